Source: an optimization exercise on an open RTL-to-GDS flow (aim: small area, a short achievable clock period and few clock cycles). Production flows keep margins and buffers that such runs may drop.
At most, simulation tests tie the RTL to the original design; equivalence was not proved.
The runs stand in the order in which they began. Some may have run side by side, so a run need not build on the results above it, and the first need not be the original design.
The series may have gaps, and a smaller design here may also do less where the tests do not look.
No functional check of the RTL was part of runs 3, 6 to 8 and 12 to 14.

--- design/flow/run.sh ---
#!/bin/bash
# synth_recipe.tcl (not shown) runs the flow's synth.tcl, then flattens the netlist and writes it again
# the make line also repeats each setting of config.mk as NAME=value (left out here)
make -C /OpenROAD-flow-scripts/flow DESIGN_CONFIG=/design/flow/config.mk WORK_HOME=/design/flow/orfs CLKGATE_MAP_FILE= SYNTH_SCRIPT=/design/flow/synth_recipe.tcl finish
--- design/flow/config.mk ---
export PLATFORM = sky130hd
export DESIGN_NAME = tpu_top
export DESIGN_NICKNAME = tpu_top
export VERILOG_FILES = /design/flow/design.v
export SDC_FILE = /design/flow/constraint.sdc
export NUM_CORES = 8
export LEC_CHECK = 0
export CAP_MARGIN = 20
export CORE_MARGIN = 2
export CORE_UTILIZATION = 40
export SLEW_MARGIN = 20
--- design/flow/constraint.sdc ---
create_clock -name core_clock -period 9.0 [get_ports {clk}]
set_input_delay 1.8000 -clock core_clock [delete_from_list [all_inputs] [get_ports {clk}]]
set_output_delay 1.8000 -clock core_clock [all_outputs]
set_load 0.01 [all_outputs]
--- design/flow/design.v ---
module addr_sel
(
	input clk,
	input [6:0] addr_serial_num,							 
	output reg [9:0] sram_raddr_w0,			 
	output reg [9:0] sram_raddr_w1,			 
	output reg [9:0] sram_raddr_d0,
	output reg [9:0] sram_raddr_d1
);
wire [9:0] sram_raddr_w0_nx;			 
wire [9:0] sram_raddr_w1_nx;			 
wire [9:0] sram_raddr_d0_nx;
wire [9:0] sram_raddr_d1_nx;
always@(posedge clk) begin				 
	sram_raddr_w0 <= sram_raddr_w0_nx;
	sram_raddr_w1 <= sram_raddr_w1_nx;
	sram_raddr_d0 <= sram_raddr_d0_nx;
	sram_raddr_d1 <= sram_raddr_d1_nx;
end
assign sram_raddr_w0_nx = (addr_serial_num<=98)? { {3{1'd0}} , addr_serial_num} : 127;
assign sram_raddr_w1_nx = (addr_serial_num>=4 && addr_serial_num<=102)? { {3{1'd0}} , addr_serial_num-7'd4} : 127;
assign sram_raddr_d0_nx = (addr_serial_num<=98)? { {3{1'd0}} , addr_serial_num} : 127;
assign sram_raddr_d1_nx = (addr_serial_num>=4 && addr_serial_num<=102)? { {3{1'd0}} , addr_serial_num-7'd4} : 127;
endmodule
module quantize#(
	parameter ARRAY_SIZE = 8,
	parameter SRAM_DATA_WIDTH = 32,
	parameter DATA_WIDTH = 8,
	parameter OUTPUT_DATA_WIDTH = 16
)
(
	input signed [ARRAY_SIZE*(DATA_WIDTH+DATA_WIDTH+5)-1:0] ori_data,
	output reg signed [ARRAY_SIZE*OUTPUT_DATA_WIDTH-1:0] quantized_data
);
localparam max_val = 32767,min_val = -32768;
localparam ORI_WIDTH = DATA_WIDTH+DATA_WIDTH+5;
reg signed [ORI_WIDTH-1:0] ori_shifted_data;
integer i;
always@* begin
	for(i=0; i<ARRAY_SIZE; i=i+1) begin	
		ori_shifted_data = ori_data[i*ORI_WIDTH +: ORI_WIDTH];
		if(ori_shifted_data >= max_val) quantized_data[i*OUTPUT_DATA_WIDTH +: OUTPUT_DATA_WIDTH] = max_val;
		else if(ori_shifted_data <= min_val) quantized_data[i*OUTPUT_DATA_WIDTH +: OUTPUT_DATA_WIDTH] = min_val;
		else quantized_data[i*OUTPUT_DATA_WIDTH +: OUTPUT_DATA_WIDTH] = ori_shifted_data[OUTPUT_DATA_WIDTH-1:0];
	end
end
endmodule
module systolic#(
	parameter ARRAY_SIZE = 8,
	parameter SRAM_DATA_WIDTH = 32,
	parameter DATA_WIDTH = 8
)
(
	input clk,
	input srstn,
	input alu_start,												 
	input [8:0] cycle_num,
	input [SRAM_DATA_WIDTH-1:0] sram_rdata_w0,		 
	input [SRAM_DATA_WIDTH-1:0] sram_rdata_w1,
	input [SRAM_DATA_WIDTH-1:0] sram_rdata_d0,		 
	input [SRAM_DATA_WIDTH-1:0] sram_rdata_d1,
	input [5:0] matrix_index,
	output reg signed [(ARRAY_SIZE*(DATA_WIDTH+DATA_WIDTH+5))-1:0] mul_outcome
);
localparam FIRST_OUT = ARRAY_SIZE+1;
localparam PARALLEL_START = ARRAY_SIZE+ARRAY_SIZE+1;
localparam OUTCOME_WIDTH = DATA_WIDTH+DATA_WIDTH+5;
reg signed [OUTCOME_WIDTH-1:0] matrix_mul_2D [0:ARRAY_SIZE-1] [0:ARRAY_SIZE-1]; 		
reg signed [OUTCOME_WIDTH-1:0] matrix_mul_2D_nx [0:ARRAY_SIZE-1] [0:ARRAY_SIZE-1]; 		
reg signed [DATA_WIDTH-1:0] data_queue [0:ARRAY_SIZE-1] [0:ARRAY_SIZE-1];
reg signed [DATA_WIDTH-1:0] weight_queue [0:ARRAY_SIZE-1] [0:ARRAY_SIZE-1];
reg signed [DATA_WIDTH+DATA_WIDTH-1:0] mul_result;
reg [5:0] upper_bound;
reg [5:0] lower_bound;
integer i,j;
always@(posedge clk) begin
	if(~srstn) begin
		for(i=0; i<ARRAY_SIZE; i=i+1) begin
			for(j=0; j<ARRAY_SIZE; j=j+1) begin
				weight_queue[i][j] <= 0;
				data_queue[i][j]   <= 0;
			end
		end
	end
	else begin
		if(alu_start) begin
			for(i=0; i<4; i=i+1) begin
				weight_queue[0][i] <= sram_rdata_w0[31-8*i-:8];
				weight_queue[0][i+4] <= sram_rdata_w1[31-8*i-:8];
			end
			for(i=1; i<ARRAY_SIZE; i=i+1) 
				for(j=0; j<ARRAY_SIZE; j=j+1) 
					weight_queue[i][j] <= weight_queue[i-1][j];
			for(i=0; i<4; i=i+1) begin
				data_queue[i][0] <= sram_rdata_d0[31-8*i-:8];
				data_queue[i+4][0] <= sram_rdata_d1[31-8*i-:8];
			end
			for(i=0; i<ARRAY_SIZE; i=i+1) 
				for(j=1; j<ARRAY_SIZE; j=j+1) 
					data_queue[i][j] <= data_queue[i][j-1];
		end
	end
end
always@(posedge clk) begin
	if(~srstn) begin
		for(i=0; i<ARRAY_SIZE; i=i+1) 
			for(j=0; j<ARRAY_SIZE; j=j+1)  
				matrix_mul_2D[i][j] <= 0;
	end
	else begin
		for(i=0; i<ARRAY_SIZE; i=i+1) 
			for(j=0; j<ARRAY_SIZE; j=j+1) 
				matrix_mul_2D[i][j] <= matrix_mul_2D_nx[i][j];
	end
end
always@(*) begin
	if(alu_start) begin			 
		for(i=0; i<ARRAY_SIZE; i=i+1) begin
			for(j=0; j<ARRAY_SIZE; j=j+1) begin
				if( (cycle_num>=FIRST_OUT && (i+j)==(cycle_num-FIRST_OUT)%16) || (cycle_num >=PARALLEL_START && (i+j)==(cycle_num-PARALLEL_START)%16) ) begin
					mul_result = weight_queue[i][j] * data_queue[i][j];
					matrix_mul_2D_nx[i][j] =  { {5{mul_result[15]}} , mul_result };
				end
				else if( cycle_num>=1 && i+j<=(cycle_num-1) ) begin
					mul_result = weight_queue[i][j] * data_queue[i][j];
					matrix_mul_2D_nx[i][j] = matrix_mul_2D[i][j] + { {5{mul_result[15]}} , mul_result };
				end
				else begin
				 	mul_result = 0;	
					matrix_mul_2D_nx[i][j] = matrix_mul_2D[i][j];
				end
			end
		end
	end
	else begin
		mul_result = 0;
		for(i=0; i<ARRAY_SIZE; i=i+1) 
			for(j=0; j<ARRAY_SIZE; j=j+1) 
				matrix_mul_2D_nx[i][j] = matrix_mul_2D[i][j];
	end		
end
always@(*) begin	
	if(matrix_index < ARRAY_SIZE) begin
		upper_bound = matrix_index;
		lower_bound = matrix_index + ARRAY_SIZE;
	end
	else begin
		upper_bound = matrix_index - ARRAY_SIZE;
		lower_bound = matrix_index;
	end
	for(i=0; i<ARRAY_SIZE*OUTCOME_WIDTH; i=i+1)
		mul_outcome[i] = 0;
	for(i=0; i<ARRAY_SIZE; i=i+1) begin
		for(j=0; j<ARRAY_SIZE-i; j=j+1) begin
			if(i+j == upper_bound)
				mul_outcome[i*OUTCOME_WIDTH+:OUTCOME_WIDTH] = matrix_mul_2D[i][j];
		end
	end
	for(i=1; i<ARRAY_SIZE; i=i+1) begin
		for(j=ARRAY_SIZE-i; j<ARRAY_SIZE; j=j+1) begin
			if(i+j == lower_bound)
				mul_outcome[i*OUTCOME_WIDTH+:OUTCOME_WIDTH] = matrix_mul_2D[i][j];
		end
	end
end
endmodule
module systolic_controll#(
	parameter ARRAY_SIZE = 8
)
(
	input clk,
	input srstn,
	input tpu_start,																 
	output reg sram_write_enable,
	output reg [6:0] addr_serial_num,
	output reg alu_start,																 
	output reg [8:0] cycle_num,													 
	output reg [5:0] matrix_index,													 
	output reg [1:0] data_set,
	output reg tpu_done														 
);
localparam IDLE = 3'd0, LOAD_DATA = 3'd1, WAIT1 = 3'd2, ROLLING = 3'd3;
reg [2:0] state;
reg [2:0] state_nx;
reg [1:0] data_set_nx;
reg tpu_done_nx;
reg [6:0] addr_serial_num_nx;
reg [8:0] cycle_num_nx;
reg [5:0] matrix_index_nx;
always@(posedge clk) begin
	if(~srstn) begin
		state <= IDLE;
		data_set <= 0;
		cycle_num <= 0;
		matrix_index <= 0;
		addr_serial_num <= 0;
		tpu_done <= 0;
	end
	else begin
		state <= state_nx;
		data_set <= data_set_nx;
		cycle_num <= cycle_num_nx;
		matrix_index <= matrix_index_nx;
		addr_serial_num <= addr_serial_num_nx;
		tpu_done <= tpu_done_nx;
	end
end
always@(*) begin
	case(state) 
		IDLE:	 begin
			if(tpu_start)
				state_nx = LOAD_DATA;
			else
				state_nx = IDLE;
			tpu_done_nx = 0;
		end
		LOAD_DATA: begin
			state_nx = WAIT1;
			tpu_done_nx = 0;
		end
		WAIT1: begin
			state_nx = ROLLING;
			tpu_done_nx = 0;
		end
		ROLLING: begin
			if(matrix_index==15 && data_set == 1) begin
				state_nx = IDLE;
				tpu_done_nx = 1;
			end
			else begin
				state_nx = ROLLING;
				tpu_done_nx = 0;
			end
		end
		default: begin
			state_nx = IDLE;
			tpu_done_nx = 0;
		end
	endcase
end
always@(*) begin
	case(state)
		IDLE: begin
			if(tpu_start)
				addr_serial_num_nx = 0;
			else
				addr_serial_num_nx = addr_serial_num;
		end
		LOAD_DATA:
			addr_serial_num_nx = 1;
		WAIT1: 
			addr_serial_num_nx = 2;
		ROLLING: begin
			if(addr_serial_num == 127)
				addr_serial_num_nx = addr_serial_num;
			else
				addr_serial_num_nx = addr_serial_num + 1;
		end
		default:
			addr_serial_num_nx = 0;
	endcase
end
always@(*) begin
	case(state)
		IDLE: begin
			alu_start = 0;
			cycle_num_nx = 0;
			matrix_index_nx = 0;
			data_set_nx = 0;
			sram_write_enable = 0;
		end
		LOAD_DATA: begin
			alu_start = 0;
			cycle_num_nx = 0;
			matrix_index_nx = 0;
			data_set_nx = 0;
			sram_write_enable = 0;
		end
		WAIT1: begin
			alu_start = 0;
			cycle_num_nx = 0;
			matrix_index_nx = 0;
			data_set_nx = 0;
			sram_write_enable = 0;
		end
		ROLLING: begin
			alu_start = 1;
			cycle_num_nx = cycle_num + 1;
			if(cycle_num >= ARRAY_SIZE+1) begin
				if(matrix_index == 15) begin
					matrix_index_nx = 0;
					data_set_nx = data_set + 1;
				end
				else begin
					matrix_index_nx = matrix_index + 1;
					data_set_nx = data_set;
				end
				sram_write_enable = 1;
			end
			else begin
				matrix_index_nx = 0;
				data_set_nx = data_set;
				sram_write_enable = 0;
			end
		end
		default: begin
			alu_start = 0;
			cycle_num_nx = 0;
			matrix_index_nx = 0;
			data_set_nx = 0;
			sram_write_enable = 0;
		end
	endcase
end
endmodule
module write_out#(
	parameter ARRAY_SIZE = 8,
	parameter OUTPUT_DATA_WIDTH = 16
)
(
	input clk,
	input srstn,
	input sram_write_enable,
	input [1:0] data_set,
	input [5:0] matrix_index,
	input signed [ARRAY_SIZE*OUTPUT_DATA_WIDTH-1:0] quantized_data,
	output reg sram_write_enable_a0,
	output reg [ARRAY_SIZE*OUTPUT_DATA_WIDTH-1:0] sram_wdata_a,
 	output reg [5:0] sram_waddr_a,
	output reg sram_write_enable_b0,
	output reg [ARRAY_SIZE*OUTPUT_DATA_WIDTH-1:0] sram_wdata_b,
 	output reg [5:0] sram_waddr_b,
	output reg sram_write_enable_c0,
	output reg [ARRAY_SIZE*OUTPUT_DATA_WIDTH-1:0] sram_wdata_c,
 	output reg [5:0] sram_waddr_c
);
integer i;
localparam MAX_INDEX = ARRAY_SIZE - 1;
reg sram_write_enable_a0_nx;
reg sram_write_enable_b0_nx;
reg sram_write_enable_c0_nx;
reg [ARRAY_SIZE*OUTPUT_DATA_WIDTH-1:0] sram_wdata_a_nx;
reg [ARRAY_SIZE*OUTPUT_DATA_WIDTH-1:0] sram_wdata_b_nx;
reg [ARRAY_SIZE*OUTPUT_DATA_WIDTH-1:0] sram_wdata_c_nx;
reg [5:0] sram_waddr_a_nx;
reg [5:0] sram_waddr_b_nx;
reg [5:0] sram_waddr_c_nx;
always@(posedge clk) begin
	if(~srstn) begin
		sram_write_enable_a0 <= 1;
		sram_write_enable_b0 <= 1;
		sram_write_enable_c0 <= 1;
		sram_wdata_a <= 0;
		sram_wdata_b <= 0;
		sram_wdata_c <= 0;
		sram_waddr_a <= 0;
		sram_waddr_b <= 0;
		sram_waddr_c <= 0;
	end
	else begin
		sram_write_enable_a0 <= sram_write_enable_a0_nx;
		sram_write_enable_b0 <= sram_write_enable_b0_nx;
		sram_write_enable_c0 <= sram_write_enable_c0_nx;
		sram_wdata_a <= sram_wdata_a_nx;
		sram_wdata_b <= sram_wdata_b_nx;
		sram_wdata_c <= sram_wdata_c_nx;
		sram_waddr_a <= sram_waddr_a_nx;
		sram_waddr_b <= sram_waddr_b_nx;
		sram_waddr_c <= sram_waddr_c_nx;
	end
end
always@(*) begin
	if(sram_write_enable) begin
		case(data_set)
			0: begin
				if(matrix_index < ARRAY_SIZE) begin
					sram_write_enable_a0_nx = 0;
					for(i=0; i<ARRAY_SIZE; i=i+1) begin
						if(i<=matrix_index)
							sram_wdata_a_nx[(MAX_INDEX-i)*OUTPUT_DATA_WIDTH +: OUTPUT_DATA_WIDTH] = quantized_data[i*OUTPUT_DATA_WIDTH +: OUTPUT_DATA_WIDTH];
						else
							sram_wdata_a_nx[(MAX_INDEX-i)*OUTPUT_DATA_WIDTH +: OUTPUT_DATA_WIDTH] = 0;
					end
					sram_waddr_a_nx = matrix_index;
				end
				else begin							 
					sram_write_enable_a0_nx = 0;
				 	for(i=0; i<ARRAY_SIZE; i=i+1) begin
						if(i < 15-matrix_index)
							sram_wdata_a_nx[(MAX_INDEX-i)*OUTPUT_DATA_WIDTH +: OUTPUT_DATA_WIDTH] = quantized_data[(i+1+(matrix_index-ARRAY_SIZE))*OUTPUT_DATA_WIDTH +: OUTPUT_DATA_WIDTH];
						else
							sram_wdata_a_nx[(MAX_INDEX-i)*OUTPUT_DATA_WIDTH +: OUTPUT_DATA_WIDTH] = 0;
					end
					sram_waddr_a_nx = matrix_index;
				end
			end
			default: begin
				sram_write_enable_a0_nx = 1;
				for(i=0; i<ARRAY_SIZE*OUTPUT_DATA_WIDTH; i=i+1) 
					sram_wdata_a_nx[i] = 0;
				sram_waddr_a_nx = 0;
			end
		endcase
	end
	else begin
		sram_write_enable_a0_nx = 1;
		for(i=0; i<ARRAY_SIZE*OUTPUT_DATA_WIDTH; i=i+1) 
			sram_wdata_a_nx[i] = 0;
		sram_waddr_a_nx = 0;
	end
end
always@(*) begin
	if(sram_write_enable) begin
		case(data_set)
			0: begin
				if(matrix_index < ARRAY_SIZE) begin			 
					sram_write_enable_b0_nx = 1;
					for(i=0; i<ARRAY_SIZE*OUTPUT_DATA_WIDTH; i=i+1) 
						sram_wdata_b_nx[i] = 0;
					sram_waddr_b_nx = 0;
				end
				else begin														 
					sram_write_enable_b0_nx = 0;
					for(i=0; i<ARRAY_SIZE; i=i+1) begin
						if(i <= matrix_index-ARRAY_SIZE)
							sram_wdata_b_nx[(MAX_INDEX-i)*OUTPUT_DATA_WIDTH +: OUTPUT_DATA_WIDTH] = quantized_data[i*OUTPUT_DATA_WIDTH +: OUTPUT_DATA_WIDTH];
						else
							sram_wdata_b_nx[(MAX_INDEX-i)*OUTPUT_DATA_WIDTH +: OUTPUT_DATA_WIDTH] = 0;
					end	
					sram_waddr_b_nx = matrix_index - ARRAY_SIZE;
				end
			end
			1: begin
				if(matrix_index < ARRAY_SIZE) begin
					sram_write_enable_b0_nx = 0;
					for(i=0; i<ARRAY_SIZE; i=i+1) begin
						if(i < ARRAY_SIZE-matrix_index-1)
							sram_wdata_b_nx[(MAX_INDEX-i)*OUTPUT_DATA_WIDTH +: OUTPUT_DATA_WIDTH] = quantized_data[(i+1+matrix_index)*OUTPUT_DATA_WIDTH +: OUTPUT_DATA_WIDTH];
						else
							sram_wdata_b_nx[(MAX_INDEX-i)*OUTPUT_DATA_WIDTH +: OUTPUT_DATA_WIDTH] = 0;
					end
					sram_waddr_b_nx = matrix_index + ARRAY_SIZE;	
				end
				else begin
					sram_write_enable_b0_nx = 1;
					for(i=0; i<ARRAY_SIZE*OUTPUT_DATA_WIDTH; i=i+1)
						sram_wdata_b_nx[i] = 0;
					sram_waddr_b_nx = 0;
				end
			end
			default: begin
				sram_write_enable_b0_nx = 1;
				for(i=0; i<ARRAY_SIZE*OUTPUT_DATA_WIDTH; i=i+1) 
					sram_wdata_b_nx[i] = 0;
				sram_waddr_b_nx = 0;
			end
		endcase
	end
	else begin
		sram_write_enable_b0_nx = 1;
		for(i=0; i<ARRAY_SIZE*OUTPUT_DATA_WIDTH; i=i+1) 
			sram_wdata_b_nx[i] = 0;
		sram_waddr_b_nx = 0;
	end
end
always@(*) begin
	if(sram_write_enable) begin
		case(data_set)
			1: begin
				if(matrix_index < ARRAY_SIZE) begin			 
					sram_write_enable_c0_nx = 0;
					for(i=0; i<ARRAY_SIZE; i=i+1) begin
						if(i<=matrix_index)
							sram_wdata_c_nx[(MAX_INDEX-i)*OUTPUT_DATA_WIDTH +: OUTPUT_DATA_WIDTH] = quantized_data[i*OUTPUT_DATA_WIDTH +: OUTPUT_DATA_WIDTH];
						else
							sram_wdata_c_nx[(MAX_INDEX-i)*OUTPUT_DATA_WIDTH +: OUTPUT_DATA_WIDTH] = 0;
					end
					sram_waddr_c_nx = matrix_index;
				end
				else begin														 
					sram_write_enable_c0_nx = 0;
					for(i=0; i<ARRAY_SIZE; i=i+1) begin
						if(i < 15-matrix_index)
							sram_wdata_c_nx[(MAX_INDEX-i)*OUTPUT_DATA_WIDTH +: OUTPUT_DATA_WIDTH] = quantized_data[(i+1+(matrix_index-ARRAY_SIZE))*OUTPUT_DATA_WIDTH +: OUTPUT_DATA_WIDTH];
						else
							sram_wdata_c_nx[(MAX_INDEX-i)*OUTPUT_DATA_WIDTH +: OUTPUT_DATA_WIDTH] = 0;
					end	
					sram_waddr_c_nx = matrix_index;
				end
			end
			default: begin
				sram_write_enable_c0_nx = 1;
				for(i=0; i<ARRAY_SIZE*OUTPUT_DATA_WIDTH; i=i+1) 
					sram_wdata_c_nx[i] = 0;
				sram_waddr_c_nx = 0;
			end
		endcase
	end
	else begin
		sram_write_enable_c0_nx = 1;
		for(i=0; i<ARRAY_SIZE*OUTPUT_DATA_WIDTH; i=i+1) 
			sram_wdata_c_nx[i] = 0;
		sram_waddr_c_nx = 0;
	end
end
endmodule
module tpu_top#(
	parameter ARRAY_SIZE = 8,
	parameter SRAM_DATA_WIDTH = 32,
	parameter DATA_WIDTH = 8,
	parameter OUTPUT_DATA_WIDTH = 16
)
(
	input clk,
	input srstn,
	input tpu_start,
	input [SRAM_DATA_WIDTH-1:0] sram_rdata_w0,
	input [SRAM_DATA_WIDTH-1:0] sram_rdata_w1,
	input [SRAM_DATA_WIDTH-1:0] sram_rdata_d0,
	input [SRAM_DATA_WIDTH-1:0] sram_rdata_d1,
	output [9:0] sram_raddr_w0,
	output [9:0] sram_raddr_w1,
	output [9:0] sram_raddr_d0,
	output [9:0] sram_raddr_d1,
	output sram_write_enable_a0,
	output [ARRAY_SIZE*OUTPUT_DATA_WIDTH-1:0] sram_wdata_a,
	output [5:0] sram_waddr_a,
	output sram_write_enable_b0,
	output [ARRAY_SIZE*OUTPUT_DATA_WIDTH-1:0] sram_wdata_b,
	output [5:0] sram_waddr_b,
	output sram_write_enable_c0,
	output [ARRAY_SIZE*OUTPUT_DATA_WIDTH-1:0] sram_wdata_c,
	output [5:0] sram_waddr_c,
	output tpu_done
);
localparam ORI_WIDTH = DATA_WIDTH+DATA_WIDTH+5;
wire [6:0] addr_serial_num;
wire signed [ARRAY_SIZE*ORI_WIDTH-1:0] ori_data;
wire signed [ARRAY_SIZE*OUTPUT_DATA_WIDTH-1:0] quantized_data;
wire alu_start;
wire [8:0] cycle_num;
wire [5:0] matrix_index;
wire sram_write_enable;
wire [1:0] data_set;
addr_sel addr_sel 
(
	.clk(clk),
	.addr_serial_num(addr_serial_num),	
	.sram_raddr_w0(sram_raddr_w0),
	.sram_raddr_w1(sram_raddr_w1),
	.sram_raddr_d0(sram_raddr_d0),
	.sram_raddr_d1(sram_raddr_d1)
);
quantize #(
	.ARRAY_SIZE(ARRAY_SIZE),
	.SRAM_DATA_WIDTH(SRAM_DATA_WIDTH),
	.DATA_WIDTH(DATA_WIDTH),
	.OUTPUT_DATA_WIDTH(OUTPUT_DATA_WIDTH)
) quantize
(
	.ori_data(ori_data),
	.quantized_data(quantized_data)	
);
systolic #(
	.ARRAY_SIZE(ARRAY_SIZE),
	.SRAM_DATA_WIDTH(SRAM_DATA_WIDTH),
	.DATA_WIDTH(DATA_WIDTH)
) systolic
(
	.clk(clk),
	.srstn(srstn),
	.alu_start(alu_start),
	.cycle_num(cycle_num),
	.sram_rdata_w0(sram_rdata_w0),
	.sram_rdata_w1(sram_rdata_w1),
	.sram_rdata_d0(sram_rdata_d0),
	.sram_rdata_d1(sram_rdata_d1),
	.matrix_index(matrix_index),
	.mul_outcome(ori_data)
);
systolic_controll  #(
	.ARRAY_SIZE(ARRAY_SIZE)
) systolic_controll
(
	.clk(clk),
	.srstn(srstn),
	.tpu_start(tpu_start),
	.sram_write_enable(sram_write_enable),
	.addr_serial_num(addr_serial_num),
	.alu_start(alu_start),
	.cycle_num(cycle_num),
	.matrix_index(matrix_index),
	.data_set(data_set),
	.tpu_done(tpu_done)
);
write_out #(
	.ARRAY_SIZE(ARRAY_SIZE),
	.OUTPUT_DATA_WIDTH(OUTPUT_DATA_WIDTH)
) write_out
(
	.clk(clk), 
	.srstn(srstn),
	.sram_write_enable(sram_write_enable),
	.data_set(data_set),
	.matrix_index(matrix_index),
	.quantized_data(quantized_data),
	.sram_write_enable_a0(sram_write_enable_a0),
	.sram_wdata_a(sram_wdata_a),
	.sram_waddr_a(sram_waddr_a),
	.sram_write_enable_b0(sram_write_enable_b0),
	.sram_wdata_b(sram_wdata_b),
	.sram_waddr_b(sram_waddr_b),
	.sram_write_enable_c0(sram_write_enable_c0),
	.sram_wdata_c(sram_wdata_c),
	.sram_waddr_c(sram_waddr_c)
);
endmodule
==> summary.txt, run 1 <==
Placement
  • # port buffers: 564
  • GPL Wtd Cong: 1.11
  • DP HPWL: 1150 mm

Route
  • WL final: 1440 mm
  • DR vias: 309,000
  • TritonRoute pass-1 iters: 13
  • Antenna Nets Post-Route: 0
  • WL per Instance: 26.8 microns
  • M1 WL: 567 mm
  • Max Used Layer: met5
  • DR vias/cell: 5.77
  • DRC errors left: 0
  • 1st-iter DRT viols: 31,900
  • Met3 routed WL: 136 mm
  • Met2 WL: 616 mm

Min path
  • Hold_sp: systolic_controll.addr_serial_num[6]
  • Worst hold stages: 0
  • Hold Path Class: reg2reg
  • Hold path endpoint: addr_sel.sram_raddr_w0[6]

Layout
  • Fin nets: 48,900
  • Area growth from synthesis to layout: 9.34%
  • Most frequent cells in the layout: 5,498 x inv_1, 4,892 x nand2_1, 3,584 x fa_1, 3,278 x a21oi_1, 3,174 x ha_1
  • Commonest non-fill, non-tap cell in the layout: inv_1
  • Layout cells sized above 1: 0.0445
  • Reg area: 0.0563 sq mm
  • # fillers: 85,000
  • Multi-input gate area: 0.256 sq mm

Critical path
  • Worst R2R Start: systolic_controll.matrix_index[4]
  • CP arrival: 9.37 ns
  • Reg2Reg Setup Slack: 0.69 ns
  • Kind of critical path: reg2reg
  • Worst EP required: 10.05 ns
  • Critical Path Start Type: flip-flop
  • Critical Path Sink Type: flip-flop
  • Worst-path maximum fanout: 24
  • RR Endpoint: write_out.sram_wdata_c[22]
  • Worst Reg-to-Reg Cells: 19

Run
  • Max Cap Viol: 0

Synth
  • Mapped Cells: 42,500
  • Post-synth top area cell: fa_1
  • Syn_area_per_cell: 8.01 sq um
  • Area of the mapped netlist: 0.341 sq mm
  • Synth unique cells: 111
  • Ys async rst share: 0
  • Sequential area share after synthesis: 0.165
  • Post-synth top flop: dfxtp_1
  • #FFs+latches synth: 2,814
  • Post-synth EDFFs: 0
  • Yosys warns: 12
  • Top post-synthesis cells by area: fa_1 21%, dfxtp_1 17%, ha_1 12%
  • Yosys top cell area share: 0.211

CTS
  • CTS buffer count: 385
  • CTS resizes: 0
  • Clock Path Buffers: 4
  • Hold-fix buffers at CTS: 0
  • Reg clk slew, reported paths: 0.06 ns
  • CTS Sinks: 2,814
  • Post-CTS Setup Bufs: 0
  • CTS Root Cell: clkbuf_16
  • TritonCTS clock tree: built
  • Clock latency (worst-skew pair): 1.19 ns
  • H-tree Lvls: 5

GRT
  • Antenna violations before repair: 165
  • Vias in the first global route: 300,000
  • First-pass GRT wire length: 2080 mm
  • Largest net degree at the start of global routing: 178
  • GRT Residual Overflow: 0
  • GRT Total Usage: 0.324

Status
  • Outcome: timing/DRC/antenna clean

STA
  • Fin. max-slew vios: 0
  • Tcrit/Tclk final: 0.924
  • Setup TNS Final: 0 ns
  • Slew @ Worst Pin: 1.43 ns
  • Unrepaired setup endpoints after global routing: false
  • Final hold viol count: 0
  • Max Clock Freq: 0.120 GHz
  • Endpoints failing setup: 0
  • Fin Clk Skew: 0.167 ns
  • Slew margin rel.: 0.0411
  • Fin crit period: 8.31 ns

Die
  • Die width: 927 microns
  • Io pins: 577
  • CORE AREA: 0.850 sq mm
  • Die Y: 927 microns
  • Initial Util: 0.401
  • Cell Rows: 339
  • DIE AREA: 0.859 sq mm
[worst max-delay path by stage]
| stage | from | to | slack (ns) |
|---|---|---|---|
| 2_1_floorplan | systolic_controll.matrix_index[0] | write_out.sram_wdata_b[100] | 2.42 |
| 3_3_place_gp | systolic_controll.matrix_index[0] | write_out.sram_wdata_a[59] | 0.99 |
| 3_5_place_dp | systolic_controll.matrix_index[4] | write_out.sram_wdata_c[22] | 1.28 |
| 4_1_cts | systolic.weight_queue[39][7] | systolic.matrix_mul_2D[39][20] | 1.20 |
| 5_1_grt | systolic.weight_queue[39][7] | systolic.matrix_mul_2D[39][19] | 0.65 |
| 6_report | systolic_controll.matrix_index[4] | write_out.sram_wdata_c[22] | 0.69 |
[critical path, cell delays in order, from the launching register on]
cell     delay (ns)
dfxtp_2        0.33
inv_1          0.12
ha_1           0.22
ha_2           0.19
inv_1          0.04
buf_4          0.18
ha_4           0.74
nor4b_4        0.90
buf_4          0.30
nand2_2        0.28
nand2_1        0.72
o21ai_0        0.29
nor4_2         0.53
a21oi_1        0.18
a31oi_1        0.87
nand2_1        0.64
o21ai_0        0.97
a21o_1         0.32
nor2_1         0.09
a221o_1        0.30
[synthesized netlist by cell type, types with 253 or more instances]
cell type	instances
inv_1	5503
nand2_1	4909
fa_1	3584
a21oi_1	3295
ha_1	3181
and2_1	3112
nor2_1	3075
dfxtp_1	2814
clkbuf_1	1918
o21ai_0	1699
xnor2_1	1469
nor3_1	916
a211oi_1	597
nand3_1	574
xor2_1	564
a21o_1	404
nand2b_1	369
a311oi_1	288
o211ai_1	288
a31oi_1	253
[metrics by stage]
step	std cells	utilization	cell area [sq um]	hold WS, ns	setup WS [ns]
floorplan	42500	-	341000	0.419	2.42
global placement	52800	0.421	358000	0.413	0.989
detailed placement	52900	0.422	359000	0.419	1.28
CTS	53600	0.438	372000	0.428	1.20
global route	53600	0.438	372000	0.442	0.646
finish	53700	0.438	373000	0.426	0.688
[registers in the layout (all words and copies together) (netlist names), 2 cells and up]
register	count
systolic.matrix_mul_2D	1344
systolic.data_queue	512
systolic.weight_queue	512
write_out.sram_wdata_a	128
write_out.sram_wdata_b	128
write_out.sram_wdata_c	128
systolic_controll.cycle_num	9
addr_sel.sram_raddr_w0	7
addr_sel.sram_raddr_w1	7
systolic_controll.addr_serial_num	7
systolic_controll.matrix_index	6
write_out.sram_waddr_a	6
write_out.sram_waddr_b	6
write_out.sram_waddr_c	6
systolic_controll.data_set	2
systolic_controll.state	2
[layer usage]
| layer | global-route usage | vias up |
|---|---|---|
| li1 | - | 140000 |
| met1 | 0.405 | 153000 |
| met2 | 0.497 | 13500 |
| met3 | 0.0805 | 3625 |
| met4 | 0.216 | 86 |
| met5 | 0.000995 | - |
[final cells by class]
cell class              count  area share
flip-flops and latches   2814       0.151
inverters                5511      0.0556
clock buffers             521      0.0292
multi-input cells       32000       0.688
diodes                    129    0.000866
well taps               11300      0.0378
clock inverters           176     0.00656
repair buffers           1274      0.0311
[cells by family (layout without fill, tap and decap cells)]
group | after synthesis | after routing | synth area share
simple gates | 14100 | 14100 | 0.195
buf+inv | 7719 | 7482 | 0.0864
xor+xnor | 2033 | 2033 | 0.0522
other cells | 1 | 141 | 0.0000110
fa+ha+maj | 6765 | 6765 | 0.327
mux | 260 | 260 | 0.00865
flops | 2814 | 2814 | 0.165
compound gates | 8867 | 8867 | 0.165
Testbench counts, summed over its fixed seeds: cycles 5,880.
Power of run 1 is not shown: the default activity estimate is doubtful for this run.
==> inputs of run 2 (changes only) <==
==> design/flow/design.v (replaced) <==
module addr_sel (
	input clk,
	input srstn,
	input [5:0] cnt_nx_a,
	input [5:0] cnt,
	output [9:0] sram_raddr_w0,
	output [9:0] sram_raddr_w1,
	output [9:0] sram_raddr_d0,
	output [9:0] sram_raddr_d1
);
reg [5:0] a1;
always @(posedge clk)
	if (~srstn) a1 <= 6'd60;
	else a1 <= cnt_nx_a - 6'd4;
assign sram_raddr_w0 = {4'd0, cnt};
assign sram_raddr_d0 = {4'd0, cnt};
assign sram_raddr_w1 = {4'd0, a1};
assign sram_raddr_d1 = {4'd0, a1};
endmodule
module quantize (
	input  [8*38-1:0] row_acc,
	output reg [8*16-1:0] quantized_data
);
integer i;
reg [18:0] v;
always @(*) begin
	for (i = 0; i < 8; i = i + 1) begin
		v = row_acc[38*i +: 19] + row_acc[38*i+19 +: 19];
		if (v[18:15] == 4'b0000 || v[18:15] == 4'b1111)
			quantized_data[16*i +: 16] = v[15:0];
		else
			quantized_data[16*i +: 16] = v[18] ? 16'h8000 : 16'h7fff;
	end
end
endmodule
module systolic (
	input clk,
	input [7:0] clrg,                       
	input [31:0] sram_rdata_w0,
	input [31:0] sram_rdata_w1,
	input [31:0] sram_rdata_d0,
	input [31:0] sram_rdata_d1,
	output [8*38-1:0] row_acc               
);
reg [7:0] dq [0:7][0:7];                    
reg [7:0] wq [0:7][0:7];                    
wire [37:0] acc [0:7][0:7];
integer i, j;
always @(posedge clk) begin
	for (i = 0; i < 4; i = i + 1) begin
		dq[i][0]   <= sram_rdata_d0[31-8*i -: 8];
		dq[i+4][0] <= sram_rdata_d1[31-8*i -: 8];
		wq[0][i]   <= sram_rdata_w0[31-8*i -: 8];
		wq[0][i+4] <= sram_rdata_w1[31-8*i -: 8];
	end
	for (i = 0; i < 8; i = i + 1)
		for (j = 1; j < 8; j = j + 1) begin
			dq[i][j] <= dq[i][j-1];
			wq[j][i] <= wq[j-1][i];
		end
end
genvar gi, gj;
generate
	for (gi = 0; gi < 8; gi = gi + 1) begin : r
		for (gj = 0; gj < 8; gj = gj + 1) begin : c
			pe pe (
				.clk(clk),
				.clr(clrg[(gi+gj)%8]),
				.x(dq[gi][gj]),
				.y(wq[gi][gj]),
				.acc(acc[gi][gj])
			);
		end
		reg [37:0] m;
		always @(*) begin
			m = 38'd0;
			for (j = 0; j < 8; j = j + 1)
				m = m | ({38{clrg[(gi+j)%8]}} & acc[gi][j]);
		end
		assign row_acc[38*gi +: 38] = m;
	end
endgenerate
endmodule
module pe (
	input clk,
	input clr,
	input [7:0] x,
	input [7:0] y,
	output [37:0] acc                       
);
reg [18:0] as_q, ac_q;
wire [18:0] ns, nc;
wire [18:0] as_in = clr ? 19'h40800 : as_q;
wire [18:0] ac_in = clr ? 19'h00000 : ac_q;
pe_tree t (.x(x), .y(y), .as(as_in), .ac(ac_in), .ns(ns), .nc(nc));
always @(posedge clk) begin
	as_q <= ns;
	ac_q <= nc;
end
assign acc = {ac_q, as_q};
endmodule
module pe_tree (
	input  [7:0]  x,
	input  [7:0]  y,
	input  [18:0] as,
	input  [18:0] ac,
	output [18:0] ns,
	output [18:0] nc
);
wire p0_0, p0_1, p0_2, p0_3, p0_4, p0_5, p0_6, p0_7, p1_0, p1_1, p1_2, p1_3, p1_4, p1_5, p1_6, p1_7, p2_0, p2_1, p2_2, p2_3, p2_4, p2_5, p2_6, p2_7, p3_0, p3_1, p3_2, p3_3, p3_4, p3_5, p3_6, p3_7, p4_0, p4_1, p4_2, p4_3, p4_4, p4_5, p4_6, p4_7, p5_0, p5_1, p5_2, p5_3, p5_4, p5_5, p5_6, p5_7, p6_0, p6_1, p6_2, p6_3, p6_4, p6_5, p6_6, p6_7, p7_0, p7_1, p7_2, p7_3, p7_4, p7_5, p7_6, p7_7, s0, c0, s1, c1, s2, c2, s3, c3, s4, c4, s5, c5, s6, c6, s7, c7, s8, c8, s9, c9, s10, c10, s11, c11, s12, c12, s13, c13, s14, c14, s15, c15, s16, c16, s17, c17, s18, c18, s19, c19, s20, c20, s21, c21, s22, c22, s23, c23, s24, c24, s25, c25, s26, c26, s27, c27, s28, c28, s29, c29, s30, c30, s31, c31, s32, c32, s33, c33, s34, c34, s35, c35, s36, c36, s37, c37, s38, c38, s39, c39, s40, c40, s41, c41, s42, c42, s43, c43, s44, c44, s45, c45, s46, c46, s47, c47, s48, c48, s49, c49, s50, c50, s51, c51, s52, c52, s53, c53, s54, c54, s55, c55, s56, c56, s57, c57, s58, c58, s59, c59, s60, c60, s61, c61, s62, c62, s63, c63, s64, c64, s65, c65, s66, c66, s67, c67, s68, c68, s69, c69, s70, c70, s71, c71, s72, c72, s73, c73, s74;
assign p0_0 = x[0] & y[0];
assign p0_1 = x[0] & y[1];
assign p0_2 = x[0] & y[2];
assign p0_3 = x[0] & y[3];
assign p0_4 = x[0] & y[4];
assign p0_5 = x[0] & y[5];
assign p0_6 = x[0] & y[6];
assign p0_7 = ~(x[0] & y[7]);
assign p1_0 = x[1] & y[0];
assign p1_1 = x[1] & y[1];
assign p1_2 = x[1] & y[2];
assign p1_3 = x[1] & y[3];
assign p1_4 = x[1] & y[4];
assign p1_5 = x[1] & y[5];
assign p1_6 = x[1] & y[6];
assign p1_7 = ~(x[1] & y[7]);
assign p2_0 = x[2] & y[0];
assign p2_1 = x[2] & y[1];
assign p2_2 = x[2] & y[2];
assign p2_3 = x[2] & y[3];
assign p2_4 = x[2] & y[4];
assign p2_5 = x[2] & y[5];
assign p2_6 = x[2] & y[6];
assign p2_7 = ~(x[2] & y[7]);
assign p3_0 = x[3] & y[0];
assign p3_1 = x[3] & y[1];
assign p3_2 = x[3] & y[2];
assign p3_3 = x[3] & y[3];
assign p3_4 = x[3] & y[4];
assign p3_5 = x[3] & y[5];
assign p3_6 = x[3] & y[6];
assign p3_7 = ~(x[3] & y[7]);
assign p4_0 = x[4] & y[0];
assign p4_1 = x[4] & y[1];
assign p4_2 = x[4] & y[2];
assign p4_3 = x[4] & y[3];
assign p4_4 = x[4] & y[4];
assign p4_5 = x[4] & y[5];
assign p4_6 = x[4] & y[6];
assign p4_7 = ~(x[4] & y[7]);
assign p5_0 = x[5] & y[0];
assign p5_1 = x[5] & y[1];
assign p5_2 = x[5] & y[2];
assign p5_3 = x[5] & y[3];
assign p5_4 = x[5] & y[4];
assign p5_5 = x[5] & y[5];
assign p5_6 = x[5] & y[6];
assign p5_7 = ~(x[5] & y[7]);
assign p6_0 = x[6] & y[0];
assign p6_1 = x[6] & y[1];
assign p6_2 = x[6] & y[2];
assign p6_3 = x[6] & y[3];
assign p6_4 = x[6] & y[4];
assign p6_5 = x[6] & y[5];
assign p6_6 = x[6] & y[6];
assign p6_7 = ~(x[6] & y[7]);
assign p7_0 = ~(x[7] & y[0]);
assign p7_1 = ~(x[7] & y[1]);
assign p7_2 = ~(x[7] & y[2]);
assign p7_3 = ~(x[7] & y[3]);
assign p7_4 = ~(x[7] & y[4]);
assign p7_5 = ~(x[7] & y[5]);
assign p7_6 = ~(x[7] & y[6]);
assign p7_7 = x[7] & y[7];
assign s0 = p0_7 ^ p1_6;
assign c0 = p0_7 & p1_6;
assign s1 = p1_7 ^ p2_6;
assign c1 = p1_7 & p2_6;
assign s2 = p0_4 ^ p1_3;
assign c2 = p0_4 & p1_3;
assign s3 = p0_5 ^ p1_4 ^ p2_3;
assign c3 = (p0_5 & p1_4) | (p0_5 & p2_3) | (p1_4 & p2_3);
assign s4 = p3_2 ^ p4_1;
assign c4 = p3_2 & p4_1;
assign s5 = p0_6 ^ p1_5 ^ p2_4;
assign c5 = (p0_6 & p1_5) | (p0_6 & p2_4) | (p1_5 & p2_4);
assign s6 = p3_3 ^ p4_2 ^ p5_1;
assign c6 = (p3_3 & p4_2) | (p3_3 & p5_1) | (p4_2 & p5_1);
assign s7 = p6_0 ^ as[6];
assign c7 = p6_0 & as[6];
assign s8 = s0 ^ p2_5 ^ p3_4;
assign c8 = (s0 & p2_5) | (s0 & p3_4) | (p2_5 & p3_4);
assign s9 = p4_3 ^ p5_2 ^ p6_1;
assign c9 = (p4_3 & p5_2) | (p4_3 & p6_1) | (p5_2 & p6_1);
assign s10 = p7_0 ^ as[7] ^ ac[7];
assign c10 = (p7_0 & as[7]) | (p7_0 & ac[7]) | (as[7] & ac[7]);
assign s11 = s1 ^ p3_5 ^ p4_4;
assign c11 = (s1 & p3_5) | (s1 & p4_4) | (p3_5 & p4_4);
assign s12 = p5_3 ^ p6_2 ^ p7_1;
assign c12 = (p5_3 & p6_2) | (p5_3 & p7_1) | (p6_2 & p7_1);
assign s13 = as[8] ^ ac[8] ^ c0;
assign c13 = (as[8] & ac[8]) | (as[8] & c0) | (ac[8] & c0);
assign s14 = p2_7 ^ p3_6 ^ p4_5;
assign c14 = (p2_7 & p3_6) | (p2_7 & p4_5) | (p3_6 & p4_5);
assign s15 = p5_4 ^ p6_3 ^ p7_2;
assign c15 = (p5_4 & p6_3) | (p5_4 & p7_2) | (p6_3 & p7_2);
assign s16 = as[9] ^ ac[9] ^ c1;
assign c16 = (as[9] & ac[9]) | (as[9] & c1) | (ac[9] & c1);
assign s17 = p3_7 ^ p4_6 ^ p5_5;
assign c17 = (p3_7 & p4_6) | (p3_7 & p5_5) | (p4_6 & p5_5);
assign s18 = p6_4 ^ p7_3 ^ as[10];
assign c18 = (p6_4 & p7_3) | (p6_4 & as[10]) | (p7_3 & as[10]);
assign s19 = p4_7 ^ p5_6 ^ p6_5;
assign c19 = (p4_7 & p5_6) | (p4_7 & p6_5) | (p5_6 & p6_5);
assign s20 = p0_2 ^ p1_1;
assign c20 = p0_2 & p1_1;
assign s21 = p0_3 ^ p1_2 ^ p2_1;
assign c21 = (p0_3 & p1_2) | (p0_3 & p2_1) | (p1_2 & p2_1);
assign s22 = p3_0 ^ as[3];
assign c22 = p3_0 & as[3];
assign s23 = s2 ^ p2_2 ^ p3_1;
assign c23 = (s2 & p2_2) | (s2 & p3_1) | (p2_2 & p3_1);
assign s24 = p4_0 ^ as[4] ^ ac[4];
assign c24 = (p4_0 & as[4]) | (p4_0 & ac[4]) | (as[4] & ac[4]);
assign s25 = s3 ^ s4 ^ p5_0;
assign c25 = (s3 & s4) | (s3 & p5_0) | (s4 & p5_0);
assign s26 = as[5] ^ ac[5] ^ c2;
assign c26 = (as[5] & ac[5]) | (as[5] & c2) | (ac[5] & c2);
assign s27 = s5 ^ s6 ^ s7;
assign c27 = (s5 & s6) | (s5 & s7) | (s6 & s7);
assign s28 = ac[6] ^ c3 ^ c4;
assign c28 = (ac[6] & c3) | (ac[6] & c4) | (c3 & c4);
assign s29 = s8 ^ s9 ^ s10;
assign c29 = (s8 & s9) | (s8 & s10) | (s9 & s10);
assign s30 = c5 ^ c6 ^ c7;
assign c30 = (c5 & c6) | (c5 & c7) | (c6 & c7);
assign s31 = s11 ^ s12 ^ s13;
assign c31 = (s11 & s12) | (s11 & s13) | (s12 & s13);
assign s32 = c8 ^ c9 ^ c10;
assign c32 = (c8 & c9) | (c8 & c10) | (c9 & c10);
assign s33 = s14 ^ s15 ^ s16;
assign c33 = (s14 & s15) | (s14 & s16) | (s15 & s16);
assign s34 = c11 ^ c12 ^ c13;
assign c34 = (c11 & c12) | (c11 & c13) | (c12 & c13);
assign s35 = s17 ^ s18 ^ ac[10];
assign c35 = (s17 & s18) | (s17 & ac[10]) | (s18 & ac[10]);
assign s36 = c14 ^ c15 ^ c16;
assign c36 = (c14 & c15) | (c14 & c16) | (c15 & c16);
assign s37 = s19 ^ p7_4 ^ as[11];
assign c37 = (s19 & p7_4) | (s19 & as[11]) | (p7_4 & as[11]);
assign s38 = ac[11] ^ c17 ^ c18;
assign c38 = (ac[11] & c17) | (ac[11] & c18) | (c17 & c18);
assign s39 = p5_7 ^ p6_6 ^ p7_5;
assign c39 = (p5_7 & p6_6) | (p5_7 & p7_5) | (p6_6 & p7_5);
assign s40 = as[12] ^ ac[12] ^ c19;
assign c40 = (as[12] & ac[12]) | (as[12] & c19) | (ac[12] & c19);
assign s41 = p6_7 ^ p7_6 ^ as[13];
assign c41 = (p6_7 & p7_6) | (p6_7 & as[13]) | (p7_6 & as[13]);
assign s42 = p0_1 ^ p1_0;
assign c42 = p0_1 & p1_0;
assign s43 = s20 ^ p2_0 ^ as[2];
assign c43 = (s20 & p2_0) | (s20 & as[2]) | (p2_0 & as[2]);
assign s44 = s21 ^ s22 ^ ac[3];
assign c44 = (s21 & s22) | (s21 & ac[3]) | (s22 & ac[3]);
assign s45 = s23 ^ s24 ^ c21;
assign c45 = (s23 & s24) | (s23 & c21) | (s24 & c21);
assign s46 = s25 ^ s26 ^ c23;
assign c46 = (s25 & s26) | (s25 & c23) | (s26 & c23);
assign s47 = s27 ^ s28 ^ c25;
assign c47 = (s27 & s28) | (s27 & c25) | (s28 & c25);
assign s48 = s29 ^ s30 ^ c27;
assign c48 = (s29 & s30) | (s29 & c27) | (s30 & c27);
assign s49 = s31 ^ s32 ^ c29;
assign c49 = (s31 & s32) | (s31 & c29) | (s32 & c29);
assign s50 = s33 ^ s34 ^ c31;
assign c50 = (s33 & s34) | (s33 & c31) | (s34 & c31);
assign s51 = s35 ^ s36 ^ c33;
assign c51 = (s35 & s36) | (s35 & c33) | (s36 & c33);
assign s52 = s37 ^ s38 ^ c35;
assign c52 = (s37 & s38) | (s37 & c35) | (s38 & c35);
assign s53 = s39 ^ s40 ^ c37;
assign c53 = (s39 & s40) | (s39 & c37) | (s40 & c37);
assign s54 = s41 ^ ac[13] ^ c39;
assign c54 = (s41 & ac[13]) | (s41 & c39) | (ac[13] & c39);
assign s55 = p7_7 ^ as[14] ^ ac[14];
assign c55 = (p7_7 & as[14]) | (p7_7 & ac[14]) | (as[14] & ac[14]);
assign s56 = p0_0 ^ as[0];
assign c56 = p0_0 & as[0];
assign s57 = s42 ^ as[1] ^ ac[1];
assign c57 = (s42 & as[1]) | (s42 & ac[1]) | (as[1] & ac[1]);
assign s58 = s43 ^ ac[2] ^ c42;
assign c58 = (s43 & ac[2]) | (s43 & c42) | (ac[2] & c42);
assign s59 = s44 ^ c20 ^ c43;
assign c59 = (s44 & c20) | (s44 & c43) | (c20 & c43);
assign s60 = s45 ^ c22 ^ c44;
assign c60 = (s45 & c22) | (s45 & c44) | (c22 & c44);
assign s61 = s46 ^ c24 ^ c45;
assign c61 = (s46 & c24) | (s46 & c45) | (c24 & c45);
assign s62 = s47 ^ c26 ^ c46;
assign c62 = (s47 & c26) | (s47 & c46) | (c26 & c46);
assign s63 = s48 ^ c28 ^ c47;
assign c63 = (s48 & c28) | (s48 & c47) | (c28 & c47);
assign s64 = s49 ^ c30 ^ c48;
assign c64 = (s49 & c30) | (s49 & c48) | (c30 & c48);
assign s65 = s50 ^ c32 ^ c49;
assign c65 = (s50 & c32) | (s50 & c49) | (c32 & c49);
assign s66 = s51 ^ c34 ^ c50;
assign c66 = (s51 & c34) | (s51 & c50) | (c34 & c50);
assign s67 = s52 ^ c36 ^ c51;
assign c67 = (s52 & c36) | (s52 & c51) | (c36 & c51);
assign s68 = s53 ^ c38 ^ c52;
assign c68 = (s53 & c38) | (s53 & c52) | (c38 & c52);
assign s69 = s54 ^ c40 ^ c53;
assign c69 = (s54 & c40) | (s54 & c53) | (c40 & c53);
assign s70 = s55 ^ c41 ^ c54;
assign c70 = (s55 & c41) | (s55 & c54) | (c41 & c54);
assign s71 = as[15] ^ ac[15] ^ c55;
assign c71 = (as[15] & ac[15]) | (as[15] & c55) | (ac[15] & c55);
assign s72 = as[16] ^ ac[16];
assign c72 = as[16] & ac[16];
assign s73 = as[17] ^ ac[17];
assign c73 = as[17] & ac[17];
assign s74 = as[18] ^ ac[18];
assign ns[0] = s56;
assign nc[0] = ac[0];
assign ns[1] = s57;
assign nc[1] = c56;
assign ns[2] = s58;
assign nc[2] = c57;
assign ns[3] = s59;
assign nc[3] = c58;
assign ns[4] = s60;
assign nc[4] = c59;
assign ns[5] = s61;
assign nc[5] = c60;
assign ns[6] = s62;
assign nc[6] = c61;
assign ns[7] = s63;
assign nc[7] = c62;
assign ns[8] = s64;
assign nc[8] = c63;
assign ns[9] = s65;
assign nc[9] = c64;
assign ns[10] = s66;
assign nc[10] = c65;
assign ns[11] = s67;
assign nc[11] = c66;
assign ns[12] = s68;
assign nc[12] = c67;
assign ns[13] = s69;
assign nc[13] = c68;
assign ns[14] = s70;
assign nc[14] = c69;
assign ns[15] = s71;
assign nc[15] = c70;
assign ns[16] = s72;
assign nc[16] = c71;
assign ns[17] = s73;
assign nc[17] = c72;
assign ns[18] = s74;
assign nc[18] = c73;
endmodule
module systolic_controll (
	input clk,
	input srstn,
	input tpu_start,
	output reg [5:0] cnt,
	output [5:0] cnt_nx,
	output reg [7:0] clrg,
	output [7:0] kn_oh,
	output [2:0] kn,
	output [2:0] wr_new,
	output [2:0] wr_old,
	output reg tpu_done
);
reg running;
assign cnt_nx = (running | tpu_start) ? ((cnt == 6'd41) ? 6'd0 : cnt + 6'd1) : 6'd0;
wire [5:0] u = cnt - 6'd11;
wire [2:0] g_nx = cnt_nx[2:0] + 3'd6;
always @(posedge clk) begin
	if (~srstn) begin
		cnt <= 6'd0;
		running <= 1'b0;
		tpu_done <= 1'b0;
	end else begin
		cnt <= cnt_nx;
		running <= (running | tpu_start) & (cnt != 6'd41);
		tpu_done <= running & (cnt == 6'd41);
	end
	clrg <= 8'd1 << g_nx;
end
assign kn = u[2:0];
assign kn_oh = {clrg[0], clrg[7:1]};
wire new_ok = running && cnt >= 6'd11 && cnt <= 6'd34;
wire old_ok = running && cnt >= 6'd19 && cnt <= 6'd41 && u[2:0] != 3'd7;
wire [1:0] sn = u[4:3];
assign wr_new = new_ok ? (3'b001 << sn) : 3'b000;
assign wr_old = old_ok ? (3'b001 << (sn - 2'd1)) : 3'b000;
endmodule
module write_out (
	input clk,
	input srstn,
	input [8*16-1:0] quantized_data,
	input [7:0] kn_oh,                      
	input [2:0] wr_new,                     
	input [2:0] wr_old,                     
	input [2:0] kn,
	output sram_write_enable_a0,
	output [127:0] sram_wdata_a,
	output [5:0] sram_waddr_a,
	output sram_write_enable_b0,
	output [127:0] sram_wdata_b,
	output [5:0] sram_waddr_b,
	output sram_write_enable_c0,
	output [127:0] sram_wdata_c,
	output [5:0] sram_waddr_c
);
reg [15:0] r [0:7];
reg [127:0] on_q, oo_q;
reg [2:0] we_q, seln_q, old_q;
reg [2:0] kn_q;
reg [127:0] nw, ow;
reg le;
integer i, q;
always @(*) begin
	for (i = 0; i < 8; i = i + 1) begin
		le = 1'b0;
		for (q = i; q < 8; q = q + 1) le = le | kn_oh[q];
		nw[16*(7-i) +: 16] = le ? r[i] : 16'd0;
	end
	for (q = 0; q < 8; q = q + 1) begin
		ow[16*q +: 16] = 16'd0;
		for (i = 8 - q; i < 8; i = i + 1)
			ow[16*q +: 16] = ow[16*q +: 16] | ({16{kn_oh[i+q-8]}} & r[i]);
	end
end
always @(posedge clk) begin
	for (i = 0; i < 8; i = i + 1)
		r[i] <= quantized_data[16*i +: 16];
	on_q <= nw;
	oo_q <= ow;
	seln_q <= wr_new;
	old_q <= wr_old;
	kn_q <= kn;
	if (~srstn)
		we_q <= 3'b111;
	else
		we_q <= ~(wr_new | wr_old);
end
assign sram_write_enable_a0 = we_q[0];
assign sram_write_enable_b0 = we_q[1];
assign sram_write_enable_c0 = we_q[2];
assign sram_wdata_a = seln_q[0] ? on_q : oo_q;
assign sram_wdata_b = seln_q[1] ? on_q : oo_q;
assign sram_wdata_c = seln_q[2] ? on_q : oo_q;
assign sram_waddr_a = {2'b00, old_q[0], kn_q};
assign sram_waddr_b = {2'b00, old_q[1], kn_q};
assign sram_waddr_c = {2'b00, old_q[2], kn_q};
endmodule
module tpu_top#(
	parameter ARRAY_SIZE = 8,
	parameter SRAM_DATA_WIDTH = 32,
	parameter DATA_WIDTH = 8,
	parameter OUTPUT_DATA_WIDTH = 16
)
(
	input clk,
	input srstn,
	input tpu_start,
	input [SRAM_DATA_WIDTH-1:0] sram_rdata_w0,
	input [SRAM_DATA_WIDTH-1:0] sram_rdata_w1,
	input [SRAM_DATA_WIDTH-1:0] sram_rdata_d0,
	input [SRAM_DATA_WIDTH-1:0] sram_rdata_d1,
	output [9:0] sram_raddr_w0,
	output [9:0] sram_raddr_w1,
	output [9:0] sram_raddr_d0,
	output [9:0] sram_raddr_d1,
	output sram_write_enable_a0,
	output [ARRAY_SIZE*OUTPUT_DATA_WIDTH-1:0] sram_wdata_a,
	output [5:0] sram_waddr_a,
	output sram_write_enable_b0,
	output [ARRAY_SIZE*OUTPUT_DATA_WIDTH-1:0] sram_wdata_b,
	output [5:0] sram_waddr_b,
	output sram_write_enable_c0,
	output [ARRAY_SIZE*OUTPUT_DATA_WIDTH-1:0] sram_wdata_c,
	output [5:0] sram_waddr_c,
	output tpu_done
);
wire [5:0] cnt, cnt_nx;
wire [7:0] clrg, kn_oh;
wire [2:0] kn, wr_new, wr_old;
wire [8*38-1:0] row_acc;
wire [8*16-1:0] quantized_data;
systolic_controll systolic_controll (
	.clk(clk), .srstn(srstn), .tpu_start(tpu_start),
	.cnt(cnt), .cnt_nx(cnt_nx), .clrg(clrg), .kn_oh(kn_oh), .kn(kn),
	.wr_new(wr_new), .wr_old(wr_old), .tpu_done(tpu_done)
);
addr_sel addr_sel (
	.clk(clk), .srstn(srstn), .cnt_nx_a(cnt_nx), .cnt(cnt),
	.sram_raddr_w0(sram_raddr_w0), .sram_raddr_w1(sram_raddr_w1),
	.sram_raddr_d0(sram_raddr_d0), .sram_raddr_d1(sram_raddr_d1)
);
systolic systolic (
	.clk(clk), .clrg(clrg),
	.sram_rdata_w0(sram_rdata_w0), .sram_rdata_w1(sram_rdata_w1),
	.sram_rdata_d0(sram_rdata_d0), .sram_rdata_d1(sram_rdata_d1),
	.row_acc(row_acc)
);
quantize quantize (.row_acc(row_acc), .quantized_data(quantized_data));
write_out write_out (
	.clk(clk), .srstn(srstn), .quantized_data(quantized_data),
	.kn_oh(kn_oh), .wr_new(wr_new), .wr_old(wr_old), .kn(kn),
	.sram_write_enable_a0(sram_write_enable_a0), .sram_wdata_a(sram_wdata_a), .sram_waddr_a(sram_waddr_a),
	.sram_write_enable_b0(sram_write_enable_b0), .sram_wdata_b(sram_wdata_b), .sram_waddr_b(sram_waddr_b),
	.sram_write_enable_c0(sram_write_enable_c0), .sram_wdata_c(sram_wdata_c), .sram_waddr_c(sram_waddr_c)
);
endmodule
==> run 2 against run 1 <==
  * Still clean
  * First-iteration DRC count decreased by 58%
  * Final cell count shrank 41%
  * Maximum frequency up 34%
  * Wire length fell by 41%
  * Global-route usage shrank 4.7 points
  * Die area down 29%
  * Synthesized area down 29%
  * Sequential cell count increased by 978
  * Highest routed layer unchanged
==> summary.txt, run 2 <==
Layout
  • Fin nets: 27,900 (was 48,900)
  • Layout cells sized above 1: 0.0562 (was 0.0445)
  • Max reg flops: 1,216 (was 1,344)
  • Final non-filler cell total: 31,600 (was 53,700)
  • Most frequent cells in the layout: 4,040 x fa_1, 3,781 x dfxtp_1, 3,310 x inv_1, 2,720 x and2_1, 1,593 x nand2_1 (was 5,498 x inv_1, 4,892 x nand2_1, 3,584 x fa_1, 3,278 x a21oi_1, 3,174 x ha_1)
  • Commonest non-fill, non-tap cell in the layout: fa_1 (was inv_1)
  • Largest regs: systolic.r.c.pe.as_q (1216), systolic.r.c.pe.ac_q (1152) (was systolic.matrix_mul_2D (1344), systolic.data_queue (512), systolic.weight_queue (512))
  • Largest Register: systolic.r.c.pe.as_q (was systolic.matrix_mul_2D)
  • Area growth from synthesis to layout: 12.8% (was 9.34%)

Critical path
  • CP Launch Point: write_out.seln_q[1] (was systolic_controll.matrix_index[4])
  • Worst Reg-to-Reg Cells: 13 (was 19)
  • Worst R2R Start: systolic_controll.clrg[2] (was systolic_controll.matrix_index[4])
  • Critical Path Start Type: flip-flop (unchanged)
  • CP arrival: 4.38 ns (was 9.37 ns)
  • Kind of critical path: reg2out (was reg2reg)
  • Worst-path maximum fanout: 51 (was 24)
  • Critical Path Sink Type: output pin (was flip-flop)
  • Worst EP required: 7.20 ns (was 10.05 ns)

GRT
  • Antenna violations before repair: 192 (was 165)
  • Largest net degree at the start of global routing: 149 (was 178)
  • GRT Total Usage: 0.278 (was 0.324)
  • First-pass GRT wire length: 1240 mm (was 2080 mm)
  • Vias in the first global route: 176,000 (was 300,000)
  • GRT Residual Overflow: 0 (unchanged)

Route
  • TritonRoute pass-1 iters: 8 (was 13)
  • DR vias/cell: 5.21 (was 5.77)
  • Antenna Nets Post-Route: 0 (unchanged)
  • 1st-iter DRT viols: 13,300 (was 31,900)
  • DRC errors left: 0 (unchanged)
  • WL final: 853 mm (was 1440 mm)
  • DR vias: 165,000 (was 309,000)
  • WL per Instance: 27.0 microns (was 26.8 microns)

STA
  • WHS: 0.446 ns (was 0.426 ns)
  • Fin Clk Skew: 0.110 ns (was 0.167 ns)
  • Slew @ Worst Pin: 1.32 ns (was 1.43 ns)
  • Slew margin rel.: 0.119 (was 0.0411)
  • Setup TNS Final: 0 ns (unchanged)
  • Endpoints failing setup: 0 (unchanged)
  • Final hold viol count: 0 (unchanged)
  • Max Clock Freq: 0.162 GHz (was 0.120 GHz)
  • Fin. max-slew vios: 0 (unchanged)
  • Fin crit period: 6.18 ns (was 8.31 ns)
  • Unrepaired setup endpoints after global routing: false (unchanged)
  • Tcrit/Tclk final: 0.687 (was 0.924)

Synth
  • Sequential area share after synthesis: 0.312 (was 0.165)
  • Synth unique cells: 89 (was 111)
  • List of most frequent post-synthesis cells: 4,040 x fa_1, 3,792 x dfxtp_1, 3,310 x inv_1, 2,720 x and2_1, 1,593 x nand2_1 (was 5,503 x inv_1, 4,909 x nand2_1, 3,584 x fa_1, 3,295 x a21oi_1, 3,181 x ha_1)
  • Area of the mapped netlist: 0.243 sq mm (was 0.341 sq mm)
  • Top post-synthesis cells by area: fa_1 33%, dfxtp_1 31%, and2_1 7.0% (was fa_1 21%, dfxtp_1 17%, ha_1 12%)
  • Most instantiated library cell after synthesis: fa_1 (was inv_1)
  • Post-synth top flop: dfxtp_1 (unchanged)
  • Ys async rst share: 0 (unchanged)
  • Post-synth top area cell: fa_1 (unchanged)
  • Yosys warns: 11 (was 12)
  • Mapped Cells: 22,400 (was 42,500)
  • #FFs+latches synth: 3,792 (was 2,814)
  • Post-synth EDFFs: 0 (unchanged)
  • Yosys top cell area share: 0.333 (was 0.211)
  • Syn_area_per_cell: 10.9 sq um (was 8.01 sq um)

CTS
  • CTS Root Cell: clkbuf_16 (unchanged)
  • Post-CTS Setup Bufs: 0 (unchanged)
  • Reg clk slew, reported paths: 0.06 ns (about the same)
  • Hold-fix buffers at CTS: 0 (unchanged)
  • Clock latency (worst-skew pair): 1.11 ns (was 1.19 ns)
  • TritonCTS clock tree: built (unchanged)
  • H-tree Lvls: 5 (unchanged)
  • CTS resizes: 0 (unchanged)
  • CTS buffer count: 438 (was 385)
  • Clock Path Buffers: 4 (unchanged)
  • CTS Sinks: 3,792 (was 2,814)

Die
  • Initial Util: 0.401 (about the same)
  • DIE AREA: 0.614 sq mm (was 0.859 sq mm)
  • Die width: 784 microns (was 927 microns)
  • Cell Rows: 286 (was 339)
  • Io pins: 577 (unchanged)
  • CORE AREA: 0.606 sq mm (was 0.850 sq mm)
  • Die Y: 784 microns (was 927 microns)

Run
  • Max Cap Viol: 0 (unchanged)

Min path
  • Hold Path Class: reg2reg (unchanged)
  • Hold_sp: write_out.r[0][15] (was systolic_controll.addr_serial_num[6])
  • Worst hold stages: 1 (was 0)

Status
  • Outcome: timing/DRC/antenna clean (unchanged)

Placement
  • Dpl cells: 30,500 (was 52,900)
  • GPL Wtd Cong: 0.959 (was 1.11)
  • # port buffers: 554 (was 564)
  • DP HPWL: 678 mm (was 1150 mm)
run 2: changes by cell type after synthesis, moves of 585 or more:
cell,previous run,this run
o21ai_0,1699,99
dfxtp_1,2814,3792
a211oi_1,597,12
clkbuf_1,1918,596
ha_1,3181,845
xnor2_1,1469,122
nand2_1,4909,1593
nor2b_1,249,1528
nor2_1,3075,138
a22oi_1,121,1304
nor3_1,916,17
inv_1,5503,3310
a21oi_1,3295,122
run 2: critical path, cell delays in order (launching register included):
cell	delay, ns
dfxtp_4	0.85
buf_4	0.56
buf_4	0.83
mux2_2	0.43
clkdlybuf4s50_1	0.48
run 2: path summary, 6_finish.rpt:
| path | endpoint | slack (ns) |
|---|---|---|
| setup / recovery | sram_wdata_b[80] | 2.82 |
| hold / removal | write_out.on_q[127] | 0.45 |
| setup reg to reg | write_out.r[6][8] | 3.73 |
| hold reg to reg | write_out.on_q[127] | 0.45 |
run 2: routing by layer:
layer	part of all wire	vias up	GRT usage
met5	0.00051	-	0
li1	-	70700	-
met3	0.083	1678	0.0663
met1	0.40	85900	0.360
met4	0.072	66	0.164
met2	0.44	6584	0.425
run 2: area by class of cell:
| cell class | instances | area (sq um) |
|---|---|---|
| tap | 8064 | 10100 |
| antenna | 370 | 926 |
| clock inverter | 221 | 3320 |
| fill | 56700 | 332000 |
| sequential | 3792 | 76000 |
| timing repair buffer | 707 | 6980 |
| inverter | 3310 | 12400 |
| multi-input combinational | 14600 | 152000 |
| clock buffer | 584 | 12400 |
run 2: cells by family (layout without fill, tap and decap cells):
| group | after synthesis | count (layout) | synth area share |
|---|---|---|---|
| AOI/OAI and AO/OA | 1863 | 1863 | 0.0566 |
| xor gates and xnor gates | 199 | 199 | 0.00717 |
| adders and majority gates | 4885 | 4885 | 0.376 |
| buffers and inverters | 4006 | 4822 | 0.0628 |
| DFF | 3792 | 3792 | 0.312 |
| muxes | 340 | 340 | 0.0157 |
| other | 1 | 392 | 0.0000154 |
| and+or+nand+nor | 7281 | 7281 | 0.169 |
run 2: metrics by stage:
step | setup slack (ns) | utilization | cell area (sq um)
after floorplan | 4.84 | - | 243000
after global placement | 3.80 | 0.425 | 258000
after detailed placement | 3.80 | 0.425 | 258000
after CTS | 2.69 | 0.451 | 273000
after global routing | 2.67 | 0.452 | 274000
final | 2.82 | 0.452 | 274000
Testbench counts for the RTL of run 2, summed over its fixed seeds: cycles 5,624.
Power of run 2 is not shown: the default activity estimate is doubtful for this run.
==> inputs of run 3 (changes only) <==
--- a/design/flow/design.v
+++ b/design/flow/design.v
@@ -36,5 +36,6 @@
 module systolic (
 	input clk,
-	input [7:0] clrg,                       
+	input srstn,
+	input go,                               
 	input [31:0] sram_rdata_w0,
 	input [31:0] sram_rdata_w1,
@@ -44,4 +45,5 @@
 );
 reg [7:0] dq [0:7][0:7];                    
+reg [7:0] clr [0:7];                        
 reg [7:0] wq [0:7][0:7];                    
 wire [37:0] acc [0:7][0:7];
@@ -55,4 +57,9 @@
 	end
 	for (i = 0; i < 8; i = i + 1)
+		if (~srstn)
+			clr[i] <= 8'd1 << ((14 - i) % 8);
+		else if (go)
+			clr[i] <= {clr[i][6:0], clr[i][7]};
+	for (i = 0; i < 8; i = i + 1)
 		for (j = 1; j < 8; j = j + 1) begin
 			dq[i][j] <= dq[i][j-1];
@@ -66,5 +73,5 @@
 			pe pe (
 				.clk(clk),
-				.clr(clrg[(gi+gj)%8]),
+				.clr(clr[gi][gj]),
 				.x(dq[gi][gj]),
 				.y(wq[gi][gj]),
@@ -76,5 +83,5 @@
 			m = 38'd0;
 			for (j = 0; j < 8; j = j + 1)
-				m = m | ({38{clrg[(gi+j)%8]}} & acc[gi][j]);
+				m = m | ({38{clr[gi][j]}} & acc[gi][j]);
 		end
 		assign row_acc[38*gi +: 38] = m;
@@ -366,4 +373,5 @@
 	input tpu_start,
 	output reg [5:0] cnt,
+	output go,
 	output [5:0] cnt_nx,
 	output reg [7:0] clrg,
@@ -391,4 +399,5 @@
 end
 assign kn = u[2:0];
+assign go = running | tpu_start;
 assign kn_oh = {clrg[0], clrg[7:1]};
 wire new_ok = running && cnt >= 6'd11 && cnt <= 6'd34;
@@ -417,6 +426,6 @@
 );
 reg [15:0] r [0:7];
-reg [127:0] on_q, oo_q;
-reg [2:0] we_q, seln_q, old_q;
+reg [127:0] wa_q, wb_q, wc_q;
+reg [2:0] we_q, old_q;
 reg [2:0] kn_q;
 reg [127:0] nw, ow;
@@ -438,7 +447,7 @@
 	for (i = 0; i < 8; i = i + 1)
 		r[i] <= quantized_data[16*i +: 16];
-	on_q <= nw;
-	oo_q <= ow;
-	seln_q <= wr_new;
+	wa_q <= wr_new[0] ? nw : ow;
+	wb_q <= wr_new[1] ? nw : ow;
+	wc_q <= wr_new[2] ? nw : ow;
 	old_q <= wr_old;
 	kn_q <= kn;
@@ -451,7 +460,7 @@
 assign sram_write_enable_b0 = we_q[1];
 assign sram_write_enable_c0 = we_q[2];
-assign sram_wdata_a = seln_q[0] ? on_q : oo_q;
-assign sram_wdata_b = seln_q[1] ? on_q : oo_q;
-assign sram_wdata_c = seln_q[2] ? on_q : oo_q;
+assign sram_wdata_a = wa_q;
+assign sram_wdata_b = wb_q;
+assign sram_wdata_c = wc_q;
 assign sram_waddr_a = {2'b00, old_q[0], kn_q};
 assign sram_waddr_b = {2'b00, old_q[1], kn_q};
@@ -488,4 +497,5 @@
 );
 wire [5:0] cnt, cnt_nx;
+wire go;
 wire [7:0] clrg, kn_oh;
 wire [2:0] kn, wr_new, wr_old;
@@ -494,5 +504,5 @@
 systolic_controll systolic_controll (
 	.clk(clk), .srstn(srstn), .tpu_start(tpu_start),
-	.cnt(cnt), .cnt_nx(cnt_nx), .clrg(clrg), .kn_oh(kn_oh), .kn(kn),
+	.cnt(cnt), .go(go), .cnt_nx(cnt_nx), .clrg(clrg), .kn_oh(kn_oh), .kn(kn),
 	.wr_new(wr_new), .wr_old(wr_old), .tpu_done(tpu_done)
 );
@@ -503,5 +513,5 @@
 );
 systolic systolic (
-	.clk(clk), .clrg(clrg),
+	.clk(clk), .srstn(srstn), .go(go),
 	.sram_rdata_w0(sram_rdata_w0), .sram_rdata_w1(sram_rdata_w1),
 	.sram_rdata_d0(sram_rdata_d0), .sram_rdata_d1(sram_rdata_d1),
--- a/design/flow/config.mk
+++ b/design/flow/config.mk
@@ -6,6 +6,8 @@
 export NUM_CORES = 8
 export LEC_CHECK = 0
+export ABC_CLOCK_PERIOD_IN_PS = 3500
 export CAP_MARGIN = 20
 export CORE_MARGIN = 2
-export CORE_UTILIZATION = 40
+export CORE_UTILIZATION = 50
+export SETUP_SLACK_MARGIN = 5
 export SLEW_MARGIN = 20
==> run 3 against run 2 <==
  * Sequential cell count rose by 205
  * Count of clock-buffer cells in the layout rose by 7
  * Clock skew decreased by 0.025 ns
  * First-iteration DRC count increased by 24%
  * Sequential share of layout area up 1.4 points
  * Final cell count fell by 3.6%
  * Wire length up 4.2%
  * Cell area grew 0.75%
  * Synthesized cell count is 3.5% higher
  * Critical path type unchanged
  * Still clean
  * Synthesized area increased by 1.5%
  * Via count rose by 3.0%
  * Register-to-register slack better by 1.4 ns
==> summary.txt, run 3 <==
Status
  • Outcome: timing/DRC/antenna clean (unchanged)

Layout
  • Layout cells sized above 1: 0.0477 (was 0.0562)
  • Area growth from synthesis to layout: 11.9% (was 12.8%)
  • Max reg flops: 1,216 (unchanged)
  • # fillers: 42,800 (was 56,700)
  • Multi-input gate area: 0.152 sq mm (about the same)
  • Commonest non-fill, non-tap cell in the layout: fa_1 (unchanged)
  • Fin nets: 28,600 (was 27,900)
  • Largest regs: systolic.r.c.pe.as_q (1216), systolic.r.c.pe.ac_q (1152) (unchanged)
  • Largest Register: systolic.r.c.pe.as_q (unchanged)
  • Finished Cell Area: 0.276 sq mm (was 0.274 sq mm)
  • Reg area: 0.0803 sq mm (was 0.0760 sq mm)
  • Most frequent cells in the layout: 4,039 x fa_1, 3,883 x dfxtp_1, 3,306 x inv_1, 2,634 x and2_1, 1,796 x nand2_1 (was 4,040 x fa_1, 3,781 x dfxtp_1, 3,310 x inv_1, 2,720 x and2_1, 1,593 x nand2_1)

GRT
  • GRT Total Usage: 0.357 (was 0.278)
  • Antenna violations before repair: 126 (was 192)
  • Grt met2 use: 0.528 (was 0.425)
  • Met1 global-route usage: 0.485 (was 0.360)
  • Global route hottest layer: met2 (unchanged)
  • Largest net degree at the start of global routing: 130 (was 149)
  • First-pass GRT wire length: 1280 mm (was 1240 mm)
  • M3 GR Usage: 0.0917 (was 0.0663)
  • Vias in the first global route: 177,000 (was 176,000)
  • GRT Residual Overflow: 0 (unchanged)

Placement
  • # port buffers: 554 (unchanged)
  • DP HPWL: 702 mm (was 678 mm)
  • Dpl ws: 4.11 ns (was 3.80 ns)
  • Placed inst area: 0.259 sq mm (was 0.258 sq mm)
  • GPL Wtd Cong: 0.998 (was 0.959)

STA
  • Unrepaired setup endpoints after global routing: true (was false)
  • Fin crit period: 3.95 ns (was 6.18 ns)
  • Fin Clk Skew: 0.0849 ns (was 0.110 ns)
  • Slew margin rel.: 0.0415 (was 0.119)
  • Slew @ Worst Pin: 1.44 ns (was 1.32 ns)
  • Final hold viol count: 0 (unchanged)
  • Setup WS post-layout: 5.05 ns (was 2.82 ns)
  • Endpoints failing setup: 0 (unchanged)
  • Max Clock Freq: 0.253 GHz (was 0.162 GHz)
  • Tcrit/Tclk final: 0.439 (was 0.687)
  • Setup TNS Final: 0 ns (unchanged)
  • Fin. max-slew vios: 0 (unchanged)

Synth
  • Most instantiated library cell after synthesis: fa_1 (unchanged)
  • Post-synth top area cell: fa_1 (unchanged)
  • #FFs+latches synth: 3,997 (was 3,792)
  • Post-synth EDFFs: 0 (unchanged)
  • Ys async rst share: 0 (unchanged)
  • List of most frequent post-synthesis cells: 4,040 x fa_1, 3,997 x dfxtp_1, 3,306 x inv_1, 2,634 x and2_1, 1,796 x nand2_1 (was 4,040 x fa_1, 3,792 x dfxtp_1, 3,310 x inv_1, 2,720 x and2_1, 1,593 x nand2_1)
  • Mapped Cells: 23,100 (was 22,400)
  • Syn_area_per_cell: 10.7 sq um (was 10.9 sq um)
  • Yosys warns: 13 (was 11)
  • Yosys top cell area share: 0.328 (was 0.333)
  • Area of the mapped netlist: 0.247 sq mm (was 0.243 sq mm)
  • Post-synth top flop: dfxtp_1 (unchanged)
  • Top post-synthesis cells by area: fa_1 33%, dfxtp_1 32%, and2_1 6.7% (was fa_1 33%, dfxtp_1 31%, and2_1 7.0%)
  • Sequential area share after synthesis: 0.324 (was 0.312)
  • Synth unique cells: 68 (was 89)

Critical path
  • Reg2Reg Setup Slack: 5.09 ns (was 3.73 ns)
  • Slowest CP cell: clkdlybuf4s50_1 (was dfxtp_4)
  • Worst-path maximum fanout: 1 (was 51)
  • Critical path's top delay family: buffers and inverters (unchanged)
  • CP arrival: 2.15 ns (was 4.38 ns)
  • Worst R2R Start: systolic.clr[0][6] (was systolic_controll.clrg[2])
  • Kind of critical path: reg2out (unchanged)
  • Critical Path Sink Type: output pin (unchanged)
  • Worst EP required: 7.20 ns (about the same)
  • Critical Path Start Type: flip-flop (unchanged)
  • Worst Path Buf+Inv: 1 (was 3)
  • RR Endpoint: write_out.r[0][3] (was write_out.r[6][8])
  • Worst Reg-to-Reg Cells: 12 (was 13)
  • CP Cell Sequence: clkdlybuf4s50_1 (was buf_4 > buf_4 > mux2_2 > clkdlybuf4s50_1)
  • Max stage delay on crit path: 0.60 ns (was 0.85 ns)

Route
  • Antenna Nets Post-Route: 0 (unchanged)
  • DR vias: 170,000 (was 165,000)
  • TritonRoute pass-1 iters: 9 (was 8)
  • DR vias/cell: 5.57 (was 5.21)
  • WL per Instance: 29.1 microns (was 27.0 microns)
  • DRC errors left: 0 (unchanged)
  • WL final: 888 mm (was 853 mm)
  • 1st-iter DRT viols: 16,400 (was 13,300)

CTS
  • Hold-fix buffers at CTS: 0 (unchanged)
  • CTS Sinks: 3,997 (was 3,792)
  • H-tree Lvls: 5 (unchanged)
  • TritonCTS clock tree: built (unchanged)
  • Clock Path Buffers: 4 (unchanged)
  • Reg clk slew, reported paths: 0.06 ns (about the same)
  • CTS Root Cell: clkbuf_16 (unchanged)
  • CTS buffer count: 450 (was 438)
  • Clock latency (worst-skew pair): 1.07 ns (was 1.11 ns)

Die
  • DIE AREA: 0.499 sq mm (was 0.614 sq mm)
  • Die width: 707 microns (was 784 microns)
  • Die Y: 707 microns (was 784 microns)
  • Initial Util: 0.501 (was 0.401)
  • CORE AREA: 0.493 sq mm (was 0.606 sq mm)
  • Cell Rows: 258 (was 286)
  • Io pins: 577 (unchanged)

Min path
  • Worst hold stages: 2 (was 1)
  • Hold Path Class: reg2reg (unchanged)
  • Hold_sp: systolic.r[0].c[6].pe.ac_q[18] (was write_out.r[0][15])
  • Hold path endpoint: systolic.r[0].c[6].pe.as_q[18] (was write_out.on_q[127])

Run
  • Max Cap Viol: 0 (unchanged)
-- run 3: worst min-delay path, stage by stage, from the launching register on --
cell and delay [ns]:
dfxtp_1 0.35, xnor2_1 0.08, nand2b_1 0.06
-- run 3: per-layer routing --
metal  up-vias  wire, microns
li1      72600              -
met1     88100         362000
met2      7559         385000
met3      1630          86300
met4        34          53800
met5         -            701
-- run 3: logic make-up after synthesis --
logic type      synth area share
simple gates               0.170
compound gates            0.0650
mux                    0.0000811
xor+xnor                 0.00688
other cells            0.0000152
flops                      0.324
fa+ha+maj                  0.370
buf+inv                   0.0633
-- run 3: repair_timing --
item	in CTS	in global routing
pin swaps	5	9
buffers inserted	4	12
setup endpoints to repair	300	228
gates resized for setup	146	106
-- run 3: through the flow --
stage	util	hold slack, ns	cells
detailed placement	0.526	0.473	29600
global placement	0.525	0.470	29600
floorplan	-	0.393	23200
global route	0.561	0.478	30400
finish	0.561	0.486	30500
CTS	0.559	0.477	30400
-- run 3: worst max path at each step --
stage | start | to | cells after the start
after global placement | systolic.clr[6][2] | write_out.r[6][5] | 12
after CTS | systolic.clr[6][2] | write_out.r[6][2] | 12
after global routing | systolic.clr[4][7] | write_out.r[4][7] | 15
after floorplan | systolic.clr[2][5] | write_out.r[2][11] | 15
final | write_out.wa_q[111] | sram_wdata_a[111] | 1
after detailed placement | systolic.clr[6][2] | write_out.r[6][2] | 12
-- run 3: layout make-up --
class,instances,area share
Multi-Input combinational cell,15100,0.549
Clock inverter,247,0.0128
Antenna cell,65,0.000589
Timing Repair Buffer,734,0.0268
Tap cell,6500,0.0294
Clock buffer,591,0.0460
Sequential cell,3997,0.291
Inverter,3306,0.0449
Power of run 3 is not shown: the default activity estimate is doubtful for this run.
==> inputs of run 4 (changes only) <==
--- a/design/flow/design.v
+++ b/design/flow/design.v
@@ -1,7 +1,5 @@
 module addr_sel (
-	input clk,
-	input srstn,
-	input [5:0] cnt_nx_a,
-	input [5:0] cnt,
+	input [5:0] addr0,
+	input [5:0] addr1,
 	output [9:0] sram_raddr_w0,
 	output [9:0] sram_raddr_w1,
@@ -9,15 +7,11 @@
 	output [9:0] sram_raddr_d1
 );
-reg [5:0] a1;
-always @(posedge clk)
-	if (~srstn) a1 <= 6'd60;
-	else a1 <= cnt_nx_a - 6'd4;
-assign sram_raddr_w0 = {4'd0, cnt};
-assign sram_raddr_d0 = {4'd0, cnt};
-assign sram_raddr_w1 = {4'd0, a1};
-assign sram_raddr_d1 = {4'd0, a1};
+assign sram_raddr_w0 = {4'd0, addr0};
+assign sram_raddr_d0 = {4'd0, addr0};
+assign sram_raddr_w1 = {4'd0, addr1};
+assign sram_raddr_d1 = {4'd0, addr1};
 endmodule
 module quantize (
-	input  [8*38-1:0] row_acc,
+	input  [8*19-1:0] row_sum,
 	output reg [8*16-1:0] quantized_data
 );
@@ -26,5 +20,5 @@
 always @(*) begin
 	for (i = 0; i < 8; i = i + 1) begin
-		v = row_acc[38*i +: 19] + row_acc[38*i+19 +: 19];
+		v = row_sum[19*i +: 19];
 		if (v[18:15] == 4'b0000 || v[18:15] == 4'b1111)
 			quantized_data[16*i +: 16] = v[15:0];
@@ -44,36 +38,60 @@
 	output [8*38-1:0] row_acc               
 );
-reg [7:0] dq [0:7][0:7];                    
+reg [7:0] dq [0:7][1:7];                    
+reg [7:0] wq [1:7][0:7];                    
 reg [7:0] clr [0:7];                        
-reg [7:0] wq [0:7][0:7];                    
+reg [7:0] sel [0:7];                        
+wire [7:0] d0 [0:7];                        
+wire [7:0] w0 [0:7];                        
+wire [7:0] xin [0:7][0:7];                  
+wire [7:0] yin [0:7][0:7];
 wire [37:0] acc [0:7][0:7];
 integer i, j;
+genvar gi, gj;
+generate
+	for (gi = 0; gi < 4; gi = gi + 1) begin : in
+		assign d0[gi]   = sram_rdata_d0[31-8*gi -: 8];
+		assign d0[gi+4] = sram_rdata_d1[31-8*gi -: 8];
+		assign w0[gi]   = sram_rdata_w0[31-8*gi -: 8];
+		assign w0[gi+4] = sram_rdata_w1[31-8*gi -: 8];
+	end
+endgenerate
 always @(posedge clk) begin
-	for (i = 0; i < 4; i = i + 1) begin
-		dq[i][0]   <= sram_rdata_d0[31-8*i -: 8];
-		dq[i+4][0] <= sram_rdata_d1[31-8*i -: 8];
-		wq[0][i]   <= sram_rdata_w0[31-8*i -: 8];
-		wq[0][i+4] <= sram_rdata_w1[31-8*i -: 8];
+	for (i = 0; i < 8; i = i + 1) begin
+		dq[i][1] <= ~d0[i];
+		wq[1][i] <= ~w0[i];
 	end
 	for (i = 0; i < 8; i = i + 1)
-		if (~srstn)
-			clr[i] <= 8'd1 << ((14 - i) % 8);
-		else if (go)
+		if (~srstn) begin
+			clr[i] <= 8'd1 << ((15 - i) % 8);
+			sel[i] <= 8'd1 << ((15 - i) % 8);
+		end else if (go) begin
 			clr[i] <= {clr[i][6:0], clr[i][7]};
+			sel[i] <= {sel[i][6:0], sel[i][7]};
+		end
 	for (i = 0; i < 8; i = i + 1)
-		for (j = 1; j < 8; j = j + 1) begin
+		for (j = 2; j < 8; j = j + 1) begin
 			dq[i][j] <= dq[i][j-1];
 			wq[j][i] <= wq[j-1][i];
 		end
 end
-genvar gi, gj;
 generate
 	for (gi = 0; gi < 8; gi = gi + 1) begin : r
 		for (gj = 0; gj < 8; gj = gj + 1) begin : c
-			pe pe (
+			if (gj == 0) begin : x0
+				assign xin[gi][gj] = d0[gi];
+			end else begin : xq
+				assign xin[gi][gj] = dq[gi][gj];
+			end
+			if (gi == 0) begin : y0
+				assign yin[gi][gj] = w0[gj];
+			end else begin : yq
+				assign yin[gi][gj] = wq[gi][gj];
+			end
+			pe #(.XN(gj != 0), .YN(gi != 0)) pe (
 				.clk(clk),
 				.clr(clr[gi][gj]),
-				.x(dq[gi][gj]),
-				.y(wq[gi][gj]),
+				.x(xin[gi][gj]),
+				.y(yin[gi][gj]),
 				.acc(acc[gi][gj])
 			);
@@ -83,5 +101,5 @@
 			m = 38'd0;
 			for (j = 0; j < 8; j = j + 1)
-				m = m | ({38{clr[gi][j]}} & acc[gi][j]);
+				m = m | ({38{sel[gi][j]}} & acc[gi][j]);
 		end
 		assign row_acc[38*gi +: 38] = m;
@@ -89,5 +107,8 @@
 endgenerate
 endmodule
-module pe (
+module pe #(
+	parameter XN = 0,                       
+	parameter YN = 0                        
+) (
 	input clk,
 	input clr,
@@ -100,5 +121,7 @@
 wire [18:0] as_in = clr ? 19'h40800 : as_q;
 wire [18:0] ac_in = clr ? 19'h00000 : ac_q;
-pe_tree t (.x(x), .y(y), .as(as_in), .ac(ac_in), .ns(ns), .nc(nc));
+wire [7:0] xt = XN ? ~x : x;
+wire [7:0] yt = YN ? ~y : y;
+pe_tree t (.x(xt), .y(yt), .as(as_in), .ac(ac_in), .ns(ns), .nc(nc));
 always @(posedge clk) begin
 	as_q <= ns;
@@ -292,6 +315,6 @@
 assign s55 = p7_7 ^ as[14] ^ ac[14];
 assign c55 = (p7_7 & as[14]) | (p7_7 & ac[14]) | (as[14] & ac[14]);
-assign s56 = p0_0 ^ as[0];
-assign c56 = p0_0 & as[0];
+assign s56 = p0_0 ^ as[0] ^ ac[0];
+assign c56 = (p0_0 & as[0]) | (p0_0 & ac[0]) | (as[0] & ac[0]);
 assign s57 = s42 ^ as[1] ^ ac[1];
 assign c57 = (s42 & as[1]) | (s42 & ac[1]) | (as[1] & ac[1]);
@@ -330,5 +353,5 @@
 assign s74 = as[18] ^ ac[18];
 assign ns[0] = s56;
-assign nc[0] = ac[0];
+assign nc[0] = 1'b0;
 assign ns[1] = s57;
 assign nc[1] = c56;
@@ -372,43 +395,47 @@
 	input srstn,
 	input tpu_start,
-	output reg [5:0] cnt,
+	output reg [5:0] addr0,                 
+	output reg [5:0] addr1,                 
 	output go,
-	output [5:0] cnt_nx,
-	output reg [7:0] clrg,
-	output [7:0] kn_oh,
-	output [2:0] kn,
-	output [2:0] wr_new,
-	output [2:0] wr_old,
+	output reg [7:0] kn_oh,                 
+	output reg [2:0] kn,
+	output reg [2:0] wr_new,                
+	output reg [2:0] wr_old,                
 	output reg tpu_done
 );
 reg running;
-assign cnt_nx = (running | tpu_start) ? ((cnt == 6'd41) ? 6'd0 : cnt + 6'd1) : 6'd0;
-wire [5:0] u = cnt - 6'd11;
-wire [2:0] g_nx = cnt_nx[2:0] + 3'd6;
+reg [5:0] u;
+wire last = (u == 6'd30);
+assign go = running | tpu_start;
+wire step = go & ~last;
+wire [5:0] u_nx = step ? u + 6'd1 : 6'd54;
+wire new_nx = running && u_nx <= 6'd23;
+wire old_nx = running && u_nx >= 6'd8 && u_nx <= 6'd30 && u_nx[2:0] != 3'd7;
 always @(posedge clk) begin
 	if (~srstn) begin
-		cnt <= 6'd0;
+		addr0 <= 6'd0;
+		addr1 <= 6'd60;
+		u <= 6'd54;
 		running <= 1'b0;
 		tpu_done <= 1'b0;
+		wr_new <= 3'd0;
+		wr_old <= 3'd0;
 	end else begin
-		cnt <= cnt_nx;
-		running <= (running | tpu_start) & (cnt != 6'd41);
-		tpu_done <= running & (cnt == 6'd41);
+		addr0 <= u_nx + 6'd10;
+		addr1 <= u_nx + 6'd6;
+		u <= u_nx;
+		running <= step;
+		tpu_done <= running & last;
+		wr_new <= new_nx ? (3'b001 << u_nx[4:3]) : 3'b000;
+		wr_old <= old_nx ? (3'b001 << (u_nx[4:3] - 2'd1)) : 3'b000;
 	end
-	clrg <= 8'd1 << g_nx;
+	kn <= u_nx[2:0];
+	kn_oh <= 8'd1 << u_nx[2:0];
 end
-assign kn = u[2:0];
-assign go = running | tpu_start;
-assign kn_oh = {clrg[0], clrg[7:1]};
-wire new_ok = running && cnt >= 6'd11 && cnt <= 6'd34;
-wire old_ok = running && cnt >= 6'd19 && cnt <= 6'd41 && u[2:0] != 3'd7;
-wire [1:0] sn = u[4:3];
-assign wr_new = new_ok ? (3'b001 << sn) : 3'b000;
-assign wr_old = old_ok ? (3'b001 << (sn - 2'd1)) : 3'b000;
 endmodule
 module write_out (
 	input clk,
 	input srstn,
-	input [8*16-1:0] quantized_data,
+	input [8*38-1:0] row_acc,               
 	input [7:0] kn_oh,                      
 	input [2:0] wr_new,                     
@@ -425,31 +452,35 @@
 	output [5:0] sram_waddr_c
 );
-reg [15:0] r [0:7];
+reg [8*19-1:0] r;
+wire [8*16-1:0] q;
 reg [127:0] wa_q, wb_q, wc_q;
 reg [2:0] we_q, old_q;
-reg [2:0] kn_q;
+reg [2:0] ka_q, kb_q, kc_q;                 
 reg [127:0] nw, ow;
 reg le;
-integer i, q;
+integer i, k;
+quantize quantize (.row_sum(r), .quantized_data(q));
 always @(*) begin
 	for (i = 0; i < 8; i = i + 1) begin
 		le = 1'b0;
-		for (q = i; q < 8; q = q + 1) le = le | kn_oh[q];
-		nw[16*(7-i) +: 16] = le ? r[i] : 16'd0;
+		for (k = i; k < 8; k = k + 1) le = le | kn_oh[k];
+		nw[16*(7-i) +: 16] = le ? q[16*i +: 16] : 16'd0;
 	end
-	for (q = 0; q < 8; q = q + 1) begin
-		ow[16*q +: 16] = 16'd0;
-		for (i = 8 - q; i < 8; i = i + 1)
-			ow[16*q +: 16] = ow[16*q +: 16] | ({16{kn_oh[i+q-8]}} & r[i]);
+	for (k = 0; k < 8; k = k + 1) begin
+		ow[16*k +: 16] = 16'd0;
+		for (i = 8 - k; i < 8; i = i + 1)
+			ow[16*k +: 16] = ow[16*k +: 16] | ({16{kn_oh[i+k-8]}} & q[16*i +: 16]);
 	end
 end
 always @(posedge clk) begin
 	for (i = 0; i < 8; i = i + 1)
-		r[i] <= quantized_data[16*i +: 16];
+		r[19*i +: 19] <= row_acc[38*i +: 19] + row_acc[38*i+19 +: 19];
 	wa_q <= wr_new[0] ? nw : ow;
 	wb_q <= wr_new[1] ? nw : ow;
 	wc_q <= wr_new[2] ? nw : ow;
 	old_q <= wr_old;
-	kn_q <= kn;
+	if (wr_new[0] | wr_old[0]) ka_q <= kn;
+	if (wr_new[1] | wr_old[1]) kb_q <= kn;
+	if (wr_new[2] | wr_old[2]) kc_q <= kn;
 	if (~srstn)
 		we_q <= 3'b111;
@@ -463,7 +494,7 @@
 assign sram_wdata_b = wb_q;
 assign sram_wdata_c = wc_q;
-assign sram_waddr_a = {2'b00, old_q[0], kn_q};
-assign sram_waddr_b = {2'b00, old_q[1], kn_q};
-assign sram_waddr_c = {2'b00, old_q[2], kn_q};
+assign sram_waddr_a = {2'b00, old_q[0], ka_q};
+assign sram_waddr_b = {2'b00, old_q[1], kb_q};
+assign sram_waddr_c = {2'b00, old_q[2], kc_q};
 endmodule
 module tpu_top#(
@@ -496,17 +527,16 @@
 	output tpu_done
 );
-wire [5:0] cnt, cnt_nx;
+wire [5:0] addr0, addr1;
 wire go;
-wire [7:0] clrg, kn_oh;
+wire [7:0] kn_oh;
 wire [2:0] kn, wr_new, wr_old;
 wire [8*38-1:0] row_acc;
-wire [8*16-1:0] quantized_data;
 systolic_controll systolic_controll (
 	.clk(clk), .srstn(srstn), .tpu_start(tpu_start),
-	.cnt(cnt), .go(go), .cnt_nx(cnt_nx), .clrg(clrg), .kn_oh(kn_oh), .kn(kn),
+	.addr0(addr0), .addr1(addr1), .go(go), .kn_oh(kn_oh), .kn(kn),
 	.wr_new(wr_new), .wr_old(wr_old), .tpu_done(tpu_done)
 );
 addr_sel addr_sel (
-	.clk(clk), .srstn(srstn), .cnt_nx_a(cnt_nx), .cnt(cnt),
+	.addr0(addr0), .addr1(addr1),
 	.sram_raddr_w0(sram_raddr_w0), .sram_raddr_w1(sram_raddr_w1),
 	.sram_raddr_d0(sram_raddr_d0), .sram_raddr_d1(sram_raddr_d1)
@@ -518,7 +548,6 @@
 	.row_acc(row_acc)
 );
-quantize quantize (.row_acc(row_acc), .quantized_data(quantized_data));
 write_out write_out (
-	.clk(clk), .srstn(srstn), .quantized_data(quantized_data),
+	.clk(clk), .srstn(srstn), .row_acc(row_acc),
 	.kn_oh(kn_oh), .wr_new(wr_new), .wr_old(wr_old), .kn(kn),
 	.sram_write_enable_a0(sram_write_enable_a0), .sram_wdata_a(sram_wdata_a), .sram_waddr_a(sram_waddr_a),
==> design/flow/flow/run.sh (new file) <==
#!/bin/bash
set -euo pipefail
bash standard.sh SYNTH_SCRIPT="$PWD/flow/synth_noabc.tcl" SETUP_SLACK_MARGIN=5.7 finish > make_finish.log 2>&1
==> design/flow/flow/synth_noabc.tcl (new file) <==
# synth_recipe.tcl with one change: Yosys's synth runs its fine stage without
# its internal "abc -fast", so that ORFS's extract_fa sees the full adders as
# written in the RTL (abc -fast re-encodes their XORs with mixed polarities,
# which leaves inverters between the adder cells). Everything else, including
# the registers, is the standard synthesis.
proc synth {args} {
  if {[lsearch -exact $args "fine:"] >= 0} {
    yosys synth -nofsm -noshare -noabc {*}$args
  } else {
    yosys synth -nofsm -noshare {*}$args
  }
}
source $::env(SCRIPTS_DIR)/synth.tcl
# left out here: clear keep_hierarchy, flatten, clean up, hide names made inside functions, write 1_2_yosys.v
==> design/flow/standard.sh (new file) <==
#!/bin/bash
# synth_recipe.tcl (not shown) runs the flow's synth.tcl, then flattens the netlist and writes it again
# the make line also repeats each setting of config.mk as NAME=value (left out here)
make -C /OpenROAD-flow-scripts/flow DESIGN_CONFIG=/design/flow/config.mk WORK_HOME=/design/flow/orfs CLKGATE_MAP_FILE= SYNTH_SCRIPT=/design/flow/synth_recipe.tcl "${@:-finish}"
--- a/design/flow/config.mk
+++ b/design/flow/config.mk
@@ -7,7 +7,10 @@
 export LEC_CHECK = 0
 export ABC_CLOCK_PERIOD_IN_PS = 3500
-export CAP_MARGIN = 20
+export CAP_MARGIN = 35
 export CORE_MARGIN = 2
-export CORE_UTILIZATION = 50
+export CORE_UTILIZATION = 60
+export CTS_CLUSTER_DIAMETER = 110
+export CTS_CLUSTER_SIZE = 22
 export SETUP_SLACK_MARGIN = 5
 export SLEW_MARGIN = 20
+export TNS_END_PERCENT = 10
removed: design/flow/run.sh
==> run 4 against run 3 <==
  * Still clean on timing, DRC and antenna
  * Critical path depth increased by 11
  * Wire length decreased by 3.4%
  * Via count decreased by 1.2%
  * Synthesized cell count decreased by 4.8%
  * Non-clock buffer count increased by 275
  * Count of clock-buffer cells in the layout decreased by 368
  * Maximum frequency increased by 8.9%
  * Final cell count decreased by 9.5%
  * Register-to-register slack improved by 0.29 ns
  * Synthesized area decreased by 3.4%
  * Critical path type is now reg2reg
  * Critical endpoint is now write_out.r[73]
  * Largest cell class unchanged
==> summary.txt, run 4 <==
Status
  • Outcome: timing/DRC/antenna clean (unchanged)

GRT
  • GRT Residual Overflow: 0 (unchanged)
  • Global route hottest layer: met2 (unchanged)
  • Met1 global-route usage: 0.562 (was 0.485)
  • Antenna violations before repair: 119 (was 126)
  • Grt met2 use: 0.633 (was 0.528)
  • First-pass GRT wire length: 1240 mm (was 1280 mm)
  • M3 GR Usage: 0.125 (was 0.0917)
  • GRT Total Usage: 0.431 (was 0.357)
  • Largest net degree at the start of global routing: 97 (was 130)
  • Vias in the first global route: 173,000 (was 177,000)

Critical path
  • Worst R2R Start: systolic.sel[3][1] (was systolic.clr[0][6])
  • Critical path's top delay family: compound AO/OA/AOI/OAI gates (was buffers and inverters)
  • Worst-path maximum fanout: 12 (was 1)
  • CP arrival: 4.44 ns (was 2.15 ns)
  • Worst Reg-to-Reg Cells: 12 (unchanged)
  • Max stage delay on crit path: 0.53 ns (was 0.60 ns)
  • Critical Path Sink Type: flip-flop (was output pin)
  • CP Cell Sequence: buf_12 > a22oi_2 > nand4_1 > ha_4 > buf_6 > o211ai_1 > o211ai_1 > a31o_2 > o311a_4 > o21ai_4 > buf_6 > xnor2_4 (was clkdlybuf4s50_1)
  • Worst Path Buf+Inv: 3 (was 1)
  • Worst EP required: 9.81 ns (was 7.20 ns)
  • Kind of critical path: reg2reg (was reg2out)
  • Slowest CP cell: xnor2_4 (was clkdlybuf4s50_1)
  • RR Endpoint: write_out.r[73] (was write_out.r[0][3])
  • Critical Path Start Type: flip-flop (unchanged)
  • Reg2Reg Setup Slack: 5.38 ns (was 5.09 ns)

Die
  • Die width: 634 microns (was 707 microns)
  • Initial Util: 0.603 (was 0.501)
  • Io pins: 577 (unchanged)
  • DIE AREA: 0.403 sq mm (was 0.499 sq mm)
  • Cell Rows: 231 (was 258)
  • Die Y: 634 microns (was 707 microns)
  • CORE AREA: 0.396 sq mm (was 0.493 sq mm)

STA
  • Fin Clk Skew: 0.0860 ns (was 0.0849 ns)
  • Setup TNS Final: 0 ns (unchanged)
  • Fin crit period: 3.62 ns (was 3.95 ns)
  • Max Clock Freq: 0.276 GHz (was 0.253 GHz)
  • Slew @ Worst Pin: 1.16 ns (was 1.44 ns)
  • Endpoints failing setup: 0 (unchanged)
  • Fin. max-slew vios: 0 (unchanged)
  • Final hold viol count: 0 (unchanged)
  • Slew margin rel.: 0.224 (was 0.0415)
  • Unrepaired setup endpoints after global routing: true (unchanged)
  • Tcrit/Tclk final: 0.403 (was 0.439)

Synth
  • Xor/xnor share of the synthesized area: 0.00705 (was 0.00688)
  • Top post-synthesis cells by area: fa_1 34%, dfxtp_1 33%, nor2_1 5.8% (was fa_1 33%, dfxtp_1 32%, and2_1 6.7%)
  • Most instantiated library cell after synthesis: fa_1 (unchanged)
  • Post-synth top flop: dfxtp_1 (unchanged)
  • Post-synth EDFFs: 9 (was 0)
  • Synth Area in Compound Gates: 0.0680 (was 0.0650)
  • #FFs+latches synth: 3,977 (was 3,997)
  • Largest family of logic cells by synthesized area: adder cells (unchanged)
  • Post-Synth Simple-Gate Area: 0.164 (was 0.170)
  • Post-Synth Adder-Cell Area: 0.384 (was 0.370)
  • List of most frequent post-synthesis cells: 4,040 x fa_1, 3,968 x dfxtp_1, 3,653 x nor2_1, 1,935 x nor2b_1, 1,320 x inv_1 (was 4,040 x fa_1, 3,997 x dfxtp_1, 3,306 x inv_1, 2,634 x and2_1, 1,796 x nand2_1)
  • Mapped Cells: 22,000 (was 23,100)
  • Yosys warns: 16 (was 13)
  • Sequential area share after synthesis: 0.334 (was 0.324)
  • Syn_area_per_cell: 10.8 sq um (was 10.7 sq um)
  • Yosys top cell area share: 0.339 (was 0.328)
  • Post-synthesis mux area share: 0.000787 (was 0.0000811)
  • Synth unique cells: 76 (was 68)
  • Post-synth top area cell: fa_1 (unchanged)
  • Area of the mapped netlist: 0.238 sq mm (was 0.247 sq mm)
  • Ys async rst share: 0 (unchanged)

CTS
  • Reg clk slew, reported paths: 0.10 ns (was 0.06 ns)
  • Hold-fix buffers at CTS: 0 (unchanged)
  • TritonCTS clock tree: built (unchanged)
  • Clock Path Buffers: 4 (unchanged)
  • Clock latency (worst-skew pair): 1.01 ns (was 1.07 ns)
  • CTS buffer count: 205 (was 450)
  • CTS Root Cell: clkbuf_16 (unchanged)
  • H-tree Lvls: 4 (was 5)
  • CTS Sinks: 3,977 (was 3,997)

Route
  • 1st-iter DRT viols: 19,600 (was 16,400)
  • DRC errors left: 0 (unchanged)
  • TritonRoute pass-1 iters: 10 (was 9)
  • DR vias/cell: 6.08 (was 5.57)
  • Antenna Nets Post-Route: 0 (unchanged)
  • DR vias: 168,000 (was 170,000)
  • WL final: 858 mm (was 888 mm)
  • WL per Instance: 31.1 microns (was 29.1 microns)

Min path
  • Hold Path Class: reg2reg (unchanged)
  • Hold_sp: systolic_controll.wr_old[0] (was systolic.r[0].c[6].pe.ac_q[18])
  • Worst hold stages: 0 (was 2)
  • Hold path endpoint: write_out.old_q[0] (was systolic.r[0].c[6].pe.as_q[18])

Placement
  • DP HPWL: 675 mm (was 702 mm)
  • # port buffers: 554 (unchanged)
  • GPL Wtd Cong: 1.02 (was 0.998)

Layout
  • Max reg flops: 1,216 (unchanged)
  • Layout cells sized above 1: 0.104 (was 0.0477)
  • Commonest non-fill, non-tap cell in the layout: fa_1 (unchanged)
  • Fin nets: 27,000 (was 28,600)
  • Largest Register: systolic.r.c.pe.as_q (unchanged)
  • Area growth from synthesis to layout: 8.94% (was 11.9%)
  • Largest regs: systolic.r.c.pe.as_q (1216), systolic.r.c.pe.ac_q (1152) (unchanged)
  • Most frequent cells in the layout: 4,001 x fa_1, 3,840 x dfxtp_1, 3,515 x nor2_1, 1,935 x nor2b_1, 1,250 x inv_1 (was 4,039 x fa_1, 3,883 x dfxtp_1, 3,306 x inv_1, 2,634 x and2_1, 1,796 x nand2_1)

Run
  • Max Cap Viol: 0 (unchanged)
==> run 4: worst register-to-register path, cell delays in order, from the launching register on <==
cell and delay (ns):
dfxtp_4 0.42, buf_12 0.17, a22oi_2 0.46, nand4_1 0.26, ha_4 0.35, buf_6 0.09
o211ai_1 0.09, o211ai_1 0.35, a31o_2 0.27, o311a_4 0.25, o21ai_4 0.07, buf_6 0.14
xnor2_4 0.53
==> run 4: metrics by stage <==
step / setup WS (ns) / util / std cells / hold slack [ns] / area (sq um)
after global placement: 3.87 / 0.629 / 26800 / 0.365 / 249000
final: 5.38 / 0.657 / 27600 / 0.396 / 260000
after CTS: 5.51 / 0.652 / 27200 / 0.388 / 258000
after detailed placement: 3.83 / 0.631 / 26900 / 0.365 / 250000
after floorplan: 4.90 / - / 22000 / 0.323 / 240000
after global routing: 5.34 / 0.656 / 27600 / 0.395 / 260000
==> run 4: per-layer routing <==
layer | share of wire | up-vias
met4 | 0.078 | 28
met5 | 0.00023 | -
met3 | 0.11 | 2125
met1 | 0.38 | 86500
li1 | - | 69800
met2 | 0.43 | 9528
==> run 4: how the worst max path moves through the flow <==
| stage | to | cells past startpoint | start | slack, ns |
|---|---|---|---|---|
| finish | write_out.r[73] | 12 | systolic.sel[3][1] | 5.38 |
| global route | write_out.r[69] | 12 | systolic.sel[3][1] | 5.34 |
| CTS | sram_wdata_b[45] | 1 | write_out.wb_q[45] | 5.51 |
| detailed placement | systolic.r[2].c[0].pe.as_q[8] | 7 | sram_rdata_d0[9] | 3.83 |
| global placement | systolic.r[2].c[0].pe.as_q[8] | 8 | sram_rdata_d0[10] | 3.87 |
| floorplan | systolic.r[1].c[0].pe.as_q[8] | 7 | sram_rdata_d0[18] | 4.90 |
==> run 4: logic make-up (layout without fill, tap and decap cells) <==
family / Yosys count / count (layout)
fa+ha+maj: 4888 / 4888
buf+inv: 2645 / 2633
mux: 18 / 18
compound gates: 2336 / 2336
flops: 3977 / 3977
other cells: 1 / 351
xor+xnor: 192 / 192
simple gates: 7970 / 7972
==> run 4: cell type report <==
cell class	count	area [sq um]
diodes	329	823
clock buffers	223	5320
clock inverters	14	166
fillers	31700	136000
inverters	1386	5980
multi-input cells	15400	151000
flip-flops and latches	3977	80000
well taps	5242	6560
repair buffers	1009	9670
repair inverters	1	5.00
==> run 4: timing repair <==
action,4_1_cts,5_1_grt
cloned,7,0
endpoints found under the setup margin,1193,1202
pin swaps,173,59
setup buffers,133,21
gates resized for setup,1812,280
hold endpoints to repair,0,0
Testbench counts for the RTL of run 4, summed over its fixed seeds: cycles 5,496.
Power of run 4 is not shown: the default activity estimate is doubtful for this run.
==> inputs of run 5 (changes only) <==
--- a/design/flow/config.mk
+++ b/design/flow/config.mk
@@ -14,3 +14,2 @@
 export SETUP_SLACK_MARGIN = 5
 export SLEW_MARGIN = 20
-export TNS_END_PERCENT = 10
==> run 5 against run 4 <==
  * Setup slack improved by 0.14 ns
  * Cell area rose by 1.3%
  * Critical path type is now reg2out
  * Clock skew fell by 0.021 ns
  * Synthesized cell count did not move
  * Die area did not move
  * Critical endpoint is now sram_raddr_w1[1]
  * Worst hold slack got worse by 0.0090 ns
==> summary.txt, run 5 <==
Layout
  • Layout cells sized above 1: 0.162 (was 0.104)
  • Largest Register: systolic.r.c.pe.as_q (unchanged)
  • # fillers: 30,900 (was 31,700)
  • Max reg flops: 1,216 (unchanged)
  • Multi-input gate area: 0.153 sq mm (was 0.151 sq mm)
  • Reg area: 0.0805 sq mm (was 0.0800 sq mm)
  • Most frequent cells in the layout: 3,768 x fa_1, 3,516 x dfxtp_1, 3,343 x nor2_1, 1,935 x nor2b_1, 1,222 x inv_1 (was 4,001 x fa_1, 3,840 x dfxtp_1, 3,515 x nor2_1, 1,935 x nor2b_1, 1,250 x inv_1)
  • Core Util, Final: 0.665 (was 0.657)
  • Commonest non-fill, non-tap cell in the layout: fa_1 (unchanged)
  • Area growth from synthesis to layout: 10.3% (was 8.94%)
  • Largest regs: systolic.r.c.pe.as_q (1216), systolic.r.c.pe.ac_q (1152) (unchanged)
  • Fin nets: 27,200 (was 27,000)
  • Finished Cell Area: 0.263 sq mm (was 0.260 sq mm)

GRT
  • Largest net degree at the start of global routing: 98 (was 97)
  • Vias in the first global route: 174,000 (was 173,000)
  • First-pass GRT wire length: 1240 mm (about the same)
  • Antenna violations before repair: 124 (was 119)
  • GRT Residual Overflow: 0 (unchanged)
  • GRT Total Usage: 0.432 (was 0.431)

Synth
  • Post-synth top flop: dfxtp_1 (unchanged)
  • Synth unique cells: 76 (unchanged)
  • Yosys warns: 16 (unchanged)
  • List of most frequent post-synthesis cells: 4,040 x fa_1, 3,968 x dfxtp_1, 3,653 x nor2_1, 1,935 x nor2b_1, 1,320 x inv_1 (unchanged)
  • Syn_area_per_cell: 10.8 sq um (unchanged)
  • Area of the mapped netlist: 0.238 sq mm (unchanged)
  • Most instantiated library cell after synthesis: fa_1 (unchanged)
  • Post-synth EDFFs: 9 (unchanged)
  • Ys async rst share: 0 (unchanged)
  • Post-synth top area cell: fa_1 (unchanged)
  • Mapped Cells: 22,000 (unchanged)
  • #FFs+latches synth: 3,977 (unchanged)
  • Yosys top cell area share: 0.339 (unchanged)
  • Sequential area share after synthesis: 0.334 (unchanged)
  • Top post-synthesis cells by area: fa_1 34%, dfxtp_1 33%, nor2_1 5.8% (unchanged)

Placement
  • GPL Wtd Cong: 1.01 (was 1.02)
  • DP HPWL: 679 mm (was 675 mm)
  • # port buffers: 554 (unchanged)
  • Placed inst area: 0.251 sq mm (was 0.250 sq mm)

STA
  • Setup TNS Final: 0 ns (unchanged)
  • Tcrit/Tclk final: 0.387 (was 0.403)
  • Fin. max-slew vios: 0 (unchanged)
  • Fin Clk Skew: 0.0646 ns (was 0.0860 ns)
  • Slew margin rel.: 0.209 (was 0.224)
  • Max Clock Freq: 0.287 GHz (was 0.276 GHz)
  • Slew @ Worst Pin: 1.19 ns (was 1.16 ns)
  • Final hold viol count: 0 (unchanged)
  • Endpoints failing setup: 0 (unchanged)
  • Unrepaired setup endpoints after global routing: true (unchanged)
  • Fin crit period: 3.49 ns (was 3.62 ns)

Route
  • 1st-iter DRT viols: 19,100 (was 19,600)
  • DR vias: 168,000 (about the same)
  • DRC errors left: 0 (unchanged)
  • Antenna Nets Post-Route: 0 (unchanged)
  • WL per Instance: 31.3 microns (was 31.1 microns)
  • TritonRoute pass-1 iters: 7 (was 10)
  • WL final: 864 mm (was 858 mm)
  • DR vias/cell: 6.10 (was 6.08)

Critical path
  • CP Cell Sequence: buf_4 > buf_6 (was buf_12 > a22oi_2 > nand4_1 > ha_4 > buf_6 > o211ai_1 > o211ai_1 > a31o_2 > o311a_4 > o21ai_4 > buf_6 > xnor2_4)
  • Kind of critical path: reg2out (was reg2reg)
  • Critical Path Sink Type: output pin (was flip-flop)
  • Critical Path Start Type: flip-flop (unchanged)
  • Worst Path Buf+Inv: 2 (was 3)
  • Slowest CP cell: dfxtp_4 (was xnor2_4)
  • Worst EP required: 7.20 ns (was 9.81 ns)
  • Critical path's top delay family: flip-flops (was compound AO/OA/AOI/OAI gates)
  • CP arrival: 1.69 ns (was 4.44 ns)
  • Max stage delay on crit path: 0.40 ns (was 0.53 ns)
  • Worst-path maximum fanout: 4 (was 12)

CTS
  • CTS Root Cell: clkbuf_16 (unchanged)
  • CTS buffer count: 206 (was 205)
  • CTS Sinks: 3,977 (unchanged)
  • Clock latency (worst-skew pair): 1.04 ns (was 1.01 ns)
  • Reg clk slew, reported paths: 0.10 ns (about the same)
  • TritonCTS clock tree: built (unchanged)
  • Hold-fix buffers at CTS: 0 (unchanged)
  • Clock Path Buffers: 4 (unchanged)
  • H-tree Lvls: 4 (unchanged)

Status
  • Outcome: timing/DRC/antenna clean (unchanged)

Run
  • Max Cap Viol: 0 (unchanged)

Die
  • CORE AREA: 0.396 sq mm (unchanged)
  • Io pins: 577 (unchanged)
  • Die width: 634 microns (unchanged)
  • Die Y: 634 microns (unchanged)
  • Initial Util: 0.603 (unchanged)
  • Cell Rows: 231 (unchanged)
  • DIE AREA: 0.403 sq mm (unchanged)

Min path
  • Hold Path Class: reg2reg (unchanged)
[run 5: cell counts after synthesis]
Identical to the previous run, type by type.
[run 5: path summary, 6_finish.rpt]
kind                                                   from                  to  slack [ns]  cells after the start
worst min register to register  systolic_controll.wr_old[0]  write_out.old_q[0]        0.39                      0
worst max register to register           systolic.sel[1][3]     write_out.r[37]        5.61                     11
worst min-delay path            systolic_controll.wr_old[0]  write_out.old_q[0]        0.39                      0
worst max-delay path             systolic_controll.addr1[1]    sram_raddr_w1[1]        5.51                      2
[run 5: timing repair]
item / 4_1_cts / 5_1_grt
buffers inserted: 163 / 120
pin swaps: 203 / 395
gates cloned: 3 / 3
endpoints found under the setup margin: 1191 / 536
resized for setup: 3457 / 699
[run 5: through the flow]
stage          cells  setup WS [ns]  hold WS [ns]
2_1_floorplan  22000           4.90         0.323
4_1_cts        27300           5.42         0.383
3_5_place_dp   26900           3.70         0.362
3_3_place_gp   26800           3.73         0.358
6_report       27600           5.51         0.387
5_1_grt        27600           5.48         0.379
[run 5: area by class of cell]
class                   count  area share
multi-input cells       15400       0.582
flip-flops and latches   3977       0.306
repair buffers           1144      0.0406
well taps                5242      0.0249
inverters                1386      0.0243
clock buffers             219      0.0202
diodes                    187     0.00178
clock inverters            16    0.000732
[run 5: kinds of logic (layout without fill, tap and decap cells)]
group	Yosys count	after routing	synth area share
fa+ha+maj	4888	4888	0.384
compound gates	2336	2336	0.0680
other cells	1	209	0.0000157
mux	18	18	0.000787
flops	3977	3977	0.334
buf+inv	2645	2765	0.0423
xor+xnor	192	192	0.00705
simple gates	7970	7971	0.164
[run 5: metal layers]
| metal | vias up | routed length (microns) | global-route usage |
|---|---|---|---|
| li1 | 69900 | - | - |
| met1 | 86800 | 326000 | 0.560 |
| met2 | 9370 | 374000 | 0.632 |
| met3 | 2160 | 95300 | 0.128 |
| met4 | 54 | 68600 | 0.279 |
| met5 | - | 372 | 0.00386 |
Power of run 5 is not shown: the default activity estimate is doubtful for this run.
==> inputs of run 6 (changes only) <==
--- a/design/flow/design.v
+++ b/design/flow/design.v
@@ -30,6 +30,5 @@
 module systolic (
 	input clk,
-	input srstn,
-	input go,                               
+	input tpu_start,
 	input [31:0] sram_rdata_w0,
 	input [31:0] sram_rdata_w1,
@@ -63,8 +62,8 @@
 	end
 	for (i = 0; i < 8; i = i + 1)
-		if (~srstn) begin
-			clr[i] <= 8'd1 << ((15 - i) % 8);
-			sel[i] <= 8'd1 << ((15 - i) % 8);
-		end else if (go) begin
+		if (tpu_start) begin
+			clr[i] <= 8'd1 << ((16 - i) % 8);
+			sel[i] <= 8'd1 << ((16 - i) % 8);
+		end else begin
 			clr[i] <= {clr[i][6:0], clr[i][7]};
 			sel[i] <= {sel[i][6:0], sel[i][7]};
@@ -543,5 +542,5 @@
 );
 systolic systolic (
-	.clk(clk), .srstn(srstn), .go(go),
+	.clk(clk), .tpu_start(tpu_start),
 	.sram_rdata_w0(sram_rdata_w0), .sram_rdata_w1(sram_rdata_w1),
 	.sram_rdata_d0(sram_rdata_d0), .sram_rdata_d1(sram_rdata_d1),
==> run 6 against run 5 <==
  * Final cell count is 1.9% lower
  * Sequential share of layout area rose by 0.24 points
  * Critical endpoint is now write_out.wa_q[117]
  * Setup slack better by 0.017 ns
  * Synthesized area is 0.34% lower
  * Cell area down 0.95%
  * Register-to-register slack worse by 0.08 ns
  * Critical path type is now reg2reg
==> summary.txt, run 6 <==
STA
  • Setup WS post-layout: 5.53 ns (was 5.51 ns)
  • Tcrit/Tclk final: 0.386 (was 0.387)
  • Setup TNS Final: 0 ns (unchanged)
  • Unrepaired setup endpoints after global routing: true (unchanged)
  • Fin crit period: 3.47 ns (was 3.49 ns)
  • Slew @ Worst Pin: 1.15 ns (was 1.19 ns)
  • Final hold viol count: 0 (unchanged)
  • Fin. max-slew vios: 0 (unchanged)
  • Fin Clk Skew: 0.0828 ns (was 0.0646 ns)
  • Endpoints failing setup: 0 (unchanged)
  • WHS: 0.359 ns (was 0.387 ns)
  • Slew margin rel.: 0.232 (was 0.209)
  • Max Clock Freq: 0.288 GHz (was 0.287 GHz)

Min path
  • Hold_sp: systolic_controll.wr_old[1] (was systolic_controll.wr_old[0])
  • Worst hold stages: 0 (unchanged)
  • Hold Path Class: reg2reg (unchanged)
  • Hold path endpoint: write_out.old_q[1] (was write_out.old_q[0])

Layout
  • Largest regs: systolic.r.c.pe.as_q (1216), systolic.r.c.pe.ac_q (1152) (unchanged)
  • Area growth from synthesis to layout: 9.67% (was 10.3%)
  • Multi-input gate area: 0.152 sq mm (was 0.153 sq mm)
  • Largest Register: systolic.r.c.pe.as_q (unchanged)
  • Max reg flops: 1,216 (unchanged)
  • Layout cells sized above 1: 0.160 (was 0.162)
  • Fin nets: 26,800 (was 27,200)
  • # fillers: 31,100 (was 30,900)
  • Reg area: 0.0804 sq mm (was 0.0805 sq mm)
  • Commonest non-fill, non-tap cell in the layout: fa_1 (unchanged)
  • Most frequent cells in the layout: 3,759 x fa_1, 3,549 x dfxtp_1, 3,234 x nor2_1, 2,050 x nor2b_1, 1,228 x inv_1 (was 3,768 x fa_1, 3,516 x dfxtp_1, 3,343 x nor2_1, 1,935 x nor2b_1, 1,222 x inv_1)

Critical path
  • CP arrival: 4.33 ns (was 1.69 ns)
  • Worst EP required: 9.86 ns (was 7.20 ns)
  • Kind of critical path: reg2reg (was reg2out)
  • Critical Path Sink Type: flip-flop (was output pin)
  • Worst Reg-to-Reg Cells: 6 (was 11)
  • Reg2Reg Setup Slack: 5.53 ns (was 5.61 ns)
  • Worst R2R Start: write_out.r[94] (was systolic.sel[1][3])
  • Critical Path Start Type: flip-flop (unchanged)
  • Worst-path maximum fanout: 17 (was 4)
  • RR Endpoint: write_out.wa_q[117] (was write_out.r[37])

Placement
  • GPL Wtd Cong: 1.03 (was 1.01)
  • Dpl ws: 3.67 ns (was 3.70 ns)
  • # port buffers: 554 (unchanged)
  • DP HPWL: 666 mm (was 679 mm)

CTS
  • CTS buffer count: 205 (was 206)
  • Hold-fix buffers at CTS: 0 (unchanged)
  • CTS Sinks: 3,977 (unchanged)
  • Reg clk slew, reported paths: 0.09 ns (was 0.10 ns)
  • TritonCTS clock tree: built (unchanged)
  • Clock Path Buffers: 4 (unchanged)
  • Clock latency (worst-skew pair): 1.03 ns (was 1.04 ns)
  • H-tree Lvls: 4 (unchanged)
  • CTS Root Cell: clkbuf_16 (unchanged)

GRT
  • GRT Total Usage: 0.423 (was 0.432)
  • Vias in the first global route: 171,000 (was 174,000)
  • First-pass GRT wire length: 1210 mm (was 1240 mm)
  • Largest net degree at the start of global routing: 80 (was 98)
  • Antenna violations before repair: 79 (was 124)
  • GRT Residual Overflow: 0 (unchanged)

Synth
  • Post-synth top flop: dfxtp_1 (unchanged)
  • Area of the mapped netlist: 0.238 sq mm (about the same)
  • #FFs+latches synth: 3,977 (unchanged)
  • Synth unique cells: 79 (was 76)
  • Syn_area_per_cell: 11.0 sq um (was 10.8 sq um)
  • Yosys top cell area share: 0.340 (was 0.339)
  • Ys async rst share: 0 (unchanged)
  • List of most frequent post-synthesis cells: 4,040 x fa_1, 3,968 x dfxtp_1, 3,552 x nor2_1, 2,050 x nor2b_1, 1,330 x inv_1 (was 4,040 x fa_1, 3,968 x dfxtp_1, 3,653 x nor2_1, 1,935 x nor2b_1, 1,320 x inv_1)
  • Most instantiated library cell after synthesis: fa_1 (unchanged)
  • Post-synth EDFFs: 9 (unchanged)
  • Post-synth top area cell: fa_1 (unchanged)
  • Mapped Cells: 21,600 (was 22,000)
  • Top post-synthesis cells by area: fa_1 34%, dfxtp_1 33%, nor2_1 5.6% (was fa_1 34%, dfxtp_1 33%, nor2_1 5.8%)
  • Yosys warns: 16 (unchanged)
  • Sequential area share after synthesis: 0.335 (was 0.334)

Status
  • Outcome: timing/DRC/antenna clean (unchanged)

Die
  • Die width: 633 microns (was 634 microns)
  • DIE AREA: 0.401 sq mm (was 0.403 sq mm)
  • CORE AREA: 0.395 sq mm (was 0.396 sq mm)
  • Die Y: 633 microns (was 634 microns)
  • Cell Rows: 231 (unchanged)
  • Initial Util: 0.602 (was 0.603)
  • Io pins: 577 (unchanged)

Route
  • DRC errors left: 0 (unchanged)
  • DR vias: 165,000 (was 168,000)
  • WL per Instance: 31.1 microns (was 31.3 microns)
  • DR vias/cell: 6.09 (was 6.10)
  • WL final: 842 mm (was 864 mm)
  • 1st-iter DRT viols: 17,300 (was 19,100)
  • Antenna Nets Post-Route: 0 (unchanged)
  • TritonRoute pass-1 iters: 14 (was 7)

Run
  • Max Cap Viol: 0 (unchanged)
-- run 6: changes by cell type after synthesis, moves of 29 or more --
| cell | change |
|---|---|
| clkbuf_1 | -112 |
| nand2_1 | -304 |
| mux2i_1 | +48 |
| o21a_1 | +29 |
| a21oi_1 | -128 |
| o21ai_1 | -31 |
| mux2_2 | +42 |
| nor2b_1 | +115 |
| a21boi_0 | -119 |
| nor2_1 | -101 |
| a22oi_1 | -34 |
-- run 6: worst max-delay path: stages, from the launching register on --
cell and delay [ns]:
dfxtp_1 0.71, inv_1 0.48, and2_4 0.36, nor2_1 0.49, o221ai_1 0.25, nor3_1 0.84, mux2i_1 0.16
-- run 6: repair_timing --
action	in CTS	in global routing
buffers inserted	158	77
resized for setup	3174	649
pin swaps	160	331
setup endpoints to repair	1105	464
cloned	2	2
-- run 6: how the worst max path moves through the flow --
stage	startpoint	endpoint	slack [ns]
floorplan	sram_rdata_d0[18]	systolic.r[1].c[0].pe.as_q[8]	4.90
global placement	sram_rdata_d1[10]	systolic.r[6].c[0].pe.as_q[8]	3.67
finish	write_out.r[94]	write_out.wa_q[117]	5.53
CTS	systolic_controll.addr1[3]	sram_raddr_w1[3]	5.57
global route	sram_rdata_w0[20]	systolic.r[0].c[1].pe.as_q[8]	5.57
detailed placement	sram_rdata_d1[10]	systolic.r[6].c[0].pe.as_q[8]	3.67
-- run 6: cells by family (layout without fill, tap and decap cells) --
logic type | Yosys count | after routing | share of synthesized area
AND/OR/NAND/NOR | 7728 | 7729 | 0.162
adder cells (fa/ha/maj) | 4888 | 4888 | 0.385
flip-flops | 3977 | 3977 | 0.335
buffers and inverters | 2554 | 2730 | 0.0410
AO/OA/AOI/OAI | 2157 | 2157 | 0.0650
XOR/XNOR | 177 | 177 | 0.00652
multiplexers | 108 | 108 | 0.00480
other | 1 | 77 | 0.0000158
-- run 6: layout make-up --
cell class	count	share of cell area
diodes	55	0.000528
clock inverters	18	0.000720
inverters	1396	0.0246
repair buffers	1095	0.0375
clock buffers	218	0.0203
flip-flops and latches	3977	0.308
well taps	5242	0.0252
multi-input cells	15100	0.583
repair inverters	3	0.0000816
-- run 6: per-layer routing --
layer  share of wire  GRT usage  vias up
li1                -          -    68700
met4           0.086      0.287       50
met2            0.44      0.627     8649
met1            0.38      0.545    85400
met3            0.10      0.113     2009
met5         0.00038          0        -
-- run 6: through the flow --
stage                     instance area (sq um)   util  std cells
after floorplan                          240000      -      21600
after global placement                   250000  0.633      26500
after detailed placement                 251000  0.635      26500
after CTS                                258000  0.653      26900
after global routing                     261000  0.659      27100
final                                    261000  0.660      27100
Power of run 6 is not shown: the default activity estimate is doubtful for this run.
==> inputs of run 7 (changes only) <==
--- a/design/flow/config.mk
+++ b/design/flow/config.mk
@@ -10,6 +10,7 @@
 export CORE_MARGIN = 2
 export CORE_UTILIZATION = 60
-export CTS_CLUSTER_DIAMETER = 110
-export CTS_CLUSTER_SIZE = 22
+export CTS_CLUSTER_DIAMETER = 100
+export CTS_CLUSTER_SIZE = 25
 export SETUP_SLACK_MARGIN = 5
 export SLEW_MARGIN = 20
+export TNS_END_PERCENT = 30
==> run 7 against run 6 <==
  * Non-clock buffer count is 84 lower
  * Critical path type unchanged
  * Die area is the same
  * Register-to-register slack worse by 0.09 ns
  * Cell area down 0.89%
  * Global-route usage rose by 1.0 points
  * Synthesized area stayed put
==> summary.txt, run 7 <==
Placement
  • DP HPWL: 684 mm (was 666 mm)
  • GPL Wtd Cong: 1.04 (was 1.03)
  • # port buffers: 554 (unchanged)

Critical path
  • Reg2Reg Setup Slack: 5.44 ns (was 5.53 ns)
  • CP Cell Sequence: nand2_2 > o21a_1 > a22oi_1 > nand3_1 > o21a_1 (was inv_1 > and2_4 > nor2_1 > o221ai_1 > nor3_1 > mux2i_1)
  • Critical path endpoint: write_out.wb_q[89] (was write_out.wa_q[117])
  • Worst Reg-to-Reg Cells: 5 (was 6)
  • Worst R2R Start: write_out.r[113] (was write_out.r[94])
  • Critical Path Sink Type: flip-flop (unchanged)
  • Top cell by count, worst path: o21a_1
  • Worst EP required: 9.88 ns (was 9.86 ns)
  • CP Launch Point: write_out.r[113] (was write_out.r[94])
  • Crit path depth: 5 (was 6)
  • Slowest CP cell: dfxtp_1 (was nor3_1)
  • Worst Path Buf+Inv: 0 (was 1)
  • Kind of critical path: reg2reg (unchanged)
  • Worst-path maximum fanout: 25 (was 17)
  • Critical path's top delay family: simple AND/OR/NAND/NOR gates (unchanged)
  • CP arrival: 4.44 ns (was 4.33 ns)
  • Critical Path Start Type: flip-flop (unchanged)
  • Max stage delay on crit path: 0.90 ns (was 0.84 ns)
  • RR Endpoint: write_out.wb_q[89] (was write_out.wa_q[117])

Synth
  • List of most frequent post-synthesis cells: 4,040 x fa_1, 3,968 x dfxtp_1, 3,552 x nor2_1, 2,050 x nor2b_1, 1,330 x inv_1 (unchanged)
  • Post-synth top area cell: fa_1 (unchanged)
  • Syn_area_per_cell: 11.0 sq um (unchanged)
  • #FFs+latches synth: 3,977 (unchanged)
  • Yosys warns: 16 (unchanged)
  • Area of the mapped netlist: 0.238 sq mm (unchanged)
  • Ys async rst share: 0 (unchanged)
  • Mapped Cells: 21,600 (unchanged)
  • Sequential area share after synthesis: 0.335 (unchanged)
  • Top post-synthesis cells by area: fa_1 34%, dfxtp_1 33%, nor2_1 5.6% (unchanged)
  • Post-synth top flop: dfxtp_1 (unchanged)
  • Most instantiated library cell after synthesis: fa_1 (unchanged)
  • Yosys top cell area share: 0.340 (unchanged)
  • Synth unique cells: 79 (unchanged)
  • Post-synth EDFFs: 9 (unchanged)

GRT
  • Vias in the first global route: 170,000 (was 171,000)
  • M3 GR Usage: 0.116 (was 0.113)
  • Grt met2 use: 0.631 (was 0.627)
  • GRT Residual Overflow: 0 (unchanged)
  • GRT Total Usage: 0.433 (was 0.423)
  • Largest net degree at the start of global routing: 140 (was 80)
  • First-pass GRT wire length: 1230 mm (was 1210 mm)
  • Global route hottest layer: met2 (unchanged)
  • Met1 global-route usage: 0.564 (was 0.545)
  • Antenna violations before repair: 114 (was 79)

Route
  • WL final: 861 mm (was 842 mm)
  • DR vias/cell: 6.12 (was 6.09)
  • 1st-iter DRT viols: 18,700 (was 17,300)
  • Antenna Nets Post-Route: 0 (unchanged)
  • DR vias: 166,000 (was 165,000)
  • TritonRoute pass-1 iters: 10 (was 14)
  • DRC errors left: 0 (unchanged)
  • WL per Instance: 31.8 microns (was 31.1 microns)

STA
  • Fin crit period: 3.56 ns (was 3.47 ns)
  • Fin. max-slew vios: 0 (unchanged)
  • Slew margin rel.: 0.230 (was 0.232)
  • Unrepaired setup endpoints after global routing: true (unchanged)
  • Tcrit/Tclk final: 0.395 (was 0.386)
  • Final hold viol count: 0 (unchanged)
  • Endpoints failing setup: 0 (unchanged)
  • Fin Clk Skew: 0.0556 ns (was 0.0828 ns)
  • Slew @ Worst Pin: 1.15 ns (about the same)
  • Max Clock Freq: 0.281 GHz (was 0.288 GHz)
  • Setup TNS Final: 0 ns (unchanged)

CTS
  • CTS Root Cell: clkbuf_16 (unchanged)
  • Clock latency (worst-skew pair): 1.02 ns (was 1.03 ns)
  • Reg clk slew, reported paths: 0.11 ns (was 0.09 ns)
  • CTS Sinks: 3,977 (unchanged)
  • CTS buffer count: 192 (was 205)
  • TritonCTS clock tree: built (unchanged)
  • Clock Path Buffers: 4 (unchanged)
  • Hold-fix buffers at CTS: 0 (unchanged)
  • H-tree Lvls: 4 (unchanged)

Layout
  • Most frequent cells in the layout: 3,953 x fa_1, 3,654 x dfxtp_1, 3,355 x nor2_1, 2,050 x nor2b_1, 1,260 x inv_1 (was 3,759 x fa_1, 3,549 x dfxtp_1, 3,234 x nor2_1, 2,050 x nor2b_1, 1,228 x inv_1)
  • Area growth from synthesis to layout: 8.70% (was 9.67%)
  • Core Util, Final: 0.654 (was 0.660)
  • Largest regs: systolic.r.c.pe.as_q (1216), systolic.r.c.pe.ac_q (1152) (unchanged)
  • # fillers: 31,300 (was 31,100)
  • Max reg flops: 1,216 (unchanged)
  • Layout cells sized above 1: 0.128 (was 0.160)
  • Commonest non-fill, non-tap cell in the layout: fa_1 (unchanged)
  • Fin nets: 26,700 (was 26,800)
  • Largest Register: systolic.r.c.pe.as_q (unchanged)

Status
  • Outcome: timing/DRC/antenna clean (unchanged)

Min path
  • Hold_sp: systolic_controll.wr_old[2] (was systolic_controll.wr_old[1])
  • Hold Path Class: reg2reg (unchanged)

Die
  • DIE AREA: 0.401 sq mm (unchanged)
  • Cell Rows: 231 (unchanged)
  • Die width: 633 microns (unchanged)
  • Initial Util: 0.602 (unchanged)
  • Die Y: 633 microns (unchanged)
  • Io pins: 577 (unchanged)
  • CORE AREA: 0.395 sq mm (unchanged)

Run
  • Max Cap Viol: 0 (unchanged)
[run 7: how the worst min path moves through the flow]
stage                               endpoint  slack (ns)  cells past startpoint
after detailed placement  write_out.old_q[2]        0.34                      0
after global routing      write_out.old_q[2]        0.37                      0
after global placement    write_out.old_q[1]        0.33                      0
after floorplan           write_out.old_q[0]        0.32                      0
after CTS                 write_out.old_q[1]        0.35                      0
final                     write_out.old_q[2]        0.35                      0
[run 7: layout make-up]
class / instances / area (sq um) / share of cell area
clock buffer: 214 / 5090 / 0.0197
inverter: 1396 / 6090 / 0.0236
multi-input combinational: 15100 / 151000 / 0.583
clock inverter: 39 / 499 / 0.00193
tap: 5242 / 6560 / 0.0254
timing repair buffer: 1011 / 8860 / 0.0343
antenna: 137 / 343 / 0.00133
sequential: 3977 / 80200 / 0.310
[run 7: cells by family (layout without fill, tap and decap cells)]
logic type / Yosys count / in the layout / synth area share
XOR/XNOR: 177 / 177 / 0.00652
AO/OA/AOI/OAI: 2157 / 2157 / 0.0650
flip-flops: 3977 / 3977 / 0.335
other: 1 / 159 / 0.0000158
multiplexers: 108 / 108 / 0.00480
adder cells (fa/ha/maj): 4888 / 4888 / 0.385
buffers and inverters: 2554 / 2660 / 0.0410
AND/OR/NAND/NOR: 7728 / 7729 / 0.162
[run 7: layer usage]
| layer | vias to the layer above | part of all wire |
|---|---|---|
| met4 | 36 | 0.084 |
| met3 | 2152 | 0.11 |
| met1 | 85600 | 0.38 |
| met5 | - | 0.00026 |
| li1 | 68600 | - |
| met2 | 9383 | 0.43 |
[run 7: timing repair]
action,in CTS,in global routing
buffers inserted,130,25
gates resized for setup,1852,786
cloned,1,0
pin swaps,171,96
setup endpoints to repair,1133,986
[run 7: through the flow]
step	instances	worst slack (ns)	instance area, sq um	hold WS [ns]
6_report	27100	5.44	258000	0.351
5_1_grt	27000	5.51	258000	0.365
4_1_cts	26900	5.49	257000	0.348
3_5_place_dp	26500	3.74	249000	0.337
3_3_place_gp	26500	3.76	249000	0.327
2_1_floorplan	21600	4.90	239000	0.323
Power of run 7 is not shown: the default activity estimate is doubtful for this run.
==> inputs of run 8 (changes only) <==
--- a/design/flow/design.v
+++ b/design/flow/design.v
@@ -398,4 +398,5 @@
 	output go,
 	output reg [7:0] kn_oh,                 
+	output reg [7:0] kn_le,                 
 	output reg [2:0] kn,
 	output reg [2:0] wr_new,                
@@ -431,4 +432,5 @@
 	kn <= u_nx[2:0];
 	kn_oh <= 8'd1 << u_nx[2:0];
+	kn_le <= 8'hff >> (3'd7 - u_nx[2:0]);
 end
 endmodule
@@ -438,4 +440,5 @@
 	input [8*38-1:0] row_acc,               
 	input [7:0] kn_oh,                      
+	input [7:0] kn_le,                      
 	input [2:0] wr_new,                     
 	input [2:0] wr_old,                     
@@ -457,13 +460,9 @@
 reg [2:0] ka_q, kb_q, kc_q;                 
 reg [127:0] nw, ow;
-reg le;
 integer i, k;
 quantize quantize (.row_sum(r), .quantized_data(q));
 always @(*) begin
-	for (i = 0; i < 8; i = i + 1) begin
-		le = 1'b0;
-		for (k = i; k < 8; k = k + 1) le = le | kn_oh[k];
-		nw[16*(7-i) +: 16] = le ? q[16*i +: 16] : 16'd0;
-	end
+	for (i = 0; i < 8; i = i + 1)
+		nw[16*(7-i) +: 16] = kn_le[i] ? q[16*i +: 16] : 16'd0;
 	for (k = 0; k < 8; k = k + 1) begin
 		ow[16*k +: 16] = 16'd0;
@@ -528,10 +527,10 @@
 wire [5:0] addr0, addr1;
 wire go;
-wire [7:0] kn_oh;
+wire [7:0] kn_oh, kn_le;
 wire [2:0] kn, wr_new, wr_old;
 wire [8*38-1:0] row_acc;
 systolic_controll systolic_controll (
 	.clk(clk), .srstn(srstn), .tpu_start(tpu_start),
-	.addr0(addr0), .addr1(addr1), .go(go), .kn_oh(kn_oh), .kn(kn),
+	.addr0(addr0), .addr1(addr1), .go(go), .kn_oh(kn_oh), .kn_le(kn_le), .kn(kn),
 	.wr_new(wr_new), .wr_old(wr_old), .tpu_done(tpu_done)
 );
@@ -549,5 +548,5 @@
 write_out write_out (
 	.clk(clk), .srstn(srstn), .row_acc(row_acc),
-	.kn_oh(kn_oh), .wr_new(wr_new), .wr_old(wr_old), .kn(kn),
+	.kn_oh(kn_oh), .kn_le(kn_le), .wr_new(wr_new), .wr_old(wr_old), .kn(kn),
 	.sram_write_enable_a0(sram_write_enable_a0), .sram_wdata_a(sram_wdata_a), .sram_waddr_a(sram_waddr_a),
 	.sram_write_enable_b0(sram_write_enable_b0), .sram_wdata_b(sram_wdata_b), .sram_waddr_b(sram_waddr_b),
--- a/design/flow/config.mk
+++ b/design/flow/config.mk
@@ -10,7 +10,6 @@
 export CORE_MARGIN = 2
 export CORE_UTILIZATION = 60
-export CTS_CLUSTER_DIAMETER = 100
-export CTS_CLUSTER_SIZE = 25
+export CTS_CLUSTER_DIAMETER = 110
+export CTS_CLUSTER_SIZE = 22
 export SETUP_SLACK_MARGIN = 5
 export SLEW_MARGIN = 20
-export TNS_END_PERCENT = 30
==> run 8 against run 7 <==
  * Still clean
  * Clock skew rose by 0.0082 ns
  * Synthesized cell count fell by 0.30%
  * Final cell count shrank 0.50%
  * Via count fell by 0.71%
==> summary.txt, run 8 <==
Status
  • Outcome: timing/DRC/antenna clean (unchanged)

Synth
  • Post-synth top area cell: fa_1 (unchanged)
  • Sequential area share after synthesis: 0.337 (was 0.335)
  • Post-synth EDFFs: 9 (unchanged)
  • Syn_area_per_cell: 11.0 sq um (about the same)
  • #FFs+latches synth: 3,982 (was 3,977)
  • Yosys warns: 16 (unchanged)
  • Top post-synthesis cells by area: fa_1 34%, dfxtp_1 34%, nor2_1 5.7% (was fa_1 34%, dfxtp_1 33%, nor2_1 5.6%)
  • Post-synth top flop: dfxtp_1 (unchanged)
  • Mapped Cells: 21,500 (was 21,600)
  • List of most frequent post-synthesis cells: 4,040 x fa_1, 3,973 x dfxtp_1, 3,575 x nor2_1, 2,047 x nor2b_1, 1,330 x inv_1 (was 4,040 x fa_1, 3,968 x dfxtp_1, 3,552 x nor2_1, 2,050 x nor2b_1, 1,330 x inv_1)
  • Yosys top cell area share: 0.342 (was 0.340)
  • Ys async rst share: 0 (unchanged)
  • Area of the mapped netlist: 0.237 sq mm (was 0.238 sq mm)
  • Synth unique cells: 71 (was 79)
  • Most instantiated library cell after synthesis: fa_1 (unchanged)

Critical path
  • RR Endpoint: write_out.wb_q[88] (was write_out.wb_q[89])
  • Critical Path Sink Type: flip-flop (unchanged)
  • Max stage delay on crit path: 0.65 ns (was 0.90 ns)
  • Top cell by count, worst path: nor2_1 (was o21a_1)
  • Worst Reg-to-Reg Cells: 8 (was 5)
  • Critical Path Start Type: flip-flop (unchanged)
  • Worst R2R Start: write_out.r[74] (was write_out.r[113])
  • Reg2Reg Setup Slack: 5.50 ns (was 5.44 ns)
  • Slowest CP cell: nand3_1 (was dfxtp_1)
  • Worst-path maximum fanout: 19 (was 25)
  • Worst EP required: 9.86 ns (was 9.88 ns)
  • Critical path's top delay family: simple AND/OR/NAND/NOR gates (unchanged)
  • CP Cell Sequence: nor3_1 > nor2_1 > buf_4 > nor2_1 > nor2_1 > a221oi_1 > nand3_1 > mux2_2 (was nand2_2 > o21a_1 > a22oi_1 > nand3_1 > o21a_1)
  • Kind of critical path: reg2reg (unchanged)
  • CP arrival: 4.36 ns (was 4.44 ns)
  • Worst Path Buf+Inv: 1 (was 0)

STA
  • Slew margin rel.: 0.277 (was 0.230)
  • Fin Clk Skew: 0.0638 ns (was 0.0556 ns)
  • Final hold viol count: 0 (unchanged)
  • Slew @ Worst Pin: 1.07 ns (was 1.15 ns)
  • Tcrit/Tclk final: 0.389 (was 0.395)
  • Max Clock Freq: 0.286 GHz (was 0.281 GHz)
  • Setup TNS Final: 0 ns (unchanged)
  • Unrepaired setup endpoints after global routing: true (unchanged)
  • Fin crit period: 3.50 ns (was 3.56 ns)
  • Fin. max-slew vios: 0 (unchanged)
  • Endpoints failing setup: 0 (unchanged)

GRT
  • Met1 global-route usage: 0.546 (was 0.564)
  • Vias in the first global route: 171,000 (was 170,000)
  • GRT Total Usage: 0.428 (was 0.433)
  • Antenna violations before repair: 92 (was 114)
  • First-pass GRT wire length: 1220 mm (was 1230 mm)
  • GRT Residual Overflow: 0 (unchanged)
  • Largest net degree at the start of global routing: 77 (was 140)
  • Grt met2 use: 0.623 (was 0.631)
  • M3 GR Usage: 0.115 (was 0.116)
  • Global route hottest layer: met2 (unchanged)

Min path
  • Hold path endpoint: write_out.old_q[2] (unchanged)
  • Hold_sp: systolic_controll.wr_old[2] (unchanged)
  • Worst hold stages: 0 (unchanged)
  • Hold Path Class: reg2reg (unchanged)

Layout
  • Fin nets: 26,700 (about the same)
  • Most frequent cells in the layout: 3,787 x fa_1, 3,589 x dfxtp_1, 3,280 x nor2_1, 2,047 x nor2b_1, 1,229 x inv_1 (was 3,953 x fa_1, 3,654 x dfxtp_1, 3,355 x nor2_1, 2,050 x nor2b_1, 1,260 x inv_1)
  • Multi-input gate area: 0.151 sq mm (about the same)
  • Finished Cell Area: 0.259 sq mm (was 0.258 sq mm)
  • Layout cells sized above 1: 0.156 (was 0.128)
  • Area growth from synthesis to layout: 9.49% (was 8.70%)
  • Core Util, Final: 0.660 (was 0.654)
  • Final non-filler cell total: 27,000 (was 27,100)
  • Reg area: 0.0804 sq mm (was 0.0802 sq mm)
  • Largest regs: systolic.r.c.pe.as_q (1216), systolic.r.c.pe.ac_q (1152) (unchanged)
  • Commonest non-fill, non-tap cell in the layout: fa_1 (unchanged)
  • Max reg flops: 1,216 (unchanged)
  • # fillers: 30,800 (was 31,300)
  • Largest Register: systolic.r.c.pe.as_q (unchanged)

Placement
  • # port buffers: 554 (unchanged)
  • DP HPWL: 667 mm (was 684 mm)
  • Dpl cells: 26,400 (was 26,500)
  • Placed inst area: 0.249 sq mm (about the same)
  • GPL Wtd Cong: 1.05 (was 1.04)

Route
  • Antenna Nets Post-Route: 0 (unchanged)
  • WL final: 847 mm (was 861 mm)
  • DR vias/cell: 6.11 (was 6.12)
  • DRC errors left: 0 (unchanged)
  • TritonRoute pass-1 iters: 11 (was 10)
  • WL per Instance: 31.4 microns (was 31.8 microns)
  • 1st-iter DRT viols: 17,600 (was 18,700)
  • DR vias: 165,000 (was 166,000)

Die
  • Initial Util: 0.603 (was 0.602)
  • DIE AREA: 0.400 sq mm (was 0.401 sq mm)
  • Die Y: 632 microns (was 633 microns)
  • Cell Rows: 230 (was 231)
  • Io pins: 577 (unchanged)
  • CORE AREA: 0.393 sq mm (was 0.395 sq mm)
  • Die width: 632 microns (was 633 microns)

Run
  • Max Cap Viol: 0 (unchanged)

CTS
  • Clock Path Buffers: 4 (unchanged)
  • CTS buffer count: 206 (was 192)
  • TritonCTS clock tree: built (unchanged)
  • Clock latency (worst-skew pair): 1.03 ns (was 1.02 ns)
  • Reg clk slew, reported paths: 0.09 ns (was 0.11 ns)
  • H-tree Lvls: 4 (unchanged)
  • CTS Sinks: 3,982 (was 3,977)
  • CTS Root Cell: clkbuf_16 (unchanged)
[run 8: worst max-delay path by stage]
stage | startpoint | endpoint | cells after the start
6_report | write_out.r[74] | write_out.wb_q[88] | 8
5_1_grt | systolic_controll.u[0] | sram_raddr_d0[0] | 2
4_1_cts | systolic_controll.u[0] | sram_raddr_d0[0] | 2
3_5_place_dp | sram_rdata_d1[25] | systolic.r[4].c[0].pe.as_q[8] | 7
3_3_place_gp | sram_rdata_d1[25] | systolic.r[4].c[0].pe.as_q[8] | 7
2_1_floorplan | sram_rdata_d0[18] | systolic.r[1].c[0].pe.as_q[8] | 7
[run 8: repair_timing]
action | CTS | global route
resized for setup | 3031 | 619
endpoints found under the setup margin | 1030 | 450
cloned | 0 | 1
setup buffers | 161 | 69
hold buffers | 0 | 0
pin swaps | 191 | 324
[run 8: cell type report]
cell class / count / share of cell area
Timing Repair Buffer: 1079 / 0.0349
Multi-Input combinational cell: 15000 / 0.583
Inverter: 1394 / 0.0247
Sequential cell: 3982 / 0.310
Antenna cell: 38 / 0.000367
Tap cell: 5220 / 0.0252
Clock inverter: 16 / 0.000864
Clock buffer: 223 / 0.0207
[run 8: stage by stage]
stage,hold WS [ns],setup slack [ns]
floorplan,0.323,4.90
global placement,0.384,3.68
detailed placement,0.382,3.71
CTS,0.404,5.44
global route,0.396,5.50
finish,0.407,5.50
[run 8: cells by family after synthesis]
| group | count (synthesis) | share of synthesized area |
|---|---|---|
| xor+xnor | 200 | 0.00740 |
| other cells | 1 | 0.0000158 |
| compound gates | 2084 | 0.0618 |
| buf+inv | 2555 | 0.0411 |
| fa+ha+maj | 4888 | 0.386 |
| mux | 80 | 0.00345 |
| flops | 3982 | 0.337 |
| simple gates | 7735 | 0.163 |
[run 8: metal layers]
metal,routed length [microns],vias to the layer above,part of all wire
met5,275,-,0.00032
met4,81200,26,0.096
met3,90200,2306,0.11
met2,365000,9428,0.43
met1,311000,84600,0.37
li1,-,68200,-
Power of run 8 is not shown: the default activity estimate is doubtful for this run.
==> inputs of run 9 (changes only) <==
--- a/design/flow/design.v
+++ b/design/flow/design.v
@@ -400,4 +400,5 @@
 	output reg [7:0] kn_le,                 
 	output reg [2:0] kn,
+	output reg ph,                          
 	output reg [2:0] wr_new,                
 	output reg [2:0] wr_old,                
@@ -431,4 +432,5 @@
 	end
 	kn <= u_nx[2:0];
+	ph <= u_nx[3];
 	kn_oh <= 8'd1 << u_nx[2:0];
 	kn_le <= 8'hff >> (3'd7 - u_nx[2:0]);
@@ -444,4 +446,5 @@
 	input [2:0] wr_old,                     
 	input [2:0] kn,
+	input ph,                               
 	output sram_write_enable_a0,
 	output [127:0] sram_wdata_a,
@@ -456,5 +459,5 @@
 reg [8*19-1:0] r;
 wire [8*16-1:0] q;
-reg [127:0] wa_q, wb_q, wc_q;
+reg [127:0] x_q, y_q;
 reg [2:0] we_q, old_q;
 reg [2:0] ka_q, kb_q, kc_q;                 
@@ -474,7 +477,6 @@
 	for (i = 0; i < 8; i = i + 1)
 		r[19*i +: 19] <= row_acc[38*i +: 19] + row_acc[38*i+19 +: 19];
-	wa_q <= wr_new[0] ? nw : ow;
-	wb_q <= wr_new[1] ? nw : ow;
-	wc_q <= wr_new[2] ? nw : ow;
+	x_q <= ph ? ow : nw;
+	y_q <= ph ? nw : ow;
 	old_q <= wr_old;
 	if (wr_new[0] | wr_old[0]) ka_q <= kn;
@@ -489,7 +491,7 @@
 assign sram_write_enable_b0 = we_q[1];
 assign sram_write_enable_c0 = we_q[2];
-assign sram_wdata_a = wa_q;
-assign sram_wdata_b = wb_q;
-assign sram_wdata_c = wc_q;
+assign sram_wdata_a = x_q;
+assign sram_wdata_b = y_q;
+assign sram_wdata_c = x_q;
 assign sram_waddr_a = {2'b00, old_q[0], ka_q};
 assign sram_waddr_b = {2'b00, old_q[1], kb_q};
@@ -526,5 +528,5 @@
 );
 wire [5:0] addr0, addr1;
-wire go;
+wire go, ph;
 wire [7:0] kn_oh, kn_le;
 wire [2:0] kn, wr_new, wr_old;
@@ -532,5 +534,5 @@
 systolic_controll systolic_controll (
 	.clk(clk), .srstn(srstn), .tpu_start(tpu_start),
-	.addr0(addr0), .addr1(addr1), .go(go), .kn_oh(kn_oh), .kn_le(kn_le), .kn(kn),
+	.addr0(addr0), .addr1(addr1), .go(go), .kn_oh(kn_oh), .kn_le(kn_le), .kn(kn), .ph(ph),
 	.wr_new(wr_new), .wr_old(wr_old), .tpu_done(tpu_done)
 );
@@ -548,5 +550,5 @@
 write_out write_out (
 	.clk(clk), .srstn(srstn), .row_acc(row_acc),
-	.kn_oh(kn_oh), .kn_le(kn_le), .wr_new(wr_new), .wr_old(wr_old), .kn(kn),
+	.kn_oh(kn_oh), .kn_le(kn_le), .wr_new(wr_new), .wr_old(wr_old), .kn(kn), .ph(ph),
 	.sram_write_enable_a0(sram_write_enable_a0), .sram_wdata_a(sram_wdata_a), .sram_waddr_a(sram_waddr_a),
 	.sram_write_enable_b0(sram_write_enable_b0), .sram_wdata_b(sram_wdata_b), .sram_waddr_b(sram_waddr_b),
==> design/flow/flow/run.sh (replaced) <==
#!/bin/bash
set -euo pipefail
bash standard.sh SYNTH_SCRIPT="$PWD/flow/synth_noabc.tcl" IO_CONSTRAINTS="$PWD/flow/io.tcl" SETUP_SLACK_MARGIN=5.5 finish > make_finish.log 2>&1
==> design/flow/flow/io.tcl (new file) <==
# Memories A and C take their write data from the same register (they are
# never written in the same cycle): keep each bit's two pins side by side.
for {set k 0} {$k < 128} {incr k} {
  set_io_pin_constraint -group -order -pin_names [list "sram_wdata_a\[$k\]" "sram_wdata_c\[$k\]"]
}
--- a/design/flow/config.mk
+++ b/design/flow/config.mk
@@ -10,6 +10,7 @@
 export CORE_MARGIN = 2
 export CORE_UTILIZATION = 60
-export CTS_CLUSTER_DIAMETER = 110
-export CTS_CLUSTER_SIZE = 22
+export CTS_CLUSTER_DIAMETER = 100
+export CTS_CLUSTER_SIZE = 25
 export SETUP_SLACK_MARGIN = 5
 export SLEW_MARGIN = 20
+export TNS_END_PERCENT = 30
==> run 9 against run 8 <==
  * Die area shrank 1.1%
  * Sequential cell count decreased by 127
  * Via count shrank 2.4%
  * Non-clock buffer count decreased by 177
  * Setup slack got worse by 0.21 ns
  * Critical path type is now reg2out
  * Critical endpoint is now sram_wdata_a[126]
  * Largest cell class unchanged
==> summary.txt, run 9 <==
GRT
  • Largest net degree at the start of global routing: 204 (was 77)
  • GRT Residual Overflow: 0 (unchanged)
  • First-pass GRT wire length: 1190 mm (was 1220 mm)
  • Antenna violations before repair: 126 (was 92)
  • GRT Total Usage: 0.419 (was 0.428)
  • Vias in the first global route: 168,000 (was 171,000)

CTS
  • CTS Sinks: 3,855 (was 3,982)
  • Clock latency (worst-skew pair): 0.98 ns (was 1.03 ns)
  • H-tree Lvls: 4 (unchanged)
  • CTS buffer count: 190 (was 206)
  • Clock Path Buffers: 4 (unchanged)
  • TritonCTS clock tree: built (unchanged)
  • CTS Root Cell: clkbuf_16 (unchanged)
  • Reg clk slew, reported paths: 0.10 ns (was 0.09 ns)

Route
  • Antenna Nets Post-Route: 0 (unchanged)
  • DR vias/cell: 6.06 (was 6.11)
  • WL per Instance: 30.9 microns (was 31.4 microns)
  • WL final: 821 mm (was 847 mm)
  • DRC errors left: 0 (unchanged)
  • DR vias: 161,000 (was 165,000)
  • TritonRoute pass-1 iters: 8 (was 11)
  • 1st-iter DRT viols: 16,900 (was 17,600)

Synth
  • Most instantiated library cell after synthesis: fa_1 (unchanged)
  • Yosys warns: 16 (unchanged)
  • Yosys top cell area share: 0.345 (was 0.342)
  • Synth unique cells: 85 (was 71)
  • Post-synth top flop: dfxtp_1 (unchanged)
  • #FFs+latches synth: 3,855 (was 3,982)
  • Mapped Cells: 21,200 (was 21,500)
  • Post-synth top area cell: fa_1 (unchanged)
  • List of most frequent post-synthesis cells: 4,040 x fa_1, 3,846 x dfxtp_1, 3,450 x nor2_1, 2,052 x nor2b_1, 1,334 x inv_1 (was 4,040 x fa_1, 3,973 x dfxtp_1, 3,575 x nor2_1, 2,047 x nor2b_1, 1,330 x inv_1)
  • Syn_area_per_cell: 11.0 sq um (about the same)
  • Area of the mapped netlist: 0.234 sq mm (was 0.237 sq mm)
  • Sequential area share after synthesis: 0.330 (was 0.337)
  • Post-synth EDFFs: 9 (unchanged)
  • Ys async rst share: 0 (unchanged)
  • Top post-synthesis cells by area: fa_1 35%, dfxtp_1 33%, nor2_1 5.5% (was fa_1 34%, dfxtp_1 34%, nor2_1 5.7%)

Run
  • Max Cap Viol: 0 (unchanged)

STA
  • WHS: 0.356 ns (was 0.407 ns)
  • Tcrit/Tclk final: 0.412 (was 0.389)
  • Fin Clk Skew: 0.0551 ns (was 0.0638 ns)
  • Fin. max-slew vios: 0 (unchanged)
  • Slew margin rel.: 0.261 (was 0.277)
  • Slew @ Worst Pin: 1.11 ns (was 1.07 ns)
  • Final hold viol count: 0 (unchanged)
  • Unrepaired setup endpoints after global routing: true (unchanged)
  • Setup TNS Final: 0 ns (unchanged)
  • Fin crit period: 3.71 ns (was 3.50 ns)
  • Endpoints failing setup: 0 (unchanged)
  • Max Clock Freq: 0.270 GHz (was 0.286 GHz)

Status
  • Outcome: timing/DRC/antenna clean (unchanged)

Die
  • Die width: 629 microns (was 632 microns)
  • DIE AREA: 0.395 sq mm (was 0.400 sq mm)
  • Die Y: 629 microns (was 632 microns)
  • Initial Util: 0.602 (was 0.603)
  • CORE AREA: 0.389 sq mm (was 0.393 sq mm)
  • Cell Rows: 229 (was 230)
  • Io pins: 577 (unchanged)

Critical path
  • Max stage delay on crit path: 0.56 ns (was 0.65 ns)
  • CP Cell Sequence: clkdlybuf4s50_1 (was nor3_1 > nor2_1 > buf_4 > nor2_1 > nor2_1 > a221oi_1 > nand3_1 > mux2_2)
  • Critical Path Start Type: flip-flop (unchanged)
  • Reg2Reg Setup Slack: 5.35 ns (was 5.50 ns)
  • Slowest CP cell: clkdlybuf4s50_1 (was nand3_1)
  • Worst EP required: 7.20 ns (was 9.86 ns)
  • CP arrival: 1.91 ns (was 4.36 ns)
  • Critical Path Sink Type: output pin (was flip-flop)
  • Critical path's top delay family: buffers and inverters (was simple AND/OR/NAND/NOR gates)
  • Kind of critical path: reg2out (was reg2reg)
  • Worst-path maximum fanout: 2 (was 19)
  • Worst Path Buf+Inv: 1 (unchanged)

Min path
  • Hold Path Class: reg2reg (unchanged)

Layout
  • Area growth from synthesis to layout: 7.86% (was 9.49%)
  • Final non-filler cell total: 26,500 (was 27,000)
  • # fillers: 31,200 (was 30,800)
  • Max reg flops: 1,216 (unchanged)
  • Most frequent cells in the layout: 3,955 x fa_1, 3,735 x dfxtp_1, 3,343 x nor2_1, 2,052 x nor2b_1, 1,272 x inv_1 (was 3,787 x fa_1, 3,589 x dfxtp_1, 3,280 x nor2_1, 2,047 x nor2b_1, 1,229 x inv_1)
  • Fin nets: 26,100 (was 26,700)
  • Largest regs: systolic.r.c.pe.as_q (1216), systolic.r.c.pe.ac_q (1152) (unchanged)
  • Commonest non-fill, non-tap cell in the layout: fa_1 (unchanged)
  • Largest Register: systolic.r.c.pe.as_q (unchanged)
  • Layout cells sized above 1: 0.0943 (was 0.156)

Placement
  • Dpl cells: 26,000 (was 26,400)
  • DP HPWL: 655 mm (was 667 mm)
  • # port buffers: 554 (unchanged)
  • GPL Wtd Cong: 1.01 (was 1.05)
## run 9: changes by cell type in the layout (fill, tap and decap cells not counted), moves of 87 or more
cell / previous run / this run
buf_2: 298 / 60
dfxtp_2: 320 / 55
nor2_2: 161 / 74
nor2_4: 134 / 33
clkdlybuf4s50_1: 1 / 144
dlymetal6s2s_1: 0 / 148
dfxtp_1: 3589 / 3735
a21oi_1: 261 / 148
fa_2: 253 / 85
dlygate4sd2_1: 2 / 149
buf_6: 231 / 36
fa_1: 3787 / 3955
diode_2: 38 / 162
buf_4: 428 / 288
## run 9: logic make-up (layout without fill, tap and decap cells)
| group | count (synthesis) | in the layout | synth area share |
|---|---|---|---|
| multiplexers | 59 | 59 | 0.00255 |
| AO/OA/AOI/OAI | 2004 | 2004 | 0.0620 |
| other | 1 | 184 | 0.0000160 |
| AND/OR/NAND/NOR | 7595 | 7595 | 0.162 |
| adder cells (fa/ha/maj) | 4888 | 4888 | 0.391 |
| flip-flops | 3855 | 3855 | 0.330 |
| buffers and inverters | 2656 | 2563 | 0.0453 |
| XOR/XNOR | 189 | 189 | 0.00707 |
## run 9: area by class of cell
cell class | count | area [sq um] | share of cell area
multi-input cells | 14800 | 148000 | 0.586
flip-flops and latches | 3855 | 77500 | 0.307
repair buffers | 902 | 8490 | 0.0336
well taps | 5197 | 6500 | 0.0257
inverters | 1398 | 6020 | 0.0238
clock buffers | 205 | 4890 | 0.0194
clock inverters | 58 | 708 | 0.00280
diodes | 162 | 405 | 0.00160
## run 9: path summary, 6_finish.rpt
check	from	endpoint	cells after the start
setup / recovery	write_out.x_q[126]	sram_wdata_a[126]	1
hold / removal	systolic_controll.wr_old[2]	write_out.old_q[2]	0
setup reg to reg	systolic.sel[4][6]	write_out.r[91]	11
hold reg to reg	systolic_controll.wr_old[2]	write_out.old_q[2]	0
## run 9: routing by layer
| layer | share of wire | up-vias | track usage |
|---|---|---|---|
| met1 | 0.37 | 83300 | 0.536 |
| met4 | 0.085 | 66 | 0.289 |
| li1 | - | 66900 | - |
| met2 | 0.43 | 8511 | 0.618 |
| met5 | 0.00051 | - | 0 |
| met3 | 0.11 | 2042 | 0.123 |
## run 9: per-stage QoR
| step | worst slack [ns] | area (sq um) | utilization |
|---|---|---|---|
| CTS | 5.23 | 251000 | 0.646 |
| global route | 5.26 | 252000 | 0.649 |
| finish | 5.29 | 253000 | 0.650 |
| global placement | 3.65 | 244000 | 0.628 |
| floorplan | 4.88 | 236000 | - |
| detailed placement | 3.65 | 244000 | 0.629 |
## run 9: what timing repair did
action	in CTS	in global routing
gates cloned	2	0
setup buffers	97	7
hold buffers	0	0
gates resized for setup	960	248
pin swaps	41	20
endpoints found under the setup margin	784	552
Testbench counts for the RTL of run 9, summed over its fixed seeds: cycles 5,496.
Power of run 9 is not shown: the default activity estimate is doubtful for this run.
==> inputs of run 10 (changes only) <==
==> design/flow/flow/run.sh (replaced) <==
#!/bin/bash
set -euo pipefail
bash standard.sh SYNTH_SCRIPT="$PWD/flow/synth_noabc.tcl" IO_CONSTRAINTS="$PWD/flow/io.tcl" SETUP_SLACK_MARGIN=5.9 finish > make_finish.log 2>&1
==> run 10 against run 9 <==
  * Core utilization grew 2.4 points
  * Highest routed layer unchanged
  * Still clean
  * Global-route usage grew 0.65 points
  * Critical path type is now reg2reg
  * Cell area grew 3.7%
==> summary.txt, run 10 <==
Synth
  • Top post-synthesis cells by area: fa_1 35%, dfxtp_1 33%, nor2_1 5.5% (unchanged)
  • Post-Synth Adder-Cell Area: 0.391 (unchanged)
  • Yosys top cell area share: 0.345 (unchanged)
  • Yosys warns: 16 (unchanged)
  • List of most frequent post-synthesis cells: 4,040 x fa_1, 3,846 x dfxtp_1, 3,450 x nor2_1, 2,052 x nor2b_1, 1,334 x inv_1 (unchanged)
  • Post-synthesis mux area share: 0.00255 (unchanged)
  • Sequential area share after synthesis: 0.330 (unchanged)
  • Synth Area in Compound Gates: 0.0620 (unchanged)
  • Mapped Cells: 21,200 (unchanged)
  • Syn_area_per_cell: 11.0 sq um (unchanged)
  • Post-synth EDFFs: 9 (unchanged)
  • Post-Synth Simple-Gate Area: 0.162 (unchanged)
  • #FFs+latches synth: 3,855 (unchanged)
  • Post-synth top area cell: fa_1 (unchanged)
  • Largest family of logic cells by synthesized area: adder cells (unchanged)
  • Synth unique cells: 85 (unchanged)
  • Post-synth top flop: dfxtp_1 (unchanged)
  • Ys async rst share: 0 (unchanged)
  • Xor/xnor share of the synthesized area: 0.00707 (unchanged)
  • Area of the mapped netlist: 0.234 sq mm (unchanged)
  • Most instantiated library cell after synthesis: fa_1 (unchanged)

Die
  • Cell Rows: 229 (unchanged)
  • Io pins: 577 (unchanged)
  • Die width: 629 microns (unchanged)
  • Die Y: 629 microns (unchanged)
  • Initial Util: 0.602 (unchanged)
  • CORE AREA: 0.389 sq mm (unchanged)
  • DIE AREA: 0.395 sq mm (unchanged)

Route
  • DRC errors left: 0 (unchanged)
  • WL final: 839 mm (was 821 mm)
  • Antenna Nets Post-Route: 0 (unchanged)
  • DR vias: 163,000 (was 161,000)
  • DR vias/cell: 6.07 (was 6.06)
  • TritonRoute pass-1 iters: 11 (was 8)
  • WL per Instance: 31.3 microns (was 30.9 microns)
  • 1st-iter DRT viols: 17,800 (was 16,900)

STA
  • Final hold viol count: 0 (unchanged)
  • Endpoints failing setup: 0 (unchanged)
  • WHS: 0.345 ns (was 0.356 ns)
  • Setup TNS Final: 0 ns (unchanged)
  • Unrepaired setup endpoints after global routing: true (unchanged)
  • Fin Clk Skew: 0.0461 ns (was 0.0551 ns)
  • Max Clock Freq: 0.276 GHz (was 0.270 GHz)
  • Tcrit/Tclk final: 0.402 (was 0.412)
  • Fin crit period: 3.62 ns (was 3.71 ns)
  • Slew margin rel.: 0.301 (was 0.261)
  • Slew @ Worst Pin: 1.04 ns (was 1.11 ns)
  • Fin. max-slew vios: 0 (unchanged)

Layout
  • Max reg flops: 1,216 (unchanged)
  • Multi-input gate area: 0.152 sq mm (was 0.148 sq mm)
  • Core Util, Final: 0.674 (was 0.650)
  • Commonest non-fill, non-tap cell in the layout: fa_1 (unchanged)
  • Reg area: 0.0786 sq mm (was 0.0775 sq mm)
  • # fillers: 30,000 (was 31,200)
  • Largest regs: systolic.r.c.pe.as_q (1216), systolic.r.c.pe.ac_q (1152) (unchanged)
  • Fin nets: 26,500 (was 26,100)
  • Largest Register: systolic.r.c.pe.as_q (unchanged)
  • Finished Cell Area: 0.262 sq mm (was 0.253 sq mm)
  • Most frequent cells in the layout: 3,760 x fa_1, 3,220 x dfxtp_1, 3,180 x nor2_1, 2,052 x nor2b_1, 1,246 x inv_1 (was 3,955 x fa_1, 3,735 x dfxtp_1, 3,343 x nor2_1, 2,052 x nor2b_1, 1,272 x inv_1)
  • Layout cells sized above 1: 0.183 (was 0.0943)
  • Area growth from synthesis to layout: 11.8% (was 7.86%)

Placement
  • GPL Wtd Cong: 1.01 (about the same)
  • DP HPWL: 656 mm (was 655 mm)
  • # port buffers: 554 (unchanged)
  • Placed inst area: 0.245 sq mm (was 0.244 sq mm)

Min path
  • Hold Path Class: reg2reg (unchanged)

Critical path
  • CP arrival: 4.38 ns (was 1.91 ns)
  • Worst-path maximum fanout: 5 (was 2)
  • Critical Path Sink Type: flip-flop (was output pin)
  • CP Cell Sequence: a22oi_2 > nand4_1 > fa_2 > a21o_1 > a21oi_2 > o21bai_2 > a2111oi_4 > buf_4 > o21ai_4 > a311o_1 > o211ai_1 (was clkdlybuf4s50_1)
  • Slowest CP cell: a22oi_2 (was clkdlybuf4s50_1)
  • Max stage delay on crit path: 0.45 ns (was 0.56 ns)
  • Kind of critical path: reg2reg (was reg2out)
  • Critical Path Start Type: flip-flop (unchanged)
  • Worst EP required: 9.76 ns (was 7.20 ns)

CTS
  • Clock latency (worst-skew pair): 0.99 ns (was 0.98 ns)
  • Reg clk slew, reported paths: 0.10 ns (about the same)
  • CTS Sinks: 3,855 (unchanged)
  • Hold-fix buffers at CTS: 0 (unchanged)
  • H-tree Lvls: 4 (unchanged)
  • TritonCTS clock tree: built (unchanged)
  • CTS buffer count: 189 (was 190)
  • Clock Path Buffers: 4 (unchanged)
  • CTS Root Cell: clkbuf_16 (unchanged)

GRT
  • Largest net degree at the start of global routing: 112 (was 204)
  • Vias in the first global route: 170,000 (was 168,000)
  • First-pass GRT wire length: 1210 mm (was 1190 mm)
  • Antenna violations before repair: 102 (was 126)
  • Global route hottest layer: met2 (unchanged)
  • M3 GR Usage: 0.106 (was 0.123)
  • GRT Residual Overflow: 0 (unchanged)
  • Grt met2 use: 0.632 (was 0.618)
  • GRT Total Usage: 0.426 (was 0.419)
  • Met1 global-route usage: 0.546 (was 0.536)

Status
  • Outcome: timing/DRC/antenna clean (unchanged)

Run
  • Max Cap Viol: 0 (unchanged)
## run 10: cell counts after synthesis
No cell type changed its count.
## run 10: final timing paths
kind / from / to / slack, ns / cells after the start
worst max register to register: systolic.sel[2][1] / write_out.r[53] / 5.38 / 11
worst min-delay path: systolic_controll.wr_old[0] / write_out.old_q[0] / 0.35 / 0
worst max-delay path: systolic.sel[2][1] / write_out.r[53] / 5.38 / 11
worst min register to register: systolic_controll.wr_old[0] / write_out.old_q[0] / 0.35 / 0
## run 10: layout make-up
class / instances / area share
Clock buffer: 209 / 0.0188
Timing Repair Buffer: 1263 / 0.0506
Sequential cell: 3855 / 0.300
Clock inverter: 48 / 0.00219
Inverter: 1398 / 0.0238
Tap cell: 5197 / 0.0248
Multi-Input combinational cell: 14800 / 0.579
Antenna cell: 95 / 0.000908
## run 10: through the flow
stage	std cells	setup WS (ns)
global placement	26000	3.63
CTS	26600	5.51
finish	26800	5.38
global route	26800	5.36
floorplan	21300	4.88
detailed placement	26000	3.63
## run 10: cell families after synthesis
family / after synthesis
adder cells (fa/ha/maj): 4888
AO/OA/AOI/OAI: 2004
XOR/XNOR: 189
other: 1
flip-flops: 3855
AND/OR/NAND/NOR: 7595
multiplexers: 59
buffers and inverters: 2656
## run 10: metal layers
layer	vias to the layer above	share of wire
li1	67500	-
met1	84300	0.37
met2	8809	0.44
met3	2162	0.10
met4	60	0.091
met5	-	0.00045
## run 10: repair_timing
action | CTS | global route
resized for setup | 3275 | 1744
pin swaps | 586 | 388
setup endpoints to repair | 1414 | 1400
buffers inserted | 281 | 159
cloned | 14 | 5
## run 10: worst max-delay path: cells and delay by family (launching register included)
kind	cells	cell delay [ns]
DFF	1	0.42
buffers and inverters	1	0.21
and+or+nand+nor	1	0.25
adders and majority gates	1	0.45
AOI/OAI and AO/OA	8	2.08
Power of run 10 is not shown: the default activity estimate is doubtful for this run.
==> inputs of run 11 (changes only) <==
==> design/flow/flow/run.sh (replaced) <==
#!/bin/bash
set -euo pipefail
bash standard.sh SYNTH_SCRIPT="$PWD/flow/synth_noabc.tcl" IO_CONSTRAINTS="$PWD/flow/io.tcl" BUFFER_PORTS_ARGS="-buffer_cell sky130_fd_sc_hd__buf_4" SETUP_SLACK_MARGIN=5.5 finish > make_finish.log 2>&1
--- a/design/flow/config.mk
+++ b/design/flow/config.mk
@@ -14,3 +14,2 @@
 export SETUP_SLACK_MARGIN = 5
 export SLEW_MARGIN = 20
-export TNS_END_PERCENT = 30
==> run 11 against run 10 <==
  * Count of clock-buffer cells in the layout is 4 higher
  * First-iteration DRC count up 1.7%
  * Critical path depth grew 1
  * Critical endpoint unchanged
  * Maximum frequency increased by 2.1%
  * Cell area shrank 3.9%
  * Synthesized cell count did not move
  * Largest cell class unchanged
==> summary.txt, run 11 <==
Synth
  • #FFs+latches synth: 3,855 (unchanged)
  • Post-synth top flop: dfxtp_1 (unchanged)
  • Most instantiated library cell after synthesis: fa_1 (unchanged)
  • Ys async rst share: 0 (unchanged)
  • Sequential area share after synthesis: 0.330 (unchanged)
  • Post-synth EDFFs: 9 (unchanged)
  • Yosys top cell area share: 0.345 (unchanged)
  • List of most frequent post-synthesis cells: 4,040 x fa_1, 3,846 x dfxtp_1, 3,450 x nor2_1, 2,052 x nor2b_1, 1,334 x inv_1 (unchanged)
  • Area of the mapped netlist: 0.234 sq mm (unchanged)
  • Yosys warns: 16 (unchanged)
  • Syn_area_per_cell: 11.0 sq um (unchanged)
  • Synth unique cells: 85 (unchanged)
  • Top post-synthesis cells by area: fa_1 35%, dfxtp_1 33%, nor2_1 5.5% (unchanged)
  • Post-synth top area cell: fa_1 (unchanged)
  • Mapped Cells: 21,200 (unchanged)

Critical path
  • Critical Path Sink Type: flip-flop (unchanged)
  • CP Cell Sequence: buf_12 > a22oi_2 > nand4_1 > ha_2 > fa_2 > a21o_1 > a21oi_2 > o21bai_2 > a2111oi_4 > o21ai_2 > a311o_1 > o211ai_1 (was a22oi_2 > nand4_1 > fa_2 > a21o_1 > a21oi_2 > o21bai_2 > a2111oi_4 > buf_4 > o21ai_4 > a311o_1 > o211ai_1)
  • Slowest CP cell: a2111oi_4 (was a22oi_2)
  • Worst-path maximum fanout: 19 (was 5)
  • Worst R2R Start: systolic.sel[2][7] (was systolic.sel[2][1])
  • Reg2Reg Setup Slack: 5.46 ns (was 5.38 ns)
  • Max stage delay on crit path: 0.46 ns (was 0.45 ns)
  • Kind of critical path: reg2reg (unchanged)
  • Worst EP required: 9.84 ns (was 9.76 ns)
  • CP arrival: 4.38 ns (about the same)
  • Critical path's top delay family: compound AO/OA/AOI/OAI gates (unchanged)
  • Worst Path Buf+Inv: 1 (unchanged)
  • Worst Reg-to-Reg Cells: 12 (was 11)
  • RR Endpoint: write_out.r[53] (unchanged)
  • Critical Path Start Type: flip-flop (unchanged)

STA
  • Tcrit/Tclk final: 0.394 (was 0.402)
  • Slew @ Worst Pin: 1.17 ns (was 1.04 ns)
  • Final hold viol count: 0 (unchanged)
  • Setup TNS Final: 0 ns (unchanged)
  • Slew margin rel.: 0.220 (was 0.301)
  • Fin Clk Skew: 0.0450 ns (was 0.0461 ns)
  • Fin. max-slew vios: 0 (unchanged)
  • Unrepaired setup endpoints after global routing: true (unchanged)
  • Fin crit period: 3.54 ns (was 3.62 ns)
  • Endpoints failing setup: 0 (unchanged)
  • Max Clock Freq: 0.282 GHz (was 0.276 GHz)

Route
  • 1st-iter DRT viols: 18,100 (was 17,800)
  • WL final: 819 mm (was 839 mm)
  • DRC errors left: 0 (unchanged)
  • Antenna Nets Post-Route: 0 (unchanged)
  • DR vias/cell: 6.06 (was 6.07)
  • WL per Instance: 31.0 microns (was 31.3 microns)
  • DR vias: 160,000 (was 163,000)
  • TritonRoute pass-1 iters: 7 (was 11)

Die
  • Die Y: 629 microns (unchanged)
  • DIE AREA: 0.395 sq mm (unchanged)
  • CORE AREA: 0.389 sq mm (unchanged)
  • Die width: 629 microns (unchanged)
  • Initial Util: 0.602 (unchanged)
  • Cell Rows: 229 (unchanged)
  • Io pins: 577 (unchanged)

Layout
  • Fin nets: 26,000 (was 26,500)
  • Finished Cell Area: 0.252 sq mm (was 0.262 sq mm)
  • Commonest non-fill, non-tap cell in the layout: fa_1 (unchanged)
  • Largest Register: systolic.r.c.pe.as_q (unchanged)
  • Area growth from synthesis to layout: 7.50% (was 11.8%)
  • Max reg flops: 1,216 (unchanged)
  • Layout cells sized above 1: 0.125 (was 0.183)
  • # fillers: 31,200 (was 30,000)
  • Largest regs: systolic.r.c.pe.as_q (1216), systolic.r.c.pe.ac_q (1152) (unchanged)
  • Most frequent cells in the layout: 3,788 x fa_1, 3,749 x dfxtp_1, 3,258 x nor2_1, 2,052 x nor2b_1, 1,251 x inv_1 (was 3,760 x fa_1, 3,220 x dfxtp_1, 3,180 x nor2_1, 2,052 x nor2b_1, 1,246 x inv_1)

Min path
  • Hold Path Class: reg2reg (unchanged)
  • Worst hold stages: 0 (unchanged)
  • Hold_sp: systolic_controll.wr_old[2] (was systolic_controll.wr_old[0])
  • Hold path endpoint: write_out.old_q[2] (was write_out.old_q[0])

Status
  • Outcome: timing/DRC/antenna clean (unchanged)

CTS
  • Reg clk slew, reported paths: 0.10 ns (about the same)
  • CTS Sinks: 3,855 (unchanged)
  • Clock latency (worst-skew pair): 1.01 ns (was 0.99 ns)
  • Clock Path Buffers: 4 (unchanged)
  • TritonCTS clock tree: built (unchanged)
  • H-tree Lvls: 4 (unchanged)
  • Hold-fix buffers at CTS: 0 (unchanged)
  • CTS Root Cell: clkbuf_16 (unchanged)
  • CTS buffer count: 188 (was 189)

Placement
  • Placed inst area: 0.244 sq mm (was 0.245 sq mm)
  • GPL Wtd Cong: 1.04 (was 1.01)
  • DP HPWL: 656 mm (about the same)
  • # port buffers: 554 (unchanged)

GRT
  • GRT Total Usage: 0.417 (was 0.426)
  • Largest net degree at the start of global routing: 217 (was 112)
  • First-pass GRT wire length: 1180 mm (was 1210 mm)
  • GRT Residual Overflow: 0 (unchanged)
  • Antenna violations before repair: 110 (was 102)
  • Vias in the first global route: 166,000 (was 170,000)

Run
  • Max Cap Viol: 0 (unchanged)
[run 11: cells by family (layout without fill, tap and decap cells)]
group / Yosys count / count (layout) / synth area share
simple gates: 7595 / 7595 / 0.162
fa+ha+maj: 4888 / 4888 / 0.391
flops: 3855 / 3855 / 0.330
buf+inv: 2656 / 2469 / 0.0453
compound gates: 2004 / 2004 / 0.0620
xor+xnor: 189 / 189 / 0.00707
mux: 59 / 59 / 0.00255
other cells: 1 / 193 / 0.0000160
[run 11: how the worst max path moves through the flow]
stage                             startpoint                             to  depth (start not counted)
after floorplan            sram_rdata_d0[26]  systolic.r[0].c[0].pe.as_q[8]                          7
after global placement      sram_rdata_d1[2]  systolic.r[7].c[0].pe.as_q[8]                          8
after detailed placement    sram_rdata_d1[2]  systolic.r[7].c[0].pe.as_q[8]                          8
after CTS                 systolic.sel[2][6]                write_out.r[53]                         12
after global routing      systolic.sel[2][6]                write_out.r[53]                         12
final                     systolic.sel[2][7]                write_out.r[53]                         12
[run 11: through the flow]
step	cells	utilization	worst slack (ns)	hold WS, ns
2_1_floorplan	21300	-	4.88	0.323
3_3_place_gp	26000	0.627	4.48	0.327
3_5_place_dp	26000	0.628	4.45	0.332
4_1_cts	26300	0.644	5.37	0.353
5_1_grt	26400	0.647	5.36	0.360
6_report	26400	0.648	5.46	0.353
[run 11: repair_timing]
action | in CTS | in global routing
cloned | 0 | 2
resized for setup | 192 | 132
endpoints found under the hold margin | 0 | 0
endpoints found under the setup margin | 123 | 81
pin swaps | 14 | 37
buffers inserted | 4 | 10
[run 11: final cells by class]
cell class,instances,area (sq um),share of cell area
Tap cell,5197,6500,0.0258
Clock buffer,213,5010,0.0199
Antenna cell,171,428,0.00170
Clock inverter,47,541,0.00215
Sequential cell,3855,77500,0.308
Timing Repair Buffer,811,6660,0.0264
Multi-Input combinational cell,14800,149000,0.592
Inverter,1398,6170,0.0245
[run 11: layer usage]
metal / share of wire / GRT usage / up-vias
met4: 0.076 / 0.256 / 56
met5: 0.00047 / 0 / -
met2: 0.44 / 0.616 / 8699
met1: 0.38 / 0.547 / 82900
met3: 0.11 / 0.118 / 1882
li1: - / - / 66600
Power of run 11 is not shown: the default activity estimate is doubtful for this run.
==> inputs of run 12 (changes only) <==
--- a/design/flow/design.v
+++ b/design/flow/design.v
@@ -457,5 +457,7 @@
 	output [5:0] sram_waddr_c
 );
-reg [8*19-1:0] r;
+reg [8*14-1:0] r_lo;                        
+reg [8*6-1:0] r_hi;                         
+reg [8*19-1:0] r;                           
 wire [8*16-1:0] q;
 reg [127:0] x_q, y_q;
@@ -465,4 +467,7 @@
 integer i, k;
 quantize quantize (.row_sum(r), .quantized_data(q));
+always @(*)
+	for (i = 0; i < 8; i = i + 1)
+		r[19*i +: 19] = {r_hi[6*i +: 6] + r_lo[14*i+13], r_lo[14*i +: 13]};
 always @(*) begin
 	for (i = 0; i < 8; i = i + 1)
@@ -475,6 +480,8 @@
 end
 always @(posedge clk) begin
-	for (i = 0; i < 8; i = i + 1)
-		r[19*i +: 19] <= row_acc[38*i +: 19] + row_acc[38*i+19 +: 19];
+	for (i = 0; i < 8; i = i + 1) begin
+		r_lo[14*i +: 14] <= row_acc[38*i +: 13] + row_acc[38*i+19 +: 13];
+		r_hi[6*i +: 6] <= row_acc[38*i+13 +: 6] + row_acc[38*i+32 +: 6];
+	end
 	x_q <= ph ? ow : nw;
 	y_q <= ph ? nw : ow;
==> design/flow/flow/run.sh (replaced) <==
#!/bin/bash
# The standard layout (standard.sh) with these changes:
#  - synthesis by flow/synth_noabc.tcl (the standard script, but the full
#    adders of the RTL are extracted before any ABC pass; see that file);
#  - pin placement keeps the pins of sram_wdata_a and sram_wdata_c, which
#    share their registers, next to each other (flow/io.tcl);
#  - port buffers are buf_4 (instead of the smallest-drive default);
set -euo pipefail
bash standard.sh SYNTH_SCRIPT="$PWD/flow/synth_noabc.tcl" IO_CONSTRAINTS="$PWD/flow/io.tcl" BUFFER_PORTS_ARGS="-buffer_cell sky130_fd_sc_hd__buf_4" SETUP_SLACK_MARGIN=5.5 finish > make_finish.log 2>&1
==> run 12 against run 11 <==
  * Maximum frequency rose by 0.82%
  * Global-route usage rose by 0.47 points
  * Clock skew up 0.0026 ns
  * Final cell count is 0.63% lower
  * Wire length rose by 1.1%
  * Critical path type unchanged
==> summary.txt, run 12 <==
Status
  • Outcome: timing/DRC/antenna clean (unchanged)

Layout
  • # fillers: 31,200 (about the same)
  • Area growth from synthesis to layout: 7.33% (was 7.50%)
  • Most frequent cells in the layout: 3,807 x dfxtp_1, 3,796 x fa_1, 3,196 x nor2_1, 2,046 x nor2b_1, 1,258 x inv_1 (was 3,788 x fa_1, 3,749 x dfxtp_1, 3,258 x nor2_1, 2,052 x nor2b_1, 1,251 x inv_1)
  • Layout cells sized above 1: 0.125 (about the same)
  • Largest Register: systolic.r.c.pe.as_q (unchanged)
  • Multi-input gate area: 0.149 sq mm (about the same)
  • Reg area: 0.0775 sq mm (about the same)
  • Fin nets: 26,000 (about the same)
  • Largest regs: systolic.r.c.pe.as_q (1216), systolic.r.c.pe.ac_q (1152) (unchanged)
  • Max reg flops: 1,216 (unchanged)
  • Commonest non-fill, non-tap cell in the layout: dfxtp_1 (was fa_1)

Route
  • DR vias: 161,000 (was 160,000)
  • Met3 routed WL: 84.3 mm (was 88.5 mm)
  • 1st-iter DRT viols: 17,200 (was 18,100)
  • Met2 WL: 358 mm (was 356 mm)
  • WL final: 828 mm (was 819 mm)
  • Max Used Layer: met5 (unchanged)
  • DRC errors left: 0 (unchanged)
  • WL per Instance: 31.5 microns (was 31.0 microns)
  • TritonRoute pass-1 iters: 12 (was 7)
  • Antenna Nets Post-Route: 0 (unchanged)
  • DR vias/cell: 6.12 (was 6.06)
  • M1 WL: 311 mm (about the same)

Synth
  • Post-synth EDFFs: 9 (unchanged)
  • Most instantiated library cell after synthesis: fa_1 (unchanged)
  • #FFs+latches synth: 3,863 (was 3,855)
  • Area of the mapped netlist: 0.235 sq mm (was 0.234 sq mm)
  • Post-synth top flop: dfxtp_1 (unchanged)
  • Sequential area share after synthesis: 0.330 (about the same)
  • Yosys top cell area share: 0.345 (about the same)
  • Ys async rst share: 0 (unchanged)
  • Post-synth top area cell: fa_1 (unchanged)
  • Mapped Cells: 21,100 (was 21,200)
  • Yosys warns: 16 (unchanged)
  • List of most frequent post-synthesis cells: 4,048 x fa_1, 3,854 x dfxtp_1, 3,389 x nor2_1, 2,046 x nor2b_1, 1,340 x inv_1 (was 4,040 x fa_1, 3,846 x dfxtp_1, 3,450 x nor2_1, 2,052 x nor2b_1, 1,334 x inv_1)
  • Synth unique cells: 91 (was 85)
  • Top post-synthesis cells by area: fa_1 35%, dfxtp_1 33%, nor2b_1 5.5% (was fa_1 35%, dfxtp_1 33%, nor2_1 5.5%)
  • Syn_area_per_cell: 11.1 sq um (was 11.0 sq um)

GRT
  • First-pass GRT wire length: 1190 mm (was 1180 mm)
  • Antenna violations before repair: 90 (was 110)
  • GRT Residual Overflow: 0 (unchanged)
  • GRT Total Usage: 0.422 (was 0.417)
  • Largest net degree at the start of global routing: 88 (was 217)
  • Vias in the first global route: 167,000 (was 166,000)

Placement
  • DP HPWL: 658 mm (was 656 mm)
  • # port buffers: 554 (unchanged)
  • GPL Wtd Cong: 1.02 (was 1.04)

CTS
  • H-tree Lvls: 4 (unchanged)
  • Clock latency (worst-skew pair): 0.99 ns (was 1.01 ns)
  • TritonCTS clock tree: built (unchanged)
  • Hold-fix buffers at CTS: 0 (unchanged)
  • CTS Root Cell: clkbuf_16 (unchanged)
  • Reg clk slew, reported paths: 0.10 ns (about the same)
  • CTS buffer count: 187 (was 188)
  • Clock Path Buffers: 4 (unchanged)
  • CTS Sinks: 3,863 (was 3,855)

Run
  • Max Cap Viol: 0 (unchanged)

Critical path
  • Critical Path Sink Type: flip-flop (unchanged)
  • Worst Reg-to-Reg Cells: 9 (was 12)
  • Critical Path Start Type: flip-flop (unchanged)
  • Worst-path maximum fanout: 17 (was 19)
  • CP arrival: 4.33 ns (was 4.38 ns)
  • Kind of critical path: reg2reg (unchanged)
  • Worst EP required: 9.81 ns (was 9.84 ns)

STA
  • WHS: 0.349 ns (was 0.353 ns)
  • Fin Clk Skew: 0.0477 ns (was 0.0450 ns)
  • Unrepaired setup endpoints after global routing: true (unchanged)
  • Setup TNS Final: 0 ns (unchanged)
  • Endpoints failing setup: 0 (unchanged)
  • Max Clock Freq: 0.284 GHz (was 0.282 GHz)
  • Fin crit period: 3.52 ns (was 3.54 ns)
  • Tcrit/Tclk final: 0.391 (was 0.394)
  • Final hold viol count: 0 (unchanged)
  • Slew @ Worst Pin: 1.16 ns (was 1.17 ns)
  • Fin. max-slew vios: 0 (unchanged)
  • Slew margin rel.: 0.219 (was 0.220)

Die
  • Die width: 629 microns (about the same)
  • Initial Util: 0.603 (was 0.602)
  • DIE AREA: 0.396 sq mm (was 0.395 sq mm)
  • Die Y: 629 microns (about the same)
  • Cell Rows: 229 (unchanged)
  • Io pins: 577 (unchanged)
  • CORE AREA: 0.389 sq mm (about the same)

Min path
  • Worst hold stages: 0 (unchanged)
  • Hold Path Class: reg2reg (unchanged)
[run 12: changes by cell type in the layout (fill, tap and decap cells not counted), sizes merged, moves of 45 or more]
cell / previous run / this run
diode: 171 / 91
nor3: 73 / 28
nand2: 251 / 167
nor2: 3450 / 3389
o21ai: 201 / 98
nand3: 136 / 82
a21oi: 165 / 258
[run 12: through the flow]
stage          cell area [sq um]   util  instances  worst slack [ns]
3_5_place_dp              245000  0.630      25900              4.41
3_3_place_gp              245000  0.628      25900              4.43
2_1_floorplan             238000      -      21100              4.88
5_1_grt                   252000  0.647      26200              5.45
6_report                  252000  0.647      26300              5.48
4_1_cts                   251000  0.645      26200              5.36
[run 12: cells by family (layout without fill, tap and decap cells)]
kind of cell / after synthesis / in the layout / synth area share
compound gates: 2054 / 2054 / 0.0648
mux: 72 / 72 / 0.00307
buf+inv: 2649 / 2507 / 0.0453
fa+ha+maj: 4912 / 4912 / 0.391
other cells: 1 / 113 / 0.0000160
flops: 3863 / 3863 / 0.330
xor+xnor: 202 / 202 / 0.00754
simple gates: 7363 / 7363 / 0.158
[run 12: metal layers]
| metal | vias up | track usage |
|---|---|---|
| met5 | - | 0 |
| met3 | 2122 | 0.108 |
| met1 | 83300 | 0.548 |
| met4 | 32 | 0.299 |
| met2 | 8864 | 0.618 |
| li1 | 66400 | - |
[run 12: final cells by class]
type | instances | area share
multi-input combinational | 14600 | 0.592
sequential | 3863 | 0.308
timing repair buffer | 851 | 0.0274
tap | 5197 | 0.0258
inverter | 1406 | 0.0247
clock buffer | 207 | 0.0194
clock inverter | 43 | 0.00188
antenna | 91 | 0.000904
[run 12: final timing paths]
| check | start | end | slack (ns) |
|---|---|---|---|
| worst max-delay path | write_out.r_hi[24] | write_out.y_q[91] | 5.48 |
| worst min register to register | systolic_controll.wr_old[0] | write_out.old_q[0] | 0.35 |
| worst min-delay path | systolic_controll.wr_old[0] | write_out.old_q[0] | 0.35 |
| worst max register to register | write_out.r_hi[24] | write_out.y_q[91] | 5.48 |
[run 12: timing repair]
| item | in CTS | in global routing |
|---|---|---|
| endpoints found under the setup margin | 135 | 136 |
| resized for setup | 106 | 87 |
| gates cloned | 0 | 0 |
| setup buffers | 5 | 11 |
| pin swaps | 4 | 19 |
[run 12: worst max-delay path, stage by stage (launching register included)]
cell,delay [ns]
dfxtp_1,0.33
ha_1,0.28
ha_1,0.28
nand3b_1,0.24
a221o_2,0.52
o21ai_0,0.41
o21ai_0,0.17
nor3_1,0.41
a2111oi_4,0.13
a21oi_2,0.56
Power of run 12 is not shown: the default activity estimate is doubtful for this run.
==> inputs of run 13 (changes only) <==
--- a/design/flow/config.mk
+++ b/design/flow/config.mk
@@ -9,7 +9,7 @@
 export CAP_MARGIN = 35
 export CORE_MARGIN = 2
-export CORE_UTILIZATION = 60
-export CTS_CLUSTER_DIAMETER = 100
-export CTS_CLUSTER_SIZE = 25
+export CORE_UTILIZATION = 70
+export CTS_CLUSTER_DIAMETER = 90
+export CTS_CLUSTER_SIZE = 28
 export SETUP_SLACK_MARGIN = 5
 export SLEW_MARGIN = 20
==> run 13 against run 12 <==
  * Non-clock buffer count decreased by 37
  * Register-to-register slack got worse by 0.04 ns
  * Final cell count decreased by 3.2%
  * Critical endpoint is now write_out.y_q[76]
  * Largest cell class unchanged
  * Highest routed layer unchanged
==> summary.txt, run 13 <==
Synth
  • Post-synth top flop: dfxtp_1 (unchanged)
  • Post-synth top area cell: fa_1 (unchanged)
  • Sequential area share after synthesis: 0.330 (unchanged)
  • Syn_area_per_cell: 11.1 sq um (unchanged)
  • List of most frequent post-synthesis cells: 4,048 x fa_1, 3,854 x dfxtp_1, 3,389 x nor2_1, 2,046 x nor2b_1, 1,340 x inv_1 (unchanged)
  • Ys async rst share: 0 (unchanged)
  • #FFs+latches synth: 3,863 (unchanged)
  • Post-synth EDFFs: 9 (unchanged)
  • Mapped Cells: 21,100 (unchanged)
  • Top post-synthesis cells by area: fa_1 35%, dfxtp_1 33%, nor2b_1 5.5% (unchanged)
  • Yosys top cell area share: 0.345 (unchanged)
  • Area of the mapped netlist: 0.235 sq mm (unchanged)
  • Yosys warns: 16 (unchanged)
  • Synth unique cells: 91 (unchanged)
  • Most instantiated library cell after synthesis: fa_1 (unchanged)

Route
  • DR vias/cell: 6.53 (was 6.12)
  • WL per Instance: 32.3 microns (was 31.5 microns)
  • DR vias: 166,000 (was 161,000)
  • 1st-iter DRT viols: 20,400 (was 17,200)
  • WL final: 821 mm (was 828 mm)
  • DRC errors left: 0 (unchanged)
  • Antenna Nets Post-Route: 0 (unchanged)
  • TritonRoute pass-1 iters: 9 (was 12)

Critical path
  • Top cell by count, worst path: ha_1
  • RR Endpoint: write_out.y_q[76] (was write_out.y_q[91])
  • Max stage delay on crit path: 0.75 ns (was 0.56 ns)
  • CP Cell Sequence: ha_1 > ha_1 > a21boi_0 > a221o_1 > nand2_4 > buf_4 > a21o_1 > a222oi_1 > a21boi_2 > mux2i_1 (was ha_1 > ha_1 > nand3b_1 > a221o_2 > o21ai_0 > o21ai_0 > nor3_1 > a2111oi_4 > a21oi_2)
  • Critical Path Start Type: flip-flop (unchanged)
  • Slowest CP cell: mux2i_1 (was a21oi_2)
  • Worst EP required: 9.81 ns (about the same)
  • Worst R2R Start: write_out.r_hi[42] (was write_out.r_hi[24])
  • Critical path's top delay family: compound AO/OA/AOI/OAI gates (unchanged)
  • CP arrival: 4.37 ns (was 4.33 ns)
  • Reg2Reg Setup Slack: 5.44 ns (was 5.48 ns)
  • Worst-path maximum fanout: 24 (was 17)
  • Worst Reg-to-Reg Cells: 10 (was 9)
  • Worst Path Buf+Inv: 1 (was 0)
  • Critical Path Sink Type: flip-flop (unchanged)
  • Kind of critical path: reg2reg (unchanged)

GRT
  • Vias in the first global route: 174,000 (was 167,000)
  • GRT Residual Overflow: 0 (unchanged)
  • Largest net degree at the start of global routing: 110 (was 88)
  • Antenna violations before repair: 114 (was 90)
  • First-pass GRT wire length: 1190 mm (about the same)
  • GRT Total Usage: 0.489 (was 0.422)

Layout
  • Largest regs: systolic.r.c.pe.as_q (1216), systolic.r.c.pe.ac_q (1152) (unchanged)
  • Commonest non-fill, non-tap cell in the layout: fa_1 (was dfxtp_1)
  • Fin nets: 25,900 (was 26,000)
  • # fillers: 22,400 (was 31,200)
  • Max reg flops: 1,216 (unchanged)
  • Layout cells sized above 1: 0.124 (was 0.125)
  • Area growth from synthesis to layout: 6.71% (was 7.33%)
  • Largest Register: systolic.r.c.pe.as_q (unchanged)
  • Most frequent cells in the layout: 3,796 x fa_1, 3,776 x dfxtp_1, 3,194 x nor2_1, 2,046 x nor2b_1, 1,258 x inv_1 (was 3,807 x dfxtp_1, 3,796 x fa_1, 3,196 x nor2_1, 2,046 x nor2b_1, 1,258 x inv_1)

STA
  • WHS: 0.350 ns (was 0.349 ns)
  • Setup TNS Final: 0 ns (unchanged)
  • Final hold viol count: 0 (unchanged)
  • Max Clock Freq: 0.281 GHz (was 0.284 GHz)
  • Fin Clk Skew: 0.0548 ns (was 0.0477 ns)
  • Tcrit/Tclk final: 0.395 (was 0.391)
  • Fin crit period: 3.56 ns (was 3.52 ns)
  • Endpoints failing setup: 0 (unchanged)
  • Unrepaired setup endpoints after global routing: true (unchanged)
  • Setup WS post-layout: 5.44 ns (was 5.48 ns)
  • Slew margin rel.: 0.249 (was 0.219)
  • Slew @ Worst Pin: 1.12 ns (was 1.16 ns)
  • Fin. max-slew vios: 0 (unchanged)

Min path
  • Hold path endpoint: write_out.old_q[2] (was write_out.old_q[0])
  • Hold Path Class: reg2reg (unchanged)
  • Worst hold stages: 0 (unchanged)
  • Hold_sp: systolic_controll.wr_old[2] (was systolic_controll.wr_old[0])

CTS
  • Clock Path Buffers: 4 (unchanged)
  • CTS Sinks: 3,863 (unchanged)
  • Reg clk slew, reported paths: 0.10 ns (about the same)
  • CTS Root Cell: clkbuf_16 (unchanged)
  • CTS buffer count: 178 (was 187)
  • Hold-fix buffers at CTS: 0 (unchanged)
  • TritonCTS clock tree: built (unchanged)
  • H-tree Lvls: 4 (unchanged)
  • Clock latency (worst-skew pair): 1.02 ns (was 0.99 ns)

Die
  • Initial Util: 0.703 (was 0.603)
  • DIE AREA: 0.340 sq mm (was 0.396 sq mm)
  • Die Y: 583 microns (was 629 microns)
  • Io pins: 577 (unchanged)
  • Die width: 583 microns (was 629 microns)
  • Cell Rows: 212 (was 229)
  • CORE AREA: 0.334 sq mm (was 0.389 sq mm)

Run
  • Max Cap Viol: 0 (unchanged)

Placement
  • # port buffers: 554 (unchanged)
  • GPL Wtd Cong: 1.08 (was 1.02)
  • DP HPWL: 647 mm (was 658 mm)
  • Dpl ws: 4.48 ns (was 4.41 ns)

Status
  • Outcome: timing/DRC/antenna clean (unchanged)
-- run 13: cell types whose count changed in the layout (fill, tap and decap cells not counted), moves of 9 or more --
cell       delta
clkbuf_16     -9
dfxtp_1      -31
dfxtp_2      +34
inv_8        +10
a22oi_1       +9
diode_2      -10
a22oi_2       -9
a21oi_2      -27
buf_4        -30
a21oi_1      +21
-- run 13: cells by family after synthesis --
family                     Yosys count  share of synthesized area
adders and majority gates         4912                      0.391
xor gates and xnor gates           202                    0.00754
DFF                               3863                      0.330
AOI/OAI and AO/OA                 2054                     0.0648
muxes                               72                    0.00307
and+or+nand+nor                   7363                      0.158
other                                1                  0.0000160
buffers and inverters             2649                     0.0453
-- run 13: stage by stage --
| step | area [sq um] | std cells | util |
|---|---|---|---|
| after floorplan | 238000 | 21100 | - |
| after global placement | 243000 | 25000 | 0.730 |
| after detailed placement | 244000 | 25100 | 0.731 |
| after CTS | 250000 | 25300 | 0.748 |
| after global routing | 250000 | 25400 | 0.750 |
| final | 250000 | 25400 | 0.751 |
-- run 13: how the worst max path moves through the flow --
stage	from	to	slack [ns]	cells after the start
finish	write_out.r_hi[42]	write_out.y_q[76]	5.44	10
global route	write_out.r_hi[24]	write_out.x_q[70]	5.47	11
detailed placement	sram_rdata_d0[10]	systolic.r[2].c[0].pe.as_q[8]	4.48	8
CTS	systolic.sel[6][1]	write_out.r_lo[96]	5.50	11
floorplan	sram_rdata_d0[26]	systolic.r[0].c[0].pe.as_q[8]	4.88	7
global placement	sram_rdata_d0[9]	systolic.r[2].c[0].pe.as_q[7]	4.54	8
-- run 13: layout make-up --
cell class | instances | area, sq um | area share
multi-input combinational | 14600 | 149000 | 0.595
tap | 4387 | 5490 | 0.0219
clock inverter | 68 | 878 | 0.00351
timing repair buffer | 814 | 6460 | 0.0258
sequential | 3863 | 77500 | 0.310
antenna | 81 | 203 | 0.000809
inverter | 1406 | 6220 | 0.0248
clock buffer | 197 | 4690 | 0.0187
-- run 13: per-layer routing --
layer,GRT usage,vias to the layer above,share of wire
met4,0.387,54,0.10
met1,0.607,84200,0.34
met3,0.186,3068,0.14
li1,-,66400,-
met5,0,-,0.00045
met2,0.688,12300,0.42
-- run 13: worst register-to-register path, cell delays in order, from the launching register on --
cell and delay, ns:
dfxtp_1 0.32, ha_1 0.24, ha_1 0.26, a21boi_0 0.16, a221o_1 0.43, nand2_4 0.25, buf_4 0.40, a21o_1 0.24
a222oi_1 0.08, a21boi_2 0.24, mux2i_1 0.75
-- run 13: what timing repair did --
item | in CTS | in global routing
setup buffers | 5 | 5
pin swaps | 10 | 6
setup endpoints to repair | 167 | 142
resized for setup | 79 | 97
Power of run 13 is not shown: the default activity estimate is doubtful for this run.
==> inputs of run 14 (changes only) <==
--- a/design/flow/design.v
+++ b/design/flow/design.v
@@ -137,5 +137,5 @@
 	output [18:0] nc
 );
-wire p0_0, p0_1, p0_2, p0_3, p0_4, p0_5, p0_6, p0_7, p1_0, p1_1, p1_2, p1_3, p1_4, p1_5, p1_6, p1_7, p2_0, p2_1, p2_2, p2_3, p2_4, p2_5, p2_6, p2_7, p3_0, p3_1, p3_2, p3_3, p3_4, p3_5, p3_6, p3_7, p4_0, p4_1, p4_2, p4_3, p4_4, p4_5, p4_6, p4_7, p5_0, p5_1, p5_2, p5_3, p5_4, p5_5, p5_6, p5_7, p6_0, p6_1, p6_2, p6_3, p6_4, p6_5, p6_6, p6_7, p7_0, p7_1, p7_2, p7_3, p7_4, p7_5, p7_6, p7_7, s0, c0, s1, c1, s2, c2, s3, c3, s4, c4, s5, c5, s6, c6, s7, c7, s8, c8, s9, c9, s10, c10, s11, c11, s12, c12, s13, c13, s14, c14, s15, c15, s16, c16, s17, c17, s18, c18, s19, c19, s20, c20, s21, c21, s22, c22, s23, c23, s24, c24, s25, c25, s26, c26, s27, c27, s28, c28, s29, c29, s30, c30, s31, c31, s32, c32, s33, c33, s34, c34, s35, c35, s36, c36, s37, c37, s38, c38, s39, c39, s40, c40, s41, c41, s42, c42, s43, c43, s44, c44, s45, c45, s46, c46, s47, c47, s48, c48, s49, c49, s50, c50, s51, c51, s52, c52, s53, c53, s54, c54, s55, c55, s56, c56, s57, c57, s58, c58, s59, c59, s60, c60, s61, c61, s62, c62, s63, c63, s64, c64, s65, c65, s66, c66, s67, c67, s68, c68, s69, c69, s70, c70, s71, c71, s72, c72, s73, c73, s74;
+wire p0_0, p0_1, p0_2, p0_3, p0_4, p0_5, p0_6, p0_7, p1_0, p1_1, p1_2, p1_3, p1_4, p1_5, p1_6, p1_7, p2_0, p2_1, p2_2, p2_3, p2_4, p2_5, p2_6, p2_7, p3_0, p3_1, p3_2, p3_3, p3_4, p3_5, p3_6, p3_7, p4_0, p4_1, p4_2, p4_3, p4_4, p4_5, p4_6, p4_7, p5_0, p5_1, p5_2, p5_3, p5_4, p5_5, p5_6, p5_7, p6_0, p6_1, p6_2, p6_3, p6_4, p6_5, p6_6, p6_7, p7_0, p7_1, p7_2, p7_3, p7_4, p7_5, p7_6, p7_7, s0, c0, s1, c1, s2, c2, s3, c3, s4, c4, s5, c5, s6, c6, s7, c7, s8, c8, s9, c9, s10, c10, s11, c11, s12, c12, s13, c13, s14, c14, s15, c15, s16, c16, s17, c17, s18, c18, s19, c19, s20, c20, s21, c21, s22, c22, s23, c23, s24, c24, s25, c25, s26, c26, s27, c27, s28, c28, s29, c29, s30, c30, s31, c31, s32, c32, s33, c33, s34, c34, s35, c35, s36, c36, s37, c37, s38, c38, s39, c39, s40, c40, s41, c41, s42, c42, s43, c43, s44, c44, s45, c45, s46, c46, s47, c47, s48, c48, s49, c49, s50, c50, s51, c51, s52, c52, s53, c53, s54, c54, s55, c55, s56, c56, s57, c57, s58, c58, s59, c59, s60, c60, s61, c61, s62, c62, s63, c63, s64, c64, s65, c65, s66, c66, s67, c67, s68, c68, s69, c69, s70, c70, s71, c71, s72, c72, s73, c73, s74, s75, c75, s76, c76, s77;
 assign p0_0 = x[0] & y[0];
 assign p0_1 = x[0] & y[1];
@@ -351,4 +351,9 @@
 assign c73 = as[17] & ac[17];
 assign s74 = as[18] ^ ac[18];
+assign s75 = s72 ^ c71;
+assign c75 = s72 & c71;
+assign s76 = s73 ^ c72 ^ c75;
+assign c76 = (s73 & c72) | (s73 & c75) | (c72 & c75);
+assign s77 = s74 ^ c73 ^ c76;
 assign ns[0] = s56;
 assign nc[0] = 1'b0;
@@ -383,10 +388,10 @@
 assign ns[15] = s71;
 assign nc[15] = c70;
-assign ns[16] = s72;
-assign nc[16] = c71;
-assign ns[17] = s73;
-assign nc[17] = c72;
-assign ns[18] = s74;
-assign nc[18] = c73;
+assign ns[16] = s75;
+assign nc[16] = 1'b0;
+assign ns[17] = s76;
+assign nc[17] = 1'b0;
+assign ns[18] = s77;
+assign nc[18] = 1'b0;
 endmodule
 module systolic_controll (
--- a/design/flow/config.mk
+++ b/design/flow/config.mk
@@ -9,7 +9,7 @@
 export CAP_MARGIN = 35
 export CORE_MARGIN = 2
-export CORE_UTILIZATION = 70
-export CTS_CLUSTER_DIAMETER = 90
-export CTS_CLUSTER_SIZE = 28
+export CORE_UTILIZATION = 60
+export CTS_CLUSTER_DIAMETER = 100
+export CTS_CLUSTER_SIZE = 25
 export SETUP_SLACK_MARGIN = 5
 export SLEW_MARGIN = 20
==> run 14 against run 13 <==
  * Synthesized cell count shrank 1.7%
  * Cell area shrank 1.8%
  * Final cell count rose by 1.2%
  * Core utilization is 10 points lower
  * Sequential share of layout area shrank 1.0 points
  * Highest routed layer unchanged
==> summary.txt, run 14 <==
Synth
  • Top post-synthesis cells by area: fa_1 35%, dfxtp_1 32%, nor2_1 5.7% (was fa_1 35%, dfxtp_1 33%, nor2b_1 5.5%)
  • Yosys warns: 16 (unchanged)
  • Post-synth EDFFs: 9 (unchanged)
  • Area of the mapped netlist: 0.229 sq mm (was 0.235 sq mm)
  • Yosys top cell area share: 0.354 (was 0.345)
  • List of most frequent post-synthesis cells: 4,048 x fa_1, 3,662 x dfxtp_1, 3,491 x nor2_1, 1,913 x nor2b_1, 1,329 x inv_1 (was 4,048 x fa_1, 3,854 x dfxtp_1, 3,389 x nor2_1, 2,046 x nor2b_1, 1,340 x inv_1)
  • Most instantiated library cell after synthesis: fa_1 (unchanged)
  • Ys async rst share: 0 (unchanged)
  • Post-synth top area cell: fa_1 (unchanged)
  • Synth unique cells: 85 (was 91)
  • Post-synth top flop: dfxtp_1 (unchanged)
  • Sequential area share after synthesis: 0.321 (was 0.330)
  • Mapped Cells: 20,800 (was 21,100)
  • #FFs+latches synth: 3,671 (was 3,863)
  • Syn_area_per_cell: 11.0 sq um (was 11.1 sq um)

CTS
  • Reg clk slew, reported paths: 0.10 ns (about the same)
  • Clock latency (worst-skew pair): 0.99 ns (was 1.02 ns)
  • CTS buffer count: 180 (was 178)
  • Hold-fix buffers at CTS: 0 (unchanged)
  • TritonCTS clock tree: built (unchanged)
  • Clock Path Buffers: 4 (unchanged)
  • CTS Sinks: 3,671 (was 3,863)
  • CTS Root Cell: clkbuf_16 (unchanged)
  • H-tree Lvls: 4 (unchanged)

STA
  • Slew @ Worst Pin: 1.10 ns (was 1.12 ns)
  • Final hold viol count: 0 (unchanged)
  • Tcrit/Tclk final: 0.414 (was 0.395)
  • Setup TNS Final: 0 ns (unchanged)
  • Fin. max-slew vios: 0 (unchanged)
  • Unrepaired setup endpoints after global routing: true (unchanged)
  • Endpoints failing setup: 0 (unchanged)
  • Fin crit period: 3.73 ns (was 3.56 ns)
  • Slew margin rel.: 0.257 (was 0.249)
  • Fin Clk Skew: 0.0413 ns (was 0.0548 ns)
  • Max Clock Freq: 0.268 GHz (was 0.281 GHz)

Layout
  • Largest Register: systolic.r.c.pe.as_q (unchanged)
  • Area growth from synthesis to layout: 7.39% (was 6.71%)
  • # fillers: 30,200 (was 22,400)
  • Largest regs: systolic.r.c.pe.as_q (1216), systolic.r.c.pe.ac_q (960) (was systolic.r.c.pe.as_q (1216), systolic.r.c.pe.ac_q (1152))
  • Commonest non-fill, non-tap cell in the layout: fa_1 (unchanged)
  • Layout cells sized above 1: 0.127 (was 0.124)
  • Most frequent cells in the layout: 3,857 x fa_1, 3,607 x dfxtp_1, 3,314 x nor2_1, 1,913 x nor2b_1, 1,264 x inv_1 (was 3,796 x fa_1, 3,776 x dfxtp_1, 3,194 x nor2_1, 2,046 x nor2b_1, 1,258 x inv_1)
  • Max reg flops: 1,216 (unchanged)
  • Fin nets: 25,600 (was 25,900)

GRT
  • GRT Residual Overflow: 0 (unchanged)
  • Vias in the first global route: 165,000 (was 174,000)
  • First-pass GRT wire length: 1200 mm (was 1190 mm)
  • Antenna violations before repair: 123 (was 114)
  • GRT Total Usage: 0.435 (was 0.489)
  • Largest net degree at the start of global routing: 126 (was 110)

Die
  • Cell Rows: 226 (was 212)
  • CORE AREA: 0.379 sq mm (was 0.334 sq mm)
  • Die width: 622 microns (was 583 microns)
  • Die Y: 622 microns (was 583 microns)
  • Initial Util: 0.604 (was 0.703)
  • DIE AREA: 0.387 sq mm (was 0.340 sq mm)
  • Io pins: 577 (unchanged)

Route
  • DR vias: 158,000 (was 166,000)
  • WL final: 834 mm (was 821 mm)
  • TritonRoute pass-1 iters: 13 (was 9)
  • DR vias/cell: 6.14 (was 6.53)
  • DRC errors left: 0 (unchanged)
  • WL per Instance: 32.4 microns (was 32.3 microns)
  • Antenna Nets Post-Route: 0 (unchanged)
  • 1st-iter DRT viols: 17,700 (was 20,400)

Status
  • Outcome: timing/DRC/antenna clean (unchanged)

Critical path
  • Critical Path Sink Type: flip-flop (unchanged)
  • Worst-path maximum fanout: 22 (was 24)
  • Kind of critical path: reg2reg (unchanged)
  • RR Endpoint: write_out.x_q[43] (was write_out.y_q[76])
  • Critical Path Start Type: flip-flop (unchanged)
  • Worst Reg-to-Reg Cells: 9 (was 10)
  • Worst R2R Start: write_out.r_hi[30] (was write_out.r_hi[42])
  • CP arrival: 4.51 ns (was 4.37 ns)
  • Reg2Reg Setup Slack: 5.27 ns (was 5.44 ns)
  • Worst EP required: 9.78 ns (was 9.81 ns)

Placement
  • GPL Wtd Cong: 1.06 (was 1.08)
  • DP HPWL: 667 mm (was 647 mm)
  • # port buffers: 554 (unchanged)

Min path
  • Worst hold stages: 0 (unchanged)
  • Hold_sp: systolic_controll.wr_old[0] (was systolic_controll.wr_old[2])
  • Hold Path Class: reg2reg (unchanged)
  • Hold path endpoint: write_out.old_q[0] (was write_out.old_q[2])

Run
  • Max Cap Viol: 0 (unchanged)
-- run 14: cell families after synthesis --
| kind of cell | Yosys count | synth area share |
|---|---|---|
| AOI/OAI and AO/OA | 1910 | 0.0599 |
| xor gates and xnor gates | 194 | 0.00742 |
| adders and majority gates | 4896 | 0.400 |
| buffers and inverters | 2650 | 0.0463 |
| DFF | 3671 | 0.321 |
| muxes | 116 | 0.00539 |
| other | 1 | 0.0000164 |
| and+or+nand+nor | 7325 | 0.160 |
-- run 14: worst max path at each step --
stage	from	end	slack (ns)
2_1_floorplan	sram_rdata_d0[18]	systolic.r[1].c[0].pe.as_q[8]	4.90
3_3_place_gp	sram_rdata_w1[16]	systolic.r[0].c[5].pe.as_q[7]	4.38
5_1_grt	write_out.r_hi[30]	write_out.x_q[43]	5.42
6_report	write_out.r_hi[30]	write_out.x_q[43]	5.27
4_1_cts	write_out.r_hi[36]	write_out.y_q[40]	5.38
3_5_place_dp	sram_rdata_w1[16]	systolic.r[0].c[5].pe.as_q[7]	4.39
-- run 14: routing by layer --
layer  part of all wire  GRT usage  vias up
met3               0.11      0.117     2319
met2               0.42      0.626     9203
li1                   -          -    65100
met5            0.00048   0.000247        -
met1               0.37      0.559    81600
met4              0.099      0.341       52
-- run 14: area by class of cell --
cell class | instances | area [sq um] | area share
clock inverters | 43 | 567 | 0.00230
repair buffers | 887 | 7010 | 0.0285
flip-flops and latches | 3671 | 73700 | 0.300
inverters | 1395 | 6170 | 0.0251
diodes | 72 | 180 | 0.000733
multi-input cells | 14500 | 147000 | 0.599
well taps | 5016 | 6280 | 0.0255
clock buffers | 206 | 4780 | 0.0194
-- run 14: critical path, stage by stage, from the launching register on --
cell,delay [ns]
dfxtp_1,0.32
ha_1,0.26
ha_1,0.25
nand3b_1,0.30
a221oi_2,0.31
buf_4,0.32
a21oi_1,0.17
o22ai_1,0.36
nand2_1,0.26
o21ai_0,0.96
-- run 14: timing repair --
action / in CTS / in global routing
pin swaps: 7 / 12
gates resized for setup: 137 / 77
gates cloned: 0 / 1
setup endpoints to repair: 244 / 179
buffers inserted: 12 / 10
endpoints found under the hold margin: 0 / 0
-- run 14: per-stage QoR --
step / setup slack, ns / instances / cell area [sq um] / util / hold slack, ns
after floorplan: 4.90 / 20800 / 232000 / - / 0.323
after global placement: 4.38 / 25300 / 239000 / 0.629 / 0.331
after detailed placement: 4.39 / 25400 / 239000 / 0.631 / 0.331
after CTS: 5.38 / 25700 / 245000 / 0.646 / 0.348
after global routing: 5.42 / 25700 / 246000 / 0.648 / 0.352
final: 5.27 / 25800 / 246000 / 0.648 / 0.344
Power of run 14 is not shown: the default activity estimate is doubtful for this run.
==> inputs of run 15 (changes only) <==
--- a/design/flow/design.v
+++ b/design/flow/design.v
@@ -13,18 +13,13 @@
 endmodule
 module quantize (
-	input  [8*19-1:0] row_sum,
+	input  [8*16-1:0] row_sum,
+	input  [7:0] ov,
+	input  [7:0] sg,
 	output reg [8*16-1:0] quantized_data
 );
 integer i;
-reg [18:0] v;
-always @(*) begin
-	for (i = 0; i < 8; i = i + 1) begin
-		v = row_sum[19*i +: 19];
-		if (v[18:15] == 4'b0000 || v[18:15] == 4'b1111)
-			quantized_data[16*i +: 16] = v[15:0];
-		else
-			quantized_data[16*i +: 16] = v[18] ? 16'h8000 : 16'h7fff;
-	end
-end
+always @(*)
+	for (i = 0; i < 8; i = i + 1)
+		quantized_data[16*i +: 16] = ov[i] ? (sg[i] ? 16'h8000 : 16'h7fff) : row_sum[16*i +: 16];
 endmodule
 module systolic (
@@ -463,6 +458,9 @@
 );
 reg [8*14-1:0] r_lo;                        
-reg [8*6-1:0] r_hi;                         
-reg [8*19-1:0] r;                           
+reg [8*5-1:0] r_h0, r_h1;                   
+reg [5:0] h;
+reg [5:0] h1;
+reg [8*16-1:0] r;                           
+reg [7:0] ov, sg;                           
 wire [8*16-1:0] q;
 reg [127:0] x_q, y_q;
@@ -471,8 +469,10 @@
 reg [127:0] nw, ow;
 integer i, k;
-quantize quantize (.row_sum(r), .quantized_data(q));
+quantize quantize (.row_sum(r), .ov(ov), .sg(sg), .quantized_data(q));
 always @(*)
-	for (i = 0; i < 8; i = i + 1)
-		r[19*i +: 19] = {r_hi[6*i +: 6] + r_lo[14*i+13], r_lo[14*i +: 13]};
+	for (i = 0; i < 8; i = i + 1) begin
+		{ov[i], sg[i], r[16*i+13 +: 3]} = r_lo[14*i+13] ? r_h1[5*i +: 5] : r_h0[5*i +: 5];
+		r[16*i +: 13] = r_lo[14*i +: 13];
+	end
 always @(*) begin
 	for (i = 0; i < 8; i = i + 1)
@@ -487,5 +487,8 @@
 	for (i = 0; i < 8; i = i + 1) begin
 		r_lo[14*i +: 14] <= row_acc[38*i +: 13] + row_acc[38*i+19 +: 13];
-		r_hi[6*i +: 6] <= row_acc[38*i+13 +: 6] + row_acc[38*i+32 +: 6];
+		h = row_acc[38*i+13 +: 6] + row_acc[38*i+32 +: 6];
+		h1 = h + 6'd1;
+		r_h0[5*i +: 5] <= {h[5:2] != 4'b0000 && h[5:2] != 4'b1111, h[5], h[2:0]};
+		r_h1[5*i +: 5] <= {h1[5:2] != 4'b0000 && h1[5:2] != 4'b1111, h1[5], h1[2:0]};
 	end
 	x_q <= ph ? ow : nw;
--- a/design/flow/flow/run.sh
+++ b/design/flow/flow/run.sh
@@ -7,3 +7,3 @@
 #  - port buffers are buf_4 (instead of the smallest-drive default);
 set -euo pipefail
-bash standard.sh SYNTH_SCRIPT="$PWD/flow/synth_noabc.tcl" IO_CONSTRAINTS="$PWD/flow/io.tcl" BUFFER_PORTS_ARGS="-buffer_cell sky130_fd_sc_hd__buf_4" SETUP_SLACK_MARGIN=5.5 finish > make_finish.log 2>&1
+bash standard.sh SYNTH_SCRIPT="$PWD/flow/synth_noabc.tcl" IO_CONSTRAINTS="$PWD/flow/io.tcl" BUFFER_PORTS_ARGS="-buffer_cell sky130_fd_sc_hd__buf_4" SETUP_SLACK_MARGIN=5.65 finish > make_finish.log 2>&1
==> run 15 against run 14 <==
  * Largest cell class unchanged
  * Sequential cell count is 32 higher
  * Sequential share of layout area is 0.28 points lower
  * Count of clock-buffer cells in the layout is 6 lower
  * Critical path type unchanged
  * Synthesized cell count is 1.5% higher
  * Die area is 0.65% higher
  * Wire length is 2.0% lower
==> summary.txt, run 15 <==
GRT
  • First-pass GRT wire length: 1180 mm (was 1200 mm)
  • M3 GR Usage: 0.105 (was 0.117)
  • GRT Residual Overflow: 0 (unchanged)
  • Antenna violations before repair: 63 (was 123)
  • Grt met2 use: 0.622 (was 0.626)
  • Met1 global-route usage: 0.541 (was 0.559)
  • Global route hottest layer: met2 (unchanged)
  • Vias in the first global route: 165,000 (about the same)
  • GRT Total Usage: 0.423 (was 0.435)
  • Largest net degree at the start of global routing: 237 (was 126)

Route
  • DR vias: 159,000 (was 158,000)
  • DR vias/cell: 6.06 (was 6.14)
  • TritonRoute pass-1 iters: 10 (was 13)
  • WL per Instance: 31.2 microns (was 32.4 microns)
  • 1st-iter DRT viols: 17,200 (was 17,700)
  • WL final: 818 mm (was 834 mm)
  • DRC errors left: 0 (unchanged)
  • Antenna Nets Post-Route: 0 (unchanged)

Synth
  • Post-synth top area cell: fa_1 (unchanged)
  • Xor/xnor share of the synthesized area: 0.00769 (was 0.00742)
  • Post-Synth Adder-Cell Area: 0.397 (was 0.400)
  • Post-synthesis mux area share: 0.00281 (was 0.00539)
  • Yosys warns: 16 (unchanged)
  • Synth unique cells: 77 (was 85)
  • Mapped Cells: 21,100 (was 20,800)
  • Sequential area share after synthesis: 0.322 (was 0.321)
  • Largest family of logic cells by synthesized area: adder cells (unchanged)
  • List of most frequent post-synthesis cells: 4,048 x fa_1, 3,694 x dfxtp_1, 3,533 x nor2_1, 1,936 x nor2b_1, 1,347 x inv_1 (was 4,048 x fa_1, 3,662 x dfxtp_1, 3,491 x nor2_1, 1,913 x nor2b_1, 1,329 x inv_1)
  • Yosys top cell area share: 0.352 (was 0.354)
  • Area of the mapped netlist: 0.231 sq mm (was 0.229 sq mm)
  • Post-synth top flop: dfxtp_1 (unchanged)
  • Top post-synthesis cells by area: fa_1 35%, dfxtp_1 32%, nor2_1 5.8% (was fa_1 35%, dfxtp_1 32%, nor2_1 5.7%)
  • Synth Area in Compound Gates: 0.0616 (was 0.0599)
  • Most instantiated library cell after synthesis: fa_1 (unchanged)
  • Ys async rst share: 0 (unchanged)
  • #FFs+latches synth: 3,703 (was 3,671)
  • Post-synth EDFFs: 9 (unchanged)
  • Syn_area_per_cell: 10.9 sq um (was 11.0 sq um)
  • Post-Synth Simple-Gate Area: 0.161 (was 0.160)

CTS
  • Clock Path Buffers: 4 (unchanged)
  • CTS Root Cell: clkbuf_16 (unchanged)
  • Clock latency (worst-skew pair): 0.99 ns (about the same)
  • TritonCTS clock tree: built (unchanged)
  • CTS buffer count: 183 (was 180)
  • H-tree Lvls: 4 (unchanged)
  • CTS Sinks: 3,703 (was 3,671)
  • Hold-fix buffers at CTS: 0 (unchanged)
  • Reg clk slew, reported paths: 0.10 ns (about the same)

STA
  • Tcrit/Tclk final: 0.396 (was 0.414)
  • Fin Clk Skew: 0.0508 ns (was 0.0413 ns)
  • Setup TNS Final: 0 ns (unchanged)
  • Final hold viol count: 0 (unchanged)
  • Slew margin rel.: 0.263 (was 0.257)
  • Unrepaired setup endpoints after global routing: true (unchanged)
  • Fin. max-slew vios: 0 (unchanged)
  • Max Clock Freq: 0.281 GHz (was 0.268 GHz)
  • Slew @ Worst Pin: 1.11 ns (was 1.10 ns)
  • Endpoints failing setup: 0 (unchanged)
  • Fin crit period: 3.56 ns (was 3.73 ns)

Critical path
  • Critical Path Start Type: flip-flop (unchanged)
  • CP Cell Sequence: a32oi_1 > nand2_1 > a221oi_1 > a21oi_1 (was ha_1 > ha_1 > nand3b_1 > a221oi_2 > buf_4 > a21oi_1 > o22ai_1 > nand2_1 > o21ai_0)
  • Critical Path Sink Type: flip-flop (unchanged)
  • Worst EP required: 9.83 ns (was 9.78 ns)
  • CP arrival: 4.39 ns (was 4.51 ns)
  • Kind of critical path: reg2reg (unchanged)
  • Slowest CP cell: a221oi_1 (was o21ai_0)
  • Max stage delay on crit path: 1.08 ns (was 0.96 ns)
  • Worst Path Buf+Inv: 0 (was 1)
  • Critical path's top delay family: compound AO/OA/AOI/OAI gates (unchanged)
  • Worst-path maximum fanout: 18 (was 22)

Die
  • Io pins: 577 (unchanged)
  • Die Y: 624 microns (was 622 microns)
  • Die width: 624 microns (was 622 microns)
  • Cell Rows: 227 (was 226)
  • Initial Util: 0.603 (was 0.604)
  • DIE AREA: 0.389 sq mm (was 0.387 sq mm)
  • CORE AREA: 0.382 sq mm (was 0.379 sq mm)

Placement
  • DP HPWL: 642 mm (was 667 mm)
  • GPL Wtd Cong: 1.02 (was 1.06)
  • # port buffers: 554 (unchanged)

Run
  • Max Cap Viol: 0 (unchanged)

Layout
  • Max reg flops: 1,216 (unchanged)
  • Most frequent cells in the layout: 3,739 x fa_1, 3,453 x dfxtp_1, 3,277 x nor2_1, 1,936 x nor2b_1, 1,247 x inv_1 (was 3,857 x fa_1, 3,607 x dfxtp_1, 3,314 x nor2_1, 1,913 x nor2b_1, 1,264 x inv_1)
  • Largest regs: systolic.r.c.pe.as_q (1216), systolic.r.c.pe.ac_q (960) (unchanged)
  • Area growth from synthesis to layout: 9.27% (was 7.39%)
  • Layout cells sized above 1: 0.157 (was 0.127)
  • Largest Register: systolic.r.c.pe.as_q (unchanged)
  • # fillers: 30,000 (was 30,200)
  • Commonest non-fill, non-tap cell in the layout: fa_1 (unchanged)
  • Fin nets: 26,100 (was 25,600)

Status
  • Outcome: timing/DRC/antenna clean (unchanged)

Min path
  • Hold Path Class: reg2reg (unchanged)
run 15: cell count changes in the layout (fill, tap and decap cells not counted), moves of 54 or more:
cell and delta:
a22oi_2 +83, buf_6 +98, dfxtp_1 -154, dfxtp_2 +101
dfxtp_4 +85, fa_1 -118, fa_2 +118, mux2_2 -56
nand2_1 +141, nor2_4 +54, o211ai_1 +86, o21ai_0 +54
run 15: what timing repair did:
item | in CTS | in global routing
pin swaps | 81 | 318
gates cloned | 6 | 13
setup buffers | 62 | 144
gates resized for setup | 518 | 471
setup endpoints to repair | 350 | 285
run 15: worst reg2reg max path, cell delays in order, from the launching register on:
cell and delay [ns]:
dfxtp_1 0.58, a32oi_1 0.92, nand2_1 0.64, a221oi_1 1.08, a21oi_1 0.19
run 15: area by class of cell:
class | instances | area [sq um] | share of cell area
clock inverter | 47 | 667 | 0.00265
antenna | 48 | 120 | 0.000477
tap | 5038 | 6300 | 0.0250
sequential | 3703 | 74800 | 0.297
clock buffer | 200 | 4710 | 0.0187
multi-input combinational | 14700 | 149000 | 0.593
inverter | 1415 | 6330 | 0.0251
timing repair buffer | 1078 | 9740 | 0.0387
run 15: per-stage QoR:
stage | worst slack, ns | hold WS [ns] | util | cell area, sq um | std cells
6_report | 5.44 | 0.356 | 0.659 | 252000 | 26200
2_1_floorplan | 4.88 | 0.323 | - | 233000 | 21100
5_1_grt | 5.40 | 0.358 | 0.659 | 252000 | 26200
3_5_place_dp | 4.33 | 0.332 | 0.630 | 241000 | 25700
3_3_place_gp | 4.33 | 0.334 | 0.629 | 241000 | 25700
4_1_cts | 5.50 | 0.354 | 0.650 | 249000 | 26000
run 15: worst paths after layout:
check / start / end / slack, ns / cells past startpoint
max reg2reg: write_out.r_h0[19] / write_out.y_q[87] / 5.44 / 4
min reg2reg: systolic_controll.wr_old[0] / write_out.old_q[0] / 0.36 / 0
max: write_out.r_h0[19] / write_out.y_q[87] / 5.44 / 4
min: systolic_controll.wr_old[0] / write_out.old_q[0] / 0.36 / 0
run 15: logic make-up (layout without fill, tap and decap cells):
kind of cell               after synthesis  in the layout
buffers and inverters                 2716           2740
other                                    1             70
muxes                                   63             63
AOI/OAI and AO/OA                     1984           1984
adders and majority gates             4889           4889
DFF                                   3703           3703
and+or+nand+nor                       7512           7512
xor gates and xnor gates               198            198
run 15: routing by layer:
metal / wire length [microns] / share of wire
met4: 78500 / 0.096
met5: 207 / 0.00025
met1: 303000 / 0.37
met3: 80600 / 0.099
met2: 355000 / 0.43
Testbench counts for the RTL of run 15, summed over its fixed seeds: cycles 5,496.
Power of run 15 is not shown: the default activity estimate is doubtful for this run.
==> inputs of run 16 (changes only) <==
--- a/design/flow/flow/run.sh
+++ b/design/flow/flow/run.sh
@@ -7,3 +7,3 @@
 #  - port buffers are buf_4 (instead of the smallest-drive default);
 set -euo pipefail
-bash standard.sh SYNTH_SCRIPT="$PWD/flow/synth_noabc.tcl" IO_CONSTRAINTS="$PWD/flow/io.tcl" BUFFER_PORTS_ARGS="-buffer_cell sky130_fd_sc_hd__buf_4" SETUP_SLACK_MARGIN=5.65 finish > make_finish.log 2>&1
+bash standard.sh SYNTH_SCRIPT="$PWD/flow/synth_noabc.tcl" IO_CONSTRAINTS="$PWD/flow/io.tcl" BUFFER_PORTS_ARGS="-buffer_cell sky130_fd_sc_hd__buf_4" SETUP_SLACK_MARGIN=5.5 finish > make_finish.log 2>&1
==> run 16 against run 15 <==
  * Sequential share of layout area grew 0.36 points
  * Clock skew is 0.0016 ns lower
  * Global-route usage decreased by 0.21 points
  * Via count fell by 0.84%
  * Final cell count is 0.75% lower
  * First-iteration DRC count decreased by 0.85%
  * Critical endpoint is now write_out.r_h1[34]
  * Core utilization is 1.0 points lower
  * Non-clock buffer count fell by 194
  * Setup slack got worse by 0.038 ns
  * Synthesized area did not move
  * Sequential cell count is the same
==> summary.txt, run 16 <==
Status
  • Outcome: timing/DRC/antenna clean (unchanged)

Layout
  • Final non-filler cell total: 26,000 (was 26,200)
  • Most frequent cells in the layout: 3,787 x fa_1, 3,594 x dfxtp_1, 3,341 x nor2_1, 1,936 x nor2b_1, 1,264 x inv_1 (was 3,739 x fa_1, 3,453 x dfxtp_1, 3,277 x nor2_1, 1,936 x nor2b_1, 1,247 x inv_1)
  • Layout cells sized above 1: 0.132 (was 0.157)
  • Area growth from synthesis to layout: 7.56% (was 9.27%)
  • Fin nets: 25,900 (was 26,100)
  • Largest regs: systolic.r.c.pe.as_q (1216), systolic.r.c.pe.ac_q (960) (unchanged)
  • Largest Register: systolic.r.c.pe.as_q (unchanged)
  • Max reg flops: 1,216 (unchanged)
  • Commonest non-fill, non-tap cell in the layout: fa_1 (unchanged)

Route
  • Met3 routed WL: 77.5 mm (was 80.6 mm)
  • Met2 WL: 353 mm (was 355 mm)
  • 1st-iter DRT viols: 17,000 (was 17,200)
  • M1 WL: 301 mm (was 303 mm)
  • DRC errors left: 0 (unchanged)
  • DR vias/cell: 6.06 (about the same)
  • Max Used Layer: met5 (unchanged)
  • Antenna Nets Post-Route: 0 (unchanged)
  • WL final: 809 mm (was 818 mm)
  • DR vias: 158,000 (was 159,000)
  • WL per Instance: 31.1 microns (was 31.2 microns)
  • TritonRoute pass-1 iters: 11 (was 10)

CTS
  • Clock Path Buffers: 4 (unchanged)
  • CTS Sinks: 3,703 (unchanged)
  • TritonCTS clock tree: built (unchanged)
  • CTS buffer count: 182 (was 183)
  • Clock latency (worst-skew pair): 0.98 ns (was 0.99 ns)
  • CTS Root Cell: clkbuf_16 (unchanged)
  • Reg clk slew, reported paths: 0.10 ns (about the same)
  • H-tree Lvls: 4 (unchanged)
  • Hold-fix buffers at CTS: 0 (unchanged)

Die
  • CORE AREA: 0.382 sq mm (unchanged)
  • Die Y: 624 microns (unchanged)
  • Cell Rows: 227 (unchanged)
  • Initial Util: 0.603 (unchanged)
  • Io pins: 577 (unchanged)
  • DIE AREA: 0.389 sq mm (unchanged)
  • Die width: 624 microns (unchanged)

STA
  • Max Clock Freq: 0.278 GHz (was 0.281 GHz)
  • Unrepaired setup endpoints after global routing: true (unchanged)
  • Fin crit period: 3.60 ns (was 3.56 ns)
  • Fin. max-slew vios: 0 (unchanged)
  • Setup WS post-layout: 5.40 ns (was 5.44 ns)
  • Fin Clk Skew: 0.0491 ns (was 0.0508 ns)
  • Endpoints failing setup: 0 (unchanged)
  • Slew margin rel.: 0.304 (was 0.263)
  • Tcrit/Tclk final: 0.400 (was 0.396)
  • Setup TNS Final: 0 ns (unchanged)
  • WHS: 0.357 ns (was 0.356 ns)
  • Final hold viol count: 0 (unchanged)
  • Slew @ Worst Pin: 1.04 ns (was 1.11 ns)

Synth
  • Post-synth top flop: dfxtp_1 (unchanged)
  • Area of the mapped netlist: 0.231 sq mm (unchanged)
  • Yosys top cell area share: 0.352 (unchanged)
  • #FFs+latches synth: 3,703 (unchanged)
  • Synth unique cells: 77 (unchanged)
  • Mapped Cells: 21,100 (unchanged)
  • Syn_area_per_cell: 10.9 sq um (unchanged)
  • Post-synth EDFFs: 9 (unchanged)
  • Most instantiated library cell after synthesis: fa_1 (unchanged)
  • List of most frequent post-synthesis cells: 4,048 x fa_1, 3,694 x dfxtp_1, 3,533 x nor2_1, 1,936 x nor2b_1, 1,347 x inv_1 (unchanged)
  • Ys async rst share: 0 (unchanged)
  • Sequential area share after synthesis: 0.322 (unchanged)
  • Post-synth top area cell: fa_1 (unchanged)
  • Yosys warns: 16 (unchanged)
  • Top post-synthesis cells by area: fa_1 35%, dfxtp_1 32%, nor2_1 5.8% (unchanged)

Run
  • Max Cap Viol: 0 (unchanged)

GRT
  • Antenna violations before repair: 82 (was 63)
  • GRT Total Usage: 0.421 (was 0.423)
  • Largest net degree at the start of global routing: 235 (was 237)
  • GRT Residual Overflow: 0 (unchanged)
  • First-pass GRT wire length: 1170 mm (was 1180 mm)
  • Vias in the first global route: 165,000 (about the same)

Critical path
  • CP arrival: 4.48 ns (was 4.39 ns)
  • Worst Path Buf+Inv: 3 (was 0)
  • Kind of critical path: reg2reg (unchanged)
  • Critical Path Start Type: flip-flop (unchanged)
  • Worst-path maximum fanout: 6 (was 18)
  • Worst EP required: 9.88 ns (was 9.83 ns)
  • CP Cell Sequence: buf_12 > buf_12 > a22oi_2 > nand4_1 > ha_2 > fa_2 > xor2_4 > and3_4 > nor2_1 > nor4_2 > xnor2_1 > inv_1 > and3_4 > o32ai_2 (was a32oi_1 > nand2_1 > a221oi_1 > a21oi_1)
  • Critical path's top delay family: simple AND/OR/NAND/NOR gates (was compound AO/OA/AOI/OAI gates)
  • Max stage delay on crit path: 0.49 ns (was 1.08 ns)
  • Slowest CP cell: a22oi_2 (was a221oi_1)
  • Critical Path Sink Type: flip-flop (unchanged)

Placement
  • Dpl ws: 4.49 ns (was 4.33 ns)
  • DP HPWL: 643 mm (was 642 mm)
  • GPL Wtd Cong: 1.02 (about the same)
  • # port buffers: 554 (unchanged)
  • Dpl cells: 25,700 (about the same)

Min path
  • Hold Path Class: reg2reg (unchanged)
run 16: changes by cell type in the layout (fill, tap and decap cells not counted), moves of 48 or more:
cell	delta
nor2_1	+64
dfxtp_2	-100
fa_1	+48
buf_6	-90
fa_2	-48
dfxtp_1	+141
buf_4	-50
run 16: cell families after synthesis:
family | synth area share
AOI/OAI and AO/OA | 0.0616
xor gates and xnor gates | 0.00769
adders and majority gates | 0.397
buffers and inverters | 0.0474
DFF | 0.322
muxes | 0.00281
other | 0.0000163
and+or+nand+nor | 0.161
run 16: metrics by stage:
step,utilization,area [sq um]
finish,0.649,248000
detailed placement,0.630,241000
floorplan,-,233000
global placement,0.629,240000
global route,0.648,248000
CTS,0.646,247000
run 16: repair_timing:
action                                  in CTS  in global routing
cloned                                       0                  2
resized for setup                          201                150
setup buffers                               13                 22
pin swaps                                   36                 48
endpoints found under the setup margin     113                 80
run 16: final timing paths:
check | depth (start not counted) | start | endpoint | slack, ns
worst max-delay path | 14 | systolic.sel[6][7] | write_out.r_h1[34] | 5.40
worst min-delay path | 0 | systolic_controll.wr_old[1] | write_out.old_q[1] | 0.36
worst max register to register | 14 | systolic.sel[6][7] | write_out.r_h1[34] | 5.40
worst min register to register | 0 | systolic_controll.wr_old[1] | write_out.old_q[1] | 0.36
run 16: layout make-up:
| type | instances | area (sq um) |
|---|---|---|
| timing repair buffer | 884 | 7180 |
| tap | 5038 | 6300 |
| sequential | 3703 | 74500 |
| inverter | 1415 | 6260 |
| multi-input combinational | 14700 | 148000 |
| fill | 30500 | 134000 |
| clock inverter | 42 | 543 |
| antenna | 49 | 123 |
| clock buffer | 202 | 4820 |
run 16: routing by layer:
layer / up-vias / global-route usage
met1: 81200 / 0.537
met4: 54 / 0.321
met3: 2033 / 0.101
li1: 65900 / -
met5: - / 0
met2: 8268 / 0.623
Power of run 16 is not shown: the default activity estimate is doubtful for this run.

## port drivers added, routing unchanged
The results above use ideal ports. As a check the final layouts listed here were re-extracted and re-timed, cells and wires unchanged. Step 1 (the two cells are an assumption about what drives the block):
set clk [get_ports {clk}]
set_driving_cell -lib_cell sky130_fd_sc_hd__clkbuf_16 $clk
set_driving_cell -lib_cell sky130_fd_sc_hd__buf_2 [delete_from_list [all_inputs] $clk]
Step 2, shift: input delay + t, output delay - t, t = (earliest + latest rising clock arrival at the registers) / 2. This alone moves slack from input paths to output paths. a / b / c = ideal ports / drivers / drivers and shift; a / b = the first two.
run	t, ns	setup WS [ns]	worst hold slack (ns)
run 1	1.255	0.688 / 0.688 / 0.688	0.426 / 0.426 / 0.426
run 2	1.198	2.815 / 2.673 / 3.733	0.446 / 0.446 / 0.446
run 3	1.161	5.052 / 4.919 / 4.533	0.486 / 0.486 / 0.486
run 4	1.097	5.376 / 5.376 / 4.464	0.396 / 0.396 / 0.396
run 5	1.129	5.513 / 5.389 / 4.471	0.387 / 0.387 / 0.387
run 6	1.110	5.530 / 5.518 / 4.532	0.359 / 0.359 / 0.359
run 7	1.125	5.443 / 5.441 / 4.511	0.351 / 0.351 / 0.351
run 8	1.138	5.501 / 5.371 / 4.502	0.407 / 0.407 / 0.407
run 9	1.087	5.293 / 5.163 / 4.217	0.356 / 0.356 / 0.356
run 10	1.087	5.380 / 5.380 / 4.370	0.345 / 0.345 / 0.345
run 11	1.119	5.455 / 5.377 / 4.294	0.353 / 0.353 / 0.353
run 12	1.093	5.484 / 5.444 / 4.408	0.349 / 0.349 / 0.349
run 13	1.117	5.442 / 5.354 / 4.366	0.350 / 0.350 / 0.350
run 14	1.099	5.272 / 5.272 / 4.440	0.344 / 0.344 / 0.344
run 15	1.095	5.437 / 5.410 / 4.314	0.356 / 0.356 / 0.356
run 16	1.096	5.399 / 5.360 / 4.322	0.357 / 0.357 / 0.357
After both steps every run listed still meets setup and hold. The setup slack of run 11, which loses most, moves by -0.078 ns with the drivers and by -1.161 ns with both steps.
